Source: an optimization exercise on an open RTL-to-GDS flow (aim: small area and a short achievable clock period). Production flows keep margins and buffers that such runs may drop. Where RTL was checked, it was by simulation tests only, not by an equivalence proof against the original. The runs stand in the order in which they began. Some may have run side by side, so a run need not build on the results above it, and the first need not be the original design. Some runs may be left out. An edit can pass the tests and still lose a function that they never use. Function not checked in runs 1 to 4: the RTL went through the layout flow alone. Power is estimated from default activity; no workload was simulated.

==> flow/run.sh <==
#!/bin/bash
# synth_recipe.tcl (not shown) runs the flow's synth.tcl, then flattens the netlist and writes it again
# the make line also repeats each setting of config.mk as NAME=value (left out here)
make -C /OpenROAD-flow-scripts/flow DESIGN_CONFIG=/design/flow/config.mk WORK_HOME=/design/flow/orfs CLKGATE_MAP_FILE= SYNTH_SCRIPT=/design/flow/synth_recipe.tcl finish
==> flow/config.mk <==
export PLATFORM = sky130hd
export DESIGN_NAME = TopLevel
export DESIGN_NICKNAME = TopLevel
export VERILOG_FILES = /design/flow/design.v
export SDC_FILE = /design/flow/constraint.sdc
export NUM_CORES = 8
export LEC_CHECK = 0
export CAP_MARGIN = 20
export CORE_MARGIN = 2
export CORE_UTILIZATION = 25
export PLACE_DENSITY = 0.45
export SLEW_MARGIN = 20
==> flow/constraint.sdc <==
create_clock -name core_clock -period 36.0 [get_ports {clk}]
set_input_delay 7.2000 -clock core_clock [delete_from_list [all_inputs] [get_ports {clk}]]
set_output_delay 7.2000 -clock core_clock [all_outputs]
set_load 0.01 [all_outputs]
==> flow/design.v <==
module alu2 (
    input signed [63:0] rs1,
    input signed [63:0] rs2,
    input [3:0] ALUControl,  
    output reg signed [63:0] rd
);
    wire signed [63:0] add_result;
    wire signed [63:0] sub_result;
    wire signed [63:0] xor_result;
    wire signed [63:0] or_result;
    wire signed [63:0] and_result;
    wire signed [63:0] sll_result;
    wire signed [63:0] srl_result;
    wire signed [63:0] sra_result;
    wire slt_result;
    wire sltu_result;
    wire add_cout, sub_cout;
    cla adder (
        .A(rs1),
        .B(rs2),
        .Cin(1'b0),
        .Sum(add_result),
        .Cout(add_cout)
    );
    cla_subtractor subtractor (
        .A(rs1),
        .B(rs2),
        .Sub(sub_result),
        .Cout(sub_cout)
    );
    XOR xor_op (
        .A(rs1),
        .B(rs2),
        .Y(xor_result)
    );
    OR or_op (
        .A(rs1),
        .B(rs2),
        .Y(or_result)
    );
    AND and_op (
        .A(rs1),
        .B(rs2),
        .Y(and_result)
    );
    sll shift_left (
        .a(rs1),
        .b(rs2),
        .y(sll_result)
    );
    srl shift_right_logical (
        .a(rs1),
        .b(rs2),
        .y(srl_result)
    );
    sra shift_right_arithmetic (
        .a(rs1),
        .b(rs2),
        .y(sra_result)
    );
    SLT set_less_than (
        .A(rs1),
        .B(rs2),
        .result(slt_result)
    );
    SLTU set_less_than_unsigned (
        .A(rs1),
        .B(rs2),
        .result(sltu_result)
    );
    always @(*) begin
        case (ALUControl)
            4'b0010: rd = add_result;   
            4'b0110: rd = sub_result;   
            4'b0100: rd = sll_result;   
            4'b1000: rd = {63'b0, slt_result};   
            4'b1001: rd = {63'b0, sltu_result};  
            4'b0011: rd = xor_result;   
            4'b0101: rd = srl_result;   
            4'b0111: rd = sra_result;   
            4'b0001: rd = or_result;    
            4'b0000: rd = and_result;   
            default: rd = 64'b0;
        endcase
    end
endmodule
module cla (
    input  signed [63:0] A, B,
    input                Cin,
    output signed [63:0] Sum,
    output               Cout
);
    wire [63:0] P, G;   
    wire [64:0] C;      
    assign C[0] = Cin;
    genvar i;
    generate
        for (i = 0; i < 64; i = i + 1) begin : GP_GEN
            xor (P[i], A[i], B[i]); 
            and (G[i], A[i], B[i]);
        end
    endgenerate
    generate
        for (i = 0; i < 64; i = i + 1) begin : CARRY_GEN
            wire temp;
            and (temp, P[i], C[i]);
            or  (C[i+1], G[i], temp);
        end
    endgenerate
    generate
        for (i = 0; i < 64; i = i + 1) begin : SUM_GEN
            xor (Sum[i], P[i], C[i]);
        end
    endgenerate
    assign Cout = C[64]; 
endmodule
module AND (
    input signed [63:0] A,
    input signed [63:0] B,
    output signed [63:0] Y
);
genvar i;
generate
    for (i = 0; i < 64; i = i + 1) begin : AND_GEN
        and gate(Y[i], A[i], B[i]);
    end
endgenerate
endmodule
module OR (
    input signed [63:0] A,
    input signed [63:0] B,
    output signed [63:0] Y
);
genvar i;
generate
    for (i = 0; i < 64; i = i + 1) begin : OR_GEN
        or gate(Y[i], A[i], B[i]);
    end
endgenerate
endmodule
module XOR (
    input signed [63:0] A,
    input signed [63:0] B,
    output signed [63:0] Y
);
genvar i;
generate
    for (i = 0; i < 64; i = i + 1) begin : XOR_GEN
        xor gate(Y[i], A[i], B[i]);
    end
endgenerate
endmodule
module cla_subtractor (
    input  signed [63:0] A, B,
    output signed [63:0] Sub,
    output               Cout
);
    wire signed [63:0] B_complement;
    wire signed [63:0] TwoComp_B;
    wire signed [63:0] Sum;
    wire               CarryOut;
    genvar i;
    generate
        for (i = 0; i < 64; i = i + 1) begin : NOT_GEN
            not (B_complement[i], B[i]);
        end
    endgenerate
    cla adder_1 (
        .A(B_complement),
        .B(64'b0), 
        .Cin(1'b1), 
        .Sum(TwoComp_B),
        .Cout()  
    );
    cla adder_2 (
        .A(A),
        .B(TwoComp_B),
        .Cin(1'b0), 
        .Sum(Sum),
        .Cout(CarryOut)
    );
    assign Sub = Sum;
    assign Cout = CarryOut;
endmodule
module sll (
    input  wire [63:0] a,       
    input  wire [63:0] b,       
    output wire [63:0] y        
);
    wire [63:0] s0, s1, s2, s3, s4, s5;
    wire [5:0] shift_amount = b[5:0];
    assign s0 = shift_amount[0] ? {a[62:0], 1'b0} : a;
    assign s1 = shift_amount[1] ? {s0[61:0], 2'b00} : s0;
    assign s2 = shift_amount[2] ? {s1[59:0], 4'b0000} : s1;
    assign s3 = shift_amount[3] ? {s2[55:0], 8'b00000000} : s2;
    assign s4 = shift_amount[4] ? {s3[47:0], 16'b0000000000000000} : s3;
    assign s5 = shift_amount[5] ? {s4[31:0], 32'b00000000000000000000000000000000} : s4;
    assign y = s5;
endmodule
module SLT (
    input signed [63:0] A,
    input signed [63:0] B,
    output wire result
);
    wire signed [63:0] diff;
    wire Cout;
    cla_subtractor sub(
        .A(A),
        .B(B),
        .Sub(diff),
        .Cout()  
    );
    wire sign_diff, both_pos, both_neg;
    wire result_case1, result_case2, result_case3;
    xor g1(sign_diff, A[63], B[63]);
    and g2(both_pos, ~A[63], ~B[63]);
    and g3(both_neg, A[63], B[63]);
    and g4(result_case1, sign_diff, A[63]);
    and g5(result_case2, ~sign_diff, diff[63]);
    and g6(result_case3, both_neg, ~diff[63]);
    or g7(result, result_case1, result_case2, result_case3);
endmodule
module magnitude_comparator_gates (
  input A,
  input B,
  output C,  
  output D,  
  output E   
);
  wire A_not;
  wire B_not;
  wire A_and_B_not;
  wire A_not_and_B;
  not g1 (A_not, A);      
  not g2 (B_not, B);      
  and g3 (A_and_B_not, A, B_not);  
  and g4 (A_not_and_B, A_not, B);  
  wire A_xor_B, D_not;
  xor g5 (A_xor_B, A, B);  
  not g6 (D_not, A_xor_B);  
  assign C = A_not_and_B;  
  assign E = A_and_B_not;  
  assign D = D_not;       
endmodule
module SLTU (
    input signed [63:0] A,
    input signed [63:0] B,
    output wire result
);
    integer i;
    reg found;
    reg result_reg;
    wire [63:0] C, D, E;  
    wire [63:0] A_unsigned = $unsigned(A);
    wire [63:0] B_unsigned = $unsigned(B);
    genvar j;
    generate
        for (j = 0; j < 64; j = j + 1) begin : comp_gen
            magnitude_comparator_gates comp (
                .A(A_unsigned[j]),
                .B(B_unsigned[j]),
                .C(C[j]),
                .D(D[j]),
                .E(E[j])
            );
        end
    endgenerate
    always @(*) begin
        found = 0;
        result_reg = 0;
        for (i = 63; i >= 0; i = i - 1) begin
            if (!found) begin
                if (C[i]) begin   
                    result_reg = 1;  
                    found = 1;  
                end else if (E[i]) begin   
                    result_reg = 0;  
                    found = 1;  
                end
            end
        end
    end
    assign result = result_reg;
endmodule
module sra (
    input  signed [63:0] a,       
    input  wire [63:0] b,         
    output signed [63:0] y        
);
    wire signed [63:0] s0, s1, s2, s3, s4, s5;
    wire [5:0] shift_amount = b[5:0];
    wire signed [63:0] sign_ext = {64{a[63]}};
    assign s0 = shift_amount[0] ? {sign_ext[63], a[63:1]} : a;
    assign s1 = shift_amount[1] ? {sign_ext[63:62], s0[63:2]} : s0;
    assign s2 = shift_amount[2] ? {sign_ext[63:60], s1[63:4]} : s1;
    assign s3 = shift_amount[3] ? {sign_ext[63:56], s2[63:8]} : s2;
    assign s4 = shift_amount[4] ? {sign_ext[63:48], s3[63:16]} : s3;
    assign s5 = shift_amount[5] ? {sign_ext[63:32], s4[63:32]} : s4;
    assign y = s5;
endmodule
module srl (
    input  signed [63:0] a,       
    input  wire [63:0] b,         
    output signed [63:0] y        
);
    wire signed [63:0] s0, s1, s2, s3, s4, s5;
    wire [5:0] shift_amount = b[5:0];
    assign s0 = shift_amount[0] ? {1'b0, a[63:1]} : a;
    assign s1 = shift_amount[1] ? {2'b00, s0[63:2]} : s0;
    assign s2 = shift_amount[2] ? {4'b0000, s1[63:4]} : s1;
    assign s3 = shift_amount[3] ? {8'b00000000, s2[63:8]} : s2;
    assign s4 = shift_amount[4] ? {16'b0000000000000000, s3[63:16]} : s3;
    assign s5 = shift_amount[5] ? {32'b00000000000000000000000000000000, s4[63:32]} : s4;
    assign y = s5;
endmodule
module ForwardingUnit (
    input [4:0] ID_EX_RegisterRs1,
    input [4:0] ID_EX_RegisterRs2,
    input [4:0] EX_MEM_RegisterRd,
    input [4:0] MEM_WB_RegisterRd,
    input EX_MEM_RegWrite,
    input MEM_WB_RegWrite,
    input MEM_WB_memRead,
    output reg [1:0] ForwardA,
    output reg [1:0] ForwardB
);
    always @(*) begin
        ForwardA = 2'b00;
        ForwardB = 2'b00;
        if (EX_MEM_RegWrite && (EX_MEM_RegisterRd != 0)) begin
            if (EX_MEM_RegisterRd == ID_EX_RegisterRs1)
                ForwardA = 2'b10;
            if (EX_MEM_RegisterRd == ID_EX_RegisterRs2)
                ForwardB = 2'b10;
        end
        if (MEM_WB_RegWrite && (MEM_WB_RegisterRd != 0)) begin
            if ((MEM_WB_RegisterRd == ID_EX_RegisterRs1) && !(EX_MEM_RegWrite && (EX_MEM_RegisterRd == ID_EX_RegisterRs1)))
                ForwardA = 2'b01;
            if ((MEM_WB_RegisterRd == ID_EX_RegisterRs2) && !(EX_MEM_RegWrite && (EX_MEM_RegisterRd == ID_EX_RegisterRs2)))
                ForwardB = 2'b01;
        end
        if (MEM_WB_memRead && (MEM_WB_RegisterRd != 0)) begin
            if (MEM_WB_RegisterRd == ID_EX_RegisterRs1)
                ForwardA = 2'b11;
            if (MEM_WB_RegisterRd == ID_EX_RegisterRs2)
                ForwardB = 2'b11;
        end
    end
endmodule
module ExecuteStage (
    input clk,
    input reset,
    input [63:0] PC,
    input [63:0] imm,
    input [63:0] readData1,
    input [63:0] readData2,
    input [2:0] funct3,
    input [6:0] funct7,
    input [1:0] ALUOp,
    input ALUSrc,
    input Branch,
    output wire [63:0] ALUResult,
    output wire Zero,
    input [3:0] ALUControl,
    output wire [63:0] immShifted,
    output wire [63:0] PCPlusImmShifted,
    input [63:0] EX_MEM_ALUResult,
    input [63:0] MEM_WB_ALUResult,
    input [63:0] MEM_WB_mem_readData,
    input EX_MEM_RegWrite,
    input MEM_WB_RegWrite,
    input MEM_WB_memRead,
    input [4:0] EX_MEM_rd_addr,
    input [4:0] MEM_WB_rd_addr,
    input [4:0] ID_EX_RegisterRs1,
    input [4:0] ID_EX_RegisterRs2,
    input [1:0] ForwardA,
    input [1:0] ForwardB,
    output [63:0] forwardedData1,
    output [63:0] forwardedData2
);
    assign forwardedData1 = 
        (ForwardA == 2'b10) ? EX_MEM_ALUResult :  
        (ForwardA == 2'b01) ? MEM_WB_ALUResult :  
        (ForwardA == 2'b11) ? MEM_WB_mem_readData : 
        readData1;
    assign forwardedData2 = 
        (ForwardB == 2'b10) ? EX_MEM_ALUResult :  
        (ForwardB == 2'b01) ? MEM_WB_ALUResult :  
        (ForwardB == 2'b11) ? MEM_WB_mem_readData : 
        readData2;
    wire [63:0] ALUInput2;
    assign ALUInput2 = ALUSrc ? imm : forwardedData2;
    alu2 mainALU (
        .rs1(forwardedData1),
        .rs2(ALUInput2),
        .ALUControl(ALUControl),
        .rd(ALUResult)
    );
    alu2 shiftALU (
        .rs1(imm),
        .rs2(64'd1),
        .ALUControl(4'b0100),
        .rd(immShifted)
    );
    alu2 addALU (
        .rs1(PC),
        .rs2(immShifted),
        .ALUControl(4'b0010),
        .rd(PCPlusImmShifted)
    );
    assign Zero = (ALUResult == 64'b0);
endmodule
module ALUControlUnit (
    input [2:0] funct3,
    input [6:0] funct7,
    input [1:0] ALUOp,
    output reg [3:0] ALUControl
);
    always @(*) begin
        case (ALUOp)
            2'b00: ALUControl = 4'b0010;  
            2'b01: ALUControl = 4'b0110;  
            2'b10: begin
                case ({funct7, funct3})
                    10'b0000000_000: ALUControl = 4'b0010;  
                    10'b0100000_000: ALUControl = 4'b0110;  
                    10'b0000000_111: ALUControl = 4'b0000;  
                    10'b0000000_110: ALUControl = 4'b0001;  
                    10'b0000000_100: ALUControl = 4'b0011;  
                    10'b0000000_001: ALUControl = 4'b0100;  
                    10'b0000000_101: ALUControl = 4'b0101;  
                    10'b0100000_101: ALUControl = 4'b0111;  
                    default: ALUControl = 4'b00;  
                endcase
            end
            default: ALUControl = 4'b0000;  
        endcase
    end
endmodule
module HazardDetectionUnit (
    input [4:0] IF_ID_RegisterRs1,   
    input [4:0] IF_ID_RegisterRs2,   
    input [4:0] ID_EX_RegisterRd,    
    input ID_EX_MemRead,             
    output reg stall                  
);
    always @(*) begin
        stall = 1'b0;
        if (ID_EX_MemRead && ((ID_EX_RegisterRd == IF_ID_RegisterRs1) || (ID_EX_RegisterRd == IF_ID_RegisterRs2))) begin
            stall = 1'b1;  
        end
    end
endmodule
module InstructionDecoder (
    input [31:0] instruction,   
    input stall,                
    output wire [6:0] opcode,    
    output wire [4:0] rs1,       
    output wire [4:0] rs2,       
    output wire [4:0] rd,        
    output wire [2:0] funct3,    
    output wire [6:0] funct7,    
    output wire [31:0] imm,      
    output wire Branch,          
    output wire MemRead,         
    output wire MemtoReg,        
    output wire [1:0] ALUOp,     
    output wire MemWrite,        
    output wire ALUSrc,          
    output wire RegWrite         
);
    reg Branch_reg, MemRead_reg, MemtoReg_reg;
    reg [1:0] ALUOp_reg;
    reg MemWrite_reg, ALUSrc_reg, RegWrite_reg;
    reg [31:0] imm_reg;
    assign Branch = Branch_reg;
    assign MemRead = MemRead_reg;
    assign MemtoReg = MemtoReg_reg;
    assign ALUOp = ALUOp_reg;
    assign MemWrite = MemWrite_reg;
    assign ALUSrc = ALUSrc_reg;
    assign RegWrite = RegWrite_reg;
    assign imm = imm_reg;  
    assign opcode = instruction[6:0];
    assign rs1 = instruction[19:15];
    assign rs2 = instruction[24:20];
    assign rd = instruction[11:7];
    assign funct3 = instruction[14:12];
    assign funct7 = instruction[31:25];
    always @(*) begin
        case (opcode)
            7'b0010011, 7'b0000011, 7'b1100111:
                imm_reg = {{20{instruction[31]}}, instruction[31:20]};  
            7'b0100011:
                imm_reg = {{20{instruction[31]}}, instruction[31:25], instruction[11:7]};  
            7'b1100011:
                imm_reg = {{19{instruction[31]}}, instruction[31], instruction[7], instruction[30:25], instruction[11:8], 1'b0};
            7'b0110111, 7'b0010111:
                imm_reg = {instruction[31:12], 12'b0};  
            7'b1101111:
                imm_reg = {{11{instruction[31]}}, instruction[31], instruction[19:12], instruction[20], instruction[30:21], 1'b0};
            default:
                imm_reg = 32'b0;  
        endcase
    end
    always @(*) begin
        Branch_reg = 0;
        MemRead_reg = 0;
        MemtoReg_reg = 0;
        ALUOp_reg = 2'b00;
        MemWrite_reg = 0;
        ALUSrc_reg = 0;
        RegWrite_reg = 0;
        if (stall) begin
            Branch_reg = 0;
            MemRead_reg = 0;
            MemtoReg_reg = 0;
            ALUOp_reg = 2'b00;
            MemWrite_reg = 0;
            ALUSrc_reg = 0;
            RegWrite_reg = 0;
        end
        else begin
            case (opcode)
                7'b0110011: begin
                    RegWrite_reg = 1;
                    ALUOp_reg = 2'b10;
                end
                7'b0010011, 7'b0000011: begin
                    RegWrite_reg = 1;
                    ALUSrc_reg = 1;
                    MemRead_reg = (opcode == 7'b0000011) ? 1 : 0;  
                    MemtoReg_reg = (opcode == 7'b0000011) ? 1 : 0;  
                    ALUOp_reg = 2'b00;
                end
                7'b0100011: begin
                    MemWrite_reg = 1;
                    ALUSrc_reg = 1;
                    ALUOp_reg = 2'b00;
                end
                7'b1100011: begin
                    Branch_reg = 1;
                    ALUOp_reg = 2'b01;
                end
                7'b1101111, 7'b1100111: begin
                    RegWrite_reg = 1;
                    ALUSrc_reg = 1;
                    ALUOp_reg = 2'b00;
                end
                7'b0110111, 7'b0010111: begin
                    RegWrite_reg = 1;
                    ALUSrc_reg = 1;
                    ALUOp_reg = 2'b00;
                end
                default: begin
                end
            endcase
        end
    end
endmodule
module RegisterFile (
    input clk,                     
    input reset,                   
    input regWrite,                
    input [4:0] rs1,               
    input [4:0] rs2,               
    input [4:0] rd,                
    input [63:0] writeData,        
    output wire [63:0] readData1,   
    output wire [63:0] readData2    
);
    reg [63:0] registers [0:31];
    reg [63:0] readData1_reg, readData2_reg;
    assign readData1 = readData1_reg;
    assign readData2 = readData2_reg;
    integer i;
    always @(posedge clk or posedge reset) begin
        if (reset) begin
            for (i = 0; i < 32; i = i + 1)
                registers[i] <= (i == 12) ? 64'd25 : i;
        end else if (regWrite && rd != 5'b0) begin   
            registers[rd] <= writeData;
        end
    end
    always @(*) begin
        readData1_reg = (rs1 == 5'b0) ? 64'b0 : (regWrite && rd == rs1) ? writeData : registers[rs1];  
        readData2_reg = (rs2 == 5'b0) ? 64'b0 : (regWrite && rd == rs2) ? writeData : registers[rs2];  
    end
endmodule
module ImmGen (
    input [31:0] instruction,
    input [6:0] opcode,
    output wire [63:0] imm
);
reg [63:0] imm_reg;
assign imm = imm_reg;
always @(*) begin
    case (opcode)
        7'b0010011,   
        7'b0000011,   
        7'b1100111:   
            imm_reg = {{52{instruction[31]}}, instruction[31:20]};   
        7'b0100011:   
            imm_reg = {{52{instruction[31]}}, instruction[31:25], instruction[11:7]};   
        7'b1100011:   
            imm_reg = {{51{instruction[31]}}, instruction[31], instruction[7], instruction[30:25], instruction[11:8], 1'b0};   
        7'b0110111,   
        7'b0010111:   
            imm_reg = {{32{instruction[31]}}, instruction[31:12], 12'b0};   
        7'b1101111:   
            imm_reg = {{43{instruction[31]}}, instruction[31], instruction[19:12], instruction[20], instruction[30:21], 1'b0};   
        default:
            imm_reg = 64'b0;   
    endcase
end
endmodule
module ControlUnit (
    input [6:0] opcode,        
    output wire Branch,         
    output wire MemRead,        
    output wire MemtoReg,       
    output wire [1:0] ALUOp,    
    output wire MemWrite,       
    output wire ALUSrc,         
    output wire RegWrite        
);
reg Branch_reg, MemRead_reg, MemtoReg_reg;
reg [1:0] ALUOp_reg;
reg MemWrite_reg, ALUSrc_reg, RegWrite_reg;
assign Branch = Branch_reg;
assign MemRead = MemRead_reg;
assign MemtoReg = MemtoReg_reg;
assign ALUOp = ALUOp_reg;
assign MemWrite = MemWrite_reg;
assign ALUSrc = ALUSrc_reg;
assign RegWrite = RegWrite_reg;
always @(*) begin
    Branch_reg   = 0;
    MemRead_reg  = 0;
    MemtoReg_reg = 0;
    ALUOp_reg    = 2'b00;
    MemWrite_reg = 0;
    ALUSrc_reg   = 0;
    RegWrite_reg = 0;
    case (opcode)
        7'b0110011: begin  
            RegWrite_reg = 1;
            ALUOp_reg    = 2'b10;
        end
        7'b0010011,  
        7'b0000011: begin  
            RegWrite_reg = 1;
            ALUSrc_reg   = 1;
            MemRead_reg  = (opcode == 7'b0000011) ? 1 : 0;
            MemtoReg_reg = (opcode == 7'b0000011) ? 1 : 0;
            ALUOp_reg    = 2'b00;
        end
        7'b0100011: begin  
            MemWrite_reg = 1;
            ALUSrc_reg   = 1;
            ALUOp_reg    = 2'b00;
        end
        7'b1100011: begin  
            Branch_reg   = 1;
            ALUOp_reg    = 2'b01;
        end
        7'b1101111,  
        7'b1100111: begin  
            RegWrite_reg = 1;
            ALUSrc_reg   = 1;
            ALUOp_reg    = 2'b00;
        end
        7'b0110111,  
        7'b0010111: begin  
            RegWrite_reg = 1;
            ALUSrc_reg   = 1;
            ALUOp_reg    = 2'b00;
        end
        default: begin
        end
    endcase
end
endmodule
module InstructionFetch(
    input clk,                 
    input reset,               
    input BranchTaken,         
    input [63:0] branchAddr,  
    input stall,               
    output reg [63:0] PC,      
    input [31:0] imem_data,    
    output reg [31:0] instruction  
);
    wire signed [63:0] alu_result;
    wire add_cout;
    alu2 adder (
        .rs1(PC),
        .rs2(64'd4),
        .ALUControl(4'b0010),  
        .rd(alu_result)
    );
    always @(posedge clk or posedge reset) begin
        if (reset) begin
            PC <= 64'b0;  
    end
        else if (BranchTaken) begin
                PC <= branchAddr;
    end
     else if (!stall) begin
                PC <= alu_result;  
        end
    end
    always @(*) begin
        instruction = imem_data;  
    end
endmodule
module DataMemory (
    input clk,
    input reset,  
    input [63:0] address,
    input [63:0] writeData,
    input MemWrite,
    input MemRead,  
    input Zero,
    output reg [63:0] readData,
    output BranchTaken,
    input Branch
);
    reg [63:0] memory [0:31];
    integer i;
    always @(posedge clk or posedge reset) begin
        if (reset) begin
            for (i = 0; i < 32; i = i + 1) begin
                memory[i] <= i;  
            end
        end else if (MemWrite) begin
            memory[address[7:3]] <= writeData;  
        end
    end
    always @(*) begin
        if (MemRead) begin
            readData = memory[address[7:3]];  
        end else begin
            readData = 64'b0;  
        end
    end
    assign BranchTaken = Branch & Zero;
endmodule
module write_back (
    input wire MemtoReg,          
    input wire [63:0] alu_result,    
    input wire [63:0] mem_data,      
    output wire [63:0] wb_out  
);
    assign wb_out = MemtoReg ? mem_data : alu_result;
endmodule
module TopLevel (
    input clk,
    input reset,
    output wire [63:0] imem_addr,   
    input [31:0] imem_data,         
    output wire [63:0] final_rd  
);
    wire PCSrc;
    wire [63:0] branchAddr;
    wire [63:0] PC;
    wire [31:0] instruction;
    reg [63:0] IF_ID_PC;
    reg [31:0] IF_ID_instruction;
    reg ID_EX_RegWrite;
    reg ID_EX_MemtoReg;
    reg ID_EX_Branch;
    reg ID_EX_MemRead;
    reg ID_EX_MemWrite;
    reg ID_EX_ALUSrc;
    reg [1:0] ID_EX_ALUOp;
    reg [63:0] ID_EX_PC;
    reg [63:0] ID_EX_readData1;
    reg [63:0] ID_EX_readData2;
    reg [63:0] ID_EX_imm;
    reg [6:0] ID_EX_funct7;
    reg [2:0] ID_EX_funct3;
    reg [4:0] ID_EX_rd_addr;
    reg [4:0] ID_EX_RegisterRs1;
    reg [4:0] ID_EX_RegisterRs2;
    reg EX_MEM_RegWrite;
    reg EX_MEM_MemtoReg;
    reg EX_MEM_Branch;
    reg EX_MEM_MemRead;
    reg EX_MEM_MemWrite;
    reg [63:0] EX_MEM_PCPlusImmShifted;
    reg EX_MEM_Zero;
    reg [63:0] EX_MEM_ALUResult;
    reg [63:0] EX_MEM_readData2;
    reg [4:0] EX_MEM_rd_addr;
    reg MEM_WB_RegWrite;
    reg MEM_WB_MemtoReg;
    reg [63:0] MEM_WB_mem_readData;
    reg [63:0] MEM_WB_ALUResult;
    reg [4:0] MEM_WB_rd_addr;
    reg MEM_WB_memRead; 
    wire [6:0] opcode;
    wire [4:0] rs1_addr, rs2_addr, rd_addr;
    wire [63:0] imm;
    wire [2:0] funct3;
    wire [6:0] funct7;
    wire RegWrite, MemtoReg, Branch, MemRead, MemWrite, ALUSrc;
    wire [1:0] ALUOp;
    wire [63:0] readData1, readData2, ALUInput2;
    wire [3:0] ALUControl;
    wire [63:0] ALUResult, immShifted, PCPlusImmShifted, ALUInput1;
    wire Zero;
    wire [63:0] mem_readData;
    wire branch_taken;
    wire [63:0] write_data;
    wire [1:0] ForwardA, ForwardB;
    wire stall;  
    always @(posedge clk or posedge reset) begin
        if (reset) begin
            IF_ID_PC <= 0;
            IF_ID_instruction <= 0;
            ID_EX_RegWrite <= 0;
            ID_EX_MemtoReg <= 0;
            ID_EX_Branch <= 0;
            ID_EX_MemRead <= 0;
            ID_EX_MemWrite <= 0;
            ID_EX_ALUSrc <= 0;
            ID_EX_ALUOp <= 0;
            ID_EX_PC <= 0;
            ID_EX_readData1 <= 0;
            ID_EX_readData2 <= 0;
            ID_EX_imm <= 0;
            ID_EX_funct7 <= 0;
            ID_EX_funct3 <= 0;
            ID_EX_rd_addr <= 0;
            ID_EX_RegisterRs1 <= 0;
            ID_EX_RegisterRs2 <= 0;
            EX_MEM_RegWrite <= 0;
            EX_MEM_MemtoReg <= 0;
            EX_MEM_Branch <= 0;
            EX_MEM_MemRead <= 0;
            EX_MEM_MemWrite <= 0;
            EX_MEM_PCPlusImmShifted <= 0;
            EX_MEM_Zero <= 0;
            EX_MEM_ALUResult <= 0;
            EX_MEM_readData2 <= 0;
            EX_MEM_rd_addr <= 0;
            MEM_WB_RegWrite <= 0;
            MEM_WB_MemtoReg <= 0;
            MEM_WB_mem_readData <= 0;
            MEM_WB_ALUResult <= 0;
            MEM_WB_rd_addr <= 0;
            MEM_WB_memRead <= 0;
        end else begin
            if (!stall) begin
                IF_ID_PC <= PC;
                IF_ID_instruction <= instruction;
            end
            if (!stall) begin
                ID_EX_RegWrite <= RegWrite;
                ID_EX_MemtoReg <= MemtoReg;
                ID_EX_Branch <= Branch;
                ID_EX_MemRead <= MemRead;
                ID_EX_MemWrite <= MemWrite;
                ID_EX_ALUSrc <= ALUSrc;
                ID_EX_ALUOp <= ALUOp;
                ID_EX_PC <= IF_ID_PC;
                ID_EX_readData1 <= readData1;
                ID_EX_readData2 <= readData2;
                ID_EX_imm <= imm;
                ID_EX_funct7 <= funct7;
                ID_EX_funct3 <= funct3;
                ID_EX_rd_addr <= rd_addr;
                ID_EX_RegisterRs1 <= rs1_addr;
                ID_EX_RegisterRs2 <= rs2_addr;
            end else begin
                ID_EX_RegWrite <= 0;
                ID_EX_MemtoReg <= 0;
                ID_EX_Branch <= 0;
                ID_EX_MemRead <= 0;
                ID_EX_MemWrite <= 0;
                ID_EX_ALUSrc <= 0;
                ID_EX_ALUOp <= 0;
                ID_EX_PC <= 0;
                ID_EX_readData1 <= 0;
                ID_EX_readData2 <= 0;
                ID_EX_imm <= 0;
                ID_EX_funct7 <= 0;
                ID_EX_funct3 <= 0;
                ID_EX_rd_addr <= 0;
                ID_EX_RegisterRs1 <= 0;
                ID_EX_RegisterRs2 <= 0;
            end
            EX_MEM_RegWrite <= ID_EX_RegWrite;
            EX_MEM_MemtoReg <= ID_EX_MemtoReg;
            EX_MEM_Branch <= ID_EX_Branch;
            EX_MEM_MemRead <= ID_EX_MemRead;
            EX_MEM_MemWrite <= ID_EX_MemWrite;
            EX_MEM_PCPlusImmShifted <= PCPlusImmShifted;
            EX_MEM_Zero <= Zero;
            EX_MEM_ALUResult <= ALUResult;
            EX_MEM_readData2 <= ALUInput2;
            EX_MEM_rd_addr <= ID_EX_rd_addr;
            MEM_WB_RegWrite <= EX_MEM_RegWrite;
            MEM_WB_MemtoReg <= EX_MEM_MemtoReg;
            MEM_WB_mem_readData <= mem_readData;
            MEM_WB_ALUResult <= EX_MEM_ALUResult;
            MEM_WB_rd_addr <= EX_MEM_rd_addr;
            MEM_WB_memRead <= EX_MEM_MemRead;
            if (branch_taken) begin
            IF_ID_PC <= 0;
                IF_ID_instruction <= 0;
            ID_EX_RegWrite <= 0;
                ID_EX_MemtoReg <= 0;
                ID_EX_Branch <= 0;
                ID_EX_MemRead <= 0;
                ID_EX_MemWrite <= 0;
                ID_EX_ALUSrc <= 0;
                ID_EX_ALUOp <= 0;
                ID_EX_PC <= 0;
                ID_EX_readData1 <= 0;
                ID_EX_readData2 <= 0;
                ID_EX_imm <= 0;
                ID_EX_funct7 <= 0;
                ID_EX_funct3 <= 0;
                ID_EX_rd_addr <= 0;
                ID_EX_RegisterRs1 <= 0;
                ID_EX_RegisterRs2 <= 0;
                EX_MEM_RegWrite <= 0;
            EX_MEM_MemtoReg <= 0;
            EX_MEM_Branch <= 0;
            EX_MEM_MemRead <= 0;
            EX_MEM_MemWrite <= 0;
            EX_MEM_PCPlusImmShifted <= 0;
            EX_MEM_Zero <= 0;
            EX_MEM_ALUResult <= 0;
            EX_MEM_readData2 <= 0;
            EX_MEM_rd_addr <= 0;
        end
        end
    end
    InstructionFetch ifetch (
        .clk(clk),
        .reset(reset),
        .BranchTaken(branch_taken),
        .branchAddr(EX_MEM_PCPlusImmShifted),
        .stall(stall),  
        .PC(PC),
        .imem_data(imem_data),
        .instruction(instruction)
    );
    InstructionDecoder idecode (
        .instruction(IF_ID_instruction),  
        .stall(stall),  
        .opcode(opcode),
        .rs1(rs1_addr),
        .rs2(rs2_addr),
        .rd(rd_addr),
        .funct3(funct3),
        .funct7(funct7),
        .Branch(Branch),
        .MemRead(MemRead),
        .MemtoReg(MemtoReg),
        .ALUOp(ALUOp),
        .MemWrite(MemWrite),
        .ALUSrc(ALUSrc),
        .RegWrite(RegWrite)
    );
    RegisterFile regfile (
        .clk(clk),
        .reset(reset),
        .regWrite(MEM_WB_RegWrite),
        .rs1(rs1_addr),
        .rs2(rs2_addr),
        .rd(MEM_WB_rd_addr),
        .writeData(write_data),
        .readData1(readData1),
        .readData2(readData2)
    );
    ImmGen immgen (
        .instruction(IF_ID_instruction),
        .opcode(opcode),
        .imm(imm)
    );
    ALUControlUnit alucontrolunit (
        .funct3(ID_EX_funct3),
        .funct7(ID_EX_funct7),
        .ALUOp(ID_EX_ALUOp),
        .ALUControl(ALUControl)
    );
    ForwardingUnit forwardingUnit (
        .ID_EX_RegisterRs1(ID_EX_RegisterRs1),
        .ID_EX_RegisterRs2(ID_EX_RegisterRs2),
        .EX_MEM_RegisterRd(EX_MEM_rd_addr),
        .MEM_WB_RegisterRd(MEM_WB_rd_addr),
        .EX_MEM_RegWrite(EX_MEM_RegWrite),
        .MEM_WB_RegWrite(MEM_WB_RegWrite),
        .ForwardA(ForwardA),
        .ForwardB(ForwardB),
        .MEM_WB_memRead(MEM_WB_memRead)
    );
    ExecuteStage execute (
        .clk(clk),
        .reset(reset),
        .PC(ID_EX_PC),
        .imm(ID_EX_imm),
        .readData1(ID_EX_readData1),
        .readData2(ID_EX_readData2),
        .ALUOp(ID_EX_ALUOp),
        .ALUSrc(ID_EX_ALUSrc),
        .Branch(ID_EX_Branch),
        .ALUResult(ALUResult),
        .Zero(Zero),
        .ALUControl(ALUControl),
        .immShifted(immShifted),
        .PCPlusImmShifted(PCPlusImmShifted),
        .EX_MEM_ALUResult(EX_MEM_ALUResult),
        .MEM_WB_ALUResult(MEM_WB_ALUResult),
        .EX_MEM_RegWrite(EX_MEM_RegWrite),
        .MEM_WB_RegWrite(MEM_WB_RegWrite),
        .EX_MEM_rd_addr(EX_MEM_rd_addr),
        .MEM_WB_rd_addr(MEM_WB_rd_addr),
        .ID_EX_RegisterRs1(ID_EX_RegisterRs1),
        .ID_EX_RegisterRs2(ID_EX_RegisterRs2),
        .ForwardA(ForwardA),
        .ForwardB(ForwardB),
        .forwardedData1(ALUInput1),
        .forwardedData2(ALUInput2),
        .MEM_WB_memRead(MEM_WB_memRead),
        .MEM_WB_mem_readData(MEM_WB_mem_readData)
    );
    DataMemory datamem (
        .clk(clk),
        .reset(reset),
        .address(EX_MEM_ALUResult),
        .writeData(EX_MEM_readData2),
        .MemWrite(EX_MEM_MemWrite),
        .MemRead(EX_MEM_MemRead),
        .readData(mem_readData),
        .BranchTaken(branch_taken),
        .Branch(EX_MEM_Branch),
        .Zero(EX_MEM_Zero)
    );
    write_back wb(
        .MemtoReg(MEM_WB_MemtoReg),
        .alu_result(MEM_WB_ALUResult),
        .mem_data(MEM_WB_mem_readData),
        .wb_out(write_data)
    );
    HazardDetectionUnit hazardDetection (
        .IF_ID_RegisterRs1(rs1_addr),
        .IF_ID_RegisterRs2(rs2_addr),
        .ID_EX_RegisterRd(ID_EX_rd_addr),
        .ID_EX_MemRead(ID_EX_MemRead),
        .stall(stall)
    );
    assign final_rd = write_data;  
    assign imem_addr = PC;
endmodule
==> results of run 1 <==
## Yosys cell counts, drive strengths merged (11+ instances only)
cell	instances	area share, %
nand3	316	0.68
and3	32	0.086
nand2	1446	2.3
fa	183	1.6
o31ai	19	0.061
clkbuf	1854	3.0
o32ai	13	0.049
nand4	410	1.1
nor2b	54	0.15
and2	192	0.52
a311oi	11	0.044
o2111ai	25	0.097
a31oi	49	0.13
xor2	23	0.087
a22o	571	2.2
a211oi	74	0.25
mux2i	437	1.9
a22oi	1655	5.3
buf	349	0.79
a21o	78	0.25
o221ai	85	0.32
a21oi	1962	4.2
a32oi	14	0.053
nor4	151	0.41
dfstp	161	1.8
o311ai	11	0.041
o22ai	133	0.36
mux2	2087	10
inv	313	0.51
dfrtp	4623	50
o21a	36	0.12
a2bb2oi	63	0.24
ha	254	1.4
o21ai	1060	2.3
a221oi	533	2.0
nor2	2077	3.4
or2	11	0.030
nor3	243	0.53
a222oi	158	0.68
nand2b	24	0.065
or3	24	0.065
o211ai	114	0.37
xnor2	28	0.11
## layer usage
| metal | wire [um] | GRT usage (%) | vias to the layer above |
|---|---|---|---|
| li1 | - | - | 80100 |
| met1 | 565000 | 37.7 | 106000 |
| met2 | 561000 | 40.0 | 12900 |
| met3 | 127000 | 6.20 | 3132 |
| met4 | 82600 | 14.1 | 48 |
| met5 | 471 | 0.117 | - |
## path summary, 6_finish.rpt
check | to | slack, ns
max | EX_MEM_Zero$_DFF_PP0_ | 4.83
min | MEM_WB_ALUResult[20]$_DFF_PP0_ | 0.40
max reg2reg | EX_MEM_Zero$_DFF_PP0_ | 4.83
max in group asynchronous | regfile.registers[13][4]$_DFFE_PP0P_ | 22.40
min reg2reg | MEM_WB_ALUResult[20]$_DFF_PP0_ | 0.40
min in group asynchronous | regfile.registers[28][62]$_DFFE_PP0P_ | 6.71
## final cells by class
class	instances	area [um2]	area share, %
diodes	218	546	0.203
clock buffers	807	15900	5.91
clock inverters	163	2200	0.816
inverters	318	1200	0.447
multi-input cells	14800	105000	38.9
flip-flops and latches	4784	120000	44.5
well taps	12300	15400	5.71
repair buffers	1051	9300	3.45
## sequential cells by signal (all words and copies together), names as in the netlist, 64 cells and up
register                 flops
IF_ID_PC                    64
EX_MEM_ALUResult            64
datamem.memory            2048
ID_EX_readData2             64
regfile.registers         1984
ID_EX_PC                    64
ID_EX_readData1             64
MEM_WB_mem_readData         64
ifetch.PC                   64
MEM_WB_ALUResult            64
EX_MEM_PCPlusImmShifted     64
EX_MEM_readData2            64
## report_power, final
group          total, mW  internal (mW)  switching, mW
sequential          5.84           5.59          0.242
combinational       2.04          0.496           1.55
clock               5.80           3.31           2.48
## cells by family after synthesis
logic type,count (synthesis),share of synthesized area [%]
compound gates,6752,19.4
xor+xnor,51,0.192
fa+ha+maj,437,2.94
buf+inv,2521,4.29
flops,4784,51.6
mux,2527,12.1
simple gates,5016,9.45
## critical path: cells and delay by family, from the launching register on
| kind | cells | cell delay [ns] |
|---|---|---|
| buffers and inverters | 4 | 0.84 |
| adders and majority gates | 62 | 25.35 |
| AOI/OAI and AO/OA | 8 | 2.31 |
| and+or+nand+nor | 6 | 1.47 |
| xor gates and xnor gates | 3 | 0.47 |
| DFF | 1 | 0.57 |
## through the flow
step                cells  area [um2]
floorplan           22100      232000
global placement    33200      250000
detailed placement  33200      250000
CTS                 34200      269000
global route        34300      269000
finish              34400      269000
==> impl_results.md, run 1 <==
- Post-CTS sizing: 0
- Unique masters post-synth: 102
- Crit path DAT: roughly 32 ns
- Most frequent cells in the layout: 4598 x dfrtp_1, 2083 x mux2_2, 1949 x nor2_1, 1890 x a21oi_1, 1654 x a22oi_1
- Clk Latency, worst-skew pair: approximately 1.2 ns
- Syn_area_per_cell: ~11 um2
- Worst Hold Depth: 0
- Min-delay src: EX_MEM_ALUResult[20]$_DFF_PP0_
- FP Rows: 354
- DR WL/cell: 38.8 um
- Core area: 0.928 mm2
- Crit. End Element: flip-flop
- CP Launch Point: MEM_WB_rd_addr[3]$_DFF_PP0_
- HP Class: flip-flop to flip-flop
- Final nets: 22.0k
- Post-synth EDFFs: 0
- Largest net degree at the start of global routing: 185
- Critical path class: flip-flop to flip-flop
- Commonest non-fill, non-tap cell in the layout: dfrtp_1
- CP most frequent cell: fa_1
- Max Slew Vio Count: 0
- CTS Sinks: about 4.8k
- Grt ovf: 0
- Worst-margin pin slew: between 1 and 1.5 ns
- Worst VDD drop: 0.0000524 V
- Area Overhead vs Synth: 15.9%
- Vias in the first global route: 195k
- Pwr Total: 13.7 mW
- Port bufs: 161
- Die X: 968 um
- R2R cell count: between 80 and 90
- Final HPWL DP: 824 mm
- Post-Syn Area: 0.232 mm2
- Initial DRC Count: 30.5k
- RSZ-0062 raised after global routing: false
- All-Layer GR Usage: 27.3%
- Final Hold Viols: 0
- Crit Path Max Fanout: 28
- Sequential fraction of the synthesis area: 51.6%
- CTS buffer count: 543
- CTS tree: done
- Pre-CTS setup slack: between 5 and 6 ns
- Final count of negative-setup-slack endpoints: 0
- Drt pass-1 iters: 12
- Final core utilization: 29.0%
- Critical Path Source Type: flip-flop
- Main synth FF type: dfrtp_1
- Setup TNS: 0 ns
- Initial core utilization: 25.0%
- #FFs+latches synth: 4784
- Critical path's slowest cell: nor2_1
- Layout cell share with drive strength beyond 1: 20.1%
- Io pins: roughly 160
- First-pass GRT wire length: 1790 mm
- CTS H-tree lvls: 6
- Placer Congestion: 0.987
- Slew headroom: 2.40%
- Remaining antenna violation count: 0
- Leak: roughly 120 nW
- Initial antenna violation count: about 150
- Min Hold Slack: 0.398 ns
- R2R Path Start: MEM_WB_rd_addr[3]$_DFF_PP0_
- Clock buffer depth: 4
- Pwr/cell area: 50.8 mW/mm2
- Final wirelength: roughly 1300 mm
- Post-synth ARST share: 100%
- Count of mapped cells out of synthesis: 22.1k
- Tcrit/Tclk final: between 80 and 90%
- Die area: 0.937 mm2
- Fmax achieved: ~32 MHz
- Fillcell total: about 96k
- Slowest cell delay on critical path: roughly 0.7 ns
- Setup slack after layout: 4.83 ns
- Vias per cell: slightly below 6
- DRC viols: 0
- Die H: 968 um
- Clock Pin Slew Worst Setup and Hold Paths: 0.06 ns
- Max cap viols: 0
- CP required: 37.07 ns
- Post-CTS setup buffer count: 0
- Clock root cell: clkbuf_16
- Clk_skew: 0.130 ns
- Total number of vias: 203k
- Outcome: timing/DRC/antenna clean
- Hold_buf cts: 0
- Synthesis warning total: 13
- Tmin final: 31.17 ns
==> run 2: changes to the inputs <==
==> flow/design.v (replaced) <==
module TopLevel (
    input clk,
    input reset,
    output wire [63:0] imem_addr,
    input [31:0] imem_data,
    output wire [63:0] final_rd
);
    reg  [63:2] pc;
    reg  [31:0] ifid_ir;           
    reg         ifid_v;
    reg  [63:0] idex_a, idex_b;    
    reg         idex_fa, idex_fb;  
    reg  [12:0] idex_x;            
    reg  [2:0]  idex_op;
    reg         idex_st, idex_ld, idex_we, idex_br;
    reg  [4:0]  idex_rd;
    reg  [63:0] exm_alu, exm_sd;
    reg  [12:0] exm_off;
    reg         exm_tk, exm_st, exm_ld, exm_we;
    reg  [4:0]  exm_rd;
    reg  [63:0] wb;
    reg         wb_we;
    reg  [4:0]  wb_rd;
    reg  [63:0] rf [1:31];
    reg  [31:1] rv;
    reg  [63:0] dm [0:31];
    reg  [31:0] dv;
    assign imem_addr = {pc, 2'b00};
    assign final_rd  = wb;
    wire taken = exm_tk;
    wire [31:0] ir = ifid_ir;
    wire [6:0]  opc = ir[6:0];
    wire [4:0]  rs1 = ifid_v ? ir[19:15] : 5'd0;
    wire [4:0]  rs2 = ifid_v ? ir[24:20] : 5'd0;
    wire [4:0]  rdf = ifid_v ? ir[11:7]  : 5'd0;
    wire isR   = ifid_v & (opc == 7'b0110011);
    wire isI   = ifid_v & (opc == 7'b0010011);
    wire isL   = ifid_v & (opc == 7'b0000011);
    wire isS   = ifid_v & (opc == 7'b0100011);
    wire isB   = ifid_v & (opc == 7'b1100011);
    wire isJ   = ifid_v & (opc == 7'b1101111);
    wire isJR  = ifid_v & (opc == 7'b1100111);
    wire isU   = ifid_v & ((opc == 7'b0110111) | (opc == 7'b0010111));
    wire d_we  = isR | isI | isL | isJ | isJR | isU;
    wire d_imm = isI | isL | isJ | isJR | isU;    
    wire [31:0] immI = {{20{ir[31]}}, ir[31:20]};
    wire [31:0] immU = {ir[31:12], 12'b0};
    wire [31:0] immJ = {{12{ir[31]}}, ir[19:12], ir[20], ir[30:21], 1'b0};
    wire [31:0] imm  = isU ? immU : isJ ? immJ : immI;
    wire [12:0] boff = {ir[31], ir[31], ir[7], ir[30:25], ir[11:8]} - 13'd3;
    wire [12:0] d_x  = isB ? boff : {ir[31], ir[31:25], ir[11:7]};
    wire [9:0] f73 = {ir[31:25], ir[14:12]};
    reg  [2:0] d_op;
    always @(*) begin
        if (isR) begin
            case (f73)
                10'b0000000_000: d_op = 3'd0;
                10'b0100000_000: d_op = 3'd1;
                10'b0000000_111: d_op = 3'd2;
                10'b0000000_110: d_op = 3'd3;
                10'b0000000_100: d_op = 3'd4;
                10'b0000000_001: d_op = 3'd5;
                10'b0000000_101: d_op = 3'd6;
                10'b0100000_101: d_op = 3'd7;
                default:         d_op = 3'd2;
            endcase
        end else if (isB)
            d_op = 3'd1;
        else
            d_op = 3'd0;
    end
    wire stall = idex_ld & ((idex_rd == rs1) | (idex_rd == rs2));
    wire bubble = stall | taken;
    function [63:0] rstv;
        input [4:0] a;
        rstv = (a == 5'd12) ? 64'd25 : {59'd0, a};
    endfunction
    wire [63:0] rf1 = (rs1 != 5'd0 && rv[rs1]) ? rf[rs1] : rstv(rs1);
    wire [63:0] rf2 = (rs2 != 5'd0 && rv[rs2]) ? rf[rs2] : rstv(rs2);
    wire [63:0] rd1 = (wb_we & (wb_rd == rs1) & (rs1 != 5'd0)) ? wb : rf1;
    wire [63:0] rd2 = (wb_we & (wb_rd == rs2) & (rs2 != 5'd0)) ? wb : rf2;
    wire [4:0]  midx = exm_alu[7:3];
    wire [63:0] dmr  = dv[midx] ? dm[midx] : {59'd0, midx};
    wire [63:0] wbn  = exm_ld ? dmr : exm_alu;
    wire w1 = exm_we & (exm_rd != 5'd0) & (exm_rd == rs1);
    wire w2 = exm_we & (exm_rd != 5'd0) & (exm_rd == rs2);
    wire m1 = idex_we & (idex_rd != 5'd0) & (idex_rd == rs1);
    wire m2 = idex_we & (idex_rd != 5'd0) & (idex_rd == rs2);
    wire fa = m1 & ~(w1 & exm_ld);
    wire fb = m2 & ~(w2 & exm_ld) & ~d_imm;
    wire [63:0] a_pre = w1 ? wbn : rd1;
    wire [63:0] b_pre = d_imm ? {{32{imm[31]}}, imm} : w2 ? wbn : rd2;
    wire [63:0] op1 = idex_fa ? exm_alu : idex_a;
    wire [63:0] fw2 = idex_fb ? exm_alu : idex_b;
    wire [63:0] op2 = idex_st ? {{52{idex_x[11]}}, idex_x[11:0]} : fw2;
    wire        sub = (idex_op == 3'd1);
    wire [64:0] sum_ext = {op1, 1'b1} + {op2 ^ {64{sub}}, sub};
    wire [63:0] sum = sum_ext[64:1];
    wire [5:0]  sh = op2[5:0];
    wire        shl = (idex_op == 3'd5);
    reg  [63:0] shx;
    integer k;
    always @(*) begin
        for (k = 0; k < 64; k = k + 1)
            shx[k] = shl ? op1[63-k] : op1[k];
    end
    wire        fill = (idex_op == 3'd7) & op1[63];
    wire [63:0] s0 = sh[0] ? {{1{fill}},  shx[63:1]}  : shx;
    wire [63:0] s1 = sh[1] ? {{2{fill}},  s0[63:2]}   : s0;
    wire [63:0] s2 = sh[2] ? {{4{fill}},  s1[63:4]}   : s1;
    wire [63:0] s3 = sh[3] ? {{8{fill}},  s2[63:8]}   : s2;
    wire [63:0] s4 = sh[4] ? {{16{fill}}, s3[63:16]}  : s3;
    wire [63:0] shr = sh[5] ? {{32{fill}}, s4[63:32]} : s4;
    reg  [63:0] shr_rev;
    always @(*) begin
        for (k = 0; k < 64; k = k + 1)
            shr_rev[k] = shr[63-k];
    end
    reg [63:0] res;
    always @(*) begin
        case (idex_op)
            3'd0, 3'd1: res = sum;
            3'd2:       res = op1 & op2;
            3'd3:       res = op1 | op2;
            3'd4:       res = op1 ^ op2;
            3'd5:       res = shr_rev;
            default:    res = shr;
        endcase
    end
    wire eq = (op1 == fw2);
    always @(posedge clk or posedge reset) begin
        if (reset) begin
            pc <= 62'd0;
            ifid_v <= 1'b0;
            idex_a <= 64'd0; idex_b <= 64'd0;
            idex_fa <= 1'b0; idex_fb <= 1'b0;
            idex_x <= 13'd0; idex_op <= 3'd0;
            idex_st <= 1'b0; idex_ld <= 1'b0; idex_we <= 1'b0; idex_br <= 1'b0;
            idex_rd <= 5'd0;
            exm_alu <= 64'd0; exm_sd <= 64'd0; exm_off <= 13'd0;
            exm_tk <= 1'b0; exm_st <= 1'b0; exm_ld <= 1'b0; exm_we <= 1'b0;
            exm_rd <= 5'd0;
            wb <= 64'd0; wb_we <= 1'b0; wb_rd <= 5'd0;
            rv <= 31'd0;
            dv <= 32'd0;
        end else begin
            if (taken)
                pc <= pc + {{49{exm_off[12]}}, exm_off};
            else if (!stall)
                pc <= pc + 62'd1;
            if (taken)
                ifid_v <= 1'b0;
            else if (!stall)
                ifid_v <= 1'b1;
            if (bubble) begin
                idex_a <= 64'd0; idex_b <= 64'd0;
                idex_fa <= 1'b0; idex_fb <= 1'b0;
                idex_x <= 13'd0; idex_op <= 3'd0;
                idex_st <= 1'b0; idex_ld <= 1'b0; idex_we <= 1'b0; idex_br <= 1'b0;
                idex_rd <= 5'd0;
            end else begin
                idex_a <= a_pre; idex_b <= b_pre;
                idex_fa <= fa; idex_fb <= fb;
                idex_x <= d_x; idex_op <= d_op;
                idex_st <= isS; idex_ld <= isL; idex_we <= d_we; idex_br <= isB;
                idex_rd <= rdf;
            end
            if (taken) begin
                exm_alu <= 64'd0; exm_sd <= 64'd0; exm_off <= 13'd0;
                exm_tk <= 1'b0; exm_st <= 1'b0; exm_ld <= 1'b0; exm_we <= 1'b0;
                exm_rd <= 5'd0;
            end else begin
                exm_alu <= res; exm_sd <= fw2; exm_off <= idex_x;
                exm_tk <= idex_br & eq; exm_st <= idex_st; exm_ld <= idex_ld; exm_we <= idex_we;
                exm_rd <= idex_rd;
            end
            wb <= wbn; wb_we <= exm_we; wb_rd <= exm_rd;
            if (wb_we && wb_rd != 5'd0) rv[wb_rd] <= 1'b1;
            if (exm_st) dv[midx] <= 1'b1;
        end
    end
    always @(posedge clk) begin
        if (!stall)
            ifid_ir <= imem_data;
    end
    always @(posedge clk) begin
        if (wb_we && wb_rd != 5'd0) rf[wb_rd] <= wb;
        if (exm_st) dm[midx] <= exm_sd;
    end
endmodule
==> impl_results.md, run 2 <==
- Grt met3 use: 3.47% (-2.7 points)
- Reg with most FFs: dm
- Max Slew Vio Count: 0 (unchanged)
- Largest net degree at the start of global routing: 131 (-29%)
- Setup slack after layout: 25.70 ns (+20.86 ns)
- CTS tree: done
- Final count of negative-setup-slack endpoints: 0 (unchanged)
- Placer Congestion: 0.989 (+0.19%)
- Critical Path Source Type: flip-flop
- Crit Path Max Fanout: 34 (+21%)
- Critical path's slowest cell: dfrtp_1
- Tcrit/Tclk final: 28.6% (-58 points)
- Syn_area_per_cell: 14.4 um2 (+37%)
- Clock buffer depth: 4 (unchanged)
- CTS buffer count: 534 (-1.7%)
- Comb power frac: 20.6% (+5.7 points)
- Initial antenna violation count: 37 (-76%)
- Most frequent cells in the layout: 4064 x edfxtp_1, 1136 x mux2i_1, 837 x nand2_1, 744 x mux4_2, 707 x a21oi_1
- Vias in the first global route: 142k (-27%)
- Initial DRC Count: 19.8k (-35%)
- Pwr Total: 14.5 mW (+6.1%)
- Setup TNS: 0 ns (unchanged)
- #FFs+latches synth: 4565 (-4.6%)
- Switch share: 30.5% (-0.69 points)
- Min-delay src: exm_we$_DFF_PP0_
- CP bufs+invs: 1 (-3)
- Biggest regs: dm: 2048 flops, rf: 1984 flops
- Commonest non-fill, non-tap cell in the layout: edfxtp_1
- # placed instances: 25.6k (-23%)
- CTS H-tree lvls: 6 (unchanged)
- Max reg flops: 2048 (unchanged)
- Internal power: 10.1 mW (+7.1%)
- CP Launch Point: wb[37]$_DFF_PP0_
- Count leader, synth: edfxtp_1
- Unique masters post-synth: 96 (-5.9%)
- Vias per cell: 5.52 (-6.2%)
- Io pins: 162 (unchanged)
- CP delay by family, top: flip-flops
- Sequential group share of total power: 42.9% (+0.2 points)
- Post-CTS setup buffer count: 0 (unchanged)
- Met2 usage: 29.4% (-11 points)
- Clk pwr share: 36.5% (-5.9 points)
- Sequential fraction of the synthesis area: 63.2% (+12 points)
- Max cap viols: 0 (unchanged)
- Fin cells: 26.6k (-23%)
- Die X: 927 um (-4.2%)
- Count of mapped cells out of synthesis: 14.8k (-33%)
- Worst VDD drop: 0.000109 V (+110%)
- GR Layer Usage met1: 28.3% (-9.5 points)
- Die H: 927 um (-4.2%)
- All-Layer GR Usage: 19.7% (-7.7 points)
- Crit. End Element: output port
- CTS Sinks: 4565 (-4.6%)
- Hold_buf cts: 0 (unchanged)
- Top post-synthesis cells by area: edfxtp_1 57%, mux4_2 7.9%, dfrtp_1 5.9%, mux2i_1 5.4%, a221oi_1 1.7%
- Leak: 83.9 nW (-30%)
- Post-Syn Area: 0.213 mm2 (-8.3%)
- Area Overhead vs Synth: 15.9% (about the same)
- First-pass GRT wire length: 1210 mm (-33%)
- R2R Path Start: exm_alu[3]$_DFF_PP0_
- RSZ-0062 raised after global routing: false
- Slowest cell delay on critical path: 1.04 ns (+0.32 ns)
- Grt ovf: 0 (unchanged)
- Final wirelength: 885 mm (-34%)
- Core area: 0.850 mm2 (-8.4%)
- Commonest cells post-synth: 4064 x edfxtp_1, 1141 x mux2i_1, 847 x nand2_1
- HP Class: flip-flop to flip-flop
- Pwr/cell area: 58.8 mW/mm2 (+16%)
- Port bufs: 159 (-1.2%)
- Clk Latency, worst-skew pair: 1.11 ns (-0.07 ns)
- Worst-margin pin slew: 1.29 ns (-0.167 ns)
- Yosys top cell area share: 57.3% (+7.5 points)
- Min Hold Slack: 0.404 ns (+0.00600 ns)
- Clock root cell: clkbuf_16
- Layout cell share with drive strength beyond 1: 16.0% (-4.0 points)
- Clk_skew: 0.0528 ns (-0.0772 ns)
- Pre-CTS setup slack: 24.78 ns (+19.56 ns)
- Cells along the critical path: clkdlybuf4s50_1
- Crit path DAT: 3.10 ns (-29.14 ns)
- Busiest grt layer: met2
- Total number of vias: 147k (-28%)
- Fmax achieved: 97.0 MHz (+200%)
- DRC viols: 0 (unchanged)
- Slew headroom: 11.4% (+9.0 points)
- Main synth FF type: edfxtp_1
- Largest area contributor in the netlist: edfxtp_1
- Post-CTS sizing: 0 (unchanged)
- Final HPWL DP: 530 mm (-36%)
- Tmin final: 10.30 ns (-20.86 ns)
- Final nets: 15.2k (-31%)
- Net Sw Power: 4.43 mW (+3.7%)
- DR WL/cell: 33.3 um (-14%)
- Outcome: timing/DRC/antenna clean
- Remaining antenna violation count: 0 (unchanged)
- Drt pass-1 iters: 7 (-5)
- Die area: 0.859 mm2 (-8.3%)
- CP required: 28.80 ns (-8.27 ns)
- Final Hold Viols: 0 (unchanged)
- FP Rows: 339 (-4.2%)
- Initial core utilization: 25.0% (about the same)
- Synthesis warning total: 1 (-12)
- Critical path class: flip-flop to output port
- Post-synth ARST share: 11.0% (-89 points)
- Post-synth EDFFs: 4064 (+4064)
- Clock Pin Slew Worst Setup and Hold Paths: 0.06 ns (about the same)
-- run 2: cell type report --
type                       count  area [um2]
multi-input combinational   8715       73200
antenna                       16        40.0
fill                       85100      604000
timing repair buffer         756        6660
sequential                  4565      135000
inverter                     313        1230
clock inverter               232        2330
tap                        11300       14100
clock buffer                 732       14600
-- run 2: worst paths after layout --
check / end / slack, ns / depth (start not counted)
max: final_rd[37] / 25.70 / 1
min: wb_we$_DFF_PP0_ / 0.40 / 0
max reg2reg: idex_a[43]$_DFF_PP0_ / 28.92 / 10
min reg2reg: wb_we$_DFF_PP0_ / 0.40 / 0
max in group asynchronous: exm_sd[39]$_DFF_PP0_ / 26.03 / 6
min in group asynchronous: wb[15]$_DFF_PP0_ / 6.62 / 2
-- run 2: power by group through the flow --
stage	clock network [mW]	logic, mW	registers [mW]
6_report	5.29	2.99	6.22
5_1_grt	5.59	3.10	6.24
4_1_cts	5.39	2.98	6.23
3_5_place_dp	0	2.97	6.34
3_3_place_gp	0	2.98	6.33
2_1_floorplan	0	1.62	6.34
-- run 2: through the flow --
stage,cell area (um2),utilization [%]
after floorplan,213000,-
after global routing,247000,29.0
final,247000,29.0
after CTS,247000,29.0
after global placement,230000,27.0
after detailed placement,230000,27.0
-- run 2: cell families (layout without fill, tap and decap cells) --
kind of cell / after synthesis / in the layout / synth area share, %
muxes: 2076 / 2076 / 14.3
and+or+nand+nor: 2346 / 2346 / 4.91
xor gates and xnor gates: 257 / 257 / 1.06
buffers and inverters: 1502 / 2033 / 2.83
AOI/OAI and AO/OA: 3762 / 3762 / 12.1
adders and majority gates: 272 / 272 / 1.60
DFF: 4565 / 4565 / 63.2
other: 1 / 18 / 0.00176
-- run 2: layer usage --
| layer | share of wire [%] | vias to the layer above |
|---|---|---|
| met3 | 8.5 | 1320 |
| li1 | - | 59500 |
| met2 | 43 | 7620 |
| met4 | 4.6 | 4 |
| met1 | 44 | 78400 |
| met5 | 0.0025 | - |
==> run 3: changes to the inputs <==
==> flow/design.v (replaced) <==
module aoi222 (input a1, a2, b1, b2, c1, c2, output y);
    assign y = ~((a1 & a2) | (b1 & b2) | (c1 & c2));
endmodule
module aoi22 (input a1, a2, b1, b2, output y);
    assign y = ~((a1 & a2) | (b1 & b2));
endmodule
module aosel #(parameter N = 33) (input [N-1:0] s, input [N-1:0] d, output y);
    localparam G = N / 3;
    localparam R = N - 3 * G;
    wire [G:0] n;
    genvar g;
    generate
        for (g = 0; g < G; g = g + 1) begin : grp
            aoi222 u (.a1(s[3*g]), .a2(d[3*g]), .b1(s[3*g+1]), .b2(d[3*g+1]),
                      .c1(s[3*g+2]), .c2(d[3*g+2]), .y(n[g]));
        end
        if (R == 2) begin : r2
            aoi22 u (.a1(s[N-2]), .a2(d[N-2]), .b1(s[N-1]), .b2(d[N-1]), .y(n[G]));
        end else if (R == 1) begin : r1
            assign n[G] = ~(s[N-1] & d[N-1]);
        end else begin : r0
            assign n[G] = 1'b1;
        end
    endgenerate
    assign y = ~&n;
endmodule
module aosel_e #(parameter N = 33) (input [N-1:0] s, input [N-1:0] d, input e, output y);
    localparam G = N / 3;
    localparam R = N - 3 * G;
    wire [G:0] n;
    genvar g;
    generate
        for (g = 0; g < G; g = g + 1) begin : grp
            aoi222 u (.a1(s[3*g]), .a2(d[3*g]), .b1(s[3*g+1]), .b2(d[3*g+1]),
                      .c1(s[3*g+2]), .c2(d[3*g+2]), .y(n[g]));
        end
        if (R == 2) begin : r2
            aoi22 u (.a1(s[N-2]), .a2(d[N-2]), .b1(s[N-1]), .b2(d[N-1]), .y(n[G]));
        end else if (R == 1) begin : r1
            assign n[G] = ~(s[N-1] & d[N-1]);
        end else begin : r0
            assign n[G] = 1'b1;
        end
    endgenerate
    assign y = ~&{n, ~e};
endmodule
module alu64 (
    input  [63:0] a,
    input  [63:0] b,
    input  [2:0]  op,
    output reg [63:0] y
);
    wire        sub = (op == 3'd1);
    wire [64:0] sum_ext = {a, 1'b1} + {b ^ {64{sub}}, sub};
    wire [63:0] sum = sum_ext[64:1];
    wire [5:0]  sh = b[5:0];
    wire        shl = (op == 3'd5);
    reg  [63:0] x;
    reg  [63:0] rev;
    integer k;
    always @(*) begin
        for (k = 0; k < 64; k = k + 1)
            x[k] = shl ? a[63-k] : a[k];
    end
    wire        fill = (op == 3'd7) & a[63];
    wire [63:0] s0 = sh[0] ? {{1{fill}},  x[63:1]}   : x;
    wire [63:0] s1 = sh[1] ? {{2{fill}},  s0[63:2]}  : s0;
    wire [63:0] s2 = sh[2] ? {{4{fill}},  s1[63:4]}  : s1;
    wire [63:0] s3 = sh[3] ? {{8{fill}},  s2[63:8]}  : s2;
    wire [63:0] s4 = sh[4] ? {{16{fill}}, s3[63:16]} : s3;
    wire [63:0] sr = sh[5] ? {{32{fill}}, s4[63:32]} : s4;
    always @(*) begin
        for (k = 0; k < 64; k = k + 1)
            rev[k] = sr[63-k];
    end
    always @(*) begin
        case (op)
            3'd0, 3'd1: y = sum;
            3'd2:       y = a & b;
            3'd3:       y = a | b;
            3'd4:       y = a ^ b;
            3'd5:       y = rev;
            default:    y = sr;
        endcase
    end
endmodule
module TopLevel (
    input clk,
    input reset,
    output wire [63:0] imem_addr,
    input [31:0] imem_data,
    output wire [63:0] final_rd
);
    reg  [63:2] pc;
    reg  [31:0] ifid_ir;           
    reg         ifid_v;
    reg  [63:0] idex_a, idex_b;    
    reg         idex_fa, idex_fb;  
    reg  [12:0] idex_x;            
    reg  [2:0]  idex_op;
    reg         idex_nz, idex_st, idex_ld, idex_we, idex_br;
    reg  [4:0]  idex_rd;
    reg  [63:0] exm_alu, exm_sd;
    reg  [12:0] exm_off;
    reg         exm_nz, exm_tk, exm_st, exm_ld, exm_we;
    reg  [4:0]  exm_rd;
    reg  [63:0] wb;
    reg         wb_we;
    reg  [4:0]  wb_rd;
    reg  [63:0] rf [1:31];
    reg  [31:1] rv;
    reg  [63:0] dm [0:31];
    reg  [31:0] dv;
    assign imem_addr = {pc, 2'b00};
    assign final_rd  = wb;
    wire taken = exm_tk;
    wire [31:0] ir  = ifid_ir;
    wire [6:0]  opc = ir[6:0];
    wire [4:0]  rs1 = ifid_v ? ir[19:15] : 5'd0;
    wire [4:0]  rs2 = ifid_v ? ir[24:20] : 5'd0;
    wire [4:0]  rdf = ir[11:7];
    wire isR   = ifid_v & (opc == 7'b0110011);
    wire isI   = ifid_v & (opc == 7'b0010011);
    wire isL   = ifid_v & (opc == 7'b0000011);
    wire isS   = ifid_v & (opc == 7'b0100011);
    wire isB   = ifid_v & (opc == 7'b1100011);
    wire isJ   = ifid_v & (opc == 7'b1101111);
    wire isJR  = ifid_v & (opc == 7'b1100111);
    wire isU   = ifid_v & ((opc == 7'b0110111) | (opc == 7'b0010111));
    wire d_we  = isR | isI | isL | isJ | isJR | isU;
    wire d_imm = isI | isL | isJ | isJR | isU;    
    wire [31:0] immI = {{20{ir[31]}}, ir[31:20]};
    wire [31:0] immU = {ir[31:12], 12'b0};
    wire [31:0] immJ = {{12{ir[31]}}, ir[19:12], ir[20], ir[30:21], 1'b0};
    wire [31:0] imm  = isU ? immU : isJ ? immJ : immI;
    wire [12:0] boff = {ir[31], ir[31], ir[7], ir[30:25], ir[11:8]} - 13'd3;
    wire [12:0] d_x  = isB ? boff : {ir[31], ir[31:25], ir[11:7]};
    wire [9:0] f73 = {ir[31:25], ir[14:12]};
    reg  [2:0] d_op;
    always @(*) begin
        if (isR) begin
            case (f73)
                10'b0000000_000: d_op = 3'd0;
                10'b0100000_000: d_op = 3'd1;
                10'b0000000_111: d_op = 3'd2;
                10'b0000000_110: d_op = 3'd3;
                10'b0000000_100: d_op = 3'd4;
                10'b0000000_001: d_op = 3'd5;
                10'b0000000_101: d_op = 3'd6;
                10'b0100000_101: d_op = 3'd7;
                default:         d_op = 3'd2;
            endcase
        end else if (isB)
            d_op = 3'd1;
        else
            d_op = 3'd0;
    end
    wire stall  = idex_ld & ((idex_rd == rs1) | (idex_rd == rs2));
    wire bubble = stall | taken;
    wire [4:0]  midx = exm_alu[7:3];
    wire [31:0] dsel;
    wire [31:0] dwen;
    genvar gi, gb;
    generate
        for (gi = 0; gi < 32; gi = gi + 1) begin : dmd
            assign dsel[gi] = exm_ld & dv[gi] & (midx == gi);
            assign dwen[gi] = exm_st & (midx == gi);
        end
    endgenerate
    wire s_alu  = exm_nz & ~exm_ld;
    wire s_drst = exm_ld & ~dv[midx];
    wire [63:0] wbn;
    generate
        for (gb = 0; gb < 64; gb = gb + 1) begin : wbs
            wire [32:0] d;
            for (gi = 0; gi < 32; gi = gi + 1) begin : w
                assign d[gi] = dm[gi][gb];
            end
            assign d[32] = exm_alu[gb];
            if (gb < 5) begin : lo
                aosel_e #(33) u (.s({s_alu, dsel}), .d(d), .e(s_drst & midx[gb]), .y(wbn[gb]));
            end else begin : hi
                aosel #(33) u (.s({s_alu, dsel}), .d(d), .y(wbn[gb]));
            end
        end
    endgenerate
    function [4:0] rstv;
        input [4:0] a;
        rstv = (a == 5'd12) ? 5'd25 : a;
    endfunction
    wire w1  = exm_we & (exm_rd != 5'd0) & (exm_rd == rs1);
    wire w2  = exm_we & (exm_rd != 5'd0) & (exm_rd == rs2);
    wire m1  = idex_we & (idex_rd != 5'd0) & (idex_rd == rs1);
    wire m2  = idex_we & (idex_rd != 5'd0) & (idex_rd == rs2);
    wire pt1 = wb_we & (wb_rd == rs1) & (rs1 != 5'd0);
    wire pt2 = wb_we & (wb_rd == rs2) & (rs2 != 5'd0);
    wire fa  = m1 & ~(w1 & exm_ld);
    wire fb  = m2 & ~(w2 & exm_ld) & ~d_imm;
    wire [31:1] rsel1, rsel2;
    generate
        for (gi = 1; gi < 32; gi = gi + 1) begin : rsd
            assign rsel1[gi] = ~w1 & ~pt1 & rv[gi] & (rs1 == gi);
            assign rsel2[gi] = ~d_imm & ~w2 & ~pt2 & rv[gi] & (rs2 == gi);
        end
    endgenerate
    wire v1 = (rs1 != 5'd0) & rv[rs1];
    wire v2 = (rs2 != 5'd0) & rv[rs2];
    wire s_rst1 = ~w1 & ~pt1 & ~v1;
    wire s_rst2 = ~d_imm & ~w2 & ~pt2 & ~v2;
    wire [4:0] rv1 = rstv(rs1);
    wire [4:0] rv2 = rstv(rs2);
    wire s_fw1 = w1;
    wire s_pt1 = ~w1 & pt1;
    wire s_fw2 = ~d_imm & w2;
    wire s_pt2 = ~d_imm & ~w2 & pt2;
    wire [63:0] immx = {{32{imm[31]}}, imm};
    wire [63:0] a_pre, b_pre;
    generate
        for (gb = 0; gb < 64; gb = gb + 1) begin : rds
            wire [32:0] d;
            for (gi = 1; gi < 32; gi = gi + 1) begin : w
                assign d[gi-1] = rf[gi][gb];
            end
            assign d[31] = wb[gb];
            assign d[32] = wbn[gb];
            if (gb < 5) begin : lo
                aosel_e #(33) ua (.s({s_fw1, s_pt1, rsel1}), .d(d), .e(s_rst1 & rv1[gb]), .y(a_pre[gb]));
                aosel_e #(33) ub (.s({s_fw2, s_pt2, rsel2}), .d(d),
                                  .e((s_rst2 & rv2[gb]) | (d_imm & immx[gb])), .y(b_pre[gb]));
            end else begin : hi
                aosel #(33) ua (.s({s_fw1, s_pt1, rsel1}), .d(d), .y(a_pre[gb]));
                aosel_e #(33) ub (.s({s_fw2, s_pt2, rsel2}), .d(d), .e(d_imm & immx[gb]), .y(b_pre[gb]));
            end
        end
    endgenerate
    wire [63:0] op1 = idex_fa ? exm_alu : idex_a;
    wire [63:0] fw2 = idex_fb ? exm_alu : idex_b;
    wire [63:0] op2 = idex_st ? {{52{idex_x[11]}}, idex_x[11:0]} : fw2;
    wire [63:0] res;
    alu64 alu (.a(op1), .b(op2), .op(idex_op), .y(res));
    wire eq = (op1 == fw2);
    always @(posedge clk or posedge reset) begin
        if (reset) begin
            pc <= 62'd0;
            ifid_v <= 1'b0;
            idex_nz <= 1'b0; idex_st <= 1'b0; idex_ld <= 1'b0; idex_we <= 1'b0; idex_br <= 1'b0;
            exm_nz <= 1'b0; exm_tk <= 1'b0; exm_st <= 1'b0; exm_ld <= 1'b0; exm_we <= 1'b0;
            wb <= 64'd0; wb_we <= 1'b0;
            rv <= 31'd0;
            dv <= 32'd0;
        end else begin
            if (taken)
                pc <= pc + {{49{exm_off[12]}}, exm_off};
            else if (!stall)
                pc <= pc + 62'd1;
            if (taken)
                ifid_v <= 1'b0;
            else if (!stall)
                ifid_v <= 1'b1;
            idex_nz <= ~bubble;
            idex_st <= ~bubble & isS;
            idex_ld <= ~bubble & isL;
            idex_we <= ~bubble & d_we;
            idex_br <= ~bubble & isB;
            exm_nz <= ~taken & idex_nz;
            exm_tk <= ~taken & idex_br & eq;
            exm_st <= ~taken & idex_st;
            exm_ld <= ~taken & idex_ld;
            exm_we <= ~taken & idex_we;
            wb <= wbn;
            wb_we <= exm_we;
            if (wb_we && wb_rd != 5'd0) rv[wb_rd] <= 1'b1;
            if (exm_st) dv[midx] <= 1'b1;
        end
    end
    always @(posedge clk) begin
        if (!stall)
            ifid_ir <= imem_data;
        idex_a  <= a_pre;
        idex_b  <= b_pre;
        idex_fa <= fa;
        idex_fb <= fb;
        idex_x  <= d_x;
        idex_op <= d_op;
        idex_rd <= rdf;
        exm_alu <= res;
        exm_sd  <= fw2;
        exm_off <= idex_x;
        exm_rd  <= idex_rd;
        wb_rd   <= exm_rd;
    end
    integer i;
    always @(posedge clk) begin
        for (i = 1; i < 32; i = i + 1)
            if (wb_we && wb_rd == i) rf[i] <= wb;
        for (i = 0; i < 32; i = i + 1)
            if (dwen[i]) dm[i] <= exm_sd;
    end
endmodule
--- a/flow/config.mk
+++ b/flow/config.mk
@@ -11,2 +11,3 @@
 export PLACE_DENSITY = 0.45
 export SLEW_MARGIN = 20
+export SYNTH_HIERARCHICAL = 1
==> impl_results.md, run 3 <==
- Initial antenna violation count: 103 (+180%)
- Crit Path Max Fanout: 34 (unchanged)
- Critical path's slowest cell: dfrtp_1
- Cell Area, Placed: 0.204 mm2 (-11%)
- Remaining antenna violation count: 0 (unchanged)
- Final count of negative-setup-slack endpoints: 0 (unchanged)
- Final HPWL DP: 549 mm (+3.8%)
- Tmin final: 10.35 ns (+0.0418 ns)
- Reg with most FFs: dm
- Synthesis warning total: 10 (+9)
- Area Overhead vs Synth: 18.2%
- CTS H-tree lvls: 6 (unchanged)
- Fin area: 0.221 mm2 (-11%)
- Grt ovf: 0 (unchanged)
- Initial DRC Count: 29.5k (+49%)
- Io pins: 162 (unchanged)
- Post-CTS setup buffer count: 0 (unchanged)
- Setup TNS: 0 ns (unchanged)
- Crit path DAT: 3.15 ns (+0.05 ns)
- Vias per cell: 6.03 (+9.2%)
- Most frequent cells in the layout: 4064 x edfxtp_1, 2123 x a222oi_1, 524 x clkbuf_16, 447 x buf_4, 426 x nand4_1
- Fmax achieved: 96.7 MHz (-0.40%)
- Syn_area_per_cell: 16.4 um2 (+14%)
- Largest area contributor in the netlist: edfxtp_1
- Busiest grt layer: met2
- Hold_buf cts: 0 (unchanged)
- Slew headroom: 17.1% (+5.6 points)
- Sequential group share of total power: 50.6% (+7.7 points)
- RSZ-0062 raised after global routing: false
- Die area: 0.753 mm2 (-12%)
- Largest net degree at the start of global routing: 100 (-24%)
- Tcrit/Tclk final: 28.7% (+0.12 points)
- Commonest non-fill, non-tap cell in the layout: edfxtp_1
- Clk Latency, worst-skew pair: 1.17 ns (+0.06 ns)
- CP required: 28.80 ns (about the same)
- Max Slew Vio Count: 0 (unchanged)
- Post-CTS sizing: 0 (unchanged)
- FP Rows: 317 (-6.5%)
- Clk pwr share: 45.0% (+8.5 points)
- Max cap viols: 0 (unchanged)
- CTS tree: done
- Net Sw Power: 2.76 mW (-38%)
- Drt pass-1 iters: 13 (+6)
- Core area: 0.744 mm2 (-12%)
- Unique masters post-synth: 125 (+30%)
- Port bufs: 159 (unchanged)
- Comb power frac: 4.3% (-16 points)
- Leak: 75.0 nW (-11%)
- CTS Sinks: 4567 (+0.044%)
- Sequential fraction of the synthesis area: 71.3% (+8.2 points)
- Final nets: 12.5k (-18%)
- CP delay by family, top: flip-flops
- Final Hold Viols: 0 (unchanged)
- Critical path class: flip-flop to output port
- Final wirelength: 885 mm (about the same)
- Grt met3 use: 6.32% (+2.8 points)
- Post-synth EDFFs: 4064 (unchanged)
- Vias in the first global route: 128k (-10%)
- Pwr/cell area: 52.8 mW/mm2 (-10%)
- HP Class: flip-flop to flip-flop
- Total number of vias: 136k (-7.4%)
- Clock root cell: clkbuf_16
- Slowest cell delay on critical path: 0.98 ns (-0.06 ns)
- Switch share: 23.7% (-6.9 points)
- Clock Pin Slew Worst Setup and Hold Paths: 0.06 ns (about the same)
- GR Layer Usage met1: 27.9% (-0.37 points)
- Worst VDD drop: 0.0000534 V (-51%)
- Layout cell share with drive strength beyond 1: 13.7% (-2.3 points)
- All-Layer GR Usage: 22.3% (+2.6 points)
- Worst-margin pin slew: 1.23 ns (-0.0604 ns)
- Max reg flops: 2048 (unchanged)
- Crit. End Element: output port
- Fin cells: 22.5k (-15%)
- Initial core utilization: 25.1% (about the same)
- Internal power: 8.90 mW (-12%)
- Outcome: timing/DRC/antenna clean
- DRC viols: 0 (unchanged)
- Critical Path Source Type: flip-flop
- Met2 usage: 35.1% (+5.8 points)
- # placed instances: 21.5k (-16%)
- Main synth FF type: edfxtp_1
- CP bufs+invs: 1 (unchanged)
- Commonest cells post-synth: 4064 x edfxtp_1, 2123 x a222oi_1, 427 x nor2_1
- First-pass GRT wire length: 1160 mm (-4.0%)
- Count of mapped cells out of synthesis: 11.3k (-23%)
- Clk_skew: 0.168 ns (+0.115 ns)
- Biggest regs: dm: 2048 flops, rf: 1984 flops
- Post-Syn Area: 0.187 mm2 (-12%)
- Die H: 868 um (-6.4%)
- Pwr Total: 11.7 mW (-20%)
- Top post-synthesis cells by area: edfxtp_1 65%, a222oi_1 11%, dfxtp_1 3.2%, dfrtp_1 2.7%, ha_1 2.0%
- Post-synth ARST share: 4.40% (-6.6 points)
- Die X: 868 um (-6.4%)
- Count leader, synth: edfxtp_1
- DR WL/cell: 39.3 um (+18%)
- Placer Congestion: 0.963 (-2.6%)
- Clock buffer depth: 4 (unchanged)
- CTS buffer count: 520 (-2.6%)
- #FFs+latches synth: 4567 (+0.044%)
- Yosys top cell area share: 65.4% (+8.1 points)
- Cells along the critical path: clkdlybuf4s50_1
-- run 3: routing by layer --
layer  routed length (um)  up-vias
li1                     -    52700
met1               330000    71000
met2               400000     9940
met3               102000     2203
met4                51200       44
met5                  499        -
-- run 3: area by class of cell --
type | count | area (um2)
Antenna cell | 70 | 175
Inverter | 194 | 738
Clock buffer | 712 | 14200
Fill cell | 73900 | 524000
Tap cell | 9889 | 12400
Timing Repair Buffer | 624 | 5290
Clock inverter | 233 | 2560
Sequential cell | 4567 | 133000
Multi-Input combinational cell | 6239 | 52100
-- run 3: modules after synthesis (local to each module, per instance), a selection --
| module | area [um2] | flops+latches |
|---|---|---|
| aoi222 | 10.0 | 0 |
| TopLevel | 146000 | 4567 |
| alu64 | 14600 | 0 |
-- run 3: path summary, 6_finish.rpt --
| check | start | endpoint | slack (ns) | depth (start not counted) |
|---|---|---|---|---|
| setup / recovery | wb[29]$_DFF_PP0_ | final_rd[29] | 25.65 | 1 |
| hold / removal | idex_x[12]$_DFF_P_ | exm_off[12]$_DFF_P_ | 0.33 | 0 |
| setup reg to reg | idex_fb$_DFF_P_ | exm_alu[56]$_DFF_P_ | 29.41 | 17 |
| hold reg to reg | idex_x[12]$_DFF_P_ | exm_off[12]$_DFF_P_ | 0.33 | 0 |
| max in group asynchronous | reset | rv[15]$_DFFE_PP0P_ | 27.83 | 3 |
| min in group asynchronous | reset | pc[53]$_DFFE_PP0P_ | 6.61 | 2 |
-- run 3: stage by stage --
step	hold WS, ns	worst slack [ns]	utilization, %
after floorplan	0.310	23.32	-
after global placement	0.315	26.61	27.3
after detailed placement	0.313	26.65	27.3
after CTS	0.326	25.61	29.6
after global routing	0.335	25.57	29.6
final	0.327	25.65	29.6
-- run 3: kinds of logic after synthesis --
kind of cell             synth area share [%]
other                                 0.00201
multiplexers                             2.90
XOR/XNOR                                 1.26
adder cells (fa/ha/maj)                  1.98
buffers and inverters                    1.33
flip-flops                               71.3
AO/OA/AOI/OAI                            15.5
AND/OR/NAND/NOR                          5.65
-- run 3: power by group through the flow --
stage / sequential (mW) / combinational, mW / clock, mW
after global routing: 5.90 / 0.525 / 5.52
after detailed placement: 6.01 / 0.493 / 0
after global placement: 6.01 / 0.491 / 0
after floorplan: 5.98 / 0.227 / 0
final: 5.90 / 0.506 / 5.25
after CTS: 5.90 / 0.494 / 5.31
==> run 4: changes to the inputs <==
--- a/flow/design.v
+++ b/flow/design.v
@@ -105,5 +105,6 @@
     reg         exm_nz, exm_tk, exm_st, exm_ld, exm_we;
     reg  [4:0]  exm_rd;
-    reg  [63:0] wb;
+    reg  [63:0] wb;                
+    reg  [63:0] wbo;               
     reg         wb_we;
     reg  [4:0]  wb_rd;
@@ -113,5 +114,5 @@
     reg  [31:0] dv;
     assign imem_addr = {pc, 2'b00};
-    assign final_rd  = wb;
+    assign final_rd  = wbo;
     wire taken = exm_tk;
     wire [31:0] ir  = ifid_ir;
@@ -246,5 +247,5 @@
             idex_nz <= 1'b0; idex_st <= 1'b0; idex_ld <= 1'b0; idex_we <= 1'b0; idex_br <= 1'b0;
             exm_nz <= 1'b0; exm_tk <= 1'b0; exm_st <= 1'b0; exm_ld <= 1'b0; exm_we <= 1'b0;
-            wb <= 64'd0; wb_we <= 1'b0;
+            wbo <= 64'd0; wb_we <= 1'b0;
             rv <= 31'd0;
             dv <= 32'd0;
@@ -268,5 +269,5 @@
             exm_ld <= ~taken & idex_ld;
             exm_we <= ~taken & idex_we;
-            wb <= wbn;
+            wbo <= wbn;
             wb_we <= exm_we;
             if (wb_we && wb_rd != 5'd0) rv[wb_rd] <= 1'b1;
@@ -289,4 +290,5 @@
         exm_rd  <= idex_rd;
         wb_rd   <= exm_rd;
+        wb      <= wbn;
     end
     integer i;
--- a/flow/config.mk
+++ b/flow/config.mk
@@ -8,6 +8,6 @@
 export CAP_MARGIN = 20
 export CORE_MARGIN = 2
-export CORE_UTILIZATION = 25
-export PLACE_DENSITY = 0.45
+export CORE_UTILIZATION = 50
+export PLACE_DENSITY = 0.6
 export SLEW_MARGIN = 20
 export SYNTH_HIERARCHICAL = 1
==> impl_results.md, run 4 <==
- Outcome: timing/DRC/antenna clean
- Most frequent cells in the layout: 4064 x edfxtp_1, 2123 x a222oi_1, 465 x clkbuf_16, 429 x nand4_1, 392 x buf_4
- Post-CTS sizing: 0 (unchanged)
- Fillcell total: 28.8k (-61%)
- Worst VDD drop: 0.0000589 V (+10%)
- CTS tree: done
- Initial core utilization: 50.3% (+25 points)
- Total number of vias: 138k (+1.7%)
- Max Slew Vio Count: 0 (unchanged)
- Top post-synthesis cells by area: edfxtp_1 65%, a222oi_1 11%, dfxtp_1 3.9%, dfrtp_1 2.7%, ha_1 2.0%
- DRC viols: 0 (unchanged)
- Post-synth EDFFs: 4064 (unchanged)
- CP delay by family, top: buffers and inverters
- Post-synth ARST share: 4.34% (-0.061 points)
- Final core utilization: 57.3% (+28 points)
- Clock root cell: clkbuf_16
- Placer Congestion: 1.02 (+5.8%)
- Port bufs: 159 (unchanged)
- Vias per cell: 7.87 (+30%)
- Critical path's slowest cell: buf_4
- Max cap viols: 0 (unchanged)
- RSZ-0062 raised after global routing: false
- Die X: 616 um (-29%)
- Pwr Total: 11.6 mW (-0.76%)
- #FFs+latches synth: 4631 (+1.4%)
- Sequential fraction of the synthesis area: 71.7% (+0.32 points)
- Register Area: 0.134 mm2 (+0.96%)
- Area Overhead vs Synth: 13.9%
- Min-delay src: idex_x[12]$_DFF_P_
- Fmax achieved: 105 MHz (+8.4%)
- Clk Latency, worst-skew pair: 1.05 ns (-0.12 ns)
- Tmin final: 9.54 ns (-0.804 ns)
- Final Hold Viols: 0 (unchanged)
- Final nets: 12.4k (-0.34%)
- Final HPWL DP: 507 mm (-7.8%)
- Fin area: 0.214 mm2 (-3.2%)
- Remaining antenna violation count: 0 (unchanged)
- Reg with most FFs: dm
- Count of mapped cells out of synthesis: 11.4k (+0.17%)
- Crit. End Element: asynchronous set/reset pin
- Initial antenna violation count: 107 (+3.9%)
- Clk_skew: 0.112 ns (-0.0563 ns)
- Count leader, synth: edfxtp_1
- DR WL/cell: 46.7 um (+19%)
- Max reg flops: 2048 (unchanged)
- Vias in the first global route: 131k (+2.0%)
- R2R Path Start: idex_st$_DFF_PP0_
- Final count of negative-setup-slack endpoints: 0 (unchanged)
- Reg-to-reg slack, setup: 29.32 ns (-0.09 ns)
- Worst-margin pin slew: 1.27 ns (+0.0388 ns)
- Main synth FF type: edfxtp_1
- Drt pass-1 iters: 15 (+2)
- Largest area contributor in the netlist: edfxtp_1
- Crit Path Max Fanout: 74 (+120%)
- First-pass GRT wire length: 1090 mm (-5.6%)
- Die area: 0.380 mm2 (-50%)
- Commonest non-fill, non-tap cell in the layout: edfxtp_1
- CTS H-tree lvls: 5 (-1)
- Leak: 72.0 nW (-4.0%)
- Pwr/cell area: 54.1 mW/mm2 (+2.5%)
- R2r endpoint: exm_alu[63]$_DFF_P_
- Slowest cell delay on critical path: 0.78 ns (-0.20 ns)
- Layout cell share with drive strength beyond 1: 13.0% (-0.69 points)
- Post-CTS setup buffer count: 0 (unchanged)
- CTS Sinks: 4631 (+1.4%)
- All-Layer GR Usage: 41.9% (+20 points)
- Clock Pin Slew Worst Setup and Hold Paths: 0.06 ns (about the same)
- CP required: 36.99 ns (+8.19 ns)
- Worst setup path end: idex_st$_DFF_PP0_
- CP bufs+invs: 5 (+4)
- Final wirelength: 821 mm (-7.2%)
- Crit path DAT: 10.53 ns (+7.38 ns)
- CP Launch Point: reset
- Post-Syn Area: 0.188 mm2 (+0.50%)
- Core area: 0.373 mm2 (-50%)
- Initial DRC Count: 34.6k (+17%)
- Area of the multi-input gates: 0.0521 mm2 (about the same)
- Biggest regs: dm: 2048 flops, rf: 1984 flops
- Tcrit/Tclk final: 26.5% (-2.2 points)
- Syn_area_per_cell: 16.5 um2 (+0.34%)
- Yosys top cell area share: 65.1% (-0.33 points)
- Io pins: 162 (unchanged)
- Die H: 616 um (-29%)
- Slew headroom: 15.0% (-2.1 points)
- CTS buffer count: 459 (-12%)
- CP most frequent cell: buf_4
- Critical Path Source Type: input port
- Setup TNS: 0 ns (unchanged)
- Commonest cells post-synth: 4064 x edfxtp_1, 2123 x a222oi_1, 429 x nand4_1
- Largest net degree at the start of global routing: 107 (+7.0%)
- Clock buffer depth: 4 (unchanged)
- Cells along the critical path: clkdlybuf4s50_1 > inv_8 > buf_4 > buf_4 > buf_4
- Hold_buf cts: 0 (unchanged)
- Cell Area, Placed: 0.198 mm2 (-2.7%)
- Crit path depth: 5 (+4)
- FP Rows: 224 (-29%)
- Critical path class: input port to asynchronous set/reset pin
- Synthesis warning total: 10 (unchanged)
- R2R cell count: 16 (-1)
- Grt ovf: 0 (unchanged)
- HP Class: flip-flop to flip-flop
- Unique masters post-synth: 123 (-1.6%)
==> run 4: cell count changes in the layout (fill, tap and decap cells not counted), sizes merged, moves of 13 or more <==
cell    delta
clkinv    -16
bufinv    +15
dfxtp     +64
a21oi     -46
nand2     +39
o21ai     +61
buf       -66
clkbuf    -75
a21o      +13
diode     +25
nor2      -42
==> run 4: worst min path at each step <==
stage	to	slack [ns]	cells after the start
floorplan	exm_off[12]$_DFF_P_	0.31	0
global placement	exm_off[12]$_DFF_P_	0.32	0
detailed placement	exm_off[12]$_DFF_P_	0.32	0
CTS	exm_off[12]$_DFF_P_	0.34	0
global route	exm_off[12]$_DFF_P_	0.35	0
finish	exm_off[12]$_DFF_P_	0.34	0
==> run 4: worst register-to-register path: stages, from the launching register on <==
cell       delay [ns]
dfrtp_2          0.46
buf_4            0.45
nor2b_4          0.62
buf_4            0.58
nor2_1           0.28
xnor2_1          0.69
ha_1             0.35
nand2_1          0.11
or3_4            0.45
or4_4            0.54
nor2_2           0.13
a211oi_2         0.15
a2111oi_4        0.87
a31oi_1          0.22
o211ai_2         0.20
mux2i_1          0.09
or3_1            0.36
==> run 4: logic make-up after synthesis <==
kind of cell,after synthesis,share of synthesized area [%]
AOI/OAI and AO/OA,3306,15.5
xor gates and xnor gates,255,1.20
adders and majority gates,295,1.97
buffers and inverters,481,1.13
DFF,4631,71.7
muxes,410,2.93
other,1,0.00200
and+or+nand+nor,1983,5.62
==> run 4: power by group <==
group | switching, mW | internal [mW]
Clock | 2.11 | 2.74
Combinational | 0.398 | 0.167
Sequential | 0.191 | 5.95
Total | 2.70 | 8.86
==> run 4: per-layer routing <==
metal / vias up / track usage [%] / share of wire (%)
li1: 52700 / - / -
met1: 69700 / 51.1 / 33
met2: 12900 / 62.4 / 44
met3: 2996 / 15.0 / 15
met4: 80 / 28.9 / 8.0
met5: - / 0.278 / 0.081
==> run 4: layout make-up <==
class,count,share of cell area [%]
flip-flops and latches,4631,63.0
multi-input cells,6251,24.4
clock buffers,637,6.03
well taps,4972,2.91
repair buffers,558,2.18
clock inverters,230,1.06
inverters,202,0.361
diodes,95,0.111
==> run 4: Yosys stat by module (local to each module, per instance), a selection <==
module	times used	area, um2
TopLevel	1	147000
alu64	1	14600
aoi222	2112	10.0
==> run 4: stage by stage <==
stage | std cells | setup slack, ns | hold WS (ns)
after floorplan | 11400 | 23.32 | 0.310
after global placement | 16600 | 25.49 | 0.324
after detailed placement | 16600 | 25.40 | 0.325
after CTS | 17500 | 26.42 | 0.339
after global routing | 17500 | 26.12 | 0.346
final | 17600 | 26.46 | 0.341
==> run 5: changes to the inputs <==
--- a/flow/design.v
+++ b/flow/design.v
@@ -2,7 +2,4 @@
     assign y = ~((a1 & a2) | (b1 & b2) | (c1 & c2));
 endmodule
-module aoi22 (input a1, a2, b1, b2, output y);
-    assign y = ~((a1 & a2) | (b1 & b2));
-endmodule
 module aosel #(parameter N = 33) (input [N-1:0] s, input [N-1:0] d, output y);
     localparam G = N / 3;
@@ -16,5 +13,5 @@
         end
         if (R == 2) begin : r2
-            aoi22 u (.a1(s[N-2]), .a2(d[N-2]), .b1(s[N-1]), .b2(d[N-1]), .y(n[G]));
+            assign n[G] = ~((s[N-2] & d[N-2]) | (s[N-1] & d[N-1]));
         end else if (R == 1) begin : r1
             assign n[G] = ~(s[N-1] & d[N-1]);
@@ -36,5 +33,5 @@
         end
         if (R == 2) begin : r2
-            aoi22 u (.a1(s[N-2]), .a2(d[N-2]), .b1(s[N-1]), .b2(d[N-1]), .y(n[G]));
+            assign n[G] = ~((s[N-2] & d[N-2]) | (s[N-1] & d[N-1]));
         end else if (R == 1) begin : r1
             assign n[G] = ~(s[N-1] & d[N-1]);
@@ -45,17 +42,137 @@
     assign y = ~&{n, ~e};
 endmodule
+module pgb (input gh, ph, gl, pl, output g, p);
+    assign g = gh | (ph & gl);
+    assign p = ph & pl;
+endmodule
+module pgg (input gh, ph, gl, output g);
+    assign g = gh | (ph & gl);
+endmodule
+module and2c (input a, b, output y);
+    assign y = a & b;
+endmodule
+module pcnext (input [63:2] pc, input tk, input [12:0] off, output [63:2] pn);
+    wire [12:0] ad = tk ? off : 13'd1;
+    wire [13:0] lo = {1'b0, pc[14:2]} + {1'b0, ad};
+    wire s  = tk & off[12];
+    wire up = ~s & lo[13];           
+    wire dn = s & ~lo[13];           
+    wire [48:0] h = pc[63:15];
+    wire [48:0] a, z;
+    wire [6:0] ba, bz;
+    wire [7:0] pa, pz;
+    assign pa[0] = 1'b1;
+    assign pz[0] = 1'b1;
+    genvar k, j;
+    generate
+        for (k = 0; k < 7; k = k + 1) begin : blk
+            wire [7:0] ca, cz;
+            assign ca[0] = pa[k];
+            assign cz[0] = pz[k];
+            for (j = 0; j < 7; j = j + 1) begin : bt
+                assign a[7*k+j] = ca[j];
+                assign z[7*k+j] = cz[j];
+                if (j < 6) begin : ch
+                    and2c ua (.a(ca[j]), .b(h[7*k+j]), .y(ca[j+1]));
+                    and2c uz (.a(cz[j]), .b(~h[7*k+j]), .y(cz[j+1]));
+                end
+            end
+            assign ba[k] = &h[7*k+6:7*k];
+            assign bz[k] = ~|h[7*k+6:7*k];
+            and2c pua (.a(pa[k]), .b(ba[k]), .y(pa[k+1]));
+            and2c puz (.a(pz[k]), .b(bz[k]), .y(pz[k+1]));
+        end
+    endgenerate
+    wire [48:0] t = ({49{up}} & a) | ({49{dn}} & z);
+    assign pn = {h ^ t, lo[12:0]};
+endmodule
+module ao4 (input s0, d0, s1, d1, s2, d2, s3, d3, output y);
+    assign y = (s0 & d0) | (s1 & d1) | (s2 & d2) | (s3 & d3);
+endmodule
+module ao5 (input s0, d0, s1, d1, s2, d2, s3, d3, s4, d4, output y);
+    assign y = (s0 & d0) | (s1 & d1) | (s2 & d2) | (s3 & d3) | (s4 & d4);
+endmodule
+module alu_pg (input [63:0] a, input [63:0] b, input sub, output [63:0] p, output [63:0] g);
+    wire [63:0] bx = b ^ {64{sub}};
+    assign p = a ^ bx;
+    assign g = a & bx;
+endmodule
+module bk64 (input [63:0] p, input [63:0] g, input cin, output [63:0] c);
+    wire [63:0] G [0:11];
+    wire [63:0] P [0:11];
+    pgg u0 (.gh(g[0]), .ph(p[0]), .gl(cin), .g(G[0][0]));
+    assign P[0][0] = 1'b0;
+    assign G[0][63:1] = g[63:1];
+    assign P[0][63:1] = p[63:1];
+    genvar l, i;
+    generate
+        for (l = 0; l < 6; l = l + 1) begin : up
+            for (i = 0; i < 64; i = i + 1) begin : b
+                if (((i + 1) % (2 << l)) == 0) begin : c
+                    if (i == (2 << l) - 1) begin : gr
+                        pgg u (.gh(G[l][i]), .ph(P[l][i]), .gl(G[l][i - (1 << l)]), .g(G[l+1][i]));
+                        assign P[l+1][i] = 1'b0;
+                    end else begin : bl
+                        pgb u (.gh(G[l][i]), .ph(P[l][i]), .gl(G[l][i - (1 << l)]), .pl(P[l][i - (1 << l)]),
+                               .g(G[l+1][i]), .p(P[l+1][i]));
+                    end
+                end else begin : w
+                    assign G[l+1][i] = G[l][i];
+                    assign P[l+1][i] = P[l][i];
+                end
+            end
+        end
+        for (l = 4; l >= 0; l = l - 1) begin : dn
+            for (i = 0; i < 64; i = i + 1) begin : b
+                if (((i + 1) % (2 << l)) == (1 << l) && i >= (2 << l)) begin : c
+                    pgg u (.gh(G[10-l][i]), .ph(P[10-l][i]), .gl(G[10-l][i - (1 << l)]), .g(G[11-l][i]));
+                    assign P[11-l][i] = 1'b0;
+                end else begin : w
+                    assign G[11-l][i] = G[10-l][i];
+                    assign P[11-l][i] = P[10-l][i];
+                end
+            end
+        end
+    endgenerate
+    assign c = G[11];
+endmodule
+module shr64 (input [63:0] x, input fill, input [5:0] sh, output [63:0] y);
+    wire [3:0] d = {sh[1:0] == 2'd3, sh[1:0] == 2'd2, sh[1:0] == 2'd1, sh[1:0] == 2'd0};
+    wire [3:0] e = {sh[3:2] == 2'd3, sh[3:2] == 2'd2, sh[3:2] == 2'd1, sh[3:2] == 2'd0};
+    wire [3:0] f = {sh[5:4] == 2'd3, sh[5:4] == 2'd2, sh[5:4] == 2'd1, sh[5:4] == 2'd0};
+    wire [66:0]  xe = {{3{fill}}, x};
+    wire [63:0]  y1;
+    wire [75:0]  y1e = {{12{fill}}, y1};
+    wire [63:0]  y2;
+    wire [111:0] y2e = {{48{fill}}, y2};
+    genvar i;
+    generate
+        for (i = 0; i < 64; i = i + 1) begin : s
+            ao4 u1 (.s0(d[0]), .d0(xe[i]),  .s1(d[1]), .d1(xe[i+1]),  .s2(d[2]), .d2(xe[i+2]),  .s3(d[3]), .d3(xe[i+3]),  .y(y1[i]));
+            ao4 u2 (.s0(e[0]), .d0(y1e[i]), .s1(e[1]), .d1(y1e[i+4]), .s2(e[2]), .d2(y1e[i+8]), .s3(e[3]), .d3(y1e[i+12]), .y(y2[i]));
+            ao4 u3 (.s0(f[0]), .d0(y2e[i]), .s1(f[1]), .d1(y2e[i+16]), .s2(f[2]), .d2(y2e[i+32]), .s3(f[3]), .d3(y2e[i+48]), .y(y[i]));
+        end
+    endgenerate
+endmodule
 module alu64 (
     input  [63:0] a,
     input  [63:0] b,
     input  [2:0]  op,
-    output reg [63:0] y
+    output [63:0] y,
+    output        eq
 );
-    wire        sub = (op == 3'd1);
-    wire [64:0] sum_ext = {a, 1'b1} + {b ^ {64{sub}}, sub};
-    wire [63:0] sum = sum_ext[64:1];
-    wire [5:0]  sh = b[5:0];
-    wire        shl = (op == 3'd5);
-    reg  [63:0] x;
-    reg  [63:0] rev;
+    wire sub   = (op == 3'd1);
+    wire shl   = (op == 3'd5);
+    wire s_sum = (op == 3'd0) | (op == 3'd1);
+    wire s_g   = (op == 3'd2) | (op == 3'd3);
+    wire s_p   = (op == 3'd3) | (op == 3'd4);
+    wire s_shr = (op == 3'd6) | (op == 3'd7);
+    wire fill  = (op == 3'd7) & a[63];
+    wire [63:0] p, g, c;
+    alu_pg upg (.a(a), .b(b), .sub(sub), .p(p), .g(g));
+    bk64 ubk (.p(p), .g(g), .cin(sub), .c(c));
+    wire [63:0] sum = p ^ {c[62:0], sub};
+    assign eq = &p;
+    reg [63:0] x;
     integer k;
     always @(*) begin
@@ -63,25 +180,13 @@
             x[k] = shl ? a[63-k] : a[k];
     end
-    wire        fill = (op == 3'd7) & a[63];
-    wire [63:0] s0 = sh[0] ? {{1{fill}},  x[63:1]}   : x;
-    wire [63:0] s1 = sh[1] ? {{2{fill}},  s0[63:2]}  : s0;
-    wire [63:0] s2 = sh[2] ? {{4{fill}},  s1[63:4]}  : s1;
-    wire [63:0] s3 = sh[3] ? {{8{fill}},  s2[63:8]}  : s2;
-    wire [63:0] s4 = sh[4] ? {{16{fill}}, s3[63:16]} : s3;
-    wire [63:0] sr = sh[5] ? {{32{fill}}, s4[63:32]} : s4;
-    always @(*) begin
-        for (k = 0; k < 64; k = k + 1)
-            rev[k] = sr[63-k];
-    end
-    always @(*) begin
-        case (op)
-            3'd0, 3'd1: y = sum;
-            3'd2:       y = a & b;
-            3'd3:       y = a | b;
-            3'd4:       y = a ^ b;
-            3'd5:       y = rev;
-            default:    y = sr;
-        endcase
-    end
+    wire [63:0] sr;
+    shr64 ush (.x(x), .fill(fill), .sh(b[5:0]), .y(sr));
+    genvar i;
+    generate
+        for (i = 0; i < 64; i = i + 1) begin : r
+            ao5 u (.s0(s_sum), .d0(sum[i]), .s1(s_g), .d1(g[i]), .s2(s_p), .d2(p[i]),
+                   .s3(s_shr), .d3(sr[i]), .s4(shl), .d4(sr[63-i]), .y(y[i]));
+        end
+    endgenerate
 endmodule
 module TopLevel (
@@ -101,12 +206,9 @@
     reg         idex_nz, idex_st, idex_ld, idex_we, idex_br;
     reg  [4:0]  idex_rd;
-    reg  [63:0] exm_alu, exm_sd;
+    reg  [63:0] exm_alu;
     reg  [12:0] exm_off;
-    reg         exm_nz, exm_tk, exm_st, exm_ld, exm_we;
+    reg         exm_nz, exm_tk, exm_ld, exm_we;
     reg  [4:0]  exm_rd;
-    reg  [63:0] wb;                
     reg  [63:0] wbo;               
-    reg         wb_we;
-    reg  [4:0]  wb_rd;
     reg  [63:0] rf [1:31];
     reg  [31:1] rv;
@@ -161,10 +263,8 @@
     wire [4:0]  midx = exm_alu[7:3];
     wire [31:0] dsel;
-    wire [31:0] dwen;
     genvar gi, gb;
     generate
         for (gi = 0; gi < 32; gi = gi + 1) begin : dmd
             assign dsel[gi] = exm_ld & dv[gi] & (midx == gi);
-            assign dwen[gi] = exm_st & (midx == gi);
         end
     endgenerate
@@ -194,6 +294,4 @@
     wire m1  = idex_we & (idex_rd != 5'd0) & (idex_rd == rs1);
     wire m2  = idex_we & (idex_rd != 5'd0) & (idex_rd == rs2);
-    wire pt1 = wb_we & (wb_rd == rs1) & (rs1 != 5'd0);
-    wire pt2 = wb_we & (wb_rd == rs2) & (rs2 != 5'd0);
     wire fa  = m1 & ~(w1 & exm_ld);
     wire fb  = m2 & ~(w2 & exm_ld) & ~d_imm;
@@ -201,35 +299,32 @@
     generate
         for (gi = 1; gi < 32; gi = gi + 1) begin : rsd
-            assign rsel1[gi] = ~w1 & ~pt1 & rv[gi] & (rs1 == gi);
-            assign rsel2[gi] = ~d_imm & ~w2 & ~pt2 & rv[gi] & (rs2 == gi);
+            assign rsel1[gi] = ~w1 & rv[gi] & (rs1 == gi);
+            assign rsel2[gi] = ~d_imm & ~w2 & rv[gi] & (rs2 == gi);
         end
     endgenerate
     wire v1 = (rs1 != 5'd0) & rv[rs1];
     wire v2 = (rs2 != 5'd0) & rv[rs2];
-    wire s_rst1 = ~w1 & ~pt1 & ~v1;
-    wire s_rst2 = ~d_imm & ~w2 & ~pt2 & ~v2;
+    wire s_rst1 = ~w1 & ~v1;
+    wire s_rst2 = ~d_imm & ~w2 & ~v2;
     wire [4:0] rv1 = rstv(rs1);
     wire [4:0] rv2 = rstv(rs2);
     wire s_fw1 = w1;
-    wire s_pt1 = ~w1 & pt1;
     wire s_fw2 = ~d_imm & w2;
-    wire s_pt2 = ~d_imm & ~w2 & pt2;
     wire [63:0] immx = {{32{imm[31]}}, imm};
     wire [63:0] a_pre, b_pre;
     generate
         for (gb = 0; gb < 64; gb = gb + 1) begin : rds
-            wire [32:0] d;
+            wire [31:0] d;
             for (gi = 1; gi < 32; gi = gi + 1) begin : w
                 assign d[gi-1] = rf[gi][gb];
             end
-            assign d[31] = wb[gb];
-            assign d[32] = wbn[gb];
+            assign d[31] = wbn[gb];
             if (gb < 5) begin : lo
-                aosel_e #(33) ua (.s({s_fw1, s_pt1, rsel1}), .d(d), .e(s_rst1 & rv1[gb]), .y(a_pre[gb]));
-                aosel_e #(33) ub (.s({s_fw2, s_pt2, rsel2}), .d(d),
+                aosel_e #(32) ua (.s({s_fw1, rsel1}), .d(d), .e(s_rst1 & rv1[gb]), .y(a_pre[gb]));
+                aosel_e #(32) ub (.s({s_fw2, rsel2}), .d(d),
                                   .e((s_rst2 & rv2[gb]) | (d_imm & immx[gb])), .y(b_pre[gb]));
             end else begin : hi
-                aosel #(33) ua (.s({s_fw1, s_pt1, rsel1}), .d(d), .y(a_pre[gb]));
-                aosel_e #(33) ub (.s({s_fw2, s_pt2, rsel2}), .d(d), .e(d_imm & immx[gb]), .y(b_pre[gb]));
+                aosel #(32) ua (.s({s_fw1, rsel1}), .d(d), .y(a_pre[gb]));
+                aosel_e #(32) ub (.s({s_fw2, rsel2}), .d(d), .e(d_imm & immx[gb]), .y(b_pre[gb]));
             end
         end
@@ -239,6 +334,17 @@
     wire [63:0] op2 = idex_st ? {{52{idex_x[11]}}, idex_x[11:0]} : fw2;
     wire [63:0] res;
-    alu64 alu (.a(op1), .b(op2), .op(idex_op), .y(res));
-    wire eq = (op1 == fw2);
+    wire eq;
+    alu64 alu (.a(op1), .b(op2), .op(idex_op), .y(res), .eq(eq));
+    wire        st_en = idex_st & ~taken;
+    wire [7:0]  sadr  = op1[7:0] + idex_x[7:0];    
+    wire [4:0]  widx  = sadr[7:3];
+    wire [31:0] dwen;
+    generate
+        for (gi = 0; gi < 32; gi = gi + 1) begin : dmw
+            assign dwen[gi] = st_en & (widx == gi);
+        end
+    endgenerate
+    wire [63:2] pc_next;
+    pcnext upc (.pc(pc), .tk(taken), .off(exm_off), .pn(pc_next));
     always @(posedge clk or posedge reset) begin
         if (reset) begin
@@ -246,13 +352,11 @@
             ifid_v <= 1'b0;
             idex_nz <= 1'b0; idex_st <= 1'b0; idex_ld <= 1'b0; idex_we <= 1'b0; idex_br <= 1'b0;
-            exm_nz <= 1'b0; exm_tk <= 1'b0; exm_st <= 1'b0; exm_ld <= 1'b0; exm_we <= 1'b0;
-            wbo <= 64'd0; wb_we <= 1'b0;
+            exm_nz <= 1'b0; exm_tk <= 1'b0; exm_ld <= 1'b0; exm_we <= 1'b0;
+            wbo <= 64'd0;
             rv <= 31'd0;
             dv <= 32'd0;
         end else begin
-            if (taken)
-                pc <= pc + {{49{exm_off[12]}}, exm_off};
-            else if (!stall)
-                pc <= pc + 62'd1;
+            if (taken | ~stall)
+                pc <= pc_next;
             if (taken)
                 ifid_v <= 1'b0;
@@ -266,11 +370,9 @@
             exm_nz <= ~taken & idex_nz;
             exm_tk <= ~taken & idex_br & eq;
-            exm_st <= ~taken & idex_st;
             exm_ld <= ~taken & idex_ld;
             exm_we <= ~taken & idex_we;
             wbo <= wbn;
-            wb_we <= exm_we;
-            if (wb_we && wb_rd != 5'd0) rv[wb_rd] <= 1'b1;
-            if (exm_st) dv[midx] <= 1'b1;
+            if (exm_we && exm_rd != 5'd0) rv[exm_rd] <= 1'b1;
+            if (st_en) dv[widx] <= 1'b1;
         end
     end
@@ -286,16 +388,13 @@
         idex_rd <= rdf;
         exm_alu <= res;
-        exm_sd  <= fw2;
         exm_off <= idex_x;
         exm_rd  <= idex_rd;
-        wb_rd   <= exm_rd;
-        wb      <= wbn;
     end
     integer i;
     always @(posedge clk) begin
         for (i = 1; i < 32; i = i + 1)
-            if (wb_we && wb_rd == i) rf[i] <= wb;
+            if (exm_we && exm_rd == i) rf[i] <= wbn;
         for (i = 0; i < 32; i = i + 1)
-            if (dwen[i]) dm[i] <= exm_sd;
+            if (dwen[i]) dm[i] <= fw2;
     end
 endmodule
==> flow/flow/run.sh (new file) <==
#!/bin/bash
# Layout flow: the standard ORFS flow (standard.sh, standard synthesis included),
# changed only through ORFS's own hooks:
#  - the port buffers are buf_4 cells instead of the default delay buffer;
#  - before the standard repair_design, flow/pre_resize.tcl buffers the reset net
#    (the net that feeds the flip-flops' asynchronous reset pins) as a gain-based tree
#    and gives the flip-flops that drive output ports a stronger drive.
# The clock period and constraints are the design's (constraint.sdc, unchanged).
set -euo pipefail
W=$(pwd)
export BUFFER_PORTS_ARGS="-buffer_cell sky130_fd_sc_hd__buf_4"
export PRE_RESIZE_TCL="$W/flow/pre_resize.tcl"
export MAX_REPAIR_ANTENNAS_ITER_DRT=10
bash standard.sh > "$W/standard.log" 2>&1
==> flow/flow/pre_resize.tcl (new file) <==
# Runs before ORFS's repair_design (PRE_RESIZE_TCL hook).
set block [ord::get_db_block]

proc rst_loads {net} {
  set n 0
  foreach it [$net getITerms] {
    set m [[$it getMTerm] getName]
    if {$m eq "RESET_B" || $m eq "SET_B"} { incr n }
  }
  return $n
}

# 1. Reset net: take out the buffers placed on it so far, then buffer it as a
#    gain-based tree; every other net is left to the standard repair_design.
set roots {}
foreach net [$block getNets] {
  if {[rst_loads $net] > 20} { lappend roots $net }
}
set bufs {}
foreach net $roots {
  set drv [$net getFirstOutput]
  if {$drv eq "NULL"} continue
  set inst [$drv getInst]
  if {[string match *__buf_* [[$inst getMaster] getName]]} { lappend bufs [$inst getName] }
}
if {[llength $bufs] > 0} {
  puts "pre_resize: removing reset buffers: $bufs"
  foreach b $bufs { remove_buffers $b }
}
set rst {}
foreach net [$block getNets] {
  if {[rst_loads $net] > 20} { lappend rst $net }
}
puts "pre_resize: reset nets: [llength $rst]"
foreach net [$block getNets] { $net setDoNotTouch 1 }
foreach net $rst { $net setDoNotTouch 0 }
repair_design -buffer_gain 4.0 -verbose
foreach net [$block getNets] { $net setDoNotTouch 0 }

# 2. Flip-flops driving output ports (through their port buffer): drive strength 2.
set n 0
foreach port [$block getBTerms] {
  if {[$port getIoType] ne "OUTPUT"} continue
  set net [$port getNet]
  if {$net eq "NULL"} continue
  set drv [$net getFirstOutput]
  if {$drv eq "NULL"} continue
  set buf [$drv getInst]
  foreach it [$buf getITerms] {
    if {![$it isInputSignal]} continue
    set in [$it getNet]
    if {$in eq "NULL"} continue
    set src [$in getFirstOutput]
    if {$src eq "NULL"} continue
    set ff [$src getInst]
    set m [[$ff getMaster] getName]
    if {[regsub {__(df[a-z]+)_1$} $m {__\1_2} m2]} {
      replace_cell [$ff getName] $m2
      incr n
    }
  }
}
puts "pre_resize: upsized $n output flip-flops"
==> flow/standard.sh (new file) <==
#!/bin/bash
# synth_recipe.tcl (not shown) runs the flow's synth.tcl, then flattens the netlist and writes it again
# the make line also repeats each setting of config.mk as NAME=value (left out here)
make -C /OpenROAD-flow-scripts/flow DESIGN_CONFIG=/design/flow/config.mk WORK_HOME=/design/flow/orfs CLKGATE_MAP_FILE= SYNTH_SCRIPT=/design/flow/synth_recipe.tcl "${@:-finish}"
--- a/flow/config.mk
+++ b/flow/config.mk
@@ -8,6 +8,8 @@
 export CAP_MARGIN = 20
 export CORE_MARGIN = 2
-export CORE_UTILIZATION = 50
-export PLACE_DENSITY = 0.6
+export CORE_UTILIZATION = 40
+export CTS_CLUSTER_DIAMETER = 80
+export CTS_CLUSTER_SIZE = 20
+export PLACE_DENSITY = 0.55
 export SLEW_MARGIN = 20
 export SYNTH_HIERARCHICAL = 1
removed: flow/run.sh
==> impl_results.md, run 5 <==
- Outcome: timing/DRC/antenna clean
- Tmin final: 8.80 ns (-0.739 ns)
- DR WL/cell: 42.1 um (-9.9%)
- CP required: 28.80 ns (-8.19 ns)
- Slew headroom: 19.7% (+4.8 points)
- Total number of vias: 125k (-9.5%)
- Cells along the critical path: buf_4
- Final count of negative-setup-slack endpoints: 0 (unchanged)
- Max reg flops: 2048 (unchanged)
- Initial DRC Count: 30.0k (-13%)
- First-pass GRT wire length: 972 mm (-11%)
- Net Sw Power: 2.26 mW (-16%)
- Layout cell share with drive strength beyond 1: 14.0% (+1.0 points)
- Crit Path Max Fanout: 7 (-91%)
- CTS tree: done
- DRC viols: 0 (unchanged)
- Clock Pin Slew Worst Setup and Hold Paths: 0.08 ns (+0.02 ns)
- Worst-margin pin slew: 1.20 ns (-0.0656 ns)
- Final wirelength: 723 mm (-12%)
- Pwr/cell area: 48.6 mW/mm2 (-10%)
- Count of mapped cells out of synthesis: 10.2k (-10%)
- Initial antenna violation count: 76 (-29%)
- Final HPWL DP: 437 mm (-14%)
- Hold_buf cts: 0 (unchanged)
- Internal power: 7.43 mW (-16%)
- Vias in the first global route: 120k (-8.4%)
- Grt ovf: 0 (unchanged)
- Fillcell total: 38.8k (+35%)
- CTS buffer count: 284 (-38%)
- HP Class: flip-flop to flip-flop
- Clk_skew: 0.111 ns (-0.000777 ns)
- Sequential group share of total power: 59.7% (+6.6 points)
- Area Overhead vs Synth: 11.8%
- Biggest regs: dm: 2048 flops, rf: 1984 flops
- Post-CTS sizing: 0 (unchanged)
- Clock buffer depth: 4 (unchanged)
- Switch share: 23.3% (-0.059 points)
- Die H: 672 um (+9.0%)
- Max cap viols: 0 (unchanged)
- Syn_area_per_cell: 17.5 um2 (+5.7%)
- Fmax achieved: 114 MHz (+8.4%)
- Synthesis warning total: 11 (+1)
- Clk pwr share: 35.3% (-6.7 points)
- Critical path's slowest cell: dfrtp_2
- Crit path DAT: 1.60 ns (-8.93 ns)
- Port bufs: 159 (unchanged)
- Remaining antenna violation count: 0 (unchanged)
- Die area: 0.451 mm2 (+19%)
- Vias per cell: 7.29 (-7.4%)
- Final Hold Viols: 0 (unchanged)
- Slowest cell delay on critical path: 0.46 ns (-0.32 ns)
- Most frequent cells in the layout: 4064 x edfxtp_1, 2048 x a222oi_1, 501 x a22oi_1, 496 x buf_4, 398 x nand2_1
- RSZ-0062 raised after global routing: false
- Initial core utilization: 40.1% (-10 points)
- Crit. End Element: output port
- Drt pass-1 iters: 22 (+7)
- Io pins: 162 (unchanged)
- Worst VDD drop: 0.0000360 V (-39%)
- Post-CTS setup buffer count: 0 (unchanged)
- Setup TNS: 0 ns (unchanged)
- Max Slew Vio Count: 0 (unchanged)
- Largest net degree at the start of global routing: 104 (-2.8%)
- Reg with most FFs: dm
- Core area: 0.444 mm2 (+19%)
- Crit path depth: 1 (-4)
- Commonest non-fill, non-tap cell in the layout: edfxtp_1
- CTS H-tree lvls: 5 (unchanged)
- Register Area: 0.132 mm2 (-1.9%)
- Final core utilization: 44.8% (-12 points)
- Die X: 672 um (+9.0%)
- R2R cell count: 17 (+1)
- Clock root cell: clkbuf_16
- Final nets: 11.0k (-11%)
- Setup slack after layout: 27.20 ns (+0.739 ns)
- Comb power frac: 5.0% (about the same)
- All-Layer GR Usage: 30.7% (-11 points)
- CP bufs+invs: 1 (-4)
- Post-Syn Area: 0.178 mm2 (-4.9%)
- Critical Path Source Type: flip-flop
- Area of the multi-input gates: 0.0467 mm2 (-10%)
- Placer Congestion: 0.947 (-7.1%)
- CP delay by family, top: flip-flops
- Clk Latency, worst-skew pair: 1.04 ns (about the same)
- CTS Sinks: 4496 (-2.9%)
- Worst Hold Depth: 0 (unchanged)
- Tcrit/Tclk final: 24.5% (-2.1 points)
- Critical path class: flip-flop to output port
- Pre-CTS setup slack: 27.78 ns (+2.38 ns)
- Leak: 69.3 nW (-3.7%)
- FP Rows: 245 (+9.4%)
run 5: metrics by stage:
stage,instances,hold slack [ns],instance area (um2),total power [mW]
final,17200,0.348,199000,9.69
after floorplan,10200,0.310,178000,6.11
after global placement,16500,0.318,190000,6.34
after detailed placement,16500,0.328,190000,6.36
after global routing,17100,0.352,199000,9.92
after CTS,17000,0.351,199000,9.70
run 5: power groups by stage:
stage	Clock (mW)	Sequential (mW)	Combinational (mW)
3_3_place_gp	0	5.90	0.443
2_1_floorplan	0	5.87	0.237
5_1_grt	3.64	5.79	0.499
4_1_cts	3.46	5.78	0.463
6_report	3.42	5.78	0.480
3_5_place_dp	0	5.90	0.462
run 5: final cells by class:
class,count,area share (%)
sequential,4496,66.1
multi-input combinational,5516,23.4
clock buffer,451,3.97
tap,5928,3.72
timing repair buffer,504,1.95
clock inverter,59,0.471
antenna,131,0.164
inverter,81,0.161
run 5: metal layers:
| layer | routed length (um) | up-vias | GRT usage [%] |
|---|---|---|---|
| li1 | - | 48500 | - |
| met1 | 262000 | 64600 | 39.2 |
| met2 | 327000 | 10100 | 48.1 |
| met3 | 95500 | 1991 | 9.14 |
| met4 | 38200 | 34 | 14.6 |
| met5 | 228 | - | 0 |
run 5: path summary, 6_finish.rpt:
path	from	endpoint	slack, ns
max	pc[33]$_DFFE_PP0P_	imem_addr[33]	27.20
min	idex_x[12]$_DFF_P_	exm_off[12]$_DFF_P_	0.35
max reg2reg	exm_alu[3]$_DFF_P_	exm_alu[63]$_DFF_P_	29.84
min reg2reg	idex_x[12]$_DFF_P_	exm_off[12]$_DFF_P_	0.35
max in group asynchronous	reset	wbo[48]$_DFF_PP0_	28.79
min in group asynchronous	reset	wbo[56]$_DFF_PP0_	6.23
==> run 6: changes to the inputs <==
==> flow/run.sh (new file) <==
#!/bin/bash
# synth_recipe.tcl (not shown) runs the flow's synth.tcl, then flattens the netlist and writes it again
# the make line also repeats each setting of config.mk as NAME=value (left out here)
make -C /OpenROAD-flow-scripts/flow DESIGN_CONFIG=/design/flow/config.mk WORK_HOME=/design/flow/orfs CLKGATE_MAP_FILE= SYNTH_SCRIPT=/design/flow/synth_recipe.tcl finish
removed: flow/flow/run.sh
removed: flow/flow/pre_resize.tcl
removed: flow/standard.sh
==> impl_results.md, run 6 <==
- Outcome: timing/DRC/antenna clean
- Final nets: 11.0k (-0.16%)
- Crit Path Max Fanout: 7 (unchanged)
- CP bufs+invs: 1 (unchanged)
- FP Rows: 245 (unchanged)
- Critical path class: flip-flop to output port
- Post-CTS sizing: 0 (unchanged)
- Post-CTS setup buffer count: 0 (unchanged)
- Leak: 69.0 nW (-0.43%)
- All-Layer GR Usage: 30.4% (-0.32 points)
- Drt pass-1 iters: 15 (-32%)
- Critical Path Source Type: flip-flop
- Reg-to-reg slack, setup: 29.82 ns (-0.02 ns)
- Post-Syn Area: 0.178 mm2 (unchanged)
- Crit path DAT: 2.06 ns (+0.46 ns)
- Commonest non-fill, non-tap cell in the layout: edfxtp_1
- Worst-margin pin slew: 1.24 ns (+0.0351 ns)
- Area of the multi-input gates: 0.0467 mm2 (about the same)
- Clk Latency, worst-skew pair: 1.01 ns (-0.03 ns)
- Vias per cell: 7.31 (+0.32%)
- CP required: 28.80 ns (about the same)
- Die area: 0.451 mm2 (unchanged)
- Max reg flops: 2048 (unchanged)
- CTS Sinks: 4496 (unchanged)
- Fillcell total: 38.6k (-0.35%)
- Critical path's slowest cell: clkdlybuf4s50_1
- CTS buffer count: 282 (-0.70%)
- DRC viols: 0 (unchanged)
- R2r endpoint: exm_alu[63]$_DFF_P_
- CTS H-tree lvls: 5 (unchanged)
- Clock buffer depth: 4 (unchanged)
- Cells along the critical path: clkdlybuf4s50_1
- Worst Hold Path EP: exm_off[12]$_DFF_P_
- Total number of vias: 125k (+0.00080%)
- CP delay by family, top: buffers and inverters
- Syn_area_per_cell: 17.5 um2 (unchanged)
- RSZ-0062 raised after global routing: false
- Reg with most FFs: dm
- Slowest cell delay on critical path: 0.62 ns (+0.16 ns)
- R2R Path Start: exm_alu[3]$_DFF_P_
- Max Slew Vio Count: 0 (unchanged)
- Min-delay src: idex_x[12]$_DFF_P_
- Port bufs: 159 (unchanged)
- # placed instances: 16.5k (-0.097%)
- Slew headroom: 15.2% (-4.5 points)
- Tmin final: 9.26 ns (+0.455 ns)
- Synthesis warning total: 11 (unchanged)
- First-pass GRT wire length: 966 mm (-0.63%)
- Fmax achieved: 108 MHz (-4.9%)
- Clock Pin Slew Worst Setup and Hold Paths: 0.08 ns (about the same)
- Most frequent cells in the layout: 4064 x edfxtp_1, 2048 x a222oi_1, 501 x a22oi_1, 398 x nand2_1, 349 x nand4_1
- Io pins: 162 (unchanged)
- Die H: 672 um (unchanged)
- Worst VDD drop: 0.0000338 V (-6.2%)
- Largest net degree at the start of global routing: 97 (-6.7%)
- Max cap viols: 0 (unchanged)
- Biggest regs: dm: 2048 flops, rf: 1984 flops
- Register Area: 0.132 mm2 (-0.12%)
- Remaining antenna violation count: 0 (unchanged)
- Setup TNS: 0 ns (unchanged)
- Final Hold Viols: 0 (unchanged)
- DR WL/cell: 41.7 um (-0.87%)
- Final HPWL DP: 420 mm (-4.0%)
- Core area: 0.444 mm2 (unchanged)
- Pwr/cell area: 48.3 mW/mm2 (-0.62%)
- Grt ovf: 0 (unchanged)
- Placer Congestion: 0.951 (+0.40%)
- Fin cells: 17.1k (-0.32%)
- Crit. End Element: output port
- Hold_buf cts: 0 (unchanged)
- HP Class: flip-flop to flip-flop
- Clock root cell: clkbuf_16
- Initial antenna violation count: 83 (+9.2%)
- Final wirelength: 714 mm (-1.2%)
- Crit path depth: 1 (unchanged)
- Clk_skew: 0.0860 ns (-0.0249 ns)
- Initial core utilization: 40.1% (unchanged)
- Tcrit/Tclk final: 25.7% (+1.3 points)
- Worst Hold Depth: 0 (unchanged)
- Vias in the first global route: 121k (+0.96%)
- Count of mapped cells out of synthesis: 10.2k (unchanged)
- CTS tree: done
- Layout cell share with drive strength beyond 1: 11.3% (-2.7 points)
- Initial DRC Count: 29.9k (-0.50%)
- R2R cell count: 17 (unchanged)
- Die X: 672 um (unchanged)
- Final count of negative-setup-slack endpoints: 0 (unchanged)
- Area Overhead vs Synth: 11.6%
run 6: worst max path at each step:
stage / from / slack (ns) / to
finish: pc[19]$_DFFE_PP0P_ / 26.74 / imem_addr[19]
detailed placement: reset / 26.18 / wbo[36]$_DFF_PP0_
floorplan: reset / 23.37 / dv[0]$_DFFE_PP0P_
global placement: reset / 26.22 / wbo[36]$_DFF_PP0_
global route: pc[54]$_DFFE_PP0P_ / 26.65 / imem_addr[54]
CTS: pc[19]$_DFFE_PP0P_ / 26.67 / imem_addr[19]
run 6: area by class of cell:
cell class | instances | share of cell area (%)
tap | 5928 | 3.73
sequential | 4496 | 66.2
clock inverter | 59 | 0.400
clock buffer | 440 | 3.91
inverter | 81 | 0.157
timing repair buffer | 488 | 2.05
multi-input combinational | 5516 | 23.5
antenna | 103 | 0.130
run 6: through the flow:
step           cell area, um2  util, %  worst slack, ns  power [mW]  hold slack (ns)
3_3_place_gp           190000     42.8            26.22        6.34            0.316
5_1_grt                199000     44.7            26.65        9.85            0.341
4_1_cts                199000     44.7            26.67        9.64            0.335
2_1_floorplan          178000        -            23.37        6.11            0.310
6_report               199000     44.8            26.74        9.61            0.334
3_5_place_dp           190000     42.8            26.18        6.35            0.314
run 6: metal layers:
metal	vias up	global-route usage (%)	wire, um
li1	48400	-	-
met1	64300	38.6	255000
met2	10200	47.5	321000
met3	2117	9.06	97200
met4	40	15.1	40300
met5	-	0.149	301
run 6: worst register-to-register path, delay by kind of cell, from the launching register on:
family	cells	cell delay [ns]
compound gates	10	3.05
xor+xnor	2	0.16
fa+ha+maj	1	0.41
flops	1	0.96
mux	2	1.25
simple gates	2	0.24
run 6: power by group:
group	total, mW	internal (mW)	switching [mW]
sequential	5.78	5.73	0.0489
combinational	0.474	0.121	0.353
clock	3.36	1.55	1.81
==> run 7: changes to the inputs <==
--- a/flow/design.v
+++ b/flow/design.v
@@ -200,7 +200,10 @@
     reg  [31:0] ifid_ir;           
     reg         ifid_v;
-    reg  [63:0] idex_a, idex_b;    
+    reg  [31:12] idex_hi;          
+    reg         idex_v;            
+    reg         idex_r2;           
+    reg         idex_imm, idex_u, idex_j;  
     reg         idex_fa, idex_fb;  
-    reg  [12:0] idex_x;            
+    reg  [4:0]  idex_e1, idex_e2;  
     reg  [2:0]  idex_op;
     reg         idex_nz, idex_st, idex_ld, idex_we, idex_br;
@@ -233,10 +236,4 @@
     wire d_we  = isR | isI | isL | isJ | isJR | isU;
     wire d_imm = isI | isL | isJ | isJR | isU;    
-    wire [31:0] immI = {{20{ir[31]}}, ir[31:20]};
-    wire [31:0] immU = {ir[31:12], 12'b0};
-    wire [31:0] immJ = {{12{ir[31]}}, ir[19:12], ir[20], ir[30:21], 1'b0};
-    wire [31:0] imm  = isU ? immU : isJ ? immJ : immI;
-    wire [12:0] boff = {ir[31], ir[31], ir[7], ir[30:25], ir[11:8]} - 13'd3;
-    wire [12:0] d_x  = isB ? boff : {ir[31], ir[31:25], ir[11:7]};
     wire [9:0] f73 = {ir[31:25], ir[14:12]};
     reg  [2:0] d_op;
@@ -286,8 +283,4 @@
         end
     endgenerate
-    function [4:0] rstv;
-        input [4:0] a;
-        rstv = (a == 5'd12) ? 5'd25 : a;
-    endfunction
     wire w1  = exm_we & (exm_rd != 5'd0) & (exm_rd == rs1);
     wire w2  = exm_we & (exm_rd != 5'd0) & (exm_rd == rs2);
@@ -296,46 +289,56 @@
     wire fa  = m1 & ~(w1 & exm_ld);
     wire fb  = m2 & ~(w2 & exm_ld) & ~d_imm;
+    function [4:0] rstv;
+        input [4:0] a;
+        rstv = (a == 5'd12) ? 5'd25 : a;
+    endfunction
+    wire rp1 = (rs1 != 5'd0) & (rv[rs1] | w1);
+    wire rp2 = (rs2 != 5'd0) & (rv[rs2] | w2);
+    wire [4:0] e1 = rp1 ? 5'd0 : rstv(rs1);
+    wire [4:0] e2 = (rp2 | d_imm) ? 5'd0 : rstv(rs2);
+    wire [4:0]  xrs1 = idex_hi[19:15];
+    wire [4:0]  xrs2 = idex_hi[24:20];
+    wire [31:0] immI = {{20{idex_hi[31]}}, idex_hi[31:20]};
+    wire [31:0] immU = {idex_hi[31:12], 12'b0};
+    wire [31:0] immJ = {{12{idex_hi[31]}}, idex_hi[19:12], idex_hi[20], idex_hi[30:21], 1'b0};
+    wire [31:0] imm  = idex_u ? immU : idex_j ? immJ : immI;
+    wire [63:0] immx = {{32{imm[31]}}, imm};
     wire [31:1] rsel1, rsel2;
     generate
         for (gi = 1; gi < 32; gi = gi + 1) begin : rsd
-            assign rsel1[gi] = ~w1 & rv[gi] & (rs1 == gi);
-            assign rsel2[gi] = ~d_imm & ~w2 & rv[gi] & (rs2 == gi);
+            assign rsel1[gi] = idex_v & rv[gi] & (xrs1 == gi);
+            assign rsel2[gi] = idex_r2 & rv[gi] & (xrs2 == gi);
         end
     endgenerate
-    wire v1 = (rs1 != 5'd0) & rv[rs1];
-    wire v2 = (rs2 != 5'd0) & rv[rs2];
-    wire s_rst1 = ~w1 & ~v1;
-    wire s_rst2 = ~d_imm & ~w2 & ~v2;
-    wire [4:0] rv1 = rstv(rs1);
-    wire [4:0] rv2 = rstv(rs2);
-    wire s_fw1 = w1;
-    wire s_fw2 = ~d_imm & w2;
-    wire [63:0] immx = {{32{imm[31]}}, imm};
-    wire [63:0] a_pre, b_pre;
+    wire [63:0] ra, rb;
     generate
         for (gb = 0; gb < 64; gb = gb + 1) begin : rds
-            wire [31:0] d;
+            wire [30:0] d;
             for (gi = 1; gi < 32; gi = gi + 1) begin : w
                 assign d[gi-1] = rf[gi][gb];
             end
-            assign d[31] = wbn[gb];
             if (gb < 5) begin : lo
-                aosel_e #(32) ua (.s({s_fw1, rsel1}), .d(d), .e(s_rst1 & rv1[gb]), .y(a_pre[gb]));
-                aosel_e #(32) ub (.s({s_fw2, rsel2}), .d(d),
-                                  .e((s_rst2 & rv2[gb]) | (d_imm & immx[gb])), .y(b_pre[gb]));
+                aosel_e #(31) ua (.s(rsel1), .d(d), .e(idex_e1[gb]), .y(ra[gb]));
+                aosel_e #(31) ub (.s(rsel2), .d(d),
+                                  .e(idex_e2[gb] | (idex_imm & immx[gb])), .y(rb[gb]));
             end else begin : hi
-                aosel #(32) ua (.s({s_fw1, rsel1}), .d(d), .y(a_pre[gb]));
-                aosel_e #(32) ub (.s({s_fw2, rsel2}), .d(d), .e(d_imm & immx[gb]), .y(b_pre[gb]));
+                aosel #(31) ua (.s(rsel1), .d(d), .y(ra[gb]));
+                aosel_e #(31) ub (.s(rsel2), .d(d), .e(idex_imm & immx[gb]), .y(rb[gb]));
             end
         end
     endgenerate
-    wire [63:0] op1 = idex_fa ? exm_alu : idex_a;
-    wire [63:0] fw2 = idex_fb ? exm_alu : idex_b;
-    wire [63:0] op2 = idex_st ? {{52{idex_x[11]}}, idex_x[11:0]} : fw2;
+    wire [11:0] simm = {idex_hi[31:25], idex_rd};      
+    wire [63:0] op1 = idex_fa ? exm_alu : ra;
+    wire [63:0] fw2 = idex_fb ? exm_alu : rb;
+    wire [63:0] sx   = {{52{simm[11]}}, simm};
+    wire        o2_e = idex_fb & ~idex_st;
+    wire        o2_r = ~idex_fb & ~idex_st;
+    wire [63:0] op2  = ({64{o2_e}} & exm_alu) | ({64{o2_r}} & rb) | ({64{idex_st}} & sx);
+    wire [12:0] boff = {idex_hi[31], idex_hi[31], idex_rd[0], idex_hi[30:25], idex_rd[4:1]} - 13'd3;
     wire [63:0] res;
     wire eq;
     alu64 alu (.a(op1), .b(op2), .op(idex_op), .y(res), .eq(eq));
     wire        st_en = idex_st & ~taken;
-    wire [7:0]  sadr  = op1[7:0] + idex_x[7:0];    
+    wire [7:0]  sadr  = op1[7:0] + simm[7:0];    
     wire [4:0]  widx  = sadr[7:3];
     wire [31:0] dwen;
@@ -380,13 +383,18 @@
         if (!stall)
             ifid_ir <= imem_data;
-        idex_a  <= a_pre;
-        idex_b  <= b_pre;
+        idex_hi <= ir[31:12];
+        idex_v  <= ifid_v;
+        idex_r2 <= ifid_v & ~d_imm;
+        idex_imm <= d_imm;
+        idex_u  <= isU;
+        idex_j  <= isJ;
         idex_fa <= fa;
         idex_fb <= fb;
-        idex_x  <= d_x;
+        idex_e1 <= e1;
+        idex_e2 <= e2;
         idex_op <= d_op;
         idex_rd <= rdf;
         exm_alu <= res;
-        exm_off <= idex_x;
+        exm_off <= boff;
         exm_rd  <= idex_rd;
     end
==> flow/flow/run.sh (new file) <==
#!/bin/bash
# Layout flow: the standard ORFS flow (standard.sh, standard synthesis included),
# changed only through ORFS's own hooks:
#  - the port buffers are buf_4 cells instead of the default delay buffer;
#  - before the standard repair_design, flow/pre_resize.tcl buffers the reset net
#    (the net that feeds the flip-flops' asynchronous reset pins) as a gain-based tree
#    and gives the flip-flops that drive output ports a stronger drive.
# The clock period and constraints are the design's (constraint.sdc, unchanged).
set -euo pipefail
W=$(pwd)
export BUFFER_PORTS_ARGS="-buffer_cell sky130_fd_sc_hd__buf_4"
export PRE_RESIZE_TCL="$W/flow/pre_resize.tcl"
export MAX_REPAIR_ANTENNAS_ITER_DRT=10
bash standard.sh > "$W/standard.log" 2>&1
==> flow/flow/pre_resize.tcl (new file) <==
# Runs before ORFS's repair_design (PRE_RESIZE_TCL hook).
set block [ord::get_db_block]

proc rst_loads {net} {
  set n 0
  foreach it [$net getITerms] {
    set m [[$it getMTerm] getName]
    if {$m eq "RESET_B" || $m eq "SET_B"} { incr n }
  }
  return $n
}

# 1. Reset net: take out the buffers placed on it so far, then buffer it as a
#    gain-based tree; every other net is left to the standard repair_design.
set roots {}
foreach net [$block getNets] {
  if {[rst_loads $net] > 20} { lappend roots $net }
}
set bufs {}
foreach net $roots {
  set drv [$net getFirstOutput]
  if {$drv eq "NULL"} continue
  set inst [$drv getInst]
  if {[string match *__buf_* [[$inst getMaster] getName]]} { lappend bufs [$inst getName] }
}
if {[llength $bufs] > 0} {
  puts "pre_resize: removing reset buffers: $bufs"
  foreach b $bufs { remove_buffers $b }
}
set rst {}
foreach net [$block getNets] {
  if {[rst_loads $net] > 20} { lappend rst $net }
}
puts "pre_resize: reset nets: [llength $rst]"
foreach net [$block getNets] { $net setDoNotTouch 1 }
foreach net $rst { $net setDoNotTouch 0 }
repair_design -buffer_gain 4.0 -verbose
foreach net [$block getNets] { $net setDoNotTouch 0 }

# 2. Flip-flops driving output ports (through their port buffer): drive strength 2.
set n 0
foreach port [$block getBTerms] {
  if {[$port getIoType] ne "OUTPUT"} continue
  set net [$port getNet]
  if {$net eq "NULL"} continue
  set drv [$net getFirstOutput]
  if {$drv eq "NULL"} continue
  set buf [$drv getInst]
  foreach it [$buf getITerms] {
    if {![$it isInputSignal]} continue
    set in [$it getNet]
    if {$in eq "NULL"} continue
    set src [$in getFirstOutput]
    if {$src eq "NULL"} continue
    set ff [$src getInst]
    set m [[$ff getMaster] getName]
    if {[regsub {__(df[a-z]+)_1$} $m {__\1_2} m2]} {
      replace_cell [$ff getName] $m2
      incr n
    }
  }
}
puts "pre_resize: upsized $n output flip-flops"
==> flow/standard.sh (new file) <==
#!/bin/bash
# synth_recipe.tcl (not shown) runs the flow's synth.tcl, then flattens the netlist and writes it again
# the make line also repeats each setting of config.mk as NAME=value (left out here)
make -C /OpenROAD-flow-scripts/flow DESIGN_CONFIG=/design/flow/config.mk WORK_HOME=/design/flow/orfs CLKGATE_MAP_FILE= SYNTH_SCRIPT=/design/flow/synth_recipe.tcl "${@:-finish}"
removed: flow/run.sh
==> impl_results.md, run 7 <==
- Post-CTS sizing: 0 (unchanged)
- Slew headroom: 8.52% (-6.7 points)
- Core area: 0.437 mm2 (-1.6%)
- Cells along the critical path: buf_4
- Worst VDD drop: 0.0000389 V (+15%)
- Area Overhead vs Synth: 11.5% (about the same)
- RSZ-0062 raised after global routing: false
- Max Slew Vio Count: 0 (unchanged)
- Syn_area_per_cell: 17.6 um2 (+0.60%)
- Die area: 0.443 mm2 (-1.7%)
- Clk pwr share: 35.3% (+0.4 points)
- Initial antenna violation count: 82 (-1.2%)
- R2R Path Start: idex_hi[21]$_DFF_P_
- Commonest non-fill, non-tap cell in the layout: edfxtp_1
- Max reg flops: 2048 (unchanged)
- Cell Area, Placed: 0.187 mm2 (-1.7%)
- Vias in the first global route: 117k (-3.0%)
- Clk_skew: 0.0950 ns (+0.00895 ns)
- Drt pass-1 iters: 14 (-1)
- Largest net degree at the start of global routing: 92 (-5.2%)
- Initial DRC Count: 29.6k (-1.0%)
- Biggest regs: dm: 2048 flops, rf: 1984 flops
- Total number of vias: 123k (-1.6%)
- Io pins: 162 (unchanged)
- Switch share: 22.7% (-0.27 points)
- CP Launch Point: pc[54]$_DFFE_PP0P_
- CTS Sinks: 4390 (-2.4%)
- Critical Path Source Type: flip-flop
- Setup TNS: 0 ns (unchanged)
- Placer Congestion: 0.957 (+0.63%)
- Post-CTS setup buffer count: 0 (unchanged)
- FP Rows: 243 (-0.82%)
- HP Class: flip-flop to flip-flop
- Outcome: timing/DRC/antenna clean
- Crit. End Element: output port
- CTS buffer count: 279 (-1.1%)
- CP bufs+invs: 1 (unchanged)
- Synthesis warning total: 11 (unchanged)
- Initial core utilization: 40.1% (about the same)
- Port bufs: 159 (unchanged)
- Clk Latency, worst-skew pair: 1.03 ns (+0.02 ns)
- Fmax achieved: 113 MHz (+4.9%)
- Clock Pin Slew Worst Setup and Hold Paths: 0.08 ns (about the same)
- Fin area: 0.195 mm2 (-1.8%)
- Remaining antenna violation count: 0 (unchanged)
- Pwr/cell area: 48.0 mW/mm2 (-0.68%)
- Grt ovf: 0 (unchanged)
- Tmin final: 8.83 ns (-0.431 ns)
- Tcrit/Tclk final: 24.5% (-1.2 points)
- First-pass GRT wire length: 953 mm (-1.4%)
- CTS H-tree lvls: 5 (unchanged)
- Leak: 68.2 nW (-1.1%)
- Net Sw Power: 2.13 mW (-3.6%)
- Reg-to-reg slack, setup: 27.41 ns (-2.41 ns)
- Fin cells: 16.6k (-2.7%)
- Critical path class: flip-flop to output port
- Final wirelength: 710 mm (-0.50%)
- Die X: 666 um (-0.86%)
- Post-Syn Area: 0.175 mm2 (-1.7%)
- # placed instances: 16.1k (-2.4%)
- Crit path depth: 1 (unchanged)
- Vias per cell: 7.40 (+1.2%)
- Clock buffer depth: 4 (unchanged)
- Pwr Total: 9.38 mW (-2.4%)
- Pre-CTS setup slack: 27.79 ns (+1.61 ns)
- Sequential group share of total power: 60.1% (about the same)
- CP delay by family, top: flip-flops
- Final nets: 10.8k (-2.1%)
- R2R cell count: 24 (+7)
- Most frequent cells in the layout: 4064 x edfxtp_1, 2048 x a222oi_1, 504 x a22oi_1, 481 x buf_4, 416 x nand4_1
- Critical path's slowest cell: dfrtp_2
- Layout cell share with drive strength beyond 1: 13.0% (+1.8 points)
- Min-delay src: ifid_ir[10]$_DFFE_PN_
- Crit path DAT: 1.63 ns (-0.43 ns)
- Die H: 666 um (-0.86%)
- Worst-margin pin slew: 1.36 ns (+0.121 ns)
- Final count of negative-setup-slack endpoints: 0 (unchanged)
- All-Layer GR Usage: 30.7% (+0.30 points)
- Crit Path Max Fanout: 7 (unchanged)
- Internal power: 7.25 mW (-2.1%)
- Count of mapped cells out of synthesis: 9982 (-2.3%)
- CP required: 28.80 ns (about the same)
- Final Hold Viols: 0 (unchanged)
- DRC viols: 0 (unchanged)
- Hold_buf cts: 0 (unchanged)
- Reg with most FFs: dm
- Final HPWL DP: 421 mm (+0.32%)
- Clock root cell: clkbuf_16
- Comb power frac: 4.6% (-0.3 points)
- Slowest cell delay on critical path: 0.46 ns (-0.16 ns)
- Setup slack after layout: 27.17 ns (+0.431 ns)
- CTS tree: done
- Max cap viols: 0 (unchanged)
- Worst Hold Depth: 0 (unchanged)
- DR WL/cell: 42.7 um (+2.3%)
run 7: power by group through the flow:
stage | logic [mW] | registers [mW] | clock network (mW)
2_1_floorplan | 0.206 | 5.73 | 0
3_3_place_gp | 0.406 | 5.75 | 0
3_5_place_dp | 0.422 | 5.75 | 0
4_1_cts | 0.423 | 5.63 | 3.35
5_1_grt | 0.454 | 5.64 | 3.52
6_report | 0.436 | 5.63 | 3.31
run 7: area by class of cell:
class | count | area, um2
Clock buffer | 391 | 7600
Inverter | 75 | 298
Sequential cell | 4390 | 130000
Clock inverter | 57 | 790
Multi-Input combinational cell | 5398 | 45700
Antenna cell | 82 | 205
Timing Repair Buffer | 497 | 3940
Fill cell | 37900 | 242000
Tap cell | 5757 | 7200
run 7: metal layers:
layer	track usage, %	vias up	wire length, um
met1	39.0	63600	253000
met2	48.3	10100	322000
met4	14.4	34	38400
li1	-	47500	-
met3	9.16	1972	97100
met5	0	-	258
run 7: final timing paths:
path / endpoint
worst max register to register: exm_alu[63]$_DFF_P_
worst min-delay path: idex_rd[3]$_DFF_P_
max in group asynchronous: wbo[4]$_DFF_PP0_
worst max-delay path: imem_addr[54]
min in group asynchronous: wbo[6]$_DFF_PP0_
worst min register to register: idex_rd[3]$_DFF_P_
run 7: stage by stage:
step                hold slack (ns)  utilization [%]
floorplan                     0.323                -
global placement              0.365             42.6
detailed placement            0.359             42.7
CTS                           0.344             44.7
global route                  0.333             44.7
finish                        0.320             44.7
==> run 8: changes to the inputs <==
--- a/flow/flow/run.sh
+++ b/flow/flow/run.sh
@@ -12,3 +12,4 @@
 export PRE_RESIZE_TCL="$W/flow/pre_resize.tcl"
 export MAX_REPAIR_ANTENNAS_ITER_DRT=10
+export CTS_ARGS="-sink_clustering_enable -repair_clock_nets -sink_clustering_size 20 -sink_clustering_max_diameter 80 -apply_ndr half"
 bash standard.sh > "$W/standard.log" 2>&1
==> impl_results.md, run 8 <==
- Outcome: timing/DRC/antenna clean
- Post-CTS sizing: 0 (unchanged)
- Crit path depth: 1 (unchanged)
- Slew headroom: 8.52% (unchanged)
- Vias per cell: 7.40 (unchanged)
- First-pass GRT wire length: 953 mm (unchanged)
- CTS buffer count: 279 (unchanged)
- Critical path class: flip-flop to output port
- Pwr/cell area: 48.0 mW/mm2 (unchanged)
- Leak: 68.2 nW (unchanged)
- Remaining antenna violation count: 0 (unchanged)
- Total number of vias: 123k (unchanged)
- Clock Pin Slew Worst Setup and Hold Paths: 0.08 ns (about the same)
- Die X: 666 um (unchanged)
- Synthesis warning total: 11 (unchanged)
- Syn_area_per_cell: 17.6 um2 (unchanged)
- Post-Syn Area: 0.175 mm2 (unchanged)
- CP delay by family, top: flip-flops
- Max Slew Vio Count: 0 (unchanged)
- CTS tree: done
- Worst VDD drop: 0.0000389 V (unchanged)
- CTS H-tree lvls: 5 (unchanged)
- Initial core utilization: 40.1% (unchanged)
- Fmax achieved: 113 MHz (unchanged)
- R2R cell count: 24 (unchanged)
- Port bufs: 159 (unchanged)
- Fin cells: 16.6k (unchanged)
- Biggest regs: dm: 2048 flops, rf: 1984 flops
- # placed instances: 16.1k (unchanged)
- Crit Path Max Fanout: 7 (unchanged)
- Largest net degree at the start of global routing: 92 (unchanged)
- Final nets: 10.8k (unchanged)
- DR WL/cell: 42.7 um (unchanged)
- Area Overhead vs Synth: 11.5% (unchanged)
- Die area: 0.443 mm2 (unchanged)
- Crit path DAT: 1.63 ns (about the same)
- Hold_buf cts: 0 (unchanged)
- CTS Sinks: 4390 (unchanged)
- Area of the multi-input gates: 0.0457 mm2 (unchanged)
- Tmin final: 8.83 ns (unchanged)
- Initial DRC Count: 29.6k (unchanged)
- Clock buffer depth: 4 (unchanged)
- Final Hold Viols: 0 (unchanged)
- Post-CTS setup buffer count: 0 (unchanged)
- Die H: 666 um (unchanged)
- Worst setup path end: imem_addr[54]
- Setup TNS: 0 ns (unchanged)
- Count of mapped cells out of synthesis: 9982 (unchanged)
- CP bufs+invs: 1 (unchanged)
- Crit. End Element: output port
- Final HPWL DP: 421 mm (unchanged)
- Slowest cell delay on critical path: 0.46 ns (about the same)
- Register Area: 0.130 mm2 (unchanged)
- CP Launch Point: pc[54]$_DFFE_PP0P_
- Max reg flops: 2048 (unchanged)
- Max cap viols: 0 (unchanged)
- Critical Path Source Type: flip-flop
- CP required: 28.80 ns (about the same)
- Clock root cell: clkbuf_16
- Most frequent cells in the layout: 4064 x edfxtp_1, 2048 x a222oi_1, 504 x a22oi_1, 481 x buf_4, 416 x nand4_1
- Critical path's slowest cell: dfrtp_2
- Reg with most FFs: dm
- Clk_skew: 0.0950 ns (unchanged)
- R2r endpoint: exm_alu[63]$_DFF_P_
- Commonest non-fill, non-tap cell in the layout: edfxtp_1
- Worst-margin pin slew: 1.36 ns (unchanged)
- Core area: 0.437 mm2 (unchanged)
- Tcrit/Tclk final: 24.5% (unchanged)
- FP Rows: 243 (unchanged)
- Fillcell total: 37.9k (unchanged)
- Layout cell share with drive strength beyond 1: 13.0% (unchanged)
- RSZ-0062 raised after global routing: false
- Grt ovf: 0 (unchanged)
- Cells along the critical path: buf_4
- DRC viols: 0 (unchanged)
- Final count of negative-setup-slack endpoints: 0 (unchanged)
- R2R Path Start: idex_hi[21]$_DFF_P_
- Io pins: 162 (unchanged)
- Initial antenna violation count: 82 (unchanged)
- Placer Congestion: 0.957 (unchanged)
- Vias in the first global route: 117k (unchanged)
- HP Class: flip-flop to flip-flop
- Drt pass-1 iters: 14 (unchanged)
- Final wirelength: 710 mm (unchanged)
- Reg-to-reg slack, setup: 27.41 ns (about the same)
- Clk Latency, worst-skew pair: 1.03 ns (about the same)
- All-Layer GR Usage: 30.7% (unchanged)
run 8: cell counts in the layout (fill, tap and decap cells not counted):
Identical to the previous run, type by type.
run 8: final cells by class:
type | count | share of cell area (%)
antenna | 82 | 0.105
inverter | 75 | 0.152
multi-input combinational | 5398 | 23.4
tap | 5757 | 3.68
clock inverter | 57 | 0.404
sequential | 4390 | 66.4
timing repair buffer | 497 | 2.02
clock buffer | 391 | 3.89
run 8: routing by layer:
layer	track usage, %	routed length (um)	vias to the layer above
li1	-	-	47500
met1	39.0	253000	63600
met2	48.3	322000	10100
met3	9.16	97100	1972
met4	14.4	38400	34
met5	0	258	-
run 8: worst min path at each step:
stage | depth (start not counted) | to | slack [ns] | start
3_5_place_dp | 0 | idex_rd[4]$_DFF_P_ | 0.36 | ifid_ir[11]$_DFFE_PN_
6_report | 0 | idex_rd[3]$_DFF_P_ | 0.32 | ifid_ir[10]$_DFFE_PN_
3_3_place_gp | 0 | idex_rd[4]$_DFF_P_ | 0.37 | ifid_ir[11]$_DFFE_PN_
4_1_cts | 0 | idex_rd[4]$_DFF_P_ | 0.34 | ifid_ir[11]$_DFFE_PN_
5_1_grt | 0 | idex_rd[3]$_DFF_P_ | 0.33 | ifid_ir[10]$_DFFE_PN_
2_1_floorplan | 0 | idex_rd[0]$_DFF_P_ | 0.32 | ifid_ir[7]$_DFFE_PN_
run 8: stage by stage:
stage                     util (%)  total power, mW  hold slack, ns  cell area (um2)  setup slack [ns]
after floorplan                  -             5.94           0.323           175000             23.37
after global placement        42.6             6.15           0.365           186000             26.74
after detailed placement      42.7             6.17           0.359           187000             27.79
after CTS                     44.7             9.40           0.344           195000             27.13
after global routing          44.7             9.61           0.333           195000             27.15
final                         44.7             9.38           0.320           195000             27.17
run 8: worst register-to-register path, stage by stage (launching register included):
cell and delay [ns]:
dfxtp_1 0.41, nor2b_1 0.37, and3_1 0.30, and3_4 0.65
buf_4 0.83, a222oi_1 0.34, nand4_1 0.29, a2111o_1 0.42
mux2_2 0.69, mux2_2 0.38, xor2_1 0.10, ha_1 0.41
and2_1 0.16, a21o_1 0.21, a21o_1 0.27, a21o_1 0.47
a21o_1 0.38, a21o_1 0.39, a21o_1 0.35, a21o_1 0.23
a21o_1 0.17, a21o_1 0.13, xor2_1 0.06, a222oi_1 0.36
nand2_1 0.10
run 8: report_power, final:
part / internal [mW] / switching, mW
clock network: 1.54 / 1.77
registers: 5.60 / 0.0331
logic: 0.108 / 0.328
==> run 9: changes to the inputs <==
--- a/flow/flow/run.sh
+++ b/flow/flow/run.sh
@@ -12,4 +12,3 @@
 export PRE_RESIZE_TCL="$W/flow/pre_resize.tcl"
 export MAX_REPAIR_ANTENNAS_ITER_DRT=10
-export CTS_ARGS="-sink_clustering_enable -repair_clock_nets -sink_clustering_size 20 -sink_clustering_max_diameter 80 -apply_ndr half"
 bash standard.sh > "$W/standard.log" 2>&1
--- a/flow/config.mk
+++ b/flow/config.mk
@@ -10,5 +10,5 @@
 export CORE_UTILIZATION = 40
 export CTS_CLUSTER_DIAMETER = 80
-export CTS_CLUSTER_SIZE = 20
+export CTS_CLUSTER_SIZE = 26
 export PLACE_DENSITY = 0.55
 export SLEW_MARGIN = 20
==> impl_results.md, run 9 <==
- Switch share: 23.1% (+0.37 points)
- Clock buffer depth: 4 (unchanged)
- CTS tree: done
- Net Sw Power: 2.09 mW (-2.1%)
- Count of mapped cells out of synthesis: 9982 (unchanged)
- First-pass GRT wire length: 948 mm (-0.47%)
- CTS Sinks: 4390 (unchanged)
- Layout cell share with drive strength beyond 1: 12.7% (-0.32 points)
- Die area: 0.443 mm2 (unchanged)
- Area of the multi-input gates: 0.0457 mm2 (about the same)
- Critical Path Source Type: flip-flop
- Vias in the first global route: 117k (-0.52%)
- CTS H-tree lvls: 4 (-1)
- Setup slack after layout: 27.13 ns (-0.0453 ns)
- Pre-CTS setup slack: 27.79 ns (unchanged)
- Worst VDD drop: 0.0000445 V (+14%)
- Pwr/cell area: 46.6 mW/mm2 (-2.9%)
- Largest net degree at the start of global routing: 92 (unchanged)
- Slew headroom: 14.7% (+6.1 points)
- Vias per cell: 7.40 (about the same)
- CP delay by family, top: flip-flops
- Tmin final: 8.87 ns (+0.0453 ns)
- Initial antenna violation count: 87 (+6.1%)
- R2R Path Start: idex_hi[21]$_DFF_P_
- Die X: 666 um (unchanged)
- FP Rows: 243 (unchanged)
- Reg-to-reg slack, setup: 27.35 ns (-0.06 ns)
- Die H: 666 um (unchanged)
- Min-delay src: ifid_ir[11]$_DFFE_PN_
- Reg with most FFs: dm
- Crit path depth: 1 (unchanged)
- Leak: 67.5 nW (-1.0%)
- Sequential group share of total power: 62.3% (+2.2 points)
- Port bufs: 159 (unchanged)
- Biggest regs: dm: 2048 flops, rf: 1984 flops
- Max Slew Vio Count: 0 (unchanged)
- Tcrit/Tclk final: 24.6% (+0.13 points)
- Clk_skew: 0.0770 ns (-0.0180 ns)
- R2r endpoint: exm_alu[63]$_DFF_P_
- HP Class: flip-flop to flip-flop
- Worst Hold Depth: 0 (unchanged)
- Initial DRC Count: 29.4k (-0.47%)
- Crit path DAT: 1.67 ns (+0.04 ns)
- Clk Latency, worst-skew pair: 1.03 ns (about the same)
- Crit. End Element: output port
- DRC viols: 0 (unchanged)
- Post-CTS setup buffer count: 0 (unchanged)
- Total number of vias: 123k (-0.47%)
- Clock Pin Slew Worst Setup and Hold Paths: 0.10 ns (+0.02 ns)
- Fmax achieved: 113 MHz (-0.51%)
- Core area: 0.437 mm2 (unchanged)
- Final HPWL DP: 421 mm (unchanged)
- Outcome: timing/DRC/antenna clean
- Post-CTS sizing: 0 (unchanged)
- Io pins: 162 (unchanged)
- Remaining antenna violation count: 0 (unchanged)
- Final Hold Viols: 0 (unchanged)
- All-Layer GR Usage: 30.6% (-0.12 points)
- Worst Hold Path EP: idex_rd[4]$_DFF_P_
- Setup TNS: 0 ns (unchanged)
- Comb power frac: 4.8% (+0.2 points)
- Max cap viols: 0 (unchanged)
- Cells along the critical path: buf_4
- Slowest cell delay on critical path: 0.47 ns (about the same)
- RSZ-0062 raised after global routing: false
- Fillcell total: 38.0k (+0.33%)
- R2R cell count: 25 (+4.2%)
- Synthesis warning total: 11 (unchanged)
- Post-Syn Area: 0.175 mm2 (unchanged)
- Most frequent cells in the layout: 4064 x edfxtp_1, 2048 x a222oi_1, 504 x a22oi_1, 481 x buf_4, 416 x nand4_1
- Hold_buf cts: 0 (unchanged)
- Final count of negative-setup-slack endpoints: 0 (unchanged)
- Clk pwr share: 32.8% (-2.5 points)
- Grt ovf: 0 (unchanged)
- Final wirelength: 708 mm (-0.29%)
- Commonest non-fill, non-tap cell in the layout: edfxtp_1
- CP required: 28.80 ns (about the same)
- Register Area: 0.130 mm2 (unchanged)
- Placer Congestion: 0.957 (unchanged)
- Worst-margin pin slew: 1.27 ns (-0.0912 ns)
- Internal power: 6.95 mW (-4.1%)
- Clock root cell: clkbuf_16
- Max reg flops: 2048 (unchanged)
- Syn_area_per_cell: 17.6 um2 (unchanged)
- Initial core utilization: 40.1% (unchanged)
- Crit Path Max Fanout: 7 (unchanged)
- Critical path class: flip-flop to output port
- Area Overhead vs Synth: 10.8%
- CTS buffer count: 219 (-22%)
- CP bufs+invs: 1 (unchanged)
- Final nets: 10.7k (-0.56%)
- DR WL/cell: 42.8 um (+0.20%)
- Critical path's slowest cell: dfrtp_2
- Drt pass-1 iters: 15 (+1)
==> run 9: power by group through the flow <==
| stage | combinational (mW) | clock (mW) | sequential [mW] |
|---|---|---|---|
| 5_1_grt | 0.454 | 3.17 | 5.64 |
| 3_5_place_dp | 0.422 | 0 | 5.75 |
| 3_3_place_gp | 0.406 | 0 | 5.75 |
| 4_1_cts | 0.423 | 3.00 | 5.63 |
| 6_report | 0.437 | 2.97 | 5.63 |
| 2_1_floorplan | 0.206 | 0 | 5.73 |
==> run 9: area by class of cell <==
type | count | share of cell area [%]
timing repair buffer | 497 | 2.03
multi-input combinational | 5398 | 23.6
inverter | 75 | 0.153
antenna | 76 | 0.0980
clock buffer | 289 | 2.99
clock inverter | 83 | 0.636
tap | 5757 | 3.71
sequential | 4390 | 66.8
==> run 9: through the flow <==
stage	power (mW)	hold slack, ns	cell area (um2)	util [%]	instances
3_3_place_gp	6.15	0.365	186000	42.6	16100
6_report	9.04	0.329	194000	44.4	16600
4_1_cts	9.06	0.353	194000	44.3	16500
5_1_grt	9.26	0.350	194000	44.4	16500
3_5_place_dp	6.17	0.359	187000	42.7	16100
2_1_floorplan	5.94	0.323	175000	-	9986
==> run 9: how the worst max path moves through the flow <==
stage / from / end / slack (ns)
5_1_grt: pc[27]$_DFFE_PP0P_ / imem_addr[27] / 27.07
6_report: pc[27]$_DFFE_PP0P_ / imem_addr[27] / 27.13
3_5_place_dp: idex_hi[21]$_DFF_P_ / exm_alu[63]$_DFF_P_ / 27.79
2_1_floorplan: reset / dv[0]$_DFFE_PP0P_ / 23.37
3_3_place_gp: reset / wbo[18]$_DFF_PP0_ / 26.74
4_1_cts: pc[27]$_DFFE_PP0P_ / imem_addr[27] / 27.06
==> run 9: routing by layer <==
metal / GRT usage (%) / routed length (um)
met5: 0 / 156
met4: 14.3 / 37500
met3: 8.94 / 96700
met2: 48.2 / 322000
met1: 38.9 / 252000
==> run 10: changes to the inputs <==
--- a/flow/config.mk
+++ b/flow/config.mk
@@ -8,8 +8,8 @@
 export CAP_MARGIN = 20
 export CORE_MARGIN = 2
-export CORE_UTILIZATION = 40
+export CORE_UTILIZATION = 55
 export CTS_CLUSTER_DIAMETER = 80
-export CTS_CLUSTER_SIZE = 26
-export PLACE_DENSITY = 0.55
+export CTS_CLUSTER_SIZE = 20
+export PLACE_DENSITY = 0.65
 export SLEW_MARGIN = 20
 export SYNTH_HIERARCHICAL = 1
==> impl_results.md, run 10 <==
- Outcome: timing/DRC/antenna clean
- DRC viols: 0 (unchanged)
- Leak: 68.0 nW (+0.72%)
- Initial core utilization: 55.2% (+15 points)
- Critical path class: flip-flop to output port
- R2R Path Start: idex_hi[20]$_DFF_P_
- Die H: 568 um (-15%)
- Slew headroom: 6.97% (-7.7 points)
- Commonest non-fill, non-tap cell in the layout: edfxtp_1
- DR WL/cell: 45.2 um (+5.6%)
- Clk_skew: 0.0499 ns (-0.0271 ns)
- Clock Pin Slew Worst Setup and Hold Paths: 0.09 ns (about the same)
- Port bufs: 159 (unchanged)
- CP bufs+invs: 1 (unchanged)
- Vias per cell: 8.26 (+12%)
- Count of mapped cells out of synthesis: 9982 (unchanged)
- Crit. End Element: output port
- Cell Area, Placed: 0.185 mm2 (-1.0%)
- Cells along the critical path: buf_4
- CP required: 28.80 ns (about the same)
- CTS H-tree lvls: 5 (+1)
- Reg-to-reg slack, setup: 27.29 ns (-0.06 ns)
- Die area: 0.323 mm2 (-27%)
- CTS buffer count: 269 (+23%)
- Hold_buf cts: 0 (unchanged)
- Min Hold Slack: 0.356 ns (+0.0272 ns)
- Slowest cell delay on critical path: 0.46 ns (about the same)
- Grt ovf: 0 (unchanged)
- Final count of negative-setup-slack endpoints: 0 (unchanged)
- Largest net degree at the start of global routing: 71 (-23%)
- Fin area: 0.193 mm2 (-0.57%)
- CTS Sinks: 4390 (unchanged)
- Initial DRC Count: 33.4k (+14%)
- Final HPWL DP: 405 mm (-3.9%)
- Post-CTS setup buffer count: 0 (unchanged)
- Worst VDD drop: 0.0000499 V (+12%)
- Biggest regs: dm: 2048 flops, rf: 1984 flops
- Initial antenna violation count: 65 (-25%)
- Critical Path Source Type: flip-flop
- Clock buffer depth: 4 (unchanged)
- Remaining antenna violation count: 0 (unchanged)
- Register Area: 0.130 mm2 (unchanged)
- Max Slew Vio Count: 0 (unchanged)
- Setup slack after layout: 27.24 ns (+0.112 ns)
- R2R cell count: 26 (+4.0%)
- Worst Hold Path EP: idex_rd[0]$_DFF_P_
- Busiest grt layer: met2
- Tmin final: 8.76 ns (-0.112 ns)
- Pwr Total: 9.21 mW (+1.9%)
- Crit Path Max Fanout: 7 (unchanged)
- Most frequent cells in the layout: 4064 x edfxtp_1, 2048 x a222oi_1, 504 x a22oi_1, 498 x buf_4, 416 x nand4_1
- Synthesis warning total: 11 (unchanged)
- Die X: 568 um (-15%)
- Final wirelength: 680 mm (-4.0%)
- Post-CTS sizing: 0 (unchanged)
- Tcrit/Tclk final: 24.3% (-0.31 points)
- Post-Syn Area: 0.175 mm2 (unchanged)
- Reg with most FFs: dm
- Fmax achieved: 114 MHz (+1.3%)
- GR Layer Usage met1: 52.1% (+13 points)
- Core area: 0.318 mm2 (-27%)
- Critical path's slowest cell: dfrtp_2
- Worst-margin pin slew: 1.39 ns (+0.124 ns)
- Met2 usage: 62.6% (+14 points)
- R2r endpoint: exm_alu[63]$_DFF_P_
- Final nets: 10.8k (+0.59%)
- Worst Hold Depth: 0 (unchanged)
- RSZ-0062 raised after global routing: false
- Syn_area_per_cell: 17.6 um2 (unchanged)
- Total number of vias: 124k (+1.4%)
- Area of the multi-input gates: 0.0457 mm2 (about the same)
- Clock root cell: clkbuf_16
- Crit path DAT: 1.56 ns (-0.11 ns)
- CTS tree: done
- Area Overhead vs Synth: 10.1%
- Pwr/cell area: 47.7 mW/mm2 (+2.5%)
- Max reg flops: 2048 (unchanged)
- Vias in the first global route: 118k (+0.78%)
- Min-delay src: ifid_ir[7]$_DFFE_PN_
- Setup TNS: 0 ns (unchanged)
- Final Hold Viols: 0 (unchanged)
- Drt pass-1 iters: 15 (unchanged)
- Io pins: 162 (unchanged)
- FP Rows: 207 (-15%)
- Fillcell total: 23.2k (-39%)
- Clk Latency, worst-skew pair: 0.96 ns (-0.07 ns)
- Placer Congestion: 0.983 (+2.7%)
- Layout cell share with drive strength beyond 1: 13.0% (+0.30 points)
- Pre-CTS setup slack: 27.55 ns (-0.234 ns)
- Max cap viols: 0 (unchanged)
- CP delay by family, top: flip-flops
- All-Layer GR Usage: 40.8% (+10 points)
- Grt met3 use: 13.0% (+4.0 points)
- HP Class: flip-flop to flip-flop
- First-pass GRT wire length: 919 mm (-3.1%)
-- run 10: cell types whose count changed in the layout (fill, tap and decap cells not counted), sizes merged --
cell / change
clkbuf: +98
clkinv: -21
buf: +14
diode: -10
clkinvlp: -8
bufinv: -7
inv: +1
-- run 10: worst max-delay path by stage --
stage	start	endpoint	slack, ns	depth (start not counted)
final	pc[41]$_DFFE_PP0P_	imem_addr[41]	27.24	1
after global routing	idex_hi[20]$_DFF_P_	exm_alu[63]$_DFF_P_	27.13	26
after CTS	pc[40]$_DFFE_PP0P_	imem_addr[40]	27.20	1
after detailed placement	idex_hi[21]$_DFF_P_	exm_alu[63]$_DFF_P_	27.55	26
after global placement	reset	wbo[24]$_DFF_PP0_	26.06	5
after floorplan	reset	dv[0]$_DFFE_PP0P_	23.37	1
-- run 10: where the power goes --
group          leakage [nW]  total, mW  internal [mW]  switching, mW
clock                  3.79       3.16           1.44           1.72
combinational          20.6      0.422          0.108          0.314
sequential             43.7       5.63           5.60         0.0336
total                  68.0       9.21           7.15           2.06
-- run 10: layer usage --
layer	up-vias	wire length, um
met5	-	544
met4	34	42300
met3	2396	106000
met2	11900	304000
met1	62500	227000
li1	47500	-
-- run 10: per-stage QoR --
stage               instances  utilization, %
global route            15000            60.7
CTS                     15000            60.7
detailed placement      14600            58.2
finish                  15100            60.8
floorplan                9986               -
global placement        14500            58.1
-- run 10: layout make-up --
type / count / share of cell area, %
sequential: 4390 / 67.2
multi-input combinational: 5398 / 23.7
clock buffer: 388 / 3.77
tap: 4180 / 2.71
timing repair buffer: 510 / 2.07
clock inverter: 48 / 0.313
inverter: 75 / 0.154
antenna: 66 / 0.0856

==> port drivers added, routing unchanged <==
How much do the figures lean on ideal ports? The routed layouts below were timed once more, with nothing changed but the port constraints.
Step 1 (the two cells are an assumption about what drives the block):
set clk [get_ports {clk}]
set_driving_cell -lib_cell sky130_fd_sc_hd__clkbuf_16 $clk
set_driving_cell -lib_cell sky130_fd_sc_hd__buf_2 [delete_from_list [all_inputs] $clk]
Step 2 moves the port delays by t, midway between the first and last clock arrival at a register: inputs arrive t later, outputs are due t later. That takes back most of the time a late clock gives input paths.
Three values: ideal, step 1, step 2; two values: the first two.
run	t (ns)	setup WS [ns]	worst hold slack (ns)	worst data-port slew with drivers (ns)	pins driven straight from the clock port
run 1	1.256	4.833 / 4.833 / 4.833	0.398 / 0.398 / 0.398	0.06	1
run 2	1.210	25.696 / 25.563 / 24.921	0.404 / 0.404 / 0.404	0.06	1
run 3	1.216	25.654 / 25.520 / 26.714	0.327 / 0.327 / 0.327	0.04	1
run 4	1.104	26.458 / 26.542 / 25.438	0.341 / 0.341 / 0.341	0.05	1
run 5	1.084	27.197 / 27.088 / 27.795	0.348 / 0.348 / 0.348	0.04	1
run 6	1.074	26.742 / 26.636 / 26.291	0.334 / 0.334 / 0.334	0.04	1
run 7	1.119	27.173 / 27.036 / 27.408	0.320 / 0.320 / 0.320	0.05	1
run 8	1.119	27.173 / 27.036 / 27.408	0.320 / 0.320 / 0.320	0.05	1
run 9	1.134	27.128 / 26.993 / 27.348	0.329 / 0.329 / 0.329	0.05	1
run 10	1.060	27.240 / 27.114 / 27.295	0.356 / 0.356 / 0.356	0.04	1
After both steps every run listed still meets setup and hold. The setup slack of run 4, which loses most, moves by +0.084 ns with the drivers and by -1.020 ns with both steps. The worst setup slack also covers recovery checks on asynchronous resets.
